This design comes from an exercise in tuning for small area and a short achievable clock period on the open sky130 flow, not from production work. At most, simulation tests tie the RTL to the original design; equivalence was not proved. Runs are listed by start time; runs that overlapped did not see each other's results, and the first one shown may already differ from the original design. Some runs may be left out. An edit can pass the tests and still lose a function that they never use. The RTL of runs 3 to 7 was laid out without a check of its function.

<file path="design/flow/run.sh">
#!/bin/bash
# synth_recipe.tcl (not shown) runs the flow's synth.tcl, then flattens the netlist and writes it again
# the make line also repeats each setting of config.mk as NAME=value (left out here)
make -C /OpenROAD-flow-scripts/flow DESIGN_CONFIG=/design/flow/config.mk WORK_HOME=/design/flow/orfs CLKGATE_MAP_FILE= SYNTH_SCRIPT=/design/flow/synth_recipe.tcl finish
</file>
<file path="design/flow/config.mk">
export PLATFORM = sky130hd
export DESIGN_NAME = CentralProcessingUnit
export DESIGN_NICKNAME = CentralProcessingUnit
export VERILOG_FILES = /design/flow/design.v
export SDC_FILE = /design/flow/constraint.sdc
export NUM_CORES = 4
export LEC_CHECK = 0
export CAP_MARGIN = 20
export CORE_MARGIN = 2
export CORE_UTILIZATION = 40
export PLACE_DENSITY = 0.6
export SLEW_MARGIN = 20
</file>
<file path="design/flow/constraint.sdc">
create_clock -name core_clock -period 11.0 [get_ports {clock}]
set_input_delay 2.2000 -clock core_clock [delete_from_list [all_inputs] [get_ports {clock}]]
set_output_delay 2.2000 -clock core_clock [all_outputs]
set_load 0.01 [all_outputs]
</file>
<file path="design/flow/design.v">
parameter Z_2 = 2'bZZ;
parameter Z_4 = 4'bZZZZ;
parameter Z_8 = 8'bZZZZZZZZ;
parameter Z_16 = 16'bZZZZZZZZZZZZZZZZ;
parameter IDLE = 2'b00;
parameter WRITE_CONTROL = 2'b01;
parameter READ_CONTROL = 2'b10;
parameter REG_SP = 4'b1000;
parameter REG_EPC = 4'b1001;
parameter REG_ESP = 4'b1010;
parameter REG_IH = 4'b1011;
parameter REG_RA = 4'b1100;
parameter OP_ADDIU = 5'b01001;
parameter OP_ADDIU3 = 5'b01000;
parameter OP_B = 5'b00010;
parameter OP_BEQZ = 5'b00100;
parameter OP_BNEZ = 5'b00101;
parameter OP_LI = 5'b01101;
parameter OP_LW = 5'b10011;
parameter OP_SW = 5'b11011;
parameter OP_ADDSP3 = 5'b00000;
parameter OP_CMPI = 5'b01110;
parameter OP_LW_SP = 5'b10010;
parameter OP_SW_SP = 5'b11010;
parameter OP_INT = 5'b11111;
parameter OP_BTEQZ_PREFIX = 5'b01100;
parameter OP_BTEQZ_SUFFIX = 3'b000;
parameter OP_ADDSP_PREFIX = 5'b01100;
parameter OP_ADDSP_SUFFIX = 3'b011;
parameter OP_MTSP_PREFIX = 5'b01100;
parameter OP_MTSP_SUFFIX = 3'b100;
parameter OP_AND_PREFIX = 5'b11101;
parameter OP_AND_SUFFIX = 5'b01100;
parameter OP_CMP_PREFIX = 5'b11101;
parameter OP_CMP_SUFFIX = 5'b01010;
parameter OP_OR_PREFIX = 5'b11101;
parameter OP_OR_SUFFIX = 5'b01101;
parameter OP_NOT_PREFIX = 5'b11101;
parameter OP_NOT_SUFFIX = 5'b01111;
parameter OP_SLLV_PREFIX = 5'b11101;
parameter OP_SLLV_SUFFIX = 5'b00100;
parameter OP_SLTU_PREFIX = 5'b11101;
parameter OP_SLTU_SUFFIX = 5'b00011;
parameter OP_JR_PREFIX = 5'b11101;
parameter OP_JR_MIDFIX = 3'b000;
parameter OP_JR_SUFFIX = 5'b00000;
parameter OP_MFPC_PREFIX = 5'b11101;
parameter OP_MFPC_MIDFIX = 3'b010;
parameter OP_MFPC_SUFFIX = 5'b00000;
parameter OP_JALR_PREFIX = 5'b11101;
parameter OP_JALR_MIDFIX = 3'b110;
parameter OP_JALR_SUFFIX = 5'b00000;
parameter OP_JRRA_PREFIX = 5'b11101;
parameter OP_JRRA_MIDFIX = 3'b001;
parameter OP_JRRA_SUFFIX = 5'b00000;
parameter OP_MFIH_PREFIX = 5'b11110;
parameter OP_MFIH_SUFFIX = 8'b00000000;
parameter OP_MTIH_PREFIX = 5'b11110;
parameter OP_MTIH_SUFFIX = 8'b00000001;
parameter OP_SLL_PREFIX = 5'b00110;
parameter OP_SLL_SUFFIX = 2'b00;
parameter OP_SRA_PREFIX = 5'b00110;
parameter OP_SRA_SUFFIX = 2'b11;
parameter OP_SUBU_PREFIX = 5'b11100;
parameter OP_SUBU_SUFFIX = 2'b11;
parameter OP_ADDU_PREFIX = 5'b11100;
parameter OP_ADDU_SUFFIX = 2'b01;
parameter OP_NOP = 16'b0000100000000000;
module ByPass (
  input [3:0] sourceAddress,
  input [15:0] sourceValue,
  input [3:0] updatedAddress,
  input [15:0] updatedValue,
  output [15:0] selectedValue
);
assign selectedValue = updatedAddress == sourceAddress ? updatedValue : sourceValue;
endmodule
module Forwarder (
	input clk,
	input rst,
	input [15:0] in,
	output reg [15:0] out
);
reg [15:0] temp;
always @ (negedge clk or negedge rst) begin
	if (!rst) begin
		temp <= 0;
	end else begin
		temp <= in;
	end
end
always @ (posedge clk or negedge rst) begin
	if (!rst) begin
		out <= 0;
	end else begin
		out <= temp;
	end
end
endmodule
module Forwarder4Bit (
	input clk,
	input rst,
	input [3:0] in,
	output reg [3:0] out
);
reg [3:0] temp;
always @ (negedge clk or negedge rst) begin
	if (!rst) begin
		temp <= 0;
	end else begin
		temp <= in;
	end
end
always @ (posedge clk or negedge rst) begin
	if (!rst) begin
		out <= 0;
	end else begin
		out <= temp;
	end
end
endmodule
module InterruptSelector (
  input [15:0] normalInstruction,
  input [15:0] interruptInstruction,
  input interruptSignal,
  output [15:0] selectedInstruction
);
assign selectedInstruction = interruptSignal ? interruptInstruction : normalInstruction;
endmodule
module HardwareInterruptHandler (
  input clock, 
  input reset,
  input interruptSignal,
  input handInterruptSignalIn,
  output interruptSignalOut
);
reg [3:0] handSignalCache;
always @ (posedge clock or negedge reset) begin
  if (!reset) begin
    handSignalCache <= 4'b1111;
  end else begin
    handSignalCache[0] <= handSignalCache[1];
    handSignalCache[1] <= handSignalCache[2];
    handSignalCache[2] <= handSignalCache[3];
    handSignalCache[3] <= handInterruptSignalIn;
  end
end
assign interruptSignalOut = (handSignalCache[0] && handSignalCache[1] && !handSignalCache[2] && !handSignalCache[3]) ?  1'b1   :  interruptSignal;
endmodule
module InterruptHandler (
  input clock,
  input reset,
  input [3:0] interruptIndexIn,
  input interruptSignalIn,
  output reg interruptSignalOut,
  output reg [15:0] interruptInstructionOut
);
parameter OP_ADDIU = 5'b01001;
parameter OP_ADDIU3 = 5'b01000;
parameter OP_B = 5'b00010;
parameter OP_BEQZ = 5'b00100;
parameter OP_BNEZ = 5'b00101;
parameter OP_LI = 5'b01101;
parameter OP_LW = 5'b10011;
parameter OP_SW = 5'b11011;
parameter OP_ADDSP3 = 5'b00000;
parameter OP_CMPI = 5'b01110;
parameter OP_LW_SP = 5'b10010;
parameter OP_SW_SP = 5'b11010;
parameter OP_INT = 5'b11111;
parameter OP_BTEQZ_PREFIX = 5'b01100;
parameter OP_BTEQZ_SUFFIX = 3'b000;
parameter OP_ADDSP_PREFIX = 5'b01100;
parameter OP_ADDSP_SUFFIX = 3'b011;
parameter OP_MTSP_PREFIX = 5'b01100;
parameter OP_MTSP_SUFFIX = 3'b100;
parameter OP_AND_PREFIX = 5'b11101;
parameter OP_AND_SUFFIX = 5'b01100;
parameter OP_CMP_PREFIX = 5'b11101;
parameter OP_CMP_SUFFIX = 5'b01010;
parameter OP_OR_PREFIX = 5'b11101;
parameter OP_OR_SUFFIX = 5'b01101;
parameter OP_NOT_PREFIX = 5'b11101;
parameter OP_NOT_SUFFIX = 5'b01111;
parameter OP_SLLV_PREFIX = 5'b11101;
parameter OP_SLLV_SUFFIX = 5'b00100;
parameter OP_SLTU_PREFIX = 5'b11101;
parameter OP_SLTU_SUFFIX = 5'b00011;
parameter OP_JR_PREFIX = 5'b11101;
parameter OP_JR_MIDFIX = 3'b000;
parameter OP_JR_SUFFIX = 5'b00000;
parameter OP_MFPC_PREFIX = 5'b11101;
parameter OP_MFPC_MIDFIX = 3'b010;
parameter OP_MFPC_SUFFIX = 5'b00000;
parameter OP_JALR_PREFIX = 5'b11101;
parameter OP_JALR_MIDFIX = 3'b110;
parameter OP_JALR_SUFFIX = 5'b00000;
parameter OP_JRRA_PREFIX = 5'b11101;
parameter OP_JRRA_MIDFIX = 3'b001;
parameter OP_JRRA_SUFFIX = 5'b00000;
parameter OP_MFIH_PREFIX = 5'b11110;
parameter OP_MFIH_SUFFIX = 8'b00000000;
parameter OP_MTIH_PREFIX = 5'b11110;
parameter OP_MTIH_SUFFIX = 8'b00000001;
parameter OP_SLL_PREFIX = 5'b00110;
parameter OP_SLL_SUFFIX = 2'b00;
parameter OP_SRA_PREFIX = 5'b00110;
parameter OP_SRA_SUFFIX = 2'b11;
parameter OP_SUBU_PREFIX = 5'b11100;
parameter OP_SUBU_SUFFIX = 2'b11;
parameter OP_ADDU_PREFIX = 5'b11100;
parameter OP_ADDU_SUFFIX = 2'b01;
parameter OP_NOP = 16'b0000100000000000;
reg [3:0] interruptState;
reg [3:0] interruptIndex;
reg insideInterrupt;
localparam STATE_TOTAL = 10;
always @ (negedge clock or negedge reset) begin
  if (!reset) begin
    interruptState <= 1;
    interruptIndex <= 0;
    insideInterrupt <= 0;
  end else begin
    if (interruptSignalIn == 1 && insideInterrupt == 0 && interruptState == 1) begin
      interruptIndex <= interruptIndexIn;
      insideInterrupt <= 1;
    end else if (interruptState < STATE_TOTAL && insideInterrupt == 1) begin
      interruptState <= interruptState + 1;
    end else if (interruptState == STATE_TOTAL) begin
      interruptState <= 1;
      insideInterrupt <= 0;
      interruptIndex <= 0;
    end
  end
end
always @ (posedge clock or negedge reset) begin
  if (!reset) begin
    interruptInstructionOut <= OP_NOP;
    interruptSignalOut <= 0;
  end else begin
    if (insideInterrupt == 1) begin 
	    interruptInstructionOut <= {8'hF8, interruptState, interruptIndex};
		  interruptSignalOut <= 1;
	  end else begin
	    interruptInstructionOut <= OP_NOP;
		  interruptSignalOut <= 0;
	  end
  end
end
endmodule
module InstructionFetcher (
	input clk,
	input rst,
	input [15:0] current_PC,  
	input [15:0] mem_read,  
	output reg [15:0] current_IR_addr,
	output reg [15:0] current_IR
);
parameter OP_ADDIU = 5'b01001;
parameter OP_ADDIU3 = 5'b01000;
parameter OP_B = 5'b00010;
parameter OP_BEQZ = 5'b00100;
parameter OP_BNEZ = 5'b00101;
parameter OP_LI = 5'b01101;
parameter OP_LW = 5'b10011;
parameter OP_SW = 5'b11011;
parameter OP_ADDSP3 = 5'b00000;
parameter OP_CMPI = 5'b01110;
parameter OP_LW_SP = 5'b10010;
parameter OP_SW_SP = 5'b11010;
parameter OP_INT = 5'b11111;
parameter OP_BTEQZ_PREFIX = 5'b01100;
parameter OP_BTEQZ_SUFFIX = 3'b000;
parameter OP_ADDSP_PREFIX = 5'b01100;
parameter OP_ADDSP_SUFFIX = 3'b011;
parameter OP_MTSP_PREFIX = 5'b01100;
parameter OP_MTSP_SUFFIX = 3'b100;
parameter OP_AND_PREFIX = 5'b11101;
parameter OP_AND_SUFFIX = 5'b01100;
parameter OP_CMP_PREFIX = 5'b11101;
parameter OP_CMP_SUFFIX = 5'b01010;
parameter OP_OR_PREFIX = 5'b11101;
parameter OP_OR_SUFFIX = 5'b01101;
parameter OP_NOT_PREFIX = 5'b11101;
parameter OP_NOT_SUFFIX = 5'b01111;
parameter OP_SLLV_PREFIX = 5'b11101;
parameter OP_SLLV_SUFFIX = 5'b00100;
parameter OP_SLTU_PREFIX = 5'b11101;
parameter OP_SLTU_SUFFIX = 5'b00011;
parameter OP_JR_PREFIX = 5'b11101;
parameter OP_JR_MIDFIX = 3'b000;
parameter OP_JR_SUFFIX = 5'b00000;
parameter OP_MFPC_PREFIX = 5'b11101;
parameter OP_MFPC_MIDFIX = 3'b010;
parameter OP_MFPC_SUFFIX = 5'b00000;
parameter OP_JALR_PREFIX = 5'b11101;
parameter OP_JALR_MIDFIX = 3'b110;
parameter OP_JALR_SUFFIX = 5'b00000;
parameter OP_JRRA_PREFIX = 5'b11101;
parameter OP_JRRA_MIDFIX = 3'b001;
parameter OP_JRRA_SUFFIX = 5'b00000;
parameter OP_MFIH_PREFIX = 5'b11110;
parameter OP_MFIH_SUFFIX = 8'b00000000;
parameter OP_MTIH_PREFIX = 5'b11110;
parameter OP_MTIH_SUFFIX = 8'b00000001;
parameter OP_SLL_PREFIX = 5'b00110;
parameter OP_SLL_SUFFIX = 2'b00;
parameter OP_SRA_PREFIX = 5'b00110;
parameter OP_SRA_SUFFIX = 2'b11;
parameter OP_SUBU_PREFIX = 5'b11100;
parameter OP_SUBU_SUFFIX = 2'b11;
parameter OP_ADDU_PREFIX = 5'b11100;
parameter OP_ADDU_SUFFIX = 2'b01;
parameter OP_NOP = 16'b0000100000000000;
always @ (negedge clk) begin
	current_IR_addr <= current_PC;
end
always @ (negedge rst or posedge clk) begin
	if (!rst) begin
		current_IR <= OP_NOP;
	end else begin
		current_IR <= mem_read;
	end
end
endmodule
module InstructionDecoder (
  input clock,
  input reset,
  input [15:0] currentInstruction,
  output reg [3:0] firstRegisiterAddress,
  output reg [3:0] secondRegisiterAddress,   
  output reg [3:0] targetRegisiterAddress,
  output reg [2:0] jumpControl,
  output reg [3:0] interruptIndex,
  output reg interruptSignal,
  output reg interruptInstructionSignal
);
parameter OP_ADDIU = 5'b01001;
parameter OP_ADDIU3 = 5'b01000;
parameter OP_B = 5'b00010;
parameter OP_BEQZ = 5'b00100;
parameter OP_BNEZ = 5'b00101;
parameter OP_LI = 5'b01101;
parameter OP_LW = 5'b10011;
parameter OP_SW = 5'b11011;
parameter OP_ADDSP3 = 5'b00000;
parameter OP_CMPI = 5'b01110;
parameter OP_LW_SP = 5'b10010;
parameter OP_SW_SP = 5'b11010;
parameter OP_INT = 5'b11111;
parameter OP_BTEQZ_PREFIX = 5'b01100;
parameter OP_BTEQZ_SUFFIX = 3'b000;
parameter OP_ADDSP_PREFIX = 5'b01100;
parameter OP_ADDSP_SUFFIX = 3'b011;
parameter OP_MTSP_PREFIX = 5'b01100;
parameter OP_MTSP_SUFFIX = 3'b100;
parameter OP_AND_PREFIX = 5'b11101;
parameter OP_AND_SUFFIX = 5'b01100;
parameter OP_CMP_PREFIX = 5'b11101;
parameter OP_CMP_SUFFIX = 5'b01010;
parameter OP_OR_PREFIX = 5'b11101;
parameter OP_OR_SUFFIX = 5'b01101;
parameter OP_NOT_PREFIX = 5'b11101;
parameter OP_NOT_SUFFIX = 5'b01111;
parameter OP_SLLV_PREFIX = 5'b11101;
parameter OP_SLLV_SUFFIX = 5'b00100;
parameter OP_SLTU_PREFIX = 5'b11101;
parameter OP_SLTU_SUFFIX = 5'b00011;
parameter OP_JR_PREFIX = 5'b11101;
parameter OP_JR_MIDFIX = 3'b000;
parameter OP_JR_SUFFIX = 5'b00000;
parameter OP_MFPC_PREFIX = 5'b11101;
parameter OP_MFPC_MIDFIX = 3'b010;
parameter OP_MFPC_SUFFIX = 5'b00000;
parameter OP_JALR_PREFIX = 5'b11101;
parameter OP_JALR_MIDFIX = 3'b110;
parameter OP_JALR_SUFFIX = 5'b00000;
parameter OP_JRRA_PREFIX = 5'b11101;
parameter OP_JRRA_MIDFIX = 3'b001;
parameter OP_JRRA_SUFFIX = 5'b00000;
parameter OP_MFIH_PREFIX = 5'b11110;
parameter OP_MFIH_SUFFIX = 8'b00000000;
parameter OP_MTIH_PREFIX = 5'b11110;
parameter OP_MTIH_SUFFIX = 8'b00000001;
parameter OP_SLL_PREFIX = 5'b00110;
parameter OP_SLL_SUFFIX = 2'b00;
parameter OP_SRA_PREFIX = 5'b00110;
parameter OP_SRA_SUFFIX = 2'b11;
parameter OP_SUBU_PREFIX = 5'b11100;
parameter OP_SUBU_SUFFIX = 2'b11;
parameter OP_ADDU_PREFIX = 5'b11100;
parameter OP_ADDU_SUFFIX = 2'b01;
parameter OP_NOP = 16'b0000100000000000;
parameter Z_2 = 2'bZZ;
parameter Z_4 = 4'bZZZZ;
parameter Z_8 = 8'bZZZZZZZZ;
parameter Z_16 = 16'bZZZZZZZZZZZZZZZZ;
parameter IDLE = 2'b00;
parameter WRITE_CONTROL = 2'b01;
parameter READ_CONTROL = 2'b10;
parameter REG_SP = 4'b1000;
parameter REG_EPC = 4'b1001;
parameter REG_ESP = 4'b1010;
parameter REG_IH = 4'b1011;
parameter REG_RA = 4'b1100;
localparam NONE_CONTROL = 3'b000;
localparam B_CONTROL = 3'b001;
localparam BEQZ_CONTROL = 3'b010;
localparam BNEZ_CONTROL = 3'b011;
localparam BTEQZ_CONTROL = 3'b100;
localparam JR_CONTROL = 3'b101;
localparam JALR_CONTROL = 3'b110;
localparam JRRA_CONTROL = 3'b111;
reg [15:0] instruction;
wire [3:0] firstParameter = {1'b0, instruction[10:8]};
wire [3:0] secondParameter = {1'b0, instruction[7:5]};
wire [3:0] thirdParameter = {1'b0, instruction[4:2]};
always @ (negedge clock or negedge reset) begin
  if (!reset) begin
    instruction <= OP_NOP;
  end else begin
    instruction <= currentInstruction;
  end
end
always @ (posedge clock or negedge reset) begin
  firstRegisiterAddress <= 0;
  secondRegisiterAddress <= 0;
  targetRegisiterAddress <= 4'hf;
  interruptSignal <= 0;
  interruptIndex <= 0;
  interruptInstructionSignal <= 0;
  jumpControl <= NONE_CONTROL;
  if (!reset) begin
    firstRegisiterAddress <= 0;
    secondRegisiterAddress <= 0;
    interruptSignal <= 0;
    interruptIndex <= 0;
    interruptInstructionSignal <= 0;
    targetRegisiterAddress <= 4'hf;
    jumpControl <= NONE_CONTROL;
  end else begin
    case (instruction[15:11])
      OP_ADDIU: begin
        targetRegisiterAddress <= firstParameter;
        firstRegisiterAddress <= firstParameter;
      end
      OP_ADDIU3: begin
        targetRegisiterAddress <= secondParameter;
        firstRegisiterAddress <= firstParameter;
      end
      OP_B: begin
        jumpControl <= B_CONTROL;
      end
      OP_BEQZ: begin
        jumpControl <= BEQZ_CONTROL;
        firstRegisiterAddress <= firstParameter;
      end
      OP_BNEZ: begin
        jumpControl <= BNEZ_CONTROL;
        firstRegisiterAddress <= firstParameter;
      end
      OP_LI: begin
        targetRegisiterAddress <= firstParameter;
      end
      OP_LW: begin
        targetRegisiterAddress <= secondParameter;
        firstRegisiterAddress <= firstParameter;
      end
      OP_SW: begin
        firstRegisiterAddress <= firstParameter;
        secondRegisiterAddress <= secondParameter;
      end
      OP_ADDSP3: begin
        targetRegisiterAddress <= firstParameter;
        secondRegisiterAddress <= REG_SP;
      end
      OP_CMPI: begin
        firstRegisiterAddress <= firstParameter;
      end
      OP_LW_SP: begin
        targetRegisiterAddress <= firstParameter;
        secondRegisiterAddress <= REG_SP;
      end
      OP_SW_SP: begin
        firstRegisiterAddress <= firstParameter;
        secondRegisiterAddress <= REG_SP;
      end
      OP_INT: begin
        case (instruction[7:4])
          0: begin
            interruptSignal <= 1;
            interruptIndex <= instruction[3:0];
          end
          1: begin 
            targetRegisiterAddress <= REG_EPC;
          end
          2: begin
            targetRegisiterAddress <= REG_ESP;
            firstRegisiterAddress <= REG_SP;
          end
          3: begin
            targetRegisiterAddress <= REG_SP;
          end
          4: begin
            firstRegisiterAddress <= REG_EPC;
            secondRegisiterAddress <= REG_SP;
          end
          5: begin
            secondRegisiterAddress <= REG_SP;
          end
          6: begin
            firstRegisiterAddress <= REG_ESP;
            secondRegisiterAddress <= REG_SP;
          end
          7: begin
				interruptInstructionSignal <= 1;
            firstRegisiterAddress <= REG_IH;
          end
        endcase
      end
      5'b01100: begin
        case (instruction[10:8])
          OP_BTEQZ_SUFFIX: begin
            jumpControl <= BTEQZ_CONTROL;
          end
          OP_ADDSP_SUFFIX: begin
            targetRegisiterAddress <= REG_SP;
            secondRegisiterAddress <= REG_SP;
          end
          OP_MTSP_SUFFIX: begin
            targetRegisiterAddress <= REG_SP;
            secondRegisiterAddress <= secondParameter;
          end
        endcase
      end
      5'b11101: begin
        case (instruction[4:0])
          OP_AND_SUFFIX: begin
            targetRegisiterAddress <= firstParameter;
            firstRegisiterAddress  <= firstParameter;
            secondRegisiterAddress <= secondParameter;
          end
          OP_CMP_SUFFIX: begin
            firstRegisiterAddress <= firstParameter;
            secondRegisiterAddress <= secondParameter;
          end
          OP_OR_SUFFIX: begin
            targetRegisiterAddress <= firstParameter;
            firstRegisiterAddress <= firstParameter;
            secondRegisiterAddress <= secondParameter;
          end
          OP_NOT_SUFFIX: begin
            targetRegisiterAddress <= firstParameter;
            secondRegisiterAddress <= secondParameter;
          end
          OP_SLLV_SUFFIX: begin
            targetRegisiterAddress <= secondParameter;
            firstRegisiterAddress <= firstParameter;
            secondRegisiterAddress <= secondParameter;
          end
          OP_SLTU_SUFFIX: begin
            firstRegisiterAddress <= firstParameter;
            secondRegisiterAddress <= secondParameter;
          end
          5'b00000: begin
            case (instruction[7:5])
              OP_JR_MIDFIX: begin
				    jumpControl <= JR_CONTROL;
                firstRegisiterAddress <= firstParameter;
              end
              OP_MFPC_MIDFIX: begin
                targetRegisiterAddress <= firstParameter;
              end
              OP_JALR_MIDFIX: begin
				    jumpControl <= JALR_CONTROL;
                targetRegisiterAddress <= REG_RA;
                firstRegisiterAddress <= firstParameter;
              end
              OP_JRRA_MIDFIX: begin
				    jumpControl <= JRRA_CONTROL;
                firstRegisiterAddress <= REG_RA;
              end
            endcase
          end
        endcase
      end
      5'b11110: begin
        case (instruction[7:0])
          OP_MFIH_SUFFIX: begin
            targetRegisiterAddress <= firstParameter;
            firstRegisiterAddress <= REG_IH;
          end
          OP_MTIH_SUFFIX: begin
            targetRegisiterAddress <= REG_IH;
            firstRegisiterAddress <= firstParameter;
          end
        endcase
      end
      5'b00110: begin
        case (instruction[1:0])
          OP_SLL_SUFFIX: begin
            targetRegisiterAddress <= firstParameter;
            secondRegisiterAddress <= secondParameter;
          end
          OP_SRA_SUFFIX: begin
            targetRegisiterAddress <= firstParameter;
            secondRegisiterAddress <= secondParameter;
          end
        endcase
      end
      5'b11100: begin
        case (instruction[1:0])
          OP_SUBU_SUFFIX: begin
            targetRegisiterAddress <= thirdParameter;
            firstRegisiterAddress <= firstParameter;
            secondRegisiterAddress <= secondParameter;
          end
          OP_ADDU_SUFFIX: begin
            targetRegisiterAddress <= thirdParameter;
            firstRegisiterAddress <= firstParameter;
            secondRegisiterAddress <= secondParameter;
          end
        endcase
      end
      default: begin
      end
    endcase
  end
end
endmodule
module ProgramCounterAdder (
  input clock,
  input reset,
  input [15:0] currentPC,
  input [15:0] currentInstruction,
  input [15:0] finalRegisterValue,
  input t,
  input interruptSignal,
  input interruptInstructionSignal,
  input [2:0] jumpControl,
  output [15:0] nextPC
);
localparam NONE_CONTROL = 3'b000;
localparam B_CONTROL = 3'b001;
localparam BEQZ_CONTROL = 3'b010;
localparam BNEZ_CONTROL = 3'b011;
localparam BTEQZ_CONTROL = 3'b100;
localparam JR_CONTROL = 3'b101;
reg [15:0] instruction, jumpPC;
reg [15:0] programCounterRegister;
reg jump;
wire [15:0] immediateSignExtend_8bit = {instruction[7] ? 8'hff : 8'h00, instruction[7:0]};
wire [15:0] immediateSignExtend_11bit = {instruction[10] ?  5'b11111 : 5'b00000, instruction[10:0]};
always @ (negedge clock or negedge reset) begin
  if (!reset) begin
    instruction <= 16'h8000;  
    programCounterRegister <= 16'hffff;  
  end else begin
    instruction <= currentInstruction;
    programCounterRegister <= currentPC;
  end
end
always @ (*) begin
  jumpPC = 0;
  jump = 0;
  if (!reset) begin
    jumpPC = 0;
    jump = 0;
  end else begin
    case (jumpControl)
      NONE_CONTROL: begin
        jumpPC = 0;
        jump = 0;
      end
      B_CONTROL: begin
        jumpPC = programCounterRegister + immediateSignExtend_11bit;
        jump = 1;
      end
      BEQZ_CONTROL: begin
        if (finalRegisterValue == 0) begin
          jumpPC = programCounterRegister + immediateSignExtend_8bit;
          jump = 1;
        end
      end
      BNEZ_CONTROL: begin
        if (finalRegisterValue != 0) begin
          jumpPC = programCounterRegister + immediateSignExtend_8bit;
          jump = 1;
        end
      end
      BTEQZ_CONTROL: begin
        if (t == 0) begin
          jumpPC = programCounterRegister + immediateSignExtend_8bit;
          jump = 1;
        end
      end
      JR_CONTROL: begin
        jumpPC = finalRegisterValue;
        jump = 1;
      end
    endcase
  end
end
assign nextPC = interruptInstructionSignal ? finalRegisterValue : (interruptSignal ? programCounterRegister : (jump ? jumpPC : programCounterRegister + 1));
endmodule
module ArithmeticLogicalUnit (
  input clock,
  input reset,
  input [15:0] finalFirstRegisterValue,
  input [15:0] finalSecondRegisterValue,
  input [15:0] currentProgramCounter,
  input [15:0] currentInstruction,
  output reg [15:0] targetValue,
  output reg tRead
);
reg tWriteEnable;
reg tToWrite;
reg [15:0] programCounter;
reg [15:0] instruction;
reg [15:0] firstRegisterValue;
reg [15:0] secondRegisterValue;
wire [15:0] immediateSignExtend_8bit = {instruction[7] ? 8'hff : 8'h00, instruction[7:0]};
wire [15:0] immediateSignExtend_11bit = {instruction[10] ?  5'b11111 : 5'b00000, instruction[10:0]};
wire [15:0] immediateZeroExtend_8bit = {8'h00, instruction[7:0]};
wire [15:0] immediateSignExtend_4bit = {instruction[3] ? 12'hfff : 12'h000, instruction[3:0]};
wire [3:0] shiftImmediate = instruction[4:2] ? instruction[4:2] : 8;
parameter OP_ADDIU = 5'b01001;
parameter OP_ADDIU3 = 5'b01000;
parameter OP_B = 5'b00010;
parameter OP_BEQZ = 5'b00100;
parameter OP_BNEZ = 5'b00101;
parameter OP_LI = 5'b01101;
parameter OP_LW = 5'b10011;
parameter OP_SW = 5'b11011;
parameter OP_ADDSP3 = 5'b00000;
parameter OP_CMPI = 5'b01110;
parameter OP_LW_SP = 5'b10010;
parameter OP_SW_SP = 5'b11010;
parameter OP_INT = 5'b11111;
parameter OP_BTEQZ_PREFIX = 5'b01100;
parameter OP_BTEQZ_SUFFIX = 3'b000;
parameter OP_ADDSP_PREFIX = 5'b01100;
parameter OP_ADDSP_SUFFIX = 3'b011;
parameter OP_MTSP_PREFIX = 5'b01100;
parameter OP_MTSP_SUFFIX = 3'b100;
parameter OP_AND_PREFIX = 5'b11101;
parameter OP_AND_SUFFIX = 5'b01100;
parameter OP_CMP_PREFIX = 5'b11101;
parameter OP_CMP_SUFFIX = 5'b01010;
parameter OP_OR_PREFIX = 5'b11101;
parameter OP_OR_SUFFIX = 5'b01101;
parameter OP_NOT_PREFIX = 5'b11101;
parameter OP_NOT_SUFFIX = 5'b01111;
parameter OP_SLLV_PREFIX = 5'b11101;
parameter OP_SLLV_SUFFIX = 5'b00100;
parameter OP_SLTU_PREFIX = 5'b11101;
parameter OP_SLTU_SUFFIX = 5'b00011;
parameter OP_JR_PREFIX = 5'b11101;
parameter OP_JR_MIDFIX = 3'b000;
parameter OP_JR_SUFFIX = 5'b00000;
parameter OP_MFPC_PREFIX = 5'b11101;
parameter OP_MFPC_MIDFIX = 3'b010;
parameter OP_MFPC_SUFFIX = 5'b00000;
parameter OP_JALR_PREFIX = 5'b11101;
parameter OP_JALR_MIDFIX = 3'b110;
parameter OP_JALR_SUFFIX = 5'b00000;
parameter OP_JRRA_PREFIX = 5'b11101;
parameter OP_JRRA_MIDFIX = 3'b001;
parameter OP_JRRA_SUFFIX = 5'b00000;
parameter OP_MFIH_PREFIX = 5'b11110;
parameter OP_MFIH_SUFFIX = 8'b00000000;
parameter OP_MTIH_PREFIX = 5'b11110;
parameter OP_MTIH_SUFFIX = 8'b00000001;
parameter OP_SLL_PREFIX = 5'b00110;
parameter OP_SLL_SUFFIX = 2'b00;
parameter OP_SRA_PREFIX = 5'b00110;
parameter OP_SRA_SUFFIX = 2'b11;
parameter OP_SUBU_PREFIX = 5'b11100;
parameter OP_SUBU_SUFFIX = 2'b11;
parameter OP_ADDU_PREFIX = 5'b11100;
parameter OP_ADDU_SUFFIX = 2'b01;
parameter OP_NOP = 16'b0000100000000000;
parameter Z_2 = 2'bZZ;
parameter Z_4 = 4'bZZZZ;
parameter Z_8 = 8'bZZZZZZZZ;
parameter Z_16 = 16'bZZZZZZZZZZZZZZZZ;
parameter IDLE = 2'b00;
parameter WRITE_CONTROL = 2'b01;
parameter READ_CONTROL = 2'b10;
parameter REG_SP = 4'b1000;
parameter REG_EPC = 4'b1001;
parameter REG_ESP = 4'b1010;
parameter REG_IH = 4'b1011;
parameter REG_RA = 4'b1100;
always @ (negedge clock or negedge reset) begin
  if (!reset) begin
    programCounter <= 0;
    instruction <= OP_NOP;
    firstRegisterValue <= 0;
    secondRegisterValue <= 0;
  end else begin
    programCounter <= currentProgramCounter;
    instruction <= currentInstruction;
    firstRegisterValue <= finalFirstRegisterValue;
    secondRegisterValue <= finalSecondRegisterValue;
  end
end
always @(posedge clock or negedge reset) begin
  if (!reset) begin
    tWriteEnable <= 1;
    tToWrite <= 0;
    targetValue <= 0;
    tRead <= 0;
  end else begin
    case (instruction[15:11])
      OP_ADDIU: begin
        targetValue <= firstRegisterValue + immediateSignExtend_8bit;
      end
      OP_ADDIU3: begin
        targetValue <= firstRegisterValue + immediateSignExtend_4bit;
      end
      OP_LI: begin
        targetValue <= immediateZeroExtend_8bit;
      end
      OP_SW: begin
        targetValue <= secondRegisterValue;
      end		  
      OP_ADDSP3: begin
        targetValue <= secondRegisterValue + immediateSignExtend_8bit;
      end
      OP_CMPI: begin
        tToWrite <= firstRegisterValue != immediateSignExtend_8bit;
        if (tWriteEnable) tRead <= firstRegisterValue != immediateSignExtend_8bit;
        tWriteEnable <= 0;
      end
      OP_SW_SP: begin
		    targetValue <= firstRegisterValue;
		  end
      OP_INT: begin
        case (instruction[7:4])
          1: begin 
            targetValue <= programCounter;
          end
          2: begin
            targetValue <= firstRegisterValue;
          end
          3: begin
            targetValue <= 16'hBF20;
          end
          4: begin
            targetValue <= firstRegisterValue;
          end 
          5: begin
            targetValue <= instruction[3:0];
          end
          6: begin
            targetValue <= firstRegisterValue;
          end 
        endcase
      end
      5'b01100: begin
        case (instruction[10:8])
          OP_ADDSP_SUFFIX: begin
            targetValue <= secondRegisterValue + immediateSignExtend_8bit;
          end
          OP_MTSP_SUFFIX: begin
            targetValue <= secondRegisterValue;
          end
        endcase
      end
      5'b11101: begin
        case (instruction[4:0])
          OP_AND_SUFFIX: begin
            targetValue <= firstRegisterValue & secondRegisterValue;
          end
          OP_CMP_SUFFIX: begin
            tToWrite <= firstRegisterValue != secondRegisterValue;
            if (tWriteEnable) tRead <= firstRegisterValue != secondRegisterValue;
            tWriteEnable <= 0;
          end
          OP_OR_SUFFIX: begin
            targetValue <= firstRegisterValue | secondRegisterValue;
          end
          OP_NOT_SUFFIX: begin
            targetValue <= ~secondRegisterValue;
          end
          OP_SLLV_SUFFIX: begin
            targetValue <= secondRegisterValue << firstRegisterValue;
          end
          OP_SLTU_SUFFIX: begin
            tToWrite <= $unsigned(firstRegisterValue) < $unsigned(secondRegisterValue);
            if (tWriteEnable) tRead <= $unsigned(firstRegisterValue) < $unsigned(secondRegisterValue);
            tWriteEnable <= 0;
          end
          5'b00000: begin
            case (instruction[7:5])
              OP_MFPC_MIDFIX: begin
                targetValue <= programCounter;
              end
              OP_JALR_MIDFIX: begin
                targetValue <= programCounter;
              end
            endcase
          end
        endcase
      end
      5'b11110: begin
        case (instruction[7:0])
          OP_MFIH_SUFFIX: begin
            targetValue <= firstRegisterValue;
          end
          OP_MTIH_SUFFIX: begin
            targetValue <= firstRegisterValue;
          end
        endcase
      end
      5'b00110: begin
        case (instruction[1:0])
          OP_SLL_SUFFIX: begin
            targetValue <= secondRegisterValue << shiftImmediate;
          end
          OP_SRA_SUFFIX: begin
            targetValue <= secondRegisterValue >>> shiftImmediate;
          end
        endcase
      end
      5'b11100: begin
        case (instruction[1:0])
          OP_SUBU_SUFFIX: begin
            targetValue <= firstRegisterValue - secondRegisterValue;
          end
          OP_ADDU_SUFFIX: begin
            targetValue <= firstRegisterValue + secondRegisterValue;
          end
        endcase
      end
      default: begin
			tWriteEnable <= 1;
			targetValue <= 0;
      end
    endcase
  end
end
endmodule
module MemoryAddressCalculator (
	input clk,
	input rst,
	input [15:0] instruction_in,
	input [15:0] first_register_value,
	input [15:0] second_reigster_value,
	output reg [1:0] memory_control,
	output reg [15:0] memory_address
);
wire [15:0] immediate_from_5;
wire [15:0] immediate_from_8;
reg [15:0] instruction;
reg [15:0] rm_1, rm_2;
parameter OP_ADDIU = 5'b01001;
parameter OP_ADDIU3 = 5'b01000;
parameter OP_B = 5'b00010;
parameter OP_BEQZ = 5'b00100;
parameter OP_BNEZ = 5'b00101;
parameter OP_LI = 5'b01101;
parameter OP_LW = 5'b10011;
parameter OP_SW = 5'b11011;
parameter OP_ADDSP3 = 5'b00000;
parameter OP_CMPI = 5'b01110;
parameter OP_LW_SP = 5'b10010;
parameter OP_SW_SP = 5'b11010;
parameter OP_INT = 5'b11111;
parameter OP_BTEQZ_PREFIX = 5'b01100;
parameter OP_BTEQZ_SUFFIX = 3'b000;
parameter OP_ADDSP_PREFIX = 5'b01100;
parameter OP_ADDSP_SUFFIX = 3'b011;
parameter OP_MTSP_PREFIX = 5'b01100;
parameter OP_MTSP_SUFFIX = 3'b100;
parameter OP_AND_PREFIX = 5'b11101;
parameter OP_AND_SUFFIX = 5'b01100;
parameter OP_CMP_PREFIX = 5'b11101;
parameter OP_CMP_SUFFIX = 5'b01010;
parameter OP_OR_PREFIX = 5'b11101;
parameter OP_OR_SUFFIX = 5'b01101;
parameter OP_NOT_PREFIX = 5'b11101;
parameter OP_NOT_SUFFIX = 5'b01111;
parameter OP_SLLV_PREFIX = 5'b11101;
parameter OP_SLLV_SUFFIX = 5'b00100;
parameter OP_SLTU_PREFIX = 5'b11101;
parameter OP_SLTU_SUFFIX = 5'b00011;
parameter OP_JR_PREFIX = 5'b11101;
parameter OP_JR_MIDFIX = 3'b000;
parameter OP_JR_SUFFIX = 5'b00000;
parameter OP_MFPC_PREFIX = 5'b11101;
parameter OP_MFPC_MIDFIX = 3'b010;
parameter OP_MFPC_SUFFIX = 5'b00000;
parameter OP_JALR_PREFIX = 5'b11101;
parameter OP_JALR_MIDFIX = 3'b110;
parameter OP_JALR_SUFFIX = 5'b00000;
parameter OP_JRRA_PREFIX = 5'b11101;
parameter OP_JRRA_MIDFIX = 3'b001;
parameter OP_JRRA_SUFFIX = 5'b00000;
parameter OP_MFIH_PREFIX = 5'b11110;
parameter OP_MFIH_SUFFIX = 8'b00000000;
parameter OP_MTIH_PREFIX = 5'b11110;
parameter OP_MTIH_SUFFIX = 8'b00000001;
parameter OP_SLL_PREFIX = 5'b00110;
parameter OP_SLL_SUFFIX = 2'b00;
parameter OP_SRA_PREFIX = 5'b00110;
parameter OP_SRA_SUFFIX = 2'b11;
parameter OP_SUBU_PREFIX = 5'b11100;
parameter OP_SUBU_SUFFIX = 2'b11;
parameter OP_ADDU_PREFIX = 5'b11100;
parameter OP_ADDU_SUFFIX = 2'b01;
parameter OP_NOP = 16'b0000100000000000;
parameter Z_2 = 2'bZZ;
parameter Z_4 = 4'bZZZZ;
parameter Z_8 = 8'bZZZZZZZZ;
parameter Z_16 = 16'bZZZZZZZZZZZZZZZZ;
parameter IDLE = 2'b00;
parameter WRITE_CONTROL = 2'b01;
parameter READ_CONTROL = 2'b10;
parameter REG_SP = 4'b1000;
parameter REG_EPC = 4'b1001;
parameter REG_ESP = 4'b1010;
parameter REG_IH = 4'b1011;
parameter REG_RA = 4'b1100;
assign immediate_from_5 = {instruction[4]? 11'b11111111111: 11'b00000000000, instruction[4:0]};
assign immediate_from_8 = {instruction[7]? 8'hFF: 8'h00, instruction[7:0]};
always @ (negedge clk or negedge rst) begin
	if (!rst) begin
		instruction <= 16'b0000100000000000;
		rm_1 <= 0;
		rm_2 <= 0;
	end else begin
		instruction <= instruction_in;
		rm_1 <= first_register_value;
		rm_2 <= second_reigster_value;
	end
end
always @ (posedge clk or negedge rst) begin
	if (!rst) begin
		memory_address <= 16'hFFFF;
		memory_control <= IDLE;
	end else begin
		case (instruction[15:11])
			OP_LW_SP: begin
				memory_address <= rm_2 + immediate_from_8;
				memory_control <= READ_CONTROL;
			end
			OP_LW: begin
				memory_address <= rm_1 + immediate_from_5;
				memory_control <= READ_CONTROL;
			end
			OP_SW_SP: begin
				memory_address <= rm_2 + immediate_from_8;
				memory_control <= WRITE_CONTROL;
			end
			OP_SW: begin
				memory_address <= rm_1 + immediate_from_5;
				memory_control <= WRITE_CONTROL;
			end
      OP_INT: begin
        case (instruction[7:4])
          4: begin
            memory_address <= rm_2;
            memory_control <= WRITE_CONTROL;
          end
          5: begin
            memory_address <= rm_2 + 1;
            memory_control <= WRITE_CONTROL;
          end
          6: begin
            memory_address <= rm_2 + 2;
            memory_control <= WRITE_CONTROL;
          end 
        endcase
      end
			default begin
				memory_address <= 16'hFFFF;
				memory_control <= IDLE;
			end
		endcase
	end
end
endmodule
module MemoryInterface (
	input clk,
	input rst,
	input [15:0] memory_address_from_cpu,
	input [15:0] target_value_from_cpu,
	input [1:0] memory_control_signal_from_cpu,
	input [15:0] data_fetched_from_memory,
	output reg [15:0] memory_address_to_memory,
	output [15:0] data_fetched_to_cpu,
	output reg [1:0] memory_control_signal_to_memory,
	output reg [15:0] target_value_to_memory
);
reg [15:0] memory_address_temp;
reg [1:0] memory_control_signal_temp;
reg [15:0] target_value_temp;
assign data_fetched_to_cpu = data_fetched_from_memory;
always @ (negedge clk or negedge rst) begin
	if (!rst) begin
		memory_address_temp <= 0;
		memory_control_signal_temp <= 0;
		target_value_temp <= 0;
	end else begin
		memory_address_temp <= memory_address_from_cpu;
		memory_control_signal_temp <= memory_control_signal_from_cpu;
		target_value_temp <= target_value_from_cpu;
	end
end
always @ (posedge clk or negedge rst) begin
	if (!rst) begin
		memory_address_to_memory <= 0;
		memory_control_signal_to_memory <= 0;
		target_value_to_memory <= 0;
	end else begin
		memory_address_to_memory <= memory_address_temp;
		memory_control_signal_to_memory <= memory_control_signal_temp;
		target_value_to_memory <= target_value_temp;
	end
end
endmodule
module Selector (
  input clk, rst,
  input [1:0] memory_control,
  input [15:0] mem_data_read,
  input [15:0] alu_cal_result,
  output [15:0] select_cal_result
);
reg [15:0] temp_result;
reg [1:0] memory_control_temp;
always @ (negedge clk or negedge rst) begin
  if (!rst) begin
    temp_result <= 0;
    memory_control_temp <= 0;
  end
  else begin
    temp_result <= alu_cal_result;
	 memory_control_temp <= memory_control;
  end
end
assign select_cal_result = memory_control_temp[1]? mem_data_read : temp_result;
endmodule
module Register (
  input clock,
  input reset,
  input [3:0] firstRegisterAddress,
  input [3:0] secondRegisterAddress,
  input [3:0] targetRegisterAddress,
  input [15:0] targetValue,
  output [15:0] firstRegisterValueOrigin,
  output [15:0] secondRegisterValueOrigin,
  output [175:0] debug_registers
);
reg [207:0] registers;
assign debug_registers = {
    registers[0*16 +: 16],
    registers[1*16 +: 16],
    registers[2*16 +: 16],
    registers[3*16 +: 16],
    registers[4*16 +: 16],
    registers[5*16 +: 16],
    registers[6*16 +: 16],
    registers[7*16 +: 16],
    registers[8*16 +: 16],
    registers[9*16 +: 16],
    registers[10*16 +: 16]
};
assign firstRegisterValueOrigin = firstRegisterAddress <= 12 ? registers[firstRegisterAddress*16 +: 16] : 16'h0000;
assign secondRegisterValueOrigin = secondRegisterAddress <= 12 ? registers[secondRegisterAddress*16 +: 16] : 16'h0000;
always @ (negedge clock, negedge reset) begin
  if (!reset) begin
    registers <= 0;
  end else begin
    if (targetRegisterAddress <= 12) begin
      registers[targetRegisterAddress*16 +: 16] <= targetValue;
    end
  end
end
endmodule
module CentralProcessingUnit (
  input clock,
  input reset,
  input handInterruptSignalIn,
  input [15:0] IF_memory_read,
  output [15:0] IF_address,
  input [15:0] MEM_memory_read,
  output [1:0] MEM_memory_control,
  output [15:0] MEM_memory_address,
  output [15:0] MEM_target_value,
  output [175:0] register_value
);
wire [15:0] programCounter_0;   
wire [15:0] programCounter_1;   
wire [15:0] programCounter_2;   
wire [15:0] programCounter_3;   
wire [15:0] programCounter_4;   
wire [15:0] programCounter_5;   
wire [15:0] instruction_1_origin;
wire [15:0] instruction_1_selected;
wire [15:0] instruction_2;
wire [15:0] instruction_3;
wire [15:0] instruction_4;
wire [3:0] firstRegisterAddress;
wire [15:0] firstRegisterValueOrigin;
wire [15:0] firstRegisterValueMiddle;
wire [15:0] firstRegisterValueFinal;
wire [3:0] secondRegisterAddress;
wire [15:0] secondRegisterValueOrigin;
wire [15:0] secondRegisterValueMiddle;
wire [15:0] secondRegisterValueFinal;
wire [3:0] targetRegisterAddress_2;
wire [3:0] targetRegisterAddress_3;
wire [3:0] targetRegisterAddress_4;
wire [15:0] targetValue_3;
wire [15:0] targetValue_4;
wire t;
wire [2:0] jumpControl;
wire [1:0] memoryControl;
wire [15:0] dataMemoryAddress;
wire [15:0] dataFetched;
wire [3:0] interruptIndex;
wire interruptSignalDecoder;
wire interruptSignalHandler;
wire interruptSignalHardware;
wire interruptInstructionSignal;
wire [15:0] interruptInstruction;
ProgramCounterAdder pcAdder (
  clock,
  reset,
  programCounter_0,
  instruction_1_selected,
  firstRegisterValueFinal,
  t,
  interruptSignalHandler,
  interruptInstructionSignal,
  jumpControl,
  programCounter_0
);
InstructionFetcher fetcher (
  .clk(clock),
  .rst(reset),
  .current_PC(programCounter_0),
  .mem_read(IF_memory_read),
  .current_IR_addr(IF_address),
  .current_IR(instruction_1_origin)
);
InstructionDecoder decoder (
  clock,
  reset,
  instruction_1_selected,
  firstRegisterAddress,
  secondRegisterAddress,
  targetRegisterAddress_2,
  jumpControl,
  interruptIndex,
  interruptSignalDecoder,
  interruptInstructionSignal
);
InterruptHandler handler (
  clock,
  reset,
  interruptIndex,
  interruptSignalHardware,
  interruptSignalHandler,
  interruptInstruction
);
InterruptSelector interruptSelector (
  instruction_1_origin,
  interruptInstruction,
  interruptSignalHandler,
  instruction_1_selected
);
HardwareInterruptHandler hardwareHandler (
  clock, 
  reset,
  interruptSignalDecoder,
  handInterruptSignalIn,
  interruptSignalHardware
);
Forwarder programCounterForwarder_2 (
  clock,
  reset,
  programCounter_0,
  programCounter_2
);
Forwarder instructionForwarder_2 (
  clock,
  reset,
  instruction_1_selected,
  instruction_2
);
ByPass firstRegisiterByPass_II (
  firstRegisterAddress,
  firstRegisterValueOrigin,
  targetRegisterAddress_4,
  targetValue_4,
  firstRegisterValueMiddle
);
ByPass firstRegisiterByPass_I (
  firstRegisterAddress,
  firstRegisterValueMiddle,
  targetRegisterAddress_3,
  targetValue_3,
  firstRegisterValueFinal
);
ByPass secondRegisterByPass_II (
  secondRegisterAddress,
  secondRegisterValueOrigin,
  targetRegisterAddress_4,
  targetValue_4,
  secondRegisterValueMiddle
);
ByPass secondRegisterByPass_I (
  secondRegisterAddress,
  secondRegisterValueMiddle,
  targetRegisterAddress_3,
  targetValue_3,
  secondRegisterValueFinal
);
ArithmeticLogicalUnit alu (
  clock,
  reset,
  firstRegisterValueFinal,
  secondRegisterValueFinal,
  programCounter_2,
  instruction_2,
  targetValue_3,
  t
);
MemoryAddressCalculator addressCalculator (
  clock,
  reset,
  instruction_2,
  firstRegisterValueFinal,
  secondRegisterValueFinal,
  memoryControl,
  dataMemoryAddress
);
Forwarder4Bit targetRegisterAddressForwarder_3 (
  clock,
  reset,
  targetRegisterAddress_2,
  targetRegisterAddress_3
);
MemoryInterface memoryCommunicator (
  .clk(clock),
  .rst(reset),
  .memory_address_from_cpu(dataMemoryAddress),  
  .target_value_from_cpu(targetValue_3), 
  .memory_control_signal_from_cpu(memoryControl),  
  .data_fetched_from_memory(MEM_memory_read),
  .memory_address_to_memory(MEM_memory_address),
  .memory_control_signal_to_memory(MEM_memory_control),
  .target_value_to_memory(MEM_target_value),
  .data_fetched_to_cpu(dataFetched)     
);
Selector selector (
  .clk(clock),
  .rst(reset),
  .memory_control(memoryControl),
  .mem_data_read(dataFetched),
  .alu_cal_result(targetValue_3),
  .select_cal_result(targetValue_4)
);
Forwarder4Bit targetRegisterAddressForwarder_4 (
  clock,
  reset,
  targetRegisterAddress_3,
  targetRegisterAddress_4
);
Register register (
  clock,
  reset,
  firstRegisterAddress,
  secondRegisterAddress,
  targetRegisterAddress_4,
  targetValue_4,
  firstRegisterValueOrigin,
  secondRegisterValueOrigin,
  register_value
);
endmodule
</file>
==> run notes, run 1 <==
- The run finished with no timing, DRC or antenna violations.
- The final antenna-violating net count is 0.
- For this run, design rule violations remaining after detail routing come to 0.
- The count of buffers added on input and output ports is 260.
- The vias per cell is roughly 6.0.
- The initial core utilization is roughly two fifths.
- The longest clock path from root to sink contains 3 buffers.
- At the end of routability-driven placement, the weighted congestion stood at between 0.9 and 1.
- Of all cell types, the one taking the most synthesized area is sky130_fd_sc_hd__dfrtn_1.
- The final setup slack of the worst path is 584 ps.
- The proportion of register bits with asynchronous set or reset after synthesis is 97.1%.
- The synthesized netlist occupies a cell area of roughly 33000 sq um.
- The type of element launching the critical path is a primary input.
- For this run, the share of the core covered by cells in the final layout is a little under half.
- In the post-synthesis netlist, the biggest area contributors are sky130_fd_sc_hd__dfrtn_1 27%, sky130_fd_sc_hd__dfrtp_1 10%, sky130_fd_sc_hd__mux4_2 5.9%.
- Across the run, the number of max-cap violations was 0.
- The global-route wire length before repair is ~180 mm.
- The finished cells cover 38000 sq um.
- From synthesis to final layout, the design area changed by 14.6%.
- The synthesis warning total is 28.
- The maximum fanout count along the critical path is 8.
- The number of global-route vias before repair was 26.9k.
- Setup repair after global routing left no endpoint under its margin.
- Entering global routing, the biggest net connects 153 pins.
- The clock insertion delay at the later pin of the skew report is about 670 ps.
- The final clock skew is between 90 and 100 ps.
- The die width is approximately 290 microns.
- Ranked by instance count, the synthesized netlist is headed by 383 x sky130_fd_sc_hd__nand2_1, 353 x sky130_fd_sc_hd__dfrtn_1, 342 x sky130_fd_sc_hd__o21ai_0.
- Prior to clock tree synthesis, the placed netlist has a worst setup slack of -67.7 ps.
- For the worst setup path, the data required time is 5890 ps.
- Cells with a size suffix above 1 make up roughly an eighth of the layout.
- The net count of the finished layout is around 3.7k.
- At the pin with the least slew margin, the transition time is between 1000 and 1500 ps.
- The number of hold violations in the final report is 0.
- The wire length after detailed routing is 125 mm.
- The number of vias after detailed routing is ~28k.
- The count of buffers added by post-CTS timing repair for setup is 0.
- In this run, distinct cell masters in the synthesized netlist total just over 90.
- The detailed router finished its first iteration with between 3k and 4k violations.
- The top cell type by area accounts for a little over a quarter of the synthesized area.
- The die covers 85200 sq um.
- The overall overflow remaining after global route is 0.
- The number of enable-type register cells in the synthesized netlist is 0.
- By startpoint and endpoint, the worst setup path is classified as in2reg.
- TritonCTS built the clock tree.
- In this run the worst hold path is classified as reg2reg.
- In this run, synthesis produced a sequential element count of between 500 and 600.
- Row generation in the floorplan step produced ~110 rows.
- The pre-antenna-repair detailed-routing pass consisted of 8 iterations.
- The initial antenna violation count is 4.
- The count of pins on the block boundary is 261.
- Adding up every negative setup slack in the final design gives 0 ps.
- The share of the Yosys chip area taken by registers is just over 40%.
- The number of hold buffers added after CTS was 0.
- The max-slew violation total from the final report is 0.
- Measured against its own limit, the worst slew margin works out to 24.0%.
- From bottom edge to top edge, the die measures 292 microns.
- TritonCTS created 60 clock buffers.
- The most frequently used flop master after synthesis is sky130_fd_sc_hd__dfrtn_1.
- Detailed placement ended at an HPWL of between 90 and 100 mm.
- Clock-pin slew was measured on the worst setup and hold paths at 60 ps.
- The average wire per cell in the routed design is 26.7 microns.
- The deepest level of the CTS H-tree is 2.
- Summing all placed instances gives a cell area of roughly 36000 sq um.
- The number of nets in the synthesized netlist is between 3k and 4k.
- The average footprint of a synthesized cell is approximately 9.4 sq um.
- The type of destination of the critical path is a register.
- The number of fill cells in the layout is roughly 7.8k.
- Setup violations remaining at the end of the flow were counted as 0.
- The critical path data arrival time is 5300 ps.
- The total routing usage reported by global routing is 28.9%.
- The post-CTS resize count is 0.
- The cell sitting at the root of the clock tree is a sky130_fd_sc_hd__clkbuf_16.
- The most repeated cell in the gate-level netlist after synthesis is sky130_fd_sc_hd__nand2_1.
- In this run the standard cell core region covers 82100 sq um.
- Synthesis produced between 3k and 4k cells.
- The clock sink count is about 550.
[cells by family (layout without fill, tap and decap cells)]
family	after synthesis	count (layout)	synth area share [%]
other cells	0	1	0
xor+xnor	112	112	2.96
fa+ha+maj	133	133	5.12
compound gates	1003	1003	19.0
mux	206	206	9.58
simple gates	1019	1019	14.1
flops	548	548	41.3
buf+inv	509	606	7.96
[layer usage]
metal  part of all wire (%)  GRT usage (%)
met1                     42           41.0
met3                    9.9           6.50
met4                    4.1           10.8
met2                     44           43.1
met5                  0.020              0
[metrics by stage]
stage	instances	hold WS [ps]
final	4698	357
after global routing	4697	366
after CTS	4697	359
after floorplan	3530	354
after global placement	4549	355
after detailed placement	4550	357
[flip-flops by register name (all words and copies together), names as in the netlist, 9 cells and up]
signal and cells:
pcAdder.programCounterRegister 16, alu.programCounter 16, handler.interruptInstructionOut 9, fetcher.current_IR 16, fetcher.current_IR_addr 16, memoryCommunicator.memory_address_to_memory 16, programCounterForwarder_2.temp 16, programCounterForwarder_2.out 16
alu.secondRegisterValue 16, memoryCommunicator.target_value_temp 16, instructionForwarder_2.out 16, addressCalculator.instruction 16, instructionForwarder_2.temp 15, alu.targetValue 16, alu.firstRegisterValue 16, memoryCommunicator.memory_address_temp 16
memoryCommunicator.target_value_to_memory 16, addressCalculator.memory_address 16, register.registers 208
[placed cells by master, fill, tap and decap left out, drive strengths merged, types with 19 or more instances in the layout]
cell type / Yosys / layout
a211oi: 37 / 37
a21o: 29 / 29
a21oi: 246 / 246
a221oi: 29 / 29
a22oi: 38 / 38
a31oi: 26 / 26
and2: 22 / 22
buf: 223 / 110
clkbuf: 196 / 82
clkdlybuf4s50: 0 / 259
clkinv: 5 / 22
dfrtn: 353 / 353
dfrtp: 134 / 134
dfstp: 45 / 45
ha: 127 / 127
inv: 85 / 126
mux2: 21 / 21
mux2i: 98 / 98
mux4: 87 / 87
nand2: 383 / 383
nand2b: 31 / 31
nand3: 55 / 55
nand3b: 19 / 19
nor2: 275 / 275
nor2b: 40 / 40
nor3: 75 / 75
o21a: 24 / 24
o21ai: 345 / 345
o21bai: 23 / 23
o221ai: 23 / 23
o22ai: 30 / 30
or2: 19 / 19
xnor2: 78 / 78
xor2: 34 / 34
[layout make-up]
cell class | instances | area [sq um] | share of cell area [%]
Timing Repair Buffer | 369 | 3480 | 9.16
Tap cell | 1070 | 1340 | 3.52
Clock buffer | 82 | 1750 | 4.60
Sequential cell | 548 | 13700 | 36.0
Inverter | 89 | 334 | 0.879
Antenna cell | 1 | 2.50 | 0.00658
Multi-Input combinational cell | 2473 | 16900 | 44.5
Clock inverter | 66 | 477 | 1.25
[worst paths after layout]
path,start,end,slack [ps],cells after the start
max in group asynchronous,reset,register.registers[63],2560,3
worst max-delay path,MEM_memory_read[15],programCounterForwarder_2.temp[1],580,13
worst min-delay path,hardwareHandler.handSignalCache[1],hardwareHandler.handSignalCache[0],360,0
worst min register to register,hardwareHandler.handSignalCache[1],hardwareHandler.handSignalCache[0],360,0
min in group asynchronous,reset,decoder.secondRegisiterAddress[0],1450,1
worst max register to register,decoder.firstRegisiterAddress[0],programCounterForwarder_2.temp[1],790,12
[critical path, stage by stage]
cell and delay, ps:
sky130_fd_sc_hd__clkdlybuf4s50_1 410, sky130_fd_sc_hd__mux2i_2 300, sky130_fd_sc_hd__inv_1 110, sky130_fd_sc_hd__a21oi_1 150
sky130_fd_sc_hd__o31ai_1 100, sky130_fd_sc_hd__a22o_1 260, sky130_fd_sc_hd__or4b_1 570, sky130_fd_sc_hd__o22a_1 270
sky130_fd_sc_hd__a21boi_4 190, sky130_fd_sc_hd__buf_4 190, sky130_fd_sc_hd__nand2_1 110, sky130_fd_sc_hd__a221oi_1 220
sky130_fd_sc_hd__o21ai_0 220
Power of run 1 is not shown: the default activity estimate is doubtful for this run.
==> inputs of run 2 (changes only) <==
==> design/flow/design.v (replaced) <==
module CentralProcessingUnit (
  input clock,
  input reset,
  input handInterruptSignalIn,
  input [15:0] IF_memory_read,
  output [15:0] IF_address,
  input [15:0] MEM_memory_read,
  output reg [1:0] MEM_memory_control,
  output reg [15:0] MEM_memory_address,
  output reg [15:0] MEM_target_value,
  output [175:0] register_value
);
localparam [15:0] NOP = 16'h0800;
reg [15:0] fetched;         
reg [15:0] inst;            
reg [15:0] pc;              
reg        inInt;          
reg [3:0]  istate;
reg [3:0]  iindex;
reg [3:0]  handCache;
reg [15:0] aluResult;       
reg        tFlag;
reg        tWriteEnable;
reg [15:0] dataAddress;     
reg [1:0]  dataControl;
reg [3:0]  target3;         
reg [3:0]  target4;         
reg [207:0] regs;           
wire [15:0] selected = inInt ? {8'hF8, istate, iindex} : fetched;
reg [3:0] fa, sa, ta;
reg [2:0] jc;
reg [3:0] decIndex;
reg       decInt, decIntJump;
wire [3:0] p1 = {1'b0, inst[10:8]};
wire [3:0] p2 = {1'b0, inst[7:5]};
wire [3:0] p3 = {1'b0, inst[4:2]};
always @(*) begin
  fa = 0; sa = 0; ta = 4'hf; jc = 0; decIndex = 0; decInt = 0; decIntJump = 0;
  case (inst[15:11])
    5'b01001: begin ta = p1; fa = p1; end                  
    5'b01000: begin ta = p2; fa = p1; end                  
    5'b00010: jc = 3'd1;                                   
    5'b00100: begin jc = 3'd2; fa = p1; end                
    5'b00101: begin jc = 3'd3; fa = p1; end                
    5'b01101: ta = p1;                                     
    5'b10011: begin ta = p2; fa = p1; end                  
    5'b11011: begin fa = p1; sa = p2; end                  
    5'b00000: begin ta = p1; sa = 4'd8; end                
    5'b01110: fa = p1;                                     
    5'b10010: begin ta = p1; sa = 4'd8; end                
    5'b11010: begin fa = p1; sa = 4'd8; end                
    5'b11111: case (inst[7:4])                             
      4'd0: begin decInt = 1; decIndex = inst[3:0]; end
      4'd1: ta = 4'd9;
      4'd2: begin ta = 4'd10; fa = 4'd8; end
      4'd3: ta = 4'd8;
      4'd4: begin fa = 4'd9; sa = 4'd8; end
      4'd5: sa = 4'd8;
      4'd6: begin fa = 4'd10; sa = 4'd8; end
      4'd7: begin decIntJump = 1; fa = 4'd11; end
      default: ;
    endcase
    5'b01100: case (inst[10:8])
      3'b000: jc = 3'd4;                                   
      3'b011: begin ta = 4'd8; sa = 4'd8; end              
      3'b100: begin ta = 4'd8; sa = p2; end                
      default: ;
    endcase
    5'b11101: case (inst[4:0])
      5'b01100: begin ta = p1; fa = p1; sa = p2; end       
      5'b01010: begin fa = p1; sa = p2; end                
      5'b01101: begin ta = p1; fa = p1; sa = p2; end       
      5'b01111: begin ta = p1; sa = p2; end                
      5'b00100: begin ta = p2; fa = p1; sa = p2; end       
      5'b00011: begin fa = p1; sa = p2; end                
      5'b00000: case (inst[7:5])
        3'b000: begin jc = 3'd5; fa = p1; end              
        3'b010: ta = p1;                                   
        3'b110: begin jc = 3'd6; ta = 4'd12; fa = p1; end  
        3'b001: begin jc = 3'd7; fa = 4'd12; end           
        default: ;
      endcase
      default: ;
    endcase
    5'b11110: case (inst[7:0])
      8'h00: begin ta = p1; fa = 4'd11; end                
      8'h01: begin ta = 4'd11; fa = p1; end                
      default: ;
    endcase
    5'b00110: case (inst[1:0])
      2'b00, 2'b11: begin ta = p1; sa = p2; end            
      default: ;
    endcase
    5'b11100: case (inst[1:0])
      2'b11, 2'b01: begin ta = p3; fa = p1; sa = p2; end   
      default: ;
    endcase
    default: ;
  endcase
end
wire [15:0] wbValue = MEM_memory_control[1] ? MEM_memory_read : MEM_target_value;
function [15:0] readReg(input [3:0] a, input [207:0] r);
  readReg = (a <= 12) ? r[a*16 +: 16] : 16'h0000;
endfunction
wire [15:0] rf1 = readReg(fa, regs);
wire [15:0] rf2 = readReg(sa, regs);
wire [15:0] op1 = (fa == target3) ? aluResult : (fa == target4) ? wbValue : rf1;
wire [15:0] op2 = (sa == target3) ? aluResult : (sa == target4) ? wbValue : rf2;
wire [15:0] imm8s  = {{8{inst[7]}}, inst[7:0]};
wire [15:0] imm11s = {{5{inst[10]}}, inst[10:0]};
reg jump;
always @(*) begin
  case (jc)
    3'd1: jump = 1;
    3'd2: jump = (op1 == 0);
    3'd3: jump = (op1 != 0);
    3'd4: jump = (tFlag == 0);
    3'd5: jump = 1;
    default: jump = 0;
  endcase
end
wire [15:0] branchTarget = pc + (jc == 3'd1 ? imm11s : imm8s);
wire [15:0] jumpTarget = (jc == 3'd5) ? op1 : branchTarget;
wire [15:0] nextPC = decIntJump ? op1 : (inInt ? pc : (jump ? jumpTarget : pc + 16'd1));
assign IF_address = nextPC;
wire [15:0] imm4s = {{12{inst[3]}}, inst[3:0]};
wire [15:0] imm8z = {8'h00, inst[7:0]};
wire [15:0] imm5s = {{11{inst[4]}}, inst[4:0]};
wire [3:0] shiftImm = inst[4:2] ? {1'b0, inst[4:2]} : 4'd8;
reg [15:0] aluNext;
reg tNext, tweNext;
always @(*) begin
  aluNext = aluResult; tNext = tFlag; tweNext = tWriteEnable;
  case (inst[15:11])
    5'b01001: aluNext = op1 + imm8s;
    5'b01000: aluNext = op1 + imm4s;
    5'b01101: aluNext = imm8z;
    5'b11011: aluNext = op2;
    5'b00000: aluNext = op2 + imm8s;
    5'b01110: begin if (tWriteEnable) tNext = op1 != imm8s; tweNext = 0; end
    5'b11010: aluNext = op1;
    5'b11111: case (inst[7:4])
      4'd1: aluNext = pc;
      4'd2, 4'd4, 4'd6: aluNext = op1;
      4'd3: aluNext = 16'hBF20;
      4'd5: aluNext = {12'h000, inst[3:0]};
      default: ;
    endcase
    5'b01100: case (inst[10:8])
      3'b011: aluNext = op2 + imm8s;
      3'b100: aluNext = op2;
      default: ;
    endcase
    5'b11101: case (inst[4:0])
      5'b01100: aluNext = op1 & op2;
      5'b01010: begin if (tWriteEnable) tNext = op1 != op2; tweNext = 0; end
      5'b01101: aluNext = op1 | op2;
      5'b01111: aluNext = ~op2;
      5'b00100: aluNext = op2 << op1;
      5'b00011: begin if (tWriteEnable) tNext = op1 < op2; tweNext = 0; end
      5'b00000: case (inst[7:5])
        3'b010, 3'b110: aluNext = pc;
        default: ;
      endcase
      default: ;
    endcase
    5'b11110: case (inst[7:0])
      8'h00, 8'h01: aluNext = op1;
      default: ;
    endcase
    5'b00110: case (inst[1:0])
      2'b00: aluNext = op2 << shiftImm;
      2'b11: aluNext = op2 >> shiftImm;
      default: ;
    endcase
    5'b11100: case (inst[1:0])
      2'b11: aluNext = op1 - op2;
      2'b01: aluNext = op1 + op2;
      default: ;
    endcase
    default: begin tweNext = 1; aluNext = 0; end
  endcase
end
reg [15:0] addrNext;
reg [1:0] ctlNext;
always @(*) begin
  addrNext = dataAddress; ctlNext = dataControl;
  case (inst[15:11])
    5'b10010: begin addrNext = op2 + imm8s; ctlNext = 2'b10; end
    5'b10011: begin addrNext = op1 + imm5s; ctlNext = 2'b10; end
    5'b11010: begin addrNext = op2 + imm8s; ctlNext = 2'b01; end
    5'b11011: begin addrNext = op1 + imm5s; ctlNext = 2'b01; end
    5'b11111: case (inst[7:4])
      4'd4: begin addrNext = op2; ctlNext = 2'b01; end
      4'd5: begin addrNext = op2 + 16'd1; ctlNext = 2'b01; end
      4'd6: begin addrNext = op2 + 16'd2; ctlNext = 2'b01; end
      default: ;
    endcase
    default: begin addrNext = 16'hFFFF; ctlNext = 2'b00; end
  endcase
end
wire handEdge = handCache[0] & handCache[1] & ~handCache[2] & ~handCache[3];
wire intRequest = handEdge | decInt;
always @(posedge clock or negedge reset) begin
  if (!reset) begin
    fetched <= NOP;
    inst <= NOP;
    pc <= 16'hFFFF;
    inInt <= 0;
    istate <= 4'd1;
    iindex <= 0;
    handCache <= 4'b1111;
    aluResult <= 0;
    tFlag <= 0;
    tWriteEnable <= 1;
    dataAddress <= 16'hFFFF;
    dataControl <= 0;
    target3 <= 0;
    target4 <= 0;
    MEM_memory_address <= 0;
    MEM_memory_control <= 0;
    MEM_target_value <= 0;
  end else begin
    fetched <= IF_memory_read;
    inst <= selected;
    pc <= nextPC;
    if (intRequest && !inInt && istate == 4'd1) begin
      iindex <= decIndex;
      inInt <= 1;
    end else if (istate < 4'd10 && inInt) begin
      istate <= istate + 4'd1;
    end else if (istate == 4'd10) begin
      istate <= 4'd1;
      inInt <= 0;
      iindex <= 0;
    end
    handCache <= {handInterruptSignalIn, handCache[3:1]};
    aluResult <= aluNext;
    tFlag <= tNext;
    tWriteEnable <= tweNext;
    dataAddress <= addrNext;
    dataControl <= ctlNext;
    target3 <= ta;
    target4 <= target3;
    MEM_memory_address <= dataAddress;
    MEM_memory_control <= dataControl;
    MEM_target_value <= aluResult;
  end
end
reg [207:0] regsNext;
integer k;
always @(*) begin
  regsNext = regs;
  for (k = 0; k <= 12; k = k + 1)
    if (target4 == k) regsNext[k*16 +: 16] = wbValue;
end
always @(posedge clock or negedge reset) begin
  if (!reset) regs <= 0;
  else regs <= regsNext;
end
assign register_value = {
  regsNext[0*16 +: 16], regsNext[1*16 +: 16], regsNext[2*16 +: 16], regsNext[3*16 +: 16],
  regsNext[4*16 +: 16], regsNext[5*16 +: 16], regsNext[6*16 +: 16], regsNext[7*16 +: 16],
  regsNext[8*16 +: 16], regsNext[9*16 +: 16], regsNext[10*16 +: 16]
};
endmodule
==> run 2 against run 1 <==
Against the previous run:
- utilization increased by 1.8 points
- critical path type is now reg2out
- global-route usage increased by 9.4 points
- still clean on timing, DRC and antenna
- area after synthesis decreased by 18%
- worst hold slack improved by 7.5 ps
- largest cell class unchanged
==> run notes, run 2 <==
- The startpoint identified for the worst hold timing path is handCache[2].
- The proportion of register bits with asynchronous set or reset after synthesis is 100%.
- The relative area change from synthesis to final layout is 19.2%.
- The overall overflow remaining after global route is 0.
- The total routing usage reported by global routing is a little under two fifths.
- Ranked by instance count, the synthesized netlist is headed by 364 x sky130_fd_sc_hd__nor2_1, 357 x sky130_fd_sc_hd__a21oi_1, 307 x sky130_fd_sc_hd__dfrtp_1.
- The height of the die is ~260 microns.
- The total negative slack is 0 ps.
- The number of global-route vias before repair came to ~27k.
- The minimum period implied by the final worst setup slack is roughly 11000 ps.
- The type of the worst min-delay path is reg2reg.
- The synthesized design contains 0 enable-type register cells.
- The worst setup path startpoint is inst[1].
- In the final routed layout, each cell accounts on average for roughly 31 microns.
- After synthesis the cells add up to around 27000 sq um.
- The final clock skew is about 32 ps.
- The relative slew slack is 19.3%.
- The number of different library cells used by synthesis comes to about 100.
- The deepest level of the CTS H-tree is 2.
- Across all register-to-register paths, the minimum setup slack is 1670 ps.
- The max-slew violation total from the final report is 0.
- Clock latency on the worst-skew pair, taken at its later pin, is around 600 ps.
- The worst setup path is launched from a register.
- The initial utilization of the core area, before any placement, comes to around two fifths.
- The startpoint identified for the worst register-to-register timing path is inst[1].
- The final antenna-violating net count is 0.
- From left edge to right edge, the die measures ~260 microns.
- The number of placement rows is 95.
- The final critical path takes up between 90% and 100% of the cycle.
- The critical path goes through inv_1 -> ha_1 -> nor4b_4 -> nand4_1 -> nand2_1 -> buf_4 -> a221oi_1 -> a21oi_1 -> or4_1 -> nand2_1 -> nor4_1 -> o22a_1 -> inv_1 -> nand4_1 -> nor2_4 -> o211ai_4 -> a21oi_2 -> a222oi_1 -> clkdlybuf4s50_1.
- Buffers placed on the I/O ports in this run total 260.
- The count of buffers added by post-CTS timing repair for setup is 0.
- In the routed design, unresolved DRC markers number 0.
- On the worst path, the slowest cell contributes a delay of about 660 ps.
- The detailed router placed just under 30k vias in this run.
- The flip-flop count of the largest register after layout is roughly 210.
- After clock tree synthesis, the clock-pin slew on the worst setup and hold paths is about 60 ps.
- The core box area is about 67000 sq um.
- The first TritonRoute pass finished after 12 iterations.
- The wire length after detailed routing is about 140 mm.
- Of the cells placed in the final design, the portion with a size suffix greater than 1 is a little over a tenth.
- The proportion of synthesized chip area in sequential cells is 32.2%.
- The number of DRC violations after detailed-routing iteration 0 is 4341.
- The area share of the largest cell type after synthesis is between 20% and 30%.
- The most common cell after layout, fill and taps aside is sky130_fd_sc_hd__nor2_1.
- At the end of the flow, the number of nets in the layout was approximately 3.6k.
- Routability-driven placement finished with a final weighted congestion of 1.05.
- The global-route wire length before repair is a little under 200 mm.
- The synthesized net count is between 3k and 4k.
- The clock root buffer is sky130_fd_sc_hd__clkbuf_16.
- The worst endpoint required time is just under 9000 ps.
- The count of pins on the block boundary is roughly 260.
- For this design, the slowest cell found on the critical path is sky130_fd_sc_hd__o22a_1.
- The clock net in this run drives a total of around 350 sinks.
- Counting the buffers created by CTS gives 42.
- The tool flagged a number of max-cap violations equal to 0.
- The biggest area contributor in the post-synthesis netlist is sky130_fd_sc_hd__dfrtp_1.
- The run finished with no timing, DRC or antenna violations.
- The CTS tree is built.
- The average footprint of a synthesized cell is between 8 and 9 sq um.
- The HPWL after detailed placement is between 100 and 150 mm.
- In this run the worst path has a maximum fanout of 25.
- In the synthesized netlist, the number of instances is 3330.
- Sorting the synthesized cells by area gives the leading types as sky130_fd_sc_hd__dfrtp_1 28%, sky130_fd_sc_hd__a21oi_1 6.6%, sky130_fd_sc_hd__ha_1 5.3%.
- sky130_fd_sc_hd__nor2_1 is the most common cell in the netlist.
- The critical path data arrival time is between 8000 and 9000 ps.
- The total setup violations reported at the end of the flow is 0.
- The synthesized design contains 347 register bits.
- The synthesis warning total is 1.
- Setup repair after global routing left no endpoint under its margin.
- Among all flip-flop cells after synthesis, the most frequent one is sky130_fd_sc_hd__dfrtp_1.
- The top cell types in the final layout, fill and taps aside, are 359 x sky130_fd_sc_hd__nor2_1, 355 x sky130_fd_sc_hd__a21oi_1, 304 x sky130_fd_sc_hd__dfrtp_1.
- The clock passes through at most 3 buffers.
- The register ranked first by flip-flop count is regs.
- The type of destination of the critical path is an output pin.
- The maximum clock frequency is approximately 0.094 GHz.
- The maximum number of pins on one net before global-route repair is ~150.
- In the routed layout, each cell is associated on average with a via count of just under 7.
- At the pin with the least slew margin, the transition time is 1210 ps.
- The number of hold violations in the final report came to 0.
- The initial antenna violation count was 4.
- The setup path with the least slack is of type reg2out.
- The floorplan step defined a die boundary enclosing 69900 sq um.
run 2: cell count changes in the layout (fill, tap and decap cells not counted), moves of 44 or more:
cell	delta
sky130_fd_sc_hd__dfrtp_1	+175
sky130_fd_sc_hd__and3_1	+68
sky130_fd_sc_hd__mux4_2	-76
sky130_fd_sc_hd__nor2_1	+84
sky130_fd_sc_hd__a21oi_1	+109
sky130_fd_sc_hd__nand3_1	+55
sky130_fd_sc_hd__dfrtn_1	-353
sky130_fd_sc_hd__a211oi_1	+44
sky130_fd_sc_hd__nand2_1	-108
sky130_fd_sc_hd__o21ai_0	-137
run 2: cells by family (layout without fill, tap and decap cells):
kind of cell / Yosys count / count (layout) / synth area share [%]
AOI/OAI and AO/OA: 1163 / 1163 / 28.4
xor gates and xnor gates: 94 / 94 / 3.04
adders and majority gates: 119 / 119 / 5.63
buffers and inverters: 367 / 562 / 5.40
DFF: 347 / 347 / 32.2
muxes: 155 / 155 / 6.42
other: 0 / 1 / 0
and+or+nand+nor: 1085 / 1085 / 18.9
run 2: metrics by stage:
step                      setup WS [ps]  hold WS [ps]  std cells  instance area (sq um)  util (%)
after floorplan                    3580           354       3330                  27100         -
after global placement             1350           355       4323                  30900      46.0
after detailed placement           1090           358       4323                  30900      46.0
after CTS                           441           366       4398                  32300      48.1
after global routing               41.2           373       4398                  32300      48.1
final                               368           365       4399                  32300      48.1
run 2: final timing paths:
path / to / depth (start not counted)
setup / recovery: IF_address[2] / 19
hold / removal: handCache[1] / 0
setup reg to reg: aluResult[13] / 27
max in group asynchronous: inst[4] / 3
hold reg to reg: handCache[1] / 0
min in group asynchronous: regs[35] / 1
run 2: routing by layer:
| metal | up-vias | global-route usage, % | share of wire (%) |
|---|---|---|---|
| met2 | 2188 | 55.3 | 42 |
| met3 | 394 | 10.5 | 13 |
| met1 | 14463 | 54.0 | 41 |
| met4 | 6 | 15.1 | 4.6 |
| met5 | - | 0.416 | 0.050 |
| li1 | 12702 | - | - |
run 2: final cells by class:
| type | count | area, sq um |
|---|---|---|
| diodes | 1 | 2.50 |
| clock buffers | 54 | 1170 |
| clock inverters | 21 | 254 |
| fillers | 6510 | 34800 |
| inverters | 94 | 353 |
| multi-input cells | 2616 | 17100 |
| flip-flops and latches | 347 | 8740 |
| well taps | 873 | 1090 |
| repair buffers | 393 | 3620 |
run 2: worst max-delay path: cells and delay by family, from the launching register on:
| family | cells | cell delay, ps |
|---|---|---|
| AND/OR/NAND/NOR | 8 | 3210 |
| AO/OA/AOI/OAI | 6 | 2240 |
| buffers and inverters | 4 | 1460 |
| flip-flops | 1 | 500 |
| adder cells (fa/ha/maj) | 1 | 390 |
run 2: timing repair:
item,4_1_cts,5_1_grt
gates resized for setup,0,1
hold buffers,0,0
endpoints found under the setup margin,0,1
Power of run 2 is not shown: the default activity estimate is doubtful for this run.
==> inputs of run 3 (changes only) <==
--- a/design/flow/design.v
+++ b/design/flow/design.v
@@ -99,11 +99,15 @@
   endcase
 end
 wire [15:0] wbValue = MEM_memory_control[1] ? MEM_memory_read : MEM_target_value;
-function [15:0] readReg(input [3:0] a, input [207:0] r);
-  readReg = (a <= 12) ? r[a*16 +: 16] : 16'h0000;
-endfunction
-wire [15:0] rf1 = readReg(fa, regs);
-wire [15:0] rf2 = readReg(sa, regs);
+reg [15:0] rf1, rf2;
+integer j;
+always @(*) begin
+  rf1 = 0; rf2 = 0;
+  for (j = 0; j <= 12; j = j + 1) begin
+    if (fa == j) rf1 = rf1 | regs[j*16 +: 16];
+    if (sa == j) rf2 = rf2 | regs[j*16 +: 16];
+  end
+end
 wire [15:0] op1 = (fa == target3) ? aluResult : (fa == target4) ? wbValue : rf1;
 wire [15:0] op2 = (sa == target3) ? aluResult : (sa == target4) ? wbValue : rf2;
 wire [15:0] imm8s  = {{8{inst[7]}}, inst[7:0]};
@@ -123,82 +127,122 @@
 wire [15:0] jumpTarget = (jc == 3'd5) ? op1 : branchTarget;
 wire [15:0] nextPC = decIntJump ? op1 : (inInt ? pc : (jump ? jumpTarget : pc + 16'd1));
 assign IF_address = nextPC;
-wire [15:0] imm4s = {{12{inst[3]}}, inst[3:0]};
-wire [15:0] imm8z = {8'h00, inst[7:0]};
-wire [15:0] imm5s = {{11{inst[4]}}, inst[4:0]};
+localparam A_OP1 = 1'b0, A_OP2 = 1'b1;
+localparam T_HOLD = 3'd0, T_SUM = 3'd1, T_OP1 = 3'd2, T_OP2 = 3'd3, T_PC = 3'd4,
+           T_CONST = 3'd5, T_LOGIC = 3'd6, T_SHIFT = 3'd7;
+reg aSel;             
+reg bOp2;             
+reg inv;              
+reg [15:0] imm;
+reg [2:0] tSel;
+reg [15:0] constVal;
+reg [1:0] logicOp;    
+reg shRight, shVar;
+reg cmpNe, cmpLt;     
+reg tweSet;           
+reg memOp;            
+reg [1:0] memCtl;
+reg memHold;          
 wire [3:0] shiftImm = inst[4:2] ? {1'b0, inst[4:2]} : 4'd8;
-reg [15:0] aluNext;
-reg tNext, tweNext;
-always @(*) begin
-  aluNext = aluResult; tNext = tFlag; tweNext = tWriteEnable;
+always @(*) begin
+  aSel = A_OP1; bOp2 = 0; inv = 0; imm = 0; tSel = T_HOLD; constVal = 0;
+  logicOp = 0; shRight = 0; shVar = 0; cmpNe = 0; cmpLt = 0; tweSet = 0;
+  memOp = 0; memCtl = 2'b00; memHold = 0;
   case (inst[15:11])
-    5'b01001: aluNext = op1 + imm8s;
-    5'b01000: aluNext = op1 + imm4s;
-    5'b01101: aluNext = imm8z;
-    5'b11011: aluNext = op2;
-    5'b00000: aluNext = op2 + imm8s;
-    5'b01110: begin if (tWriteEnable) tNext = op1 != imm8s; tweNext = 0; end
-    5'b11010: aluNext = op1;
-    5'b11111: case (inst[7:4])
-      4'd1: aluNext = pc;
-      4'd2, 4'd4, 4'd6: aluNext = op1;
-      4'd3: aluNext = 16'hBF20;
-      4'd5: aluNext = {12'h000, inst[3:0]};
-      default: ;
-    endcase
-    5'b01100: case (inst[10:8])
-      3'b011: aluNext = op2 + imm8s;
-      3'b100: aluNext = op2;
-      default: ;
-    endcase
-    5'b11101: case (inst[4:0])
-      5'b01100: aluNext = op1 & op2;
-      5'b01010: begin if (tWriteEnable) tNext = op1 != op2; tweNext = 0; end
-      5'b01101: aluNext = op1 | op2;
-      5'b01111: aluNext = ~op2;
-      5'b00100: aluNext = op2 << op1;
-      5'b00011: begin if (tWriteEnable) tNext = op1 < op2; tweNext = 0; end
-      5'b00000: case (inst[7:5])
-        3'b010, 3'b110: aluNext = pc;
+    5'b01001: begin imm = {{8{inst[7]}}, inst[7:0]}; tSel = T_SUM; end             
+    5'b01000: begin imm = {{12{inst[3]}}, inst[3:0]}; tSel = T_SUM; end            
+    5'b01101: begin tSel = T_CONST; constVal = {8'h00, inst[7:0]}; end             
+    5'b11011: begin imm = {{11{inst[4]}}, inst[4:0]}; tSel = T_OP2;                
+                    memOp = 1; memCtl = 2'b01; end
+    5'b00000: begin aSel = A_OP2; imm = {{8{inst[7]}}, inst[7:0]}; tSel = T_SUM; end  
+    5'b01110: begin imm = {{8{inst[7]}}, inst[7:0]}; inv = 1; cmpNe = 1; end       
+    5'b11010: begin aSel = A_OP2; imm = {{8{inst[7]}}, inst[7:0]}; tSel = T_OP1;   
+                    memOp = 1; memCtl = 2'b01; end
+    5'b10011: begin imm = {{11{inst[4]}}, inst[4:0]}; tweSet = 1;                   
+                    memOp = 1; memCtl = 2'b10; end
+    5'b10010: begin aSel = A_OP2; imm = {{8{inst[7]}}, inst[7:0]}; tweSet = 1;     
+                    memOp = 1; memCtl = 2'b10; end
+    5'b11111: begin                                                                
+      aSel = A_OP2; memHold = 1;
+      case (inst[7:4])
+        4'd1: tSel = T_PC;
+        4'd2: tSel = T_OP1;
+        4'd3: begin tSel = T_CONST; constVal = 16'hBF20; end
+        4'd4: begin tSel = T_OP1; memOp = 1; memCtl = 2'b01; memHold = 0; end
+        4'd5: begin tSel = T_CONST; constVal = {12'h000, inst[3:0]}; imm = 16'd1;
+                    memOp = 1; memCtl = 2'b01; memHold = 0; end
+        4'd6: begin tSel = T_OP1; imm = 16'd2; memOp = 1; memCtl = 2'b01; memHold = 0; end
         default: ;
       endcase
+    end
+    5'b01100: case (inst[10:8])
+      3'b011: begin aSel = A_OP2; imm = {{8{inst[7]}}, inst[7:0]}; tSel = T_SUM; end  
+      3'b100: tSel = T_OP2;                                                        
+      default: ;
+    endcase
+    5'b11101: case (inst[4:0])
+      5'b01100: begin tSel = T_LOGIC; logicOp = 0; end                             
+      5'b01010: begin bOp2 = 1; inv = 1; cmpNe = 1; end                            
+      5'b01101: begin tSel = T_LOGIC; logicOp = 1; end                             
+      5'b01111: begin tSel = T_LOGIC; logicOp = 2; end                             
+      5'b00100: begin tSel = T_SHIFT; shVar = 1; end                               
+      5'b00011: begin bOp2 = 1; inv = 1; cmpLt = 1; end                            
+      5'b00000: case (inst[7:5])
+        3'b010, 3'b110: tSel = T_PC;                                               
+        default: ;
+      endcase
       default: ;
     endcase
     5'b11110: case (inst[7:0])
-      8'h00, 8'h01: aluNext = op1;
+      8'h00, 8'h01: tSel = T_OP1;                                                  
       default: ;
     endcase
     5'b00110: case (inst[1:0])
-      2'b00: aluNext = op2 << shiftImm;
-      2'b11: aluNext = op2 >> shiftImm;
+      2'b00: tSel = T_SHIFT;                                                       
+      2'b11: begin tSel = T_SHIFT; shRight = 1; end                                
       default: ;
     endcase
     5'b11100: case (inst[1:0])
-      2'b11: aluNext = op1 - op2;
-      2'b01: aluNext = op1 + op2;
-      default: ;
-    endcase
-    default: begin tweNext = 1; aluNext = 0; end
+      2'b11: begin bOp2 = 1; inv = 1; tSel = T_SUM; end                            
+      2'b01: begin bOp2 = 1; tSel = T_SUM; end                                     
+      default: ;
+    endcase
+    default: tweSet = 1;                                                           
   endcase
 end
-reg [15:0] addrNext;
-reg [1:0] ctlNext;
-always @(*) begin
-  addrNext = dataAddress; ctlNext = dataControl;
-  case (inst[15:11])
-    5'b10010: begin addrNext = op2 + imm8s; ctlNext = 2'b10; end
-    5'b10011: begin addrNext = op1 + imm5s; ctlNext = 2'b10; end
-    5'b11010: begin addrNext = op2 + imm8s; ctlNext = 2'b01; end
-    5'b11011: begin addrNext = op1 + imm5s; ctlNext = 2'b01; end
-    5'b11111: case (inst[7:4])
-      4'd4: begin addrNext = op2; ctlNext = 2'b01; end
-      4'd5: begin addrNext = op2 + 16'd1; ctlNext = 2'b01; end
-      4'd6: begin addrNext = op2 + 16'd2; ctlNext = 2'b01; end
-      default: ;
-    endcase
-    default: begin addrNext = 16'hFFFF; ctlNext = 2'b00; end
+wire [15:0] addA = (aSel == A_OP2) ? op2 : op1;
+wire [15:0] addB = (bOp2 ? op2 : imm) ^ {16{inv}};
+wire [16:0] sum = {1'b0, addA} + {1'b0, addB} + {16'h0000, inv};
+function [15:0] rev16(input [15:0] x);
+  integer b;
+  for (b = 0; b < 16; b = b + 1) rev16[b] = x[15 - b];
+endfunction
+wire [15:0] shIn = shRight ? rev16(op2) : op2;
+wire [3:0] shAmt = shVar ? op1[3:0] : shiftImm;
+wire shZero = shVar & (|op1[15:4]);
+wire [15:0] shl = shZero ? 16'h0000 : (shIn << shAmt);
+wire [15:0] shOut = shRight ? rev16(shl) : shl;
+wire [15:0] logicOut = (logicOp == 2'd0) ? (op1 & op2) : (logicOp == 2'd1) ? (op1 | op2) : ~op2;
+reg [15:0] aluNext;
+always @(*) begin
+  case (tSel)
+    T_SUM: aluNext = sum[15:0];
+    T_OP1: aluNext = op1;
+    T_OP2: aluNext = op2;
+    T_PC: aluNext = pc;
+    T_CONST: aluNext = constVal;
+    T_LOGIC: aluNext = logicOut;
+    T_SHIFT: aluNext = shOut;
+    default: aluNext = aluResult;
   endcase
-end
+  if (tweSet) aluNext = 0;
+end
+wire cmpResult = cmpLt ? ~sum[16] : (|sum[15:0]);
+wire cmp = cmpNe | cmpLt;
+wire tNext = (cmp & tWriteEnable) ? cmpResult : tFlag;
+wire tweNext = tweSet ? 1'b1 : (cmp ? 1'b0 : tWriteEnable);
+wire [15:0] addrNext = memOp ? sum[15:0] : dataAddress;
+wire [1:0] ctlNext = memHold ? dataControl : memCtl;
 wire handEdge = handCache[0] & handCache[1] & ~handCache[2] & ~handCache[3];
 wire intRequest = handEdge | decInt;
 always @(posedge clock or negedge reset) begin
@@ -213,11 +257,9 @@
     aluResult <= 0;
     tFlag <= 0;
     tWriteEnable <= 1;
-    dataAddress <= 16'hFFFF;
     dataControl <= 0;
     target3 <= 0;
     target4 <= 0;
-    MEM_memory_address <= 0;
     MEM_memory_control <= 0;
     MEM_target_value <= 0;
   end else begin
@@ -238,26 +280,26 @@
     aluResult <= aluNext;
     tFlag <= tNext;
     tWriteEnable <= tweNext;
-    dataAddress <= addrNext;
     dataControl <= ctlNext;
     target3 <= ta;
     target4 <= target3;
-    MEM_memory_address <= dataAddress;
     MEM_memory_control <= dataControl;
     MEM_target_value <= aluResult;
   end
 end
+always @(posedge clock) begin
+  dataAddress <= addrNext;
+  MEM_memory_address <= dataAddress;
+end
+wire [15:0] wbGated = reset ? wbValue : 16'h0000;
 reg [207:0] regsNext;
 integer k;
 always @(*) begin
   regsNext = regs;
   for (k = 0; k <= 12; k = k + 1)
-    if (target4 == k) regsNext[k*16 +: 16] = wbValue;
-end
-always @(posedge clock or negedge reset) begin
-  if (!reset) regs <= 0;
-  else regs <= regsNext;
-end
+    if (target4 == k || !reset) regsNext[k*16 +: 16] = wbGated;
+end
+always @(posedge clock) regs <= regsNext;
 assign register_value = {
   regsNext[0*16 +: 16], regsNext[1*16 +: 16], regsNext[2*16 +: 16], regsNext[3*16 +: 16],
   regsNext[4*16 +: 16], regsNext[5*16 +: 16], regsNext[6*16 +: 16], regsNext[7*16 +: 16],
--- a/design/flow/config.mk
+++ b/design/flow/config.mk
@@ -5,8 +5,10 @@
 export SDC_FILE = /design/flow/constraint.sdc
 export NUM_CORES = 4
 export LEC_CHECK = 0
+export ABC_CLOCK_PERIOD_IN_PS = 6000
 export CAP_MARGIN = 20
 export CORE_MARGIN = 2
 export CORE_UTILIZATION = 40
 export PLACE_DENSITY = 0.6
+export SETUP_SLACK_MARGIN = 4
 export SLEW_MARGIN = 20
==> run 3 against run 2 <==
Against the previous run:
- still clean
- sequential cell count is the same
- clock-buffer cell count is 4 higher
- worst setup slack improved by 2400 ps
- routed wire length decreased by 15%
- cell count is 17% lower
- global-route usage increased by 1.8 points
- via count decreased by 19%
- critical path type unchanged
- highest routed layer unchanged
==> run notes, run 3 <==
- The worst pin sits at a relative slew slack of between 20% and 30%.
- The xor and xnor area share after synthesis is ~2.3%.
- The wire length after detailed routing is 117 mm.
- The CTS tree is built.
- Counting every sink on the clock net gives between 300 and 400.
- Leaving out fill and tap cells, the most frequent cells in the layout are 350 x sky130_fd_sc_hd__nand2_1, 243 x sky130_fd_sc_hd__clkdlybuf4s50_1, 192 x sky130_fd_sc_hd__dfxtp_1.
- The worst-case clock buffer depth is 3.
- For the pin with the worst max-slew slack, the measured transition is between 1000 and 1500 ps.
- The average wire per cell in the routed design is approximately 32 microns.
- The most critical setup path has its startpoint at inst[0].
- The final core utilization is a little over half.
- For this run, asynchronously set or reset flops after synthesis account for 30.8%.
- From synthesis to final layout, the design area changed by 32.0%.
- The smallest hold slack is 342 ps.
- The simple logic cell fraction of the synthesized area is approximately 18%.
- After detailed routing, the number of remaining DRC violations is 0.
- For this run, the number of Yosys warnings is 1.
- The minimum period implied by the final worst setup slack is 8240 ps.
- Timing would allow up to roughly 0.12 GHz.
- Of the total synthesized cell area, the portion taken by full adders, half adders and majority gates is 2.33%.
- Entering global routing, the biggest net connects 149 pins.
- In this run the critical register-to-register path is launched from inst[14].
- The number of vias after detailed routing is around 24k.
- The global-route wire length before repair is 166 mm.
- The number of hold violations in the final report is 0.
- Buffers inserted to repair hold after CTS numbered 0.
- Summing the sequential cell areas from Yosys gives around 36% of the chip area.
- sky130_fd_sc_hd__dfxtp_1 takes more of the synthesized area than any other cell.
- The register with the most flip-flops in the layout has 208 of them.
- The most repeated cell in the gate-level netlist after synthesis is sky130_fd_sc_hd__nand2_1.
- The number of global-route vias before repair was about 23k.
- In this run the tool buffered the top-level ports with 260 buffer cells.
- The overall overflow remaining after global route is 0.
- The most frequently used flop master after synthesis is sky130_fd_sc_hd__dfxtp_1.
- For the worst setup path, the data arrival time is slightly above 6000 ps.
- The flow ran to the end and the layout has no timing, DRC or antenna violations.
- Once routing completed, OpenROAD measured the worst setup slack at about 2800 ps.
- The count of nets left with antenna violations once routing finished came out at 0.
- More flip-flops sit in one register than any other, and that register is regs.
- The number of enable-type register cells in the synthesized netlist is 48.
- The worst setup path is captured at an output pin.
- The total iterations of the first detailed-routing run is 9.
- The fraction of the cycle the final worst path needs is about three quarters.
- The count of pins on the block boundary is between 200 and 300.
- The area share of the largest cell type after synthesis is about 17%.
- The number of flip-flops and latches in the synthesized netlist is ~350.
- The vias per cell is 6.62.
- The final clock skew is ~34 ps.
- After the last flow step, the layout net total stands at around 3k.
- The core box area is 55000 sq um.
- The max-cap check violation count is 0.
- The average footprint of a synthesized cell is about 8.8 sq um.
- The maximum fanout count along the critical path is 6.
- In this run, the number of DRC markers left after iteration 0 of detailed routing was 3024.
- The initial core utilization is between 40% and 50%.
- In this run the clock root is driven by a sky130_fd_sc_hd__clkbuf_16.
- The startpoint of the lowest-slack hold path is dataAddress[10].
- The later pin in the worst-skew pair is clocked with a latency of about 600 ps.
- The fraction of the mapped netlist area in compound gates is 29.7%.
- The CTS clock-pin slew for the worst setup and hold paths is 60 ps.
- The type of element launching the critical path is a register.
- The die outline area is about 57000 sq um.
- By area, the combinational part of the netlist is dominated by compound AO/OA/AOI/OAI gates.
- The number of buffers added by the clock tree synthesis step is 40.
- In the final layout, the share of cells above drive strength 1 is between 20 and 25%.
- Setup repair after global routing could not meet its margin everywhere.
- Global routing used 40.1% of the available tracks.
- Counting distinct cell types in the post-synthesis netlist gives 114.
- The synthesized netlist occupies a cell area of ~22000 sq um.
- The height of the die is around 240 microns.
- The commonest cells after synthesis are 359 x sky130_fd_sc_hd__nand2_1, 192 x sky130_fd_sc_hd__dfxtp_1, 182 x sky130_fd_sc_hd__o211a_1.
- Yosys attributes the largest share of cell area to sky130_fd_sc_hd__dfxtp_1 17%, sky130_fd_sc_hd__dfrtp_1 9.4%, sky130_fd_sc_hd__o211a_1 8.2%.
- The cell count after synthesis is about 2.5k.
- The total negative slack is 0 ps.
- The worst endpoint required time is around 8800 ps.
- The total setup violations reported at the end of the flow is 0.
- The multiplexer fraction of the synthesized cell area is under 10%.
- The floorplan has 86 rows.
- The wire-length estimate of the detail-placed layout is roughly 86 mm.
- The initial antenna violation count was 7.
- The synthesized net count is about 2.6k.
- From left edge to right edge, the die measures 239 microns.
- The worst hold path belongs to the class reg2reg.
- The most common cell after layout, fill and taps aside is sky130_fd_sc_hd__nand2_1.
- The H-tree was split into 2 levels.
- Routability-driven placement finished with a final weighted congestion of about 1.0.
- The max-slew violation total from the final report is 0.
- The path type of the worst setup path is reg2out.
- Timing analysis after detailed placement gives a worst setup slack of roughly 1500 ps.
run 3: worst max-delay path, stage by stage, from the launching register on:
cell	delay (ps)
sky130_fd_sc_hd__dfrtp_2	450
sky130_fd_sc_hd__buf_6	140
sky130_fd_sc_hd__ha_4	170
sky130_fd_sc_hd__or2_4	270
sky130_fd_sc_hd__a211oi_4	280
sky130_fd_sc_hd__a311oi_4	130
sky130_fd_sc_hd__o31ai_4	260
sky130_fd_sc_hd__buf_12	180
sky130_fd_sc_hd__buf_12	120
sky130_fd_sc_hd__nand4_1	260
sky130_fd_sc_hd__o211ai_1	210
sky130_fd_sc_hd__o2111ai_1	150
sky130_fd_sc_hd__or4_4	550
sky130_fd_sc_hd__a22oi_2	150
sky130_fd_sc_hd__buf_6	150
sky130_fd_sc_hd__nand4b_1	170
sky130_fd_sc_hd__nor3_4	240
sky130_fd_sc_hd__nand4b_1	190
sky130_fd_sc_hd__mux2i_4	280
sky130_fd_sc_hd__buf_6	130
sky130_fd_sc_hd__buf_4	100
sky130_fd_sc_hd__nor2_4	50
sky130_fd_sc_hd__buf_6	150
sky130_fd_sc_hd__a32o_1	220
sky130_fd_sc_hd__a211o_1	300
sky130_fd_sc_hd__buf_2	150
run 3: worst paths after layout:
check / endpoint / slack, ps / cells past startpoint
setup / recovery: IF_address[9] / 2760 / 25
hold reg to reg: MEM_memory_address[10] / 340 / 0
max in group asynchronous: handCache[3] / 8050 / 3
hold / removal: MEM_memory_address[10] / 340 / 0
min in group asynchronous: aluResult[12] / 1540 / 1
setup reg to reg: tFlag / 3560 / 33
run 3: final cells by class:
class                           instances  area, sq um
Inverter                               35          134
Clock inverter                         16          269
Antenna cell                            2         5.00
Timing Repair Buffer                  483         4420
Clock buffer                           58         1190
Sequential cell                       347         8030
Fill cell                            5049        25700
Tap cell                              748          936
Multi-Input combinational cell       1953        14300
run 3: through the flow:
step                cell area (sq um)  cells
floorplan                       22300   2530
global placement                25700   3427
detailed placement              25700   3427
CTS                             28800   3615
global route                    29300   3641
finish                          29300   3642
run 3: cell families (layout without fill, tap and decap cells):
logic type / after synthesis / after routing
buffers and inverters: 238 / 592
adders and majority gates: 40 / 40
AOI/OAI and AO/OA: 860 / 860
and+or+nand+nor: 845 / 853
xor gates and xnor gates: 54 / 54
DFF: 347 / 347
other: 0 / 2
muxes: 146 / 146
run 3: timing repair:
| action | 4_1_cts | 5_1_grt |
|---|---|---|
| setup buffers | 106 | 25 |
| endpoints found under the setup margin | 45 | 19 |
| hold endpoints to repair | 0 | 0 |
| gates resized for setup | 239 | 53 |
| gates cloned | 8 | 0 |
| pin swaps | 57 | 36 |
run 3: routing by layer:
layer | track usage [%] | vias up | wire length [microns]
li1 | - | 10249 | -
met1 | 51.6 | 11920 | 46300
met2 | 63.8 | 1584 | 52900
met3 | 8.19 | 355 | 11200
met4 | 20.5 | 6 | 6980
met5 | 0 | - | 35
Power of run 3 is not shown: the default activity estimate is doubtful for this run.
==> inputs of run 4 (changes only) <==
--- a/design/flow/design.v
+++ b/design/flow/design.v
@@ -27,16 +27,17 @@
 reg [3:0]  target4;         
 reg [207:0] regs;           
 wire [15:0] selected = inInt ? {8'hF8, istate, iindex} : fetched;
-reg [3:0] fa, sa, ta;
-reg [2:0] jc;
-reg [3:0] decIndex;
-reg       decInt, decIntJump;
-wire [3:0] p1 = {1'b0, inst[10:8]};
-wire [3:0] p2 = {1'b0, inst[7:5]};
-wire [3:0] p3 = {1'b0, inst[4:2]};
-always @(*) begin
+function [20:0] decode(input [15:0] i);
+  reg [3:0] fa, sa, ta, p1, p2, p3;
+  reg [2:0] jc;
+  reg [3:0] decIndex;
+  reg decInt, decIntJump;
+  begin
+  p1 = {1'b0, i[10:8]};
+  p2 = {1'b0, i[7:5]};
+  p3 = {1'b0, i[4:2]};
   fa = 0; sa = 0; ta = 4'hf; jc = 0; decIndex = 0; decInt = 0; decIntJump = 0;
-  case (inst[15:11])
+  case (i[15:11])
     5'b01001: begin ta = p1; fa = p1; end                  
     5'b01000: begin ta = p2; fa = p1; end                  
     5'b00010: jc = 3'd1;                                   
@@ -49,8 +50,8 @@
     5'b01110: fa = p1;                                     
     5'b10010: begin ta = p1; sa = 4'd8; end                
     5'b11010: begin fa = p1; sa = 4'd8; end                
-    5'b11111: case (inst[7:4])                             
-      4'd0: begin decInt = 1; decIndex = inst[3:0]; end
+    5'b11111: case (i[7:4])                             
+      4'd0: begin decInt = 1; decIndex = i[3:0]; end
       4'd1: ta = 4'd9;
       4'd2: begin ta = 4'd10; fa = 4'd8; end
       4'd3: ta = 4'd8;
@@ -60,20 +61,20 @@
       4'd7: begin decIntJump = 1; fa = 4'd11; end
       default: ;
     endcase
-    5'b01100: case (inst[10:8])
+    5'b01100: case (i[10:8])
       3'b000: jc = 3'd4;                                   
       3'b011: begin ta = 4'd8; sa = 4'd8; end              
       3'b100: begin ta = 4'd8; sa = p2; end                
       default: ;
     endcase
-    5'b11101: case (inst[4:0])
+    5'b11101: case (i[4:0])
       5'b01100: begin ta = p1; fa = p1; sa = p2; end       
       5'b01010: begin fa = p1; sa = p2; end                
       5'b01101: begin ta = p1; fa = p1; sa = p2; end       
       5'b01111: begin ta = p1; sa = p2; end                
       5'b00100: begin ta = p2; fa = p1; sa = p2; end       
       5'b00011: begin fa = p1; sa = p2; end                
-      5'b00000: case (inst[7:5])
+      5'b00000: case (i[7:5])
         3'b000: begin jc = 3'd5; fa = p1; end              
         3'b010: ta = p1;                                   
         3'b110: begin jc = 3'd6; ta = 4'd12; fa = p1; end  
@@ -82,50 +83,57 @@
       endcase
       default: ;
     endcase
-    5'b11110: case (inst[7:0])
+    5'b11110: case (i[7:0])
       8'h00: begin ta = p1; fa = 4'd11; end                
       8'h01: begin ta = 4'd11; fa = p1; end                
       default: ;
     endcase
-    5'b00110: case (inst[1:0])
+    5'b00110: case (i[1:0])
       2'b00, 2'b11: begin ta = p1; sa = p2; end            
       default: ;
     endcase
-    5'b11100: case (inst[1:0])
+    5'b11100: case (i[1:0])
       2'b11, 2'b01: begin ta = p3; fa = p1; sa = p2; end   
       default: ;
     endcase
     default: ;
   endcase
-end
+  decode = {fa, sa, ta, jc, decIndex, decInt, decIntJump};
+  end
+endfunction
+wire [3:0] fa, sa, ta;
+wire [2:0] jc;
+wire [3:0] decIndex;
+wire decInt, decIntJump;
+assign {fa, sa, ta, jc, decIndex, decInt, decIntJump} = decode(inst);
+wire [20:0] decNext = decode(selected);
+wire [3:0] faNext = decNext[20:17];
 wire [15:0] wbValue = MEM_memory_control[1] ? MEM_memory_read : MEM_target_value;
-reg [15:0] rf1, rf2;
-integer j;
-always @(*) begin
-  rf1 = 0; rf2 = 0;
-  for (j = 0; j <= 12; j = j + 1) begin
-    if (fa == j) rf1 = rf1 | regs[j*16 +: 16];
-    if (sa == j) rf2 = rf2 | regs[j*16 +: 16];
+function [15:0] readReg(input [3:0] a, input [207:0] r);
+  integer j;
+  begin
+    readReg = 0;
+    for (j = 0; j <= 12; j = j + 1)
+      if (a == j) readReg = readReg | r[j*16 +: 16];
   end
-end
-wire [15:0] op1 = (fa == target3) ? aluResult : (fa == target4) ? wbValue : rf1;
+endfunction
+reg [15:0] read1;
+reg byAlu1, byWb1;
+wire [15:0] read1Next = (faNext == target4) ? wbValue : readReg(faNext, regs);
+wire [15:0] rf2 = readReg(sa, regs);
+wire [15:0] op1 = byAlu1 ? aluResult : byWb1 ? wbValue : read1;
 wire [15:0] op2 = (sa == target3) ? aluResult : (sa == target4) ? wbValue : rf2;
 wire [15:0] imm8s  = {{8{inst[7]}}, inst[7:0]};
 wire [15:0] imm11s = {{5{inst[10]}}, inst[10:0]};
-reg jump;
-always @(*) begin
-  case (jc)
-    3'd1: jump = 1;
-    3'd2: jump = (op1 == 0);
-    3'd3: jump = (op1 != 0);
-    3'd4: jump = (tFlag == 0);
-    3'd5: jump = 1;
-    default: jump = 0;
-  endcase
-end
+wire zeroWb = MEM_memory_control[1] ? (MEM_memory_read == 16'h0000) : (MEM_target_value == 16'h0000);
+wire zero1 = byAlu1 ? (aluResult == 16'h0000) : byWb1 ? zeroWb : (read1 == 16'h0000);
+wire condBranch = (jc == 3'd2) | (jc == 3'd3);
+wire takenEarly = (jc == 3'd1) | ((jc == 3'd4) & ~tFlag);
+wire taken = takenEarly | ((jc == 3'd2) & zero1) | ((jc == 3'd3) & ~zero1);
+wire useOp1 = decIntJump | (~inInt & (jc == 3'd5));
 wire [15:0] branchTarget = pc + (jc == 3'd1 ? imm11s : imm8s);
-wire [15:0] jumpTarget = (jc == 3'd5) ? op1 : branchTarget;
-wire [15:0] nextPC = decIntJump ? op1 : (inInt ? pc : (jump ? jumpTarget : pc + 16'd1));
+wire [15:0] seqPC = inInt ? pc : pc + 16'd1;
+wire [15:0] nextPC = useOp1 ? op1 : ((taken & ~inInt) ? branchTarget : seqPC);
 assign IF_address = nextPC;
 localparam A_OP1 = 1'b0, A_OP2 = 1'b1;
 localparam T_HOLD = 3'd0, T_SUM = 3'd1, T_OP1 = 3'd2, T_OP2 = 3'd3, T_PC = 3'd4,
@@ -260,6 +268,8 @@
     dataControl <= 0;
     target3 <= 0;
     target4 <= 0;
+    byAlu1 <= 1;
+    byWb1 <= 1;
     MEM_memory_control <= 0;
     MEM_target_value <= 0;
   end else begin
@@ -283,11 +293,14 @@
     dataControl <= ctlNext;
     target3 <= ta;
     target4 <= target3;
+    byAlu1 <= (faNext == ta);
+    byWb1 <= (faNext == target3);
     MEM_memory_control <= dataControl;
     MEM_target_value <= aluResult;
   end
 end
 always @(posedge clock) begin
+  read1 <= read1Next;
   dataAddress <= addrNext;
   MEM_memory_address <= dataAddress;
 end
==> run 4 against run 3 <==
Against the previous run:
- synthesized cell count increased by 2.5%
- register-to-register slack improved by 640 ps
- via count fell by 3.8%
- critical path depth is 10 lower
- non-clock buffer count decreased by 79
- sequential cell count is 18 higher
- die area up 1.2%
- clock skew about the same
- utilization down 2.3 points
- worst setup slack improved by 950 ps
- global-route usage down 5.7 points
- sequential share of layout area is 2.3 points higher
==> run notes, run 4 <==
- Clock tree synthesis inserted a total of between 40 and 50 buffers.
- The clock passes through at most 3 buffers.
- Along the worst path, the maximum fanout reaches 5.
- The post-placement worst setup slack is between 2000 and 3000 ps.
- The first TritonRoute pass finished after 13 iterations.
- The proportion of register bits with asynchronous set or reset after synthesis is between 20 and 30%.
- For this design the top-level I/O count stands at between 200 and 300.
- The worst endpoint required time is between 8000 and 9000 ps.
- The delay of the slowest cell on the worst path is ~470 ps.
- The clock sink count is approximately 370.
- For the pin with the worst max-slew slack, the measured transition is 1250 ps.
- Entering global routing, the biggest net connects between 90 and 100 pins.
- The final core utilization is between 50 and 60%.
- The HPWL after detailed placement is 74.1 mm.
- The CTS clock-pin slew for the worst setup and hold paths is 60 ps.
- The core region is between 50000 and 60000 sq um.
- The count of nets left with antenna violations once routing finished came out at 0.
- The tree is rooted in a sky130_fd_sc_hd__clkbuf_16.
- Summed over all layers, the global routing overflow is 0.
- The smallest clock period supported by the final layout is computed as 7290 ps.
- The number of DRC violations after detailed-routing iteration 0 is roughly 3.3k.
- The clock insertion delay at the later pin of the skew report is 610 ps.
- The number of vias after detailed routing is around 23k.
- The height of the die is approximately 240 microns.
- The summed instance area of the synthesized netlist is 22400 sq um.
- Grouping stages by cell kind, the critical path spends the most delay in buffers and inverters.
- The register with the most flip-flops in the layout has between 200 and 250 of them.
- The synthesized design contains about 370 register bits.
- Leaving out fill and tap cells, the most frequent cell in the layout is sky130_fd_sc_hd__nand2_1.
- The first global-routing pass estimated 147 mm of wire.
- After Yosys synthesis, and, or, nand and nor cells account for between 15 and 20% of the synthesized area.
- After layout, the worst setup slack is approximately 3700 ps.
- The final routed DRC violation total is 0.
- Setup violations remaining at the end of the flow were counted as 0.
- The critical path goes through clkdlybuf4s50_1 -> nor4_1 -> nand4b_1 -> a311o_1 -> o41ai_4 -> mux2i_2 -> nor2_2 -> nor2_2 -> buf_4 -> buf_6 -> buf_6 -> buf_6 -> a211oi_4 -> a21oi_2 -> buf_2.
- The floorplan step defined a die boundary enclosing 58000 sq um.
- The floorplan has 86 rows.
- The number of global-route vias before repair is around 21k.
- The initial antenna violation count is 1.
- Setup repair after global routing could not meet its margin everywhere.
- The final weighted congestion in routability-driven placement is ~0.99.
- Timing would allow up to 0.137 GHz.
- The number of hold violations in the final report is 0.
- The multiplexer fraction of the synthesized cell area is 6.78%.
- For this block, the routed nets add up to around 100 mm of wire.
- The relative slew slack is approximately 17%.
- By instance count, the cell type seen most on the critical path is sky130_fd_sc_hd__buf_6.
- After technology mapping, the gate count stands at roughly 2.6k.
- In the post-synthesis netlist, the biggest area contributors are sky130_fd_sc_hd__dfxtp_1 19%, sky130_fd_sc_hd__dfrtp_1 9.3%, sky130_fd_sc_hd__o211a_1 7.9%.
- Adding up every negative setup slack in the final design gives 0 ps.
- The run finished with no timing, DRC or antenna violations.
- Relative to the synthesized area, the layout overhead comes to 25.5%.
- The fraction of final layout cells with drive strength greater than 1 is between 10% and 20%.
- For this run, the post-layout net count is just under 3k.
- The worst setup path is captured at an output pin.
- Data arrives at the worst endpoint at 5090 ps.
- The proportion of synthesized chip area in sequential cells is a little under two fifths.
- The path type of the worst setup path is in2out.
- The type of the worst min-delay path is reg2reg.
- The average wire per cell in the routed design is approximately 29 microns.
- For the final database, setup skew stands at approximately 35 ps.
- The layout has between 5k and 6k filler cells.
- The count of buffer and inverter cells on the critical path is 6.
- The number of nets handed over by synthesis was about 2.7k.
- For this run, the total global-route usage over all layers was measured as between 30% and 40%.
- TritonCTS built the clock tree.
- The synthesis warning total is 1.
- On the critical path, the stage with the largest delay is an instance of sky130_fd_sc_hd__a311o_1.
- The top cell types in the final layout, fill and taps aside, are 371 x sky130_fd_sc_hd__nand2_1, 230 x sky130_fd_sc_hd__clkdlybuf4s50_1, 208 x sky130_fd_sc_hd__dfxtp_1.
- STA classifies the critical path startpoint as a primary input.
- The xor and xnor area share after synthesis is between 2 and 3%.
- The max-slew violation total from the final report came to 0.
- The number of distinct library cell variants in the gate-level netlist after synthesis is just over 90.
- A synthesized cell averages ~8.7 sq um.
- The area share of the largest cell type after synthesis is 18.6%.
- Summing the areas of all compound-gate instances in the mapped netlist gives 29.2% of the synthesized area.
- The most used flip-flop cell after synthesis is sky130_fd_sc_hd__dfxtp_1.
- In the routed layout, each cell is associated on average with a via count of 6.42.
- The initial core utilization is between 40% and 50%.
- The most repeated cell in the gate-level netlist after synthesis is sky130_fd_sc_hd__nand2_1.
- The adder-cell share of the synthesized area is 2.61%.
- During placement, the flow inserted port buffers numbering 260.
- Yosys mapped a number of flops with a built-in enable equal to 48.
- The die is 241 microns wide.
- The H-tree was split into 2 levels.
- By area, the combinational part of the netlist is dominated by compound AO/OA/AOI/OAI gates.
- After synthesis, the most frequently instantiated cells are 372 x sky130_fd_sc_hd__nand2_1, 208 x sky130_fd_sc_hd__dfxtp_1, 182 x sky130_fd_sc_hd__nor2_1.
- Across the run, the number of max-cap violations was 0.
- Counting flops per register, the top entry is regs.
- The largest area contributor in the synthesized netlist is sky130_fd_sc_hd__dfxtp_1.
- Across all hold checks on the routed design, the worst slack comes to about 340 ps.
- The fraction of the cycle the final worst path needs is 66.3%.
[run 4: changes by cell type after synthesis, sizes merged, moves of 19 or more]
| cell | change |
|---|---|
| a222oi | +20 |
| o21ai | +28 |
| clkbuf | +28 |
| a22o | +29 |
| xor2 | +19 |
| a21oi | -21 |
| a211oi | +24 |
| inv | +19 |
| nor3 | -24 |
| nand4 | -23 |
| nor2 | +49 |
[run 4: through the flow]
| step | cell area [sq um] | std cells |
|---|---|---|
| after detailed placement | 25900 | 3462 |
| after global placement | 25900 | 3462 |
| final | 28100 | 3611 |
| after CTS | 27700 | 3586 |
| after floorplan | 22400 | 2592 |
| after global routing | 28100 | 3609 |
[run 4: kinds of logic after synthesis]
kind of cell	Yosys count
AOI/OAI and AO/OA	866
DFF	365
xor gates and xnor gates	69
muxes	143
and+or+nand+nor	832
buffers and inverters	270
adders and majority gates	47
[run 4: layout make-up]
cell class                 count  area, sq um  area share (%)
multi-input combinational   1958        13500            47.8
timing repair buffer         404         3730            13.3
clock buffer                  57         1190            4.22
antenna                        2         5.00          0.0178
tap                          748          936            3.33
inverter                      55          206           0.733
sequential                   365         8380            29.8
clock inverter                22          244           0.867
[run 4: metal layers]
layer | track usage (%) | routed length [microns]
met4 | 11.8 | 3970
met5 | 0 | 0
met3 | 8.12 | 11400
met1 | 48.6 | 44000
met2 | 51.4 | 44000
[run 4: final timing paths]
check / startpoint / end / slack, ps / cells after the start
max reg2reg: inst[12] / tFlag / 4200 / 21
min reg2reg: dataAddress[1] / MEM_memory_address[1] / 340 / 0
max in group asynchronous: reset / inst[6] / 7960 / 2
min: dataAddress[1] / MEM_memory_address[1] / 340 / 0
min in group asynchronous: reset / MEM_target_value[0] / 1620 / 1
max: MEM_memory_read[9] / IF_address[8] / 3710 / 15
[run 4: timing repair]
| item | in CTS | in global routing |
|---|---|---|
| resized for setup | 136 | 45 |
| pin swaps | 18 | 19 |
| hold buffers | 0 | 0 |
| endpoints found under the setup margin | 23 | 21 |
| setup buffers | 44 | 21 |
| gates cloned | 1 | 2 |
[run 4: worst register-to-register path: stages, from the launching register on]
cell                       delay (ps)
sky130_fd_sc_hd__dfrtp_2          590
sky130_fd_sc_hd__or3b_4           490
sky130_fd_sc_hd__or3_1            560
sky130_fd_sc_hd__o2111a_2         280
sky130_fd_sc_hd__buf_4            180
sky130_fd_sc_hd__o21ai_1          170
sky130_fd_sc_hd__nand4_1          530
sky130_fd_sc_hd__a21oi_2          770
sky130_fd_sc_hd__o21ai_0          220
sky130_fd_sc_hd__xor2_1           200
sky130_fd_sc_hd__ha_1             440
sky130_fd_sc_hd__a21oi_1          100
sky130_fd_sc_hd__a21oi_1          270
sky130_fd_sc_hd__o41ai_4          160
sky130_fd_sc_hd__o211ai_1         300
sky130_fd_sc_hd__o21a_1           170
sky130_fd_sc_hd__o21ai_0          100
sky130_fd_sc_hd__a21oi_1          200
sky130_fd_sc_hd__a211o_1          170
sky130_fd_sc_hd__nand4b_1          90
sky130_fd_sc_hd__or4_1            400
sky130_fd_sc_hd__o41a_1           310
Power of run 4 is not shown: the default activity estimate is doubtful for this run.
==> inputs of run 5 (changes only) <==
--- a/design/flow/design.v
+++ b/design/flow/design.v
@@ -121,19 +121,26 @@
 reg byAlu1, byWb1;
 wire [15:0] read1Next = (faNext == target4) ? wbValue : readReg(faNext, regs);
 wire [15:0] rf2 = readReg(sa, regs);
-wire [15:0] op1 = byAlu1 ? aluResult : byWb1 ? wbValue : read1;
 wire [15:0] op2 = (sa == target3) ? aluResult : (sa == target4) ? wbValue : rf2;
 wire [15:0] imm8s  = {{8{inst[7]}}, inst[7:0]};
 wire [15:0] imm11s = {{5{inst[10]}}, inst[10:0]};
-wire zeroWb = MEM_memory_control[1] ? (MEM_memory_read == 16'h0000) : (MEM_target_value == 16'h0000);
-wire zero1 = byAlu1 ? (aluResult == 16'h0000) : byWb1 ? zeroWb : (read1 == 16'h0000);
-wire condBranch = (jc == 3'd2) | (jc == 3'd3);
+wire selM1 = ~byAlu1 & byWb1 & MEM_memory_control[1];        
+wire [15:0] op1Early = byAlu1 ? aluResult : byWb1 ? MEM_target_value : read1;
+wire [15:0] op1 = selM1 ? MEM_memory_read : op1Early;
+wire zeroEarly = (op1Early == 16'h0000);
+wire nonzeroM = |MEM_memory_read;
+wire isBeqz = (jc == 3'd2);
+wire isBnez = (jc == 3'd3);
 wire takenEarly = (jc == 3'd1) | ((jc == 3'd4) & ~tFlag);
-wire taken = takenEarly | ((jc == 3'd2) & zero1) | ((jc == 3'd3) & ~zero1);
+wire takenIfZero = takenEarly | isBeqz;
+wire takenIfNonzero = takenEarly | isBnez;
+wire takenE = zeroEarly ? takenIfZero : takenIfNonzero;
+wire taken = selM1 ? (nonzeroM ? takenIfNonzero : takenIfZero) : takenE;
 wire useOp1 = decIntJump | (~inInt & (jc == 3'd5));
 wire [15:0] branchTarget = pc + (jc == 3'd1 ? imm11s : imm8s);
 wire [15:0] seqPC = inInt ? pc : pc + 16'd1;
-wire [15:0] nextPC = useOp1 ? op1 : ((taken & ~inInt) ? branchTarget : seqPC);
+wire [15:0] pcEarly = useOp1 ? op1Early : ((taken & ~inInt) ? branchTarget : seqPC);
+wire [15:0] nextPC = (useOp1 & selM1) ? MEM_memory_read : pcEarly;
 assign IF_address = nextPC;
 localparam A_OP1 = 1'b0, A_OP2 = 1'b1;
 localparam T_HOLD = 3'd0, T_SUM = 3'd1, T_OP1 = 3'd2, T_OP2 = 3'd3, T_PC = 3'd4,
==> design/flow/flow/run.sh (new file) <==
#!/bin/bash
# Standard layout, run whole; its output goes to standard.log here.
set -e
bash standard.sh > standard.log 2>&1
==> design/flow/standard.sh (new file) <==
#!/bin/bash
# synth_recipe.tcl (not shown) runs the flow's synth.tcl, then flattens the netlist and writes it again
# the make line also repeats each setting of config.mk as NAME=value (left out here)
make -C /OpenROAD-flow-scripts/flow DESIGN_CONFIG=/design/flow/config.mk WORK_HOME=/design/flow/orfs CLKGATE_MAP_FILE= SYNTH_SCRIPT=/design/flow/synth_recipe.tcl "${@:-finish}"
removed: design/flow/run.sh
==> run 5 against run 4 <==
Against the previous run:
- first-iteration DRC count decreased by 14%
- highest routed layer is now met5
- final area is 0.42% lower
- sequential share of layout area increased by 0.11 points
- clock-buffer cell count is the same
- clock skew down 6.4 ps
- area after synthesis is 1.9% higher
- worst setup slack better by 430 ps
- utilization decreased by 1.2 points
- via count is 0.95% lower
- cell count fell by 1.0%
==> run notes, run 5 <==
- The flow ran to the end and the layout has no timing, DRC or antenna violations.
- The fraction of final layout cells with drive strength greater than 1 is 12.9%.
- Synthesis produced a netlist whose cell count is about 2.6k.
- Prior to clock tree synthesis, the placed netlist has a worst setup slack of slightly below 3000 ps.
- The clock root buffer is sky130_fd_sc_hd__clkbuf_16.
- The CTS clock-pin slew for the worst setup and hold paths is ~60 ps.
- A synthesized cell averages 8.85 sq um.
- The synthesized design contains ~370 register bits.
- In this run the critical register-to-register path is launched from inst[6].
- The max-cap check violation count is 0.
- The register ranked first by flip-flop count is regs.
- The total negative slack is 0 ps.
- The deepest level of the CTS H-tree is 2.
- The worst pin sits at a relative slew slack of a little over a fifth.
- The startpoint of the lowest-slack hold path is dataAddress[12].
- The clock drives about 370 sinks.
- For this run the aggregate overflow at the end of global routing stands at 0.
- For the final database, setup skew stands at approximately 28 ps.
- The number of buffer cells added on primary ports is between 200 and 300.
- The largest area contributor in the synthesized netlist is sky130_fd_sc_hd__dfxtp_1.
- The most repeated cell in the gate-level netlist after synthesis is sky130_fd_sc_hd__nand2_1.
- The clock passes through at most 3 buffers.
- The total routing usage reported by global routing is about 34%.
- The clock insertion delay at the later pin of the skew report is a little over 600 ps.
- By area the synthesized netlist is led by sky130_fd_sc_hd__dfxtp_1 18%, sky130_fd_sc_hd__dfrtp_1 9.1%, sky130_fd_sc_hd__o211a_1 7.8%.
- The height of the die is 243 microns.
- Buffers inserted during clock tree synthesis total 43.
- The wire length after detailed routing is 105 mm.
- The path class of the tightest hold or removal check is reg2reg.
- After detailed routing, the number of remaining DRC violations is 0.
- Setup repair after global routing could not meet its margin everywhere.
- Hold repair after CTS inserted 0 buffers.
- The worst-margin pin slew is approximately 1200 ps.
- In the layout the commonest cells are 349 x sky130_fd_sc_hd__nand2_1, 227 x sky130_fd_sc_hd__clkdlybuf4s50_1, 208 x sky130_fd_sc_hd__dfxtp_1.
- The final core utilization is between 40% and 50%.
- Registers take roughly 8400 sq um.
- The proportion of register bits with asynchronous set or reset after synthesis is between 20 and 30%.
- The average wire per cell in the routed design is roughly 29 microns.
- The final setup slack of the worst path is approximately 4100 ps.
- After layout, the worst path uses between 60% and 70% of the clock period.
- The most frequently used flop master after synthesis is sky130_fd_sc_hd__dfxtp_1.
- The smallest hold slack is about 340 ps.
- Entering global routing, the biggest net connects 91 pins.
- TritonCTS built the clock tree.
- The proportion of synthesized chip area in sequential cells is roughly 37%.
- Leaving out fill and tap cells, the most frequent cell in the layout is sky130_fd_sc_hd__nand2_1.
- The total number of nets in the final design is around 2.9k.
- Data arrives at the worst endpoint at 4660 ps.
- The relative area change from synthesis to final layout is 22.7%.
- The initialized floorplan defines just under 90 standard-cell rows.
- The number of hold violations in the final report is 0.
- The type of destination of the critical path is an output pin.
- The initial core utilization is between 40 and 50%.
- The worst setup path startpoint is MEM_memory_read[13].
- At the end of routability-driven placement, the weighted congestion stood at slightly below 1.
- In the final layout, the multi-input gates occupy ~14000 sq um.
- The core box area is roughly 56000 sq um.
- The maximum fanout count along the critical path is 5.
- The total setup violations reported at the end of the flow is 0.
- Synthesis produced a netlist with a net count of about 2.7k.
- STA classifies the critical path startpoint as a primary input.
- The minimum period implied by the final worst setup slack is approximately 7000 ps.
- The path type of the worst setup path is in2out.
- The top cell type by area accounts for 18.2% of the synthesized area.
- The vias per cell is around 6.4.
- The max-slew violation total from the final report came to 0.
- The number of global-route vias before repair came to around 22k.
- Ranked by instance count, the synthesized netlist is headed by 350 x sky130_fd_sc_hd__nand2_1, 208 x sky130_fd_sc_hd__dfxtp_1, 179 x sky130_fd_sc_hd__o211a_1.
- The number of distinct library cell variants in the gate-level netlist after synthesis is around 100.
- The register with the most flip-flops in the layout has between 200 and 250 of them.
- The synthesis warning total is 1.
- Detailed placement ended at an HPWL of a little under 80 mm.
- The first global-routing pass estimated between 150 and 200 mm of wire.
- The die covers between 50000 and 60000 sq um.
- The number of vias after detailed routing is 23.0k.
- The initial antenna violation count is 3.
- Based on the critical path, the design can be clocked at up to roughly 0.15 GHz.
- The summed instance area of the synthesized netlist is 22800 sq um.
- In this run the horizontal extent of the chip is 243 microns.
- The worst endpoint required time is roughly 8800 ps.
- The final antenna-violating net count is 0.
- In this run, the number of DRC markers left after iteration 0 of detailed routing was 2802.
- The total iterations of the first detailed-routing run is 6.
- The count of pins on the block boundary is between 200 and 300.
- The filler cells instantiated in the layout total approximately 5.4k.
- Counting flops with a built-in enable in the synthesized netlist gives 48.
## run 5: cell count changes after synthesis, sizes merged, moves of 12 or more
| cell | change |
|---|---|
| nand2 | -20 |
| nand3 | +18 |
| a22o | -17 |
| a31oi | +13 |
| a22oi | +61 |
| a211oi | -27 |
| clkbuf | -18 |
| a222oi | -37 |
| nand4 | +12 |
| o21ai | -35 |
| a21oi | +19 |
| and3 | +19 |
## run 5: stage by stage
| step | area (sq um) | cells |
|---|---|---|
| 5_1_grt | 28000 | 3574 |
| 3_5_place_dp | 26300 | 3477 |
| 6_report | 28000 | 3575 |
| 4_1_cts | 27900 | 3565 |
| 3_3_place_gp | 26300 | 3477 |
| 2_1_floorplan | 22800 | 2583 |
## run 5: logic make-up after synthesis
family          share of synthesized area (%)
fa+ha+maj                                2.26
mux                                      8.21
xor+xnor                                 2.68
compound gates                           28.8
flops                                    36.6
buf+inv                                  4.44
simple gates                             17.0
## run 5: final timing paths
| path | to | slack, ps | depth (start not counted) |
|---|---|---|---|
| max | IF_address[8] | 4140 | 12 |
| min | MEM_memory_address[12] | 340 | 0 |
| max reg2reg | tFlag | 4340 | 24 |
| min reg2reg | MEM_memory_address[12] | 340 | 0 |
| max in group asynchronous | inst[5] | 7360 | 3 |
| min in group asynchronous | tFlag | 1580 | 1 |
## run 5: final cells by class
class                   instances  share of cell area (%)
clock buffers                  57                    4.32
inverters                      43                   0.576
repair buffers                360                    11.9
flip-flops and latches        365                    29.9
clock inverters                23                   0.817
diodes                          1                 0.00893
well taps                     756                    3.37
multi-input cells            1970                    49.1
## run 5: routing by layer
layer / global-route usage [%] / part of all wire, %
met1: 46.8 / 43
met2: 53.4 / 44
met3: 7.15 / 8.9
met4: 12.5 / 3.9
met5: 0 / 0.021
## run 5: repair_timing
| item | 4_1_cts | 5_1_grt |
|---|---|---|
| resized for setup | 61 | 24 |
| pin swaps | 9 | 9 |
| hold endpoints to repair | 0 | 0 |
| setup buffers | 5 | 8 |
| cloned | 3 | 0 |
| endpoints found under the setup margin | 22 | 21 |
## run 5: critical path, stage by stage
cell                            delay [ps]
sky130_fd_sc_hd__dlygate4sd2_1         290
sky130_fd_sc_hd__nor4_2                290
sky130_fd_sc_hd__nand4_1               170
sky130_fd_sc_hd__mux2i_4               330
sky130_fd_sc_hd__and3_1                230
sky130_fd_sc_hd__nor3_2                 70
sky130_fd_sc_hd__nor2_4                180
sky130_fd_sc_hd__buf_2                 220
sky130_fd_sc_hd__nor2_1                 70
sky130_fd_sc_hd__a211oi_1              200
sky130_fd_sc_hd__a21oi_1                80
sky130_fd_sc_hd__dlygate4sd2_1         330
Power of run 5 is not shown: the default activity estimate is doubtful for this run.
==> inputs of run 6 (changes only) <==
==> design/flow/flow/run.sh (replaced) <==
#!/bin/bash
# The standard layout, with the port buffers made from the smallest buffer cell
# instead of ORFS's default pick (a delay cell). Every port still gets a buffer.
set -e
export BUFFER_PORTS_ARGS="-buffer_cell sky130_fd_sc_hd__buf_1"
bash standard.sh > standard.log 2>&1
--- a/design/flow/config.mk
+++ b/design/flow/config.mk
@@ -5,10 +5,11 @@
 export SDC_FILE = /design/flow/constraint.sdc
 export NUM_CORES = 4
 export LEC_CHECK = 0
-export ABC_CLOCK_PERIOD_IN_PS = 6000
+export ABC_AREA = 1
 export CAP_MARGIN = 20
 export CORE_MARGIN = 2
-export CORE_UTILIZATION = 40
+export CORE_UTILIZATION = 50
+export CTS_BUF_LIST = sky130_fd_sc_hd__clkbuf_8
 export PLACE_DENSITY = 0.6
 export SETUP_SLACK_MARGIN = 4
 export SLEW_MARGIN = 20
==> run 6 against run 5 <==
Against the previous run:
- worst setup slack worse by 180 ps
- via count increased by 6.8%
- highest routed layer unchanged
- synthesized cell count up 19%
- sequential share of layout area grew 4.2 points
- maximum frequency fell by 2.6%
==> run notes, run 6 <==
- The run finished with no timing, DRC or antenna violations.
- Synthesis instantiated 72 different standard cells from the library.
- The final antenna-violating net count is 0.
- 0 antenna diodes ended up in the layout.
- The fraction of the cycle the final worst path needs is 64.0%.
- The clock insertion delay at the later pin of the skew report is roughly 740 ps.
- The total iterations of the first detailed-routing run is 9.
- The die covers about 45000 sq um.
- Clock skew on the completed layout was measured at approximately 42 ps.
- Setup violations remaining at the end of the flow were counted as 0.
- The simple logic cell fraction of the synthesized area is 27.6%.
- The number of placement rows is 75.
- After synthesis, the largest family of logic cells by area is simple AND/OR/NAND/NOR gates.
- The root buffer cell chosen for the clock tree is sky130_fd_sc_hd__clkbuf_8.
- The fraction of the mapped netlist area in compound gates is between 10% and 20%.
- The overall overflow remaining after global route is 0.
- The number of fill cells in the layout is slightly above 4k.
- Measured along the y axis, the die boundary spans between 200 and 250 microns.
- The critical path data arrival time is a little under 5000 ps.
- The cell count after synthesis is between 3k and 4k.
- The flip-flop count of the largest register after layout is about 210.
- The post-detailed-placement cell area is around 23000 sq um.
- The multiplexer fraction of the synthesized cell area is less than 1%.
- The max-slew violation total from the final report is 0.
- The number of global-route vias before repair is 22.2k.
- The share of the Yosys chip area taken by registers is 39.0%.
- Counting instances in the post-synthesis netlist gives the leading cell types as 745 x sky130_fd_sc_hd__nand2_1, 394 x sky130_fd_sc_hd__o21ai_0, 373 x sky130_fd_sc_hd__inv_1.
- The tightest hold path in the finished design has a slack of between 300 and 400 ps.
- The register ranked first by flip-flop count is regs.
- The CTS clock-pin slew for the worst setup and hold paths is about 50 ps.
- Dividing the detail-routed via count by the number of cells gives approximately 6.3.
- After routing the design area is ~25000 sq um.
- The setup path with the least slack is of type in2out.
- Measured along the x axis, the die boundary spans approximately 210 microns.
- The number of hold violations in the final report came to 0.
- In the post-synthesis netlist, the biggest area contributors are sky130_fd_sc_hd__dfxtp_1 19%, sky130_fd_sc_hd__nand2_1 13%, sky130_fd_sc_hd__dfrtp_1 9.7%.
- The maximum fanout count along the critical path is 50.
- The area growth from synthesis to layout is 14.4%.
- In this run the biggest area consumer among cell types represents 19.4% of the synthesized area.
- In the post-synthesis netlist, the cell with the most instances is sky130_fd_sc_hd__nand2_1.
- The global-route wire length before repair is roughly 140 mm.
- Pin placement for this block handled between 200 and 300 I/O pins.
- The number of buffer cells added on primary ports is 260.
- The minimum period implied by the final worst setup slack is between 7000 and 8000 ps.
- Entering global routing, the biggest net connects 64 pins.
- In this run the cell area of the synthesized design comes to approximately 21000 sq um.
- After the last flow step, the layout net total stands at around 3.4k.
- Yosys mapped a number of flops with a built-in enable equal to 48.
- The clock sink count is 365.
- At the pin with the least slew margin, the transition time is 1190 ps.
- The fraction of final layout cells with drive strength greater than 1 is under 10%.
- The initial antenna violation count is 2.
- The H-tree generated during clock tree synthesis spans 2 levels.
- Based on the critical path, the design can be clocked at up to about 0.14 GHz.
- The worst pin sits at a relative slew slack of between 10% and 20%.
- The total negative slack is 0 ps.
- Detailed placement finished with a half-perimeter wire length of between 70 and 80 mm.
- The synthesis warning total is 1.
- The max-cap check violation count is 0.
- Leaving out fill and tap cells, the most frequent cells in the layout are 744 x sky130_fd_sc_hd__nand2_1, 390 x sky130_fd_sc_hd__o21ai_0, 385 x sky130_fd_sc_hd__inv_1.
- The synthesized net count is between 3k and 4k.
- The post-placement worst setup slack is ~3300 ps.
- The wire length after detailed routing is ~100 mm.
- STA classifies the critical path startpoint as a primary input.
- Setup repair after global routing could not meet its margin everywhere.
- After floorplanning, the core was sized to cover 42100 sq um.
- The total of hold buffers inserted after clock tree synthesis is 0.
- The final weighted congestion in routability-driven placement is around 1.1.
- The average instance in the mapped netlist occupies 6.98 sq um.
- In this run the deepest clock path goes through 3 buffers.
- The final setup slack of the worst path is a little under 4000 ps.
- The largest area contributor in the synthesized netlist is sky130_fd_sc_hd__dfxtp_1.
- The worst endpoint required time is around 9000 ps.
- The most frequently used flop master after synthesis is sky130_fd_sc_hd__dfxtp_1.
- The number of DRC violations after detailed-routing iteration 0 is just over 4k.
- The final routed DRC violation total is 0.
- The min-delay analysis places its worst path in the category reg2reg.
- The detailed router placed roughly 25k vias in this run.
- The total routing usage reported by global routing is roughly 44%.
- The initial core utilization is between 50% and 60%.
- Synthesis inferred between 300 and 400 register bits.
- The average wire per cell in the routed design is between 20 and 30 microns.
- Summing the areas of all xor and xnor instances in the mapped netlist gives about 2.1% of the synthesized area.
- After synthesis, the share of flip-flops with an asynchronous set or reset is 29.9%.
- Leaving out fill and tap cells, the most frequent cell in the layout is sky130_fd_sc_hd__nand2_1.
- The synthesized netlist devotes roughly 2.4% of its cell area to adder and majority cells.
- TritonCTS built the clock tree.
- The number of buffers added by the clock tree synthesis step is 61.
- The type of destination of the critical path is an output pin.
[run 6: per-layer routing]
layer	GRT usage [%]	up-vias	wire [microns]
met5	0	-	27
met4	14.9	4	3890
met3	16.4	282	15100
met2	59.8	1802	39700
met1	62.2	11638	41100
li1	-	10823	-
[run 6: worst max-delay path, cell delays in order]
cell                       delay, ps
sky130_fd_sc_hd__clkbuf_8        380
sky130_fd_sc_hd__clkinv_1        120
sky130_fd_sc_hd__buf_4           280
sky130_fd_sc_hd__nor2_1          560
sky130_fd_sc_hd__inv_1           500
sky130_fd_sc_hd__o21ai_0         470
sky130_fd_sc_hd__buf_1           220
[run 6: cell families (layout without fill, tap and decap cells)]
family,Yosys count,after routing
xor+xnor,50,50
buf+inv,518,824
mux,2,2
fa+ha+maj,40,40
simple gates,1366,1368
flops,365,365
compound gates,732,732
[run 6: worst paths after layout]
check	cells past startpoint	start	slack (ps)	endpoint
setup reg to reg	45	inst[0]	4340	tFlag
hold reg to reg	0	dataAddress[5]	340	MEM_memory_address[5]
hold / removal	0	dataAddress[5]	340	MEM_memory_address[5]
setup / recovery	7	reset	3960	register_value[68]
max in group asynchronous	2	reset	8310	inst[6]
min in group asynchronous	1	reset	1420	fetched[7]
[run 6: cell type report]
class / count / area, sq um / share of cell area, %
clock buffer: 74 / 1020 / 4.15
clock inverter: 42 / 320 / 1.31
inverter: 395 / 1500 / 6.10
multi-input combinational: 2192 / 11300 / 45.9
sequential: 365 / 8370 / 34.1
tap: 539 / 674 / 2.75
timing repair buffer: 313 / 1400 / 5.71
[run 6: through the flow]
step | std cells | util (%)
floorplan | 3073 | -
global placement | 3785 | 54.3
detailed placement | 3786 | 54.4
CTS | 3903 | 57.7
global route | 3920 | 58.2
finish | 3920 | 58.2
[run 6: repair_timing]
| item | 4_1_cts | 5_1_grt |
|---|---|---|
| buffers inserted | 0 | 16 |
| cloned | 1 | 1 |
| gates resized for setup | 6 | 21 |
| pin swaps | 1 | 6 |
| setup endpoints to repair | 25 | 20 |
Power of run 6 is not shown: the default activity estimate is doubtful for this run.
==> inputs of run 7 (changes only) <==
--- a/design/flow/design.v
+++ b/design/flow/design.v
@@ -117,15 +117,15 @@
       if (a == j) readReg = readReg | r[j*16 +: 16];
   end
 endfunction
-reg [15:0] read1;
+reg [3:0] faReg;
 reg byAlu1, byWb1;
-wire [15:0] read1Next = (faNext == target4) ? wbValue : readReg(faNext, regs);
+wire [15:0] rf1 = readReg(faReg, regs);
 wire [15:0] rf2 = readReg(sa, regs);
 wire [15:0] op2 = (sa == target3) ? aluResult : (sa == target4) ? wbValue : rf2;
 wire [15:0] imm8s  = {{8{inst[7]}}, inst[7:0]};
 wire [15:0] imm11s = {{5{inst[10]}}, inst[10:0]};
 wire selM1 = ~byAlu1 & byWb1 & MEM_memory_control[1];        
-wire [15:0] op1Early = byAlu1 ? aluResult : byWb1 ? MEM_target_value : read1;
+wire [15:0] op1Early = byAlu1 ? aluResult : byWb1 ? MEM_target_value : rf1;
 wire [15:0] op1 = selM1 ? MEM_memory_read : op1Early;
 wire zeroEarly = (op1Early == 16'h0000);
 wire nonzeroM = |MEM_memory_read;
@@ -228,15 +228,17 @@
 wire [15:0] addA = (aSel == A_OP2) ? op2 : op1;
 wire [15:0] addB = (bOp2 ? op2 : imm) ^ {16{inv}};
 wire [16:0] sum = {1'b0, addA} + {1'b0, addB} + {16'h0000, inv};
-function [15:0] rev16(input [15:0] x);
-  integer b;
-  for (b = 0; b < 16; b = b + 1) rev16[b] = x[15 - b];
-endfunction
-wire [15:0] shIn = shRight ? rev16(op2) : op2;
-wire [3:0] shAmt = shVar ? op1[3:0] : shiftImm;
+wire [3:0] shK = shVar ? op1[3:0] : shiftImm;
+wire [3:0] shRot = shRight ? (4'd0 - shK) : shK;
+wire [31:0] shDouble = {op2, op2} << shRot;
+wire [15:0] shRotated = shDouble[31:16];
 wire shZero = shVar & (|op1[15:4]);
-wire [15:0] shl = shZero ? 16'h0000 : (shIn << shAmt);
-wire [15:0] shOut = shRight ? rev16(shl) : shl;
+reg [15:0] shMask;
+integer m;
+always @(*)
+  for (m = 0; m < 16; m = m + 1)
+    shMask[m] = ~shZero & (shRight ? (m + shK < 16) : (m >= shK));
+wire [15:0] shOut = shRotated & shMask;
 wire [15:0] logicOut = (logicOp == 2'd0) ? (op1 & op2) : (logicOp == 2'd1) ? (op1 | op2) : ~op2;
 reg [15:0] aluNext;
 always @(*) begin
@@ -277,6 +279,7 @@
     target4 <= 0;
     byAlu1 <= 1;
     byWb1 <= 1;
+    faReg <= 0;
     MEM_memory_control <= 0;
     MEM_target_value <= 0;
   end else begin
@@ -301,13 +304,13 @@
     target3 <= ta;
     target4 <= target3;
     byAlu1 <= (faNext == ta);
+    faReg <= faNext;
     byWb1 <= (faNext == target3);
     MEM_memory_control <= dataControl;
     MEM_target_value <= aluResult;
   end
 end
 always @(posedge clock) begin
-  read1 <= read1Next;
   dataAddress <= addrNext;
   MEM_memory_address <= dataAddress;
 end
--- a/design/flow/config.mk
+++ b/design/flow/config.mk
@@ -11,5 +11,5 @@
 export CORE_UTILIZATION = 50
 export CTS_BUF_LIST = sky130_fd_sc_hd__clkbuf_8
 export PLACE_DENSITY = 0.6
-export SETUP_SLACK_MARGIN = 4
+export SETUP_SLACK_MARGIN = 5
 export SLEW_MARGIN = 20
==> run 7 against run 6 <==
Against the previous run:
- non-clock buffer count rose by 84
- still clean
- clock-buffer cell count fell by 9
- register-to-register slack improved by 630 ps
- die area fell by 1.7%
- clock skew rose by 9.4 ps
- worst hold slack got worse by 0.84 ps
- largest cell class unchanged
- critical path type is now reg2out
- first-iteration DRC count fell by 17%
==> run notes, run 7 <==
- The deepest level of the CTS H-tree is 2.
- The worst flop-to-flop path endpoint is tFlag.
- The delay of the slowest cell on the worst path is 460 ps.
- The number of enable-type register cells in the synthesized netlist is between 40 and 50.
- The detailed router finished its first iteration with around 3.4k violations.
- The die outline area is ~44000 sq um.
- The layout has ~3.9k filler cells.
- The synthesized net count is approximately 3.1k.
- The commonest cells after synthesis are 779 x sky130_fd_sc_hd__nand2_1, 351 x sky130_fd_sc_hd__o21ai_0, 339 x sky130_fd_sc_hd__inv_1.
- Summing the areas of all and, or, nand and nor instances in the mapped netlist gives about 29% of the synthesized area.
- The die is about 210 microns wide.
- The clock root buffer is sky130_fd_sc_hd__clkbuf_8.
- The worst path meets setup with approximately 4300 ps of slack.
- The relative area change from synthesis to final layout is 22.4%.
- The final routed DRC violation total is 0.
- The first global-routing pass estimated approximately 140 mm of wire.
- The repair_antennas step left the layout with diodes totalling 0.
- The final antenna-violating net count is 0.
- In this run the count of I/O pins placed on the die edge is 261.
- The type of destination of the critical path is an output pin.
- Using the TritonRoute via totals, the vias-per-cell ratio works out to slightly above 6.
- The share of the Yosys chip area taken by registers is roughly two fifths.
- Traced cell by cell, the critical path runs through inv_1 -> nor2_2 -> nand2_2 -> o22ai_1 -> a211oi_2 -> nand4_1 -> o21ai_1 -> nand2_1 -> nor3_4 -> nand3_4 -> a21oi_4 -> o21ai_4 -> nand2_4 -> clkinvlp_4 -> nand2_1 -> nand3_1 -> o21ai_1 -> nand2_1 -> buf_2.
- In this run the cell area measured after placement is between 20000 and 25000 sq um.
- The final instance area is ~26000 sq um.
- By area the synthesized netlist is led by sky130_fd_sc_hd__dfxtp_1 18%, sky130_fd_sc_hd__nand2_1 14%, sky130_fd_sc_hd__dfrtp_1 10%.
- The amount of wire on met3 after detailed routing is between 9 and 10 mm.
- Of the cells placed in the final design, the portion with a size suffix greater than 1 is around 16%.
- The worst setup path startpoint is faReg[2].
- For the pin with the worst max-slew slack, the measured transition is ~1100 ps.
- Input and output buffers added on the ports amount to 260.
- The final weighted congestion in routability-driven placement is 1.08.
- The clock sink count is about 350.
- The worst-case clock buffer depth is 3.
- The capture endpoint of the worst hold path is MEM_memory_address[9].
- The path class of the tightest hold or removal check is reg2reg.
- TritonCTS built the clock tree.
- For this run, the number of Yosys warnings is 1.
- The critical path data arrival time is ~4500 ps.
- The total negative slack is 0 ps.
- The max-slew violation total from the final report is 0.
- The top cell type by area accounts for 18.2% of the synthesized area.
- The max-cap check violation count is 0.
- The most common cell after layout, fill and taps aside is sky130_fd_sc_hd__nand2_1.
- The routed metal-1 wirelength is between 30 and 40 mm.
- After clock tree synthesis, the clock-pin slew on the worst setup and hold paths is ~60 ps.
- The relative slew slack is 27.9%.
- For this run, the leading register cell type out of synthesis is sky130_fd_sc_hd__dfxtp_1.
- The cell depth of the worst hold path is 0.
- The number of placement rows is 75.
- The startpoint identified for the worst hold timing path is dataAddress[9].
- The clock insertion delay at the later pin of the skew report is between 700 and 800 ps.
- The core box area is 41800 sq um.
- After layout, the worst path uses 60.6% of the clock period.
- The type of element launching the critical path is a register.
- The initial antenna violation count is 1.
- The register with the most flip-flops in the layout has approximately 210 of them.
- The total of hold buffers inserted after clock tree synthesis is 0.
- The minimum period implied by the final worst setup slack is 6670 ps.
- STA puts the critical path data required time at 8800 ps.
- The height of the die is 209 microns.
- Wires add up to roughly 95 mm.
- The worst flop-to-flop path startpoint is inst[15].
- In the layout the commonest cells are 748 x sky130_fd_sc_hd__nand2_1, 326 x sky130_fd_sc_hd__inv_1, 254 x sky130_fd_sc_hd__o21ai_0.
- The path type of the worst setup path is reg2out.
- Summing all multi-input logic gate instances after layout gives 11900 sq um.
- The largest area contributor in the synthesized netlist is sky130_fd_sc_hd__dfxtp_1.
- The summed instance area of the synthesized netlist is roughly 21000 sq um.
- Derived from the worst setup path, the maximum achievable clock frequency is roughly 0.15 GHz.
- The cell repeated most along the worst path is sky130_fd_sc_hd__nand2_1.
- After synthesis, the mean cell area works out to slightly below 7 sq um.
- The most repeated cell in the gate-level netlist after synthesis is sky130_fd_sc_hd__nand2_1.
- The total routing usage reported by global routing is a little over two fifths.
- Counting flops and latches in the post-synthesis netlist gives ~350.
- The first TritonRoute pass finished after 7 iterations.
- The initial core utilization is 50.5%.
- The final core utilization is 61.8%.
- The routed layout has approximately 24k vias.
- The number of global-route vias before repair is 22.7k.
- Setup repair after global routing could not meet its margin everywhere.
- The cell count after synthesis came out at between 3k and 4k.
- The adder-cell share of the synthesized area is 2.62%.
- The netlist uses 70 different library cells.
- Summing the areas of all xor and xnor instances in the mapped netlist gives under 10% of the synthesized area.
- The combinational family with the most area after synthesis is simple AND/OR/NAND/NOR gates.
- The register-to-register path setup slack is ~5000 ps.
- After detailed routing, the average wire length per cell comes to around 24 microns.
- The fraction of the mapped netlist area in compound gates is 18.5%.
- The run finished with no timing, DRC or antenna violations.
- Setup violations remaining at the end of the flow were counted as 0.
- The total number of nets in the final design is between 3k and 4k.
- The maximum fanout count along the critical path is 6.
- Detailed placement finished with a half-perimeter wire length of between 70 and 80 mm.
- Before CTS, the worst setup slack after placement is around 3300 ps.
- The slowest stage of the critical path belongs to the cell sky130_fd_sc_hd__dfrtp_2.
- The register ranked first by flip-flop count is regs.
- The maximum number of pins on one net before global-route repair is 65.
- Signal routing reaches up to met4.
- In the synthesized netlist the async set-or-reset flop fraction comes to around 32%.
- Measured in cells, the most critical reg-to-reg path has a length of 35.
- The number of hold violations in the final report is 0.
- Detailed routing placed a total of ~42 mm of wire on met2.
- Clock skew on the completed layout was measured at between 50 and 60 ps.
- The sequential cell area is approximately 8000 sq um.
- The overall overflow remaining after global route is 0.
- The multiplexer fraction of the synthesized cell area is less than 1%.
- The number of buffers added by the clock tree synthesis step is 60.
==> run 7: changes by cell type after synthesis, sizes merged, moves of 8 or more <==
cell and delta:
nand2 +35, nand4 -8, o21ai -45, nor3 +12, or2 -8, a221oi -14, inv -33, o22ai +19
a21oi -11, dfxtp -16, nor2 +40
==> run 7: repair_timing <==
item                       in CTS  in global routing
setup endpoints to repair     197                187
hold endpoints to repair        0                  0
gates cloned                    6                  1
pin swaps                      64                 68
gates resized for setup       246                149
buffers inserted               71                 34
==> run 7: cell type report <==
class                      count  area share (%)
timing repair buffer         397            8.86
clock buffer                  65            3.47
inverter                     363            5.72
tap                          539            2.61
clock inverter                46            1.35
timing repair inverter         1          0.0291
multi-input combinational   2220            46.3
sequential                   353            31.6
==> run 7: how the worst max path moves through the flow <==
stage                               to  cells after the start
finish                  IF_address[13]                     19
global route            IF_address[13]                     22
CTS                     IF_address[13]                     24
detailed placement  register_value[15]                      5
global placement    register_value[15]                      5
floorplan                IF_address[4]                     12
==> run 7: kinds of logic after synthesis <==
logic type | Yosys count
DFF | 353
adders and majority gates | 43
and+or+nand+nor | 1443
muxes | 1
buffers and inverters | 484
AOI/OAI and AO/OA | 677
xor gates and xnor gates | 52
==> run 7: through the flow <==
step / cells / hold slack, ps
detailed placement: 3761 / 329
CTS: 3949 / 342
global route: 3984 / 345
floorplan: 3053 / 323
finish: 3984 / 340
global placement: 3761 / 326
==> run 7: layer usage <==
metal	vias to the layer above	track usage, %
met5	-	0
met3	416	8.05
met4	0	29.9
li1	10891	-
met1	11194	52.3
met2	1684	67.1
==> run 7: critical path, delay by kind of cell (launching register included) <==
kind | cells | cell delay (ps)
AOI/OAI and AO/OA | 6 | 1290
buffers and inverters | 3 | 410
DFF | 1 | 460
and+or+nand+nor | 10 | 1610
Power of run 7 is not shown: the default activity estimate is doubtful for this run.
==> inputs of run 8 (changes only) <==
--- a/design/flow/design.v
+++ b/design/flow/design.v
@@ -117,30 +117,44 @@
       if (a == j) readReg = readReg | r[j*16 +: 16];
   end
 endfunction
-reg [3:0] faReg;
 reg byAlu1, byWb1;
-wire [15:0] rf1 = readReg(faReg, regs);
+reg [12:0] rsel1;
+reg [15:0] rf1;
+reg zeroRf1;                  
+integer q;
+always @(*) begin
+  rf1 = 0; zeroRf1 = 0;
+  for (q = 0; q <= 12; q = q + 1) begin
+    rf1 = rf1 | (regs[q*16 +: 16] & {16{rsel1[q]}});
+    zeroRf1 = zeroRf1 | (rsel1[q] & ~|regs[q*16 +: 16]);
+  end
+end
 wire [15:0] rf2 = readReg(sa, regs);
 wire [15:0] op2 = (sa == target3) ? aluResult : (sa == target4) ? wbValue : rf2;
 wire [15:0] imm8s  = {{8{inst[7]}}, inst[7:0]};
 wire [15:0] imm11s = {{5{inst[10]}}, inst[10:0]};
-wire selM1 = ~byAlu1 & byWb1 & MEM_memory_control[1];        
-wire [15:0] op1Early = byAlu1 ? aluResult : byWb1 ? MEM_target_value : rf1;
+wire selM1 = byWb1 & MEM_memory_control[1];        
+wire selV1 = byWb1 & ~MEM_memory_control[1];
+wire [15:0] op1Early = ({16{byAlu1}} & aluResult) | ({16{selV1}} & MEM_target_value) | rf1;
 wire [15:0] op1 = selM1 ? MEM_memory_read : op1Early;
-wire zeroEarly = (op1Early == 16'h0000);
+wire zeroEarly = (byAlu1 & ~|aluResult) | (selV1 & ~|MEM_target_value) | zeroRf1;
 wire nonzeroM = |MEM_memory_read;
 wire isBeqz = (jc == 3'd2);
 wire isBnez = (jc == 3'd3);
 wire takenEarly = (jc == 3'd1) | ((jc == 3'd4) & ~tFlag);
 wire takenIfZero = takenEarly | isBeqz;
 wire takenIfNonzero = takenEarly | isBnez;
-wire takenE = zeroEarly ? takenIfZero : takenIfNonzero;
-wire taken = selM1 ? (nonzeroM ? takenIfNonzero : takenIfZero) : takenE;
 wire useOp1 = decIntJump | (~inInt & (jc == 3'd5));
 wire [15:0] branchTarget = pc + (jc == 3'd1 ? imm11s : imm8s);
 wire [15:0] seqPC = inInt ? pc : pc + 16'd1;
-wire [15:0] pcEarly = useOp1 ? op1Early : ((taken & ~inInt) ? branchTarget : seqPC);
-wire [15:0] nextPC = (useOp1 & selM1) ? MEM_memory_read : pcEarly;
+wire [15:0] pcTaken = useOp1 ? op1Early : (inInt ? seqPC : branchTarget);
+wire [15:0] pcNotTaken = useOp1 ? op1Early : seqPC;
+wire takenE = zeroEarly ? takenIfZero : takenIfNonzero;
+wire takenWhenNonzero = selM1 ? takenIfNonzero : takenE;
+wire takenWhenZero = selM1 ? takenIfZero : takenE;
+wire [15:0] pcWhenNonzero = takenWhenNonzero ? pcTaken : pcNotTaken;
+wire [15:0] pcWhenZero = takenWhenZero ? pcTaken : pcNotTaken;
+wire [15:0] nextPC = (useOp1 & selM1) ? MEM_memory_read : (nonzeroM ? pcWhenNonzero : pcWhenZero);
 assign IF_address = nextPC;
 localparam A_OP1 = 1'b0, A_OP2 = 1'b1;
 localparam T_HOLD = 3'd0, T_SUM = 3'd1, T_OP1 = 3'd2, T_OP2 = 3'd3, T_PC = 3'd4,
@@ -271,17 +285,15 @@
     istate <= 4'd1;
     iindex <= 0;
     handCache <= 4'b1111;
-    aluResult <= 0;
     tFlag <= 0;
     tWriteEnable <= 1;
     dataControl <= 0;
-    target3 <= 0;
-    target4 <= 0;
-    byAlu1 <= 1;
-    byWb1 <= 1;
-    faReg <= 0;
+    target3 <= 4'hf;    
+    target4 <= 4'hf;
+    byAlu1 <= 0;
+    byWb1 <= 0;
+    rsel1 <= 0;
     MEM_memory_control <= 0;
-    MEM_target_value <= 0;
   end else begin
     fetched <= IF_memory_read;
     inst <= selected;
@@ -297,20 +309,21 @@
       iindex <= 0;
     end
     handCache <= {handInterruptSignalIn, handCache[3:1]};
-    aluResult <= aluNext;
     tFlag <= tNext;
     tWriteEnable <= tweNext;
     dataControl <= ctlNext;
     target3 <= ta;
     target4 <= target3;
     byAlu1 <= (faNext == ta);
-    faReg <= faNext;
-    byWb1 <= (faNext == target3);
+    byWb1 <= (faNext != ta) & (faNext == target3);
+    for (q = 0; q <= 12; q = q + 1)
+      rsel1[q] <= (faNext != ta) & (faNext != target3) & (faNext == q);
     MEM_memory_control <= dataControl;
-    MEM_target_value <= aluResult;
   end
 end
 always @(posedge clock) begin
+  aluResult <= aluNext;
+  MEM_target_value <= aluResult;
   dataAddress <= addrNext;
   MEM_memory_address <= dataAddress;
 end
==> design/flow/flow/run.sh (replaced) <==
#!/bin/bash
# Standard layout with two changes:
#  - synthesis maps the logic with a stronger ABC area script (flow/abc_area.script);
#    everything else in synthesis, registers included, is the standard one;
#  - the port buffers use the smallest buffer cell. Every port still gets a buffer.
# Each step's full output goes to a log file of its own in this folder.
set -e
HERE=$(pwd)
rm -rf "$HERE/scripts"
cp -r "$FLOW_HOME/scripts" "$HERE/scripts"
cp "$HERE/flow/abc_area.script" "$HERE/scripts/abc_area.script"
export BUFFER_PORTS_ARGS="-buffer_cell sky130_fd_sc_hd__buf_1"
bash standard.sh SCRIPTS_DIR="$HERE/scripts" synth > synth.log 2>&1
bash standard.sh finish > standard.log 2>&1
==> design/flow/flow/abc_area.script (new file) <==
strash
ifraig
dc2
dch -f
map -a -B 0.9
topo
strash
dc2
dch -f
map -a -B 0.9
topo
strash
dch -f
map -a -B 0.9
topo
stime -c
buffer -c
upsize -c
dnsize -c
--- a/design/flow/config.mk
+++ b/design/flow/config.mk
@@ -13,3 +13,4 @@
 export PLACE_DENSITY = 0.6
 export SETUP_SLACK_MARGIN = 5
 export SLEW_MARGIN = 20
+export TNS_END_PERCENT = 0
==> run 8 against run 7 <==
Against the previous run:
- still clean
- cell count fell by 12%
- synthesized cell count fell by 15%
- die area fell by 4.9%
- critical path depth fell by 10
- worst hold slack got worse by 8.4 ps
- worst setup slack got worse by 490 ps
- sequential share of layout area rose by 3.0 points
==> run notes, run 8 <==
- Measured on the finished design, the core utilization comes to 59.9%.
- Setup repair after global routing could not meet its margin everywhere.
- The average footprint of a synthesized cell is 7.69 sq um.
- Summing the areas of all compound-gate instances in the mapped netlist gives a little over a quarter of the synthesized area.
- The worst endpoint required time is about 9000 ps.
- After synthesis, the largest family of logic cells by area is compound AO/OA/AOI/OAI gates.
- In the finished design, the share of the clock period the worst path needs comes to 65.1%.
- By area the synthesized netlist is led by sky130_fd_sc_hd__dfxtp_1 22%, sky130_fd_sc_hd__inv_1 7.7%, sky130_fd_sc_hd__o22ai_1 7.3%.
- The number of different library cells used by synthesis comes to 65.
- The total number of cells along the worst setup path is 9.
- For this run, the top clock speed supported by timing is roughly 0.14 GHz.
- The most frequently used flop master after synthesis is sky130_fd_sc_hd__dfxtp_1.
- The end point of the critical path is IF_address[12].
- The type of destination of the critical path is an output pin.
- The cell family contributing the most delay on the critical path is compound AO/OA/AOI/OAI gates.
- The depth of the worst register-to-register path is between 40 and 50.
- After detailed routing, the total wire length is 111 mm.
- After detailed routing, the number of vias per cell comes to between 6 and 7.
- The cell count after synthesis is between 2k and 3k.
- Yosys instantiated no cell more often than sky130_fd_sc_hd__inv_1.
- STA classifies the critical path startpoint as a register.
- For the final database, setup skew stands at between 60 and 70 ps.
- In the layout the commonest cells are 413 x sky130_fd_sc_hd__inv_1, 288 x sky130_fd_sc_hd__nand2_1, 258 x sky130_fd_sc_hd__buf_1.
- The first TritonRoute pass finished after 8 iterations.
- The critical-path cell with the highest stage delay is sky130_fd_sc_hd__a2111oi_1.
- In this run the core area contains 73 standard-cell rows.
- The average wire per cell in the routed design is between 30 and 40 microns.
- The number of vias after detailed routing is 24.1k.
- Setup violations remaining at the end of the flow were counted as 0.
- At the end of routability-driven placement, the weighted congestion stood at about 1.1.
- The type of the worst min-delay path is reg2reg.
- The max-cap check violation count is 0.
- For this run, the number of Yosys warnings is 1.
- The adder-cell share of the synthesized area is 2.76%.
- The initial antenna violation count is 4.
- The HPWL after detailed placement is around 84 mm.
- The endpoint identified for the worst register-to-register timing path is aluResult[15].
- The register ranked first by flip-flop count is regs.
- The total number of nets in the final design is approximately 3.0k.
- The initial core utilization is between 50 and 60%.
- At the pin with the least slew margin, the transition time is 1360 ps.
- The deepest level of the CTS H-tree is 2.
- The final routed DRC violation total is 0.
- The worst-case clock buffer depth is 3.
- Once detail routing completed, the nets flagged for antenna violations numbered 0.
- The count of pins on the block boundary is ~260.
- For this run the aggregate overflow at the end of global routing stands at 0.
- The worst flop-to-flop path startpoint is inst[14].
- The clock insertion delay at the later pin of the skew report is 750 ps.
- Hold timing on the final database bottoms out at a slack of around 330 ps.
- In the synthesized netlist the async set-or-reset flop fraction comes to 24.9%.
- The proportion of synthesized chip area in sequential cells is roughly two fifths.
- The largest single stage delay on the critical path is a little over 1000 ps.
- The clock root buffer is sky130_fd_sc_hd__clkbuf_8.
- The worst register-to-register path has a setup slack of 4160 ps.
- Measured against its own limit, the worst slew margin works out to 8.75%.
- The clock sink count is about 360.
- The synthesized design contains 48 enable-type register cells.
- The fraction of final layout cells with drive strength greater than 1 is 11.4%.
- The register with the most flip-flops in the layout has ~210 of them.
- The xor and xnor area share after synthesis is approximately 2.2%.
- The count of buffer and inverter cells on the critical path is 2.
- The number of DRC violations after detailed-routing iteration 0 is approximately 3.6k.
- The simple logic cell fraction of the synthesized area is 16.7%.
- TritonCTS built the clock tree.
- The most critical setup path has its startpoint at rsel1[9].
- The area growth from synthesis to layout is 18.6%.
- The total negative slack is 0 ps.
- Traced cell by cell, the critical path runs through clkinv_1 -> o22ai_1 -> a2111oi_0 -> o2111ai_1 -> a2111oi_1 -> nor2_1 -> a221oi_1 -> a21oi_1 -> buf_1.
- The critical path is of the reg2out type.
- In this run the worst path has a maximum fanout of 9.
- The area share of the largest cell type after synthesis is between 20 and 25%.
- The run finished with no timing, DRC or antenna violations.
- Entering global routing, the biggest net connects 70 pins.
- The summed instance area of the synthesized netlist is around 20000 sq um.
- The height of the die is between 200 and 250 microns.
- The die outline area is ~42000 sq um.
- In this run, synthesis produced a sequential element count of between 300 and 400.
- The critical path data arrival time is 4960 ps.
- Counting every net in the synthesized netlist gives about 2.7k.
- After clock tree synthesis, the clock-pin slew on the worst setup and hold paths is approximately 70 ps.
- The number of buffer cells added on primary ports is 260.
- The biggest area contributor in the post-synthesis netlist is sky130_fd_sc_hd__dfxtp_1.
- The max-slew violation total from the final report was 0.
- Ranked by instance count, the synthesized netlist is headed by 409 x sky130_fd_sc_hd__inv_1, 294 x sky130_fd_sc_hd__nand2_1, 234 x sky130_fd_sc_hd__o22ai_1.
- After filler insertion, the fill cell instance count of the layout stands at between 3k and 4k.
- Counting I/O delays and the setup requirement, the final critical path takes approximately 7200 ps.
- The number of global-route vias before repair is roughly 22k.
- The die width is 204 microns.
- In the global route stage, overall resource usage came out at between 50% and 60%.
- The total of hold buffers inserted after clock tree synthesis is 0.
- The portion of synthesized area spent on multiplexers is less than 1%.
- The number of buffers added by the clock tree synthesis step is 60.
- The first global-routing pass estimated 155 mm of wire.
- The core region is between 30000 and 40000 sq um.
- The number of hold violations in the final report came to 0.
- The most common cell after layout, fill and taps aside is sky130_fd_sc_hd__inv_1.
run 8: changes by cell type in the layout (fill, tap and decap cells not counted), sizes merged, moves of 35 or more:
cell | before | now
nand3 | 241 | 74
buf | 390 | 355
a221oi | 15 | 59
o21ai | 367 | 221
o22ai | 51 | 234
nor2 | 278 | 231
inv | 370 | 435
nand2 | 810 | 296
run 8: how the worst min path moves through the flow:
stage | end | start | cells after the start
after floorplan | MEM_memory_address[0] | dataAddress[0] | 0
after global placement | MEM_memory_address[0] | dataAddress[0] | 0
after detailed placement | MEM_memory_address[15] | dataAddress[15] | 0
after CTS | MEM_memory_address[15] | dataAddress[15] | 0
after global routing | MEM_memory_address[13] | dataAddress[13] | 0
final | MEM_memory_address[15] | dataAddress[15] | 0
run 8: repair_timing:
action | in CTS | in global routing
endpoints found under the setup margin | 222 | 216
buffers inserted | 33 | 25
pin swaps | 17 | 33
resized for setup | 58 | 22
run 8: final cells by class:
class | instances | area [sq um] | share of cell area [%]
antenna | 5 | 12.5 | 0.0527
clock buffer | 71 | 977 | 4.12
clock inverter | 40 | 357 | 1.50
inverter | 429 | 1630 | 6.88
multi-input combinational | 1706 | 10100 | 42.7
sequential | 362 | 8220 | 34.7
tap | 525 | 657 | 2.77
timing repair buffer | 357 | 1730 | 7.27
run 8: logic make-up (layout without fill, tap and decap cells):
logic type,count (synthesis),count (layout)
AOI/OAI and AO/OA,846,846
xor gates and xnor gates,49,49
adders and majority gates,43,43
buffers and inverters,534,897
DFF,362,362
muxes,10,10
other,0,5
and+or+nand+nor,758,758
run 8: through the flow:
step	setup slack (ps)	instance area (sq um)	instances
2_1_floorplan	4930	20100	2602
3_3_place_gp	3010	21600	3319
3_5_place_dp	2990	21600	3319
6_report	3840	23700	3495
5_1_grt	3760	23700	3490
4_1_cts	4190	23400	3463
run 8: routing by layer:
metal	GRT usage (%)	vias to the layer above	routed length (microns)
met5	0	-	14
met2	77.3	2346	46700
met4	42.7	2	11500
li1	-	9869	-
met3	18.2	640	14900
met1	60.2	11196	38100
Power of run 8 is not shown: the default activity estimate is doubtful for this run.
==> inputs of run 9 (changes only) <==
==> design/flow/flow/run.sh (replaced) <==
#!/bin/bash
# The standard layout, with the port buffers made from the smallest buffer cell
# instead of ORFS's default pick (a delay cell). Every port still gets a buffer.
set -e
export BUFFER_PORTS_ARGS="-buffer_cell sky130_fd_sc_hd__buf_1"
bash standard.sh > standard.log 2>&1
removed: design/flow/flow/abc_area.script
==> run 9 against run 8 <==
Against the previous run:
- still clean on timing, DRC and antenna
- final area is 6.9% higher
- worst hold slack improved by 6.9 ps
- via count rose by 7.4%
- first-iteration DRC count increased by 18%
- worst setup slack improved by 700 ps
- utilization down 0.85 points
- global-route usage decreased by 6.4 points
- die area increased by 8.2%
- area after synthesis up 8.3%
- routed wire length fell by 4.8%
- clock-buffer cell count rose by 1
- cell count up 15%
- critical endpoint is now IF_address[8]
- highest routed layer unchanged
==> run notes, run 9 <==
- The total of hold buffers inserted after clock tree synthesis is 0.
- After filler insertion, the fill cell instance count of the layout stands at around 4.2k.
- The total negative slack is 0 ps.
- The type of destination of the critical path is an output pin.
- For the final database, setup skew stands at between 30 and 40 ps.
- The initial antenna violation count is 2.
- The initial utilization of the core area, before any placement, comes to between 50% and 60%.
- Leaving out fill and tap cells, the most frequent cell in the layout is sky130_fd_sc_hd__nand2_1.
- The number of DRC violations after detailed-routing iteration 0 is 4301.
- Measured on the finished design, the core utilization comes to approximately three fifths.
- After clock tree synthesis, the clock-pin slew on the worst setup and hold paths is roughly 70 ps.
- The tool flagged a number of max-cap violations equal to 0.
- The register with the most flip-flops in the layout has 208 of them.
- By area, the combinational part of the netlist is dominated by simple AND/OR/NAND/NOR gates.
- The routed layout has approximately 26k vias.
- For the worst setup path, the data required time is 8800 ps.
- In this run the clock root is driven by a sky130_fd_sc_hd__clkbuf_8.
- Compared with the post-synthesis result, the final layout area differs by 17.0%.
- The total area inside the core boundary comes to around 43000 sq um.
- The total routing usage reported by global routing is a little under half.
- The met1 global-route usage is a little under two thirds.
- The finished cells cover between 20000 and 30000 sq um.
- By count the netlist is led by 815 x sky130_fd_sc_hd__nand2_1, 363 x sky130_fd_sc_hd__o21ai_0, 314 x sky130_fd_sc_hd__inv_1.
- The largest area contributor in the synthesized netlist is sky130_fd_sc_hd__dfxtp_1.
- In this run the core area contains 76 standard-cell rows.
- The average footprint of a synthesized cell is 6.95 sq um.
- The area share of the largest cell type after synthesis is 20.7%.
- Ranked by flip-flop count, first place goes to regs.
- The critical-path cell with the highest stage delay is sky130_fd_sc_hd__or4_1.
- Global routing used about a fifth of the available met3 tracks.
- The floorplan step defined a die boundary enclosing between 40000 and 50000 sq um.
- In the synthesized netlist the async set-or-reset flop fraction comes to between 20% and 30%.
- The total number of nets in the final design is about 3.5k.
- In this run the most used layer during global routing was met1.
- After legalization and detailed placement, the total HPWL measured slightly above 80 mm.
- The height of the die is approximately 210 microns.
- The clock insertion delay at the later pin of the skew report is a little over 700 ps.
- The most used flip-flop cell after synthesis is sky130_fd_sc_hd__dfxtp_1.
- The number of buffer cells added on primary ports is 260.
- The die width is ~210 microns.
- For this run, the top clock speed supported by timing is approximately 0.15 GHz.
- Dividing the final minimum period by the clock period gives 58.7%.
- The total iterations of the first detailed-routing run is 8.
- The sequential cells in the finished layout cover a total of 8230 sq um.
- Setup violations remaining at the end of the flow were counted as 0.
- The worst-case clock buffer depth is 3.
- In the final layout, the share of cells above drive strength 1 is between 10% and 20%.
- The number of nets handed over by synthesis was approximately 3.2k.
- The worst setup path is launched from a register.
- Setup repair after global routing could not meet its margin everywhere.
- The synthesized design contains 362 register bits.
- The summed instance area of the synthesized netlist is approximately 22000 sq um.
- Dividing the detail-routed wire length by the instance count gives between 20 and 30 microns.
- The final weighted congestion in routability-driven placement is between 1 and 1.5.
- After detailed routing, the number of vias per cell comes to ~6.4.
- At the pin with the least slew margin, the transition time is roughly 1200 ps.
- The final routed DRC violation total is 0.
- The type of the worst min-delay path is reg2reg.
- The multiplexer fraction of the synthesized cell area is 0.185%.
- TritonCTS created 60 clock buffers.
- The smallest clock period supported by the final layout is computed as between 6000 and 7000 ps.
- The flow ran to the end and the layout has no timing, DRC or antenna violations.
- The critical path data arrival time is 4260 ps.
- The post-detailed-placement cell area is 23100 sq um.
- After Yosys synthesis, full adders, half adders and majority gates account for 2.55% of the synthesized area.
- Headroom to the max-slew limit came out at 19.8%.
- Synthesis produced ~3.1k cells.
- The maximum number of pins on one net before global-route repair is slightly above 50.
- For this run, the number of Yosys warnings is 1.
- The simple logic cell fraction of the synthesized area is between 30% and 40%.
- The most repeated cell in the gate-level netlist after synthesis is sky130_fd_sc_hd__nand2_1.
- The H-tree was split into 2 levels.
- After synthesis, the cell types taking the most area are sky130_fd_sc_hd__dfxtp_1 21%, sky130_fd_sc_hd__nand2_1 14%, sky130_fd_sc_hd__o21ai_0 8.4%.
- The global-route wire length before repair is 150 mm.
- Summing all multi-input logic gate instances after layout gives ~12000 sq um.
- After detailed routing, the total wire length is about 110 mm.
- The number of different library cells used by synthesis comes to 74.
- The max-slew violation total from the final report came to 0.
- The global routing met2 resource utilization is between 60% and 70%.
- The path type of the worst setup path is reg2out.
- Of the total synthesized cell area, the portion taken by XOR and XNOR cells is 2.18%.
- Of all nets on the critical path, the largest fanout is 8.
- In the layout the commonest cells are 800 x sky130_fd_sc_hd__nand2_1, 332 x sky130_fd_sc_hd__o21ai_0, 310 x sky130_fd_sc_hd__inv_1.
- Sequential cells were found to cover 37.9% of the synthesized design area.
- In this run the count of I/O pins placed on the die edge is about 260.
- The number of hold violations in the final report is 0.
- The synthesized design contains 48 enable-type register cells.
- The final antenna-violating net count is 0.
- The number of global-route vias before repair is between 20k and 25k.
- The overall overflow remaining after global route is 0.
- Summing the areas of all compound-gate instances in the mapped netlist gives a little under a fifth of the synthesized area.
- The clock sink count is between 300 and 400.
- TritonCTS built the clock tree.
- The delay of the slowest cell on the worst path is between 500 and 600 ps.
- Traced cell by cell, the critical path runs through or4_1 -> nor4_1 -> nand4_1 -> nand3_1 -> nor3_4 -> a21oi_1 -> o21ai_0 -> nand2_4 -> clkinvlp_4 -> o211ai_1 -> o21ai_1 -> a21oi_2 -> buf_2.
-- run 9: critical path, delay by kind of cell, from the launching register on --
| family | cells | cell delay, ps |
|---|---|---|
| compound gates | 5 | 780 |
| buf+inv | 2 | 420 |
| flops | 1 | 370 |
| simple gates | 6 | 1970 |
-- run 9: timing repair --
action	CTS	global route
pin swaps	9	20
resized for setup	130	92
cloned	2	1
buffers inserted	30	17
endpoints found under the setup margin	210	213
-- run 9: logic make-up after synthesis --
family | after synthesis
multiplexers | 4
buffers and inverters | 458
flip-flops | 362
XOR/XNOR | 53
AND/OR/NAND/NOR | 1514
AO/OA/AOI/OAI | 687
adder cells (fa/ha/maj) | 43
-- run 9: stage by stage --
step / hold slack [ps] / instances / worst slack, ps
global route: 346 / 4027 / 4550
CTS: 340 / 4009 / 4680
detailed placement: 328 / 3865 / 3720
global placement: 324 / 3865 / 3630
floorplan: 323 / 3121 / 5120
finish: 338 / 4028 / 4540
-- run 9: path summary, 6_finish.rpt --
| kind | slack (ps) | cells past startpoint | endpoint | start |
|---|---|---|---|---|
| setup reg to reg | 4850 | 33 | tFlag | inst[11] |
| hold / removal | 340 | 0 | MEM_memory_address[1] | dataAddress[1] |
| hold reg to reg | 340 | 0 | MEM_memory_address[1] | dataAddress[1] |
| setup / recovery | 4540 | 13 | IF_address[8] | regs[102] |
| min in group asynchronous | 1380 | 1 | iindex[0] | reset |
| max in group asynchronous | 8670 | 2 | rsel1[3] | reset |
-- run 9: layout make-up --
class / instances / share of cell area, %
well taps: 585 / 2.89
inverters: 340 / 5.25
flip-flops and latches: 362 / 32.4
repair inverters: 1 / 0.0296
repair buffers: 324 / 6.32
diodes: 1 / 0.00987
clock inverters: 40 / 0.942
clock buffers: 72 / 3.91
multi-input cells: 2303 / 48.2
-- run 9: per-layer routing --
layer	wire, microns	share of wire, %
met5	113	0.11
met4	4870	4.6
met3	17700	17
met2	41400	39
met1	41800	39
Power of run 9 is not shown: the default activity estimate is doubtful for this run.
==> inputs of run 10 (changes only) <==
--- a/design/flow/config.mk
+++ b/design/flow/config.mk
@@ -10,6 +10,8 @@
 export CORE_MARGIN = 2
 export CORE_UTILIZATION = 50
 export CTS_BUF_LIST = sky130_fd_sc_hd__clkbuf_8
+export CTS_CLUSTER_DIAMETER = 50
+export CTS_CLUSTER_SIZE = 16
 export PLACE_DENSITY = 0.6
 export SETUP_SLACK_MARGIN = 5
 export SLEW_MARGIN = 20
==> run 10 against run 9 <==
Against the previous run:
- still clean on timing, DRC and antenna
- synthesized cell count stayed put
- non-clock buffer count grew 3
- critical path depth is 4 lower
- routed wire length fell by 0.31%
- worst setup slack improved by 46 ps
- register-to-register slack worse by 70 ps
- sequential share of layout area is 0.44 points higher
- maximum frequency increased by 0.72%
- clock skew rose by 28 ps
- via count is 0.46% lower
- die area unchanged
- global-route usage decreased by 0.27 points
- largest cell class unchanged
==> run notes, run 10 <==
- The number of flip-flops and latches in the synthesized netlist is around 360.
- The initial antenna violation count is 2.
- The largest area contributor in the synthesized netlist is sky130_fd_sc_hd__dfxtp_1.
- Broken down by cell family, the worst path's largest delay share belongs to compound AO/OA/AOI/OAI gates.
- The commonest cells after synthesis are 815 x sky130_fd_sc_hd__nand2_1, 363 x sky130_fd_sc_hd__o21ai_0, 314 x sky130_fd_sc_hd__inv_1.
- Among all cell types in the netlist, the one instantiated most often is sky130_fd_sc_hd__nand2_1.
- For this run, the total global-route usage over all layers was measured as 45.3%.
- The delay of the slowest cell on the worst path is between 600 and 700 ps.
- Hold timing on the final database bottoms out at a slack of 328 ps.
- Setup violations remaining at the end of the flow were counted as 0.
- The final antenna-violating net count is 0.
- Of the cells placed in the final design, the portion with a size suffix greater than 1 is a little under an eighth.
- Ranked by flip-flop count, first place goes to regs.
- The count of buffer and inverter cells on the critical path is 2.
- The maximum number of pins on one net before global-route repair is between 50 and 60.
- The number of buffer cells added on primary ports is 260.
- The clock root buffer is sky130_fd_sc_hd__clkbuf_8.
- Detailed placement finished with a half-perimeter wire length of roughly 82 mm.
- TritonCTS built the clock tree.
- Wires add up to about 110 mm.
- The max-slew violation total from the final report was 0.
- The die outline area is approximately 45000 sq um.
- Sequential elements use a little under two fifths of the synthesized area.
- From bottom edge to top edge, the die measures between 200 and 250 microns.
- The worst-margin pin slew is 1140 ps.
- At the end of routability-driven placement, the weighted congestion stood at approximately 1.1.
- The most frequently used flop master after synthesis is sky130_fd_sc_hd__dfxtp_1.
- Of all nets on the critical path, the largest fanout is 12.
- The signal on the critical path passes through inv_1 -> o21ai_0 -> a221oi_1 -> nand4_1 -> nor4_1 -> nor2_1 -> a21oi_1 -> a31oi_4 -> buf_2.
- The initialized floorplan defines 76 standard-cell rows.
- The flow ran to the end and the layout has no timing, DRC or antenna violations.
- The tightest min-delay check is of the reg2reg type.
- Dividing the detail-routed wire length by the instance count gives roughly 26 microns.
- Data on the critical path is required at its endpoint by about 8800 ps.
- Setup total negative slack on the finished layout was measured at 0 ps.
- The CTS clock-pin slew for the worst setup and hold paths is roughly 90 ps.
- The floorplan step defined a core boundary enclosing 43000 sq um.
- The die width is 212 microns.
- The proportion of register bits with asynchronous set or reset after synthesis is between 20% and 30%.
- Each instance of the synthesized netlist takes up on average approximately 6.9 sq um.
- Counting every sink on the clock net gives 362.
- The global-route wire length before repair is approximately 150 mm.
- The most common cell after layout, fill and taps aside is sky130_fd_sc_hd__nand2_1.
- In the finished design, the share of the clock period the worst path needs comes to 58.3%.
- Measured against its own limit, the worst slew margin works out to between 20% and 30%.
- Using the TritonRoute via totals, the vias-per-cell ratio works out to 6.45.
- STA puts the critical path data arrival time at between 4000 and 5000 ps.
- The area share of the largest cell type after synthesis is between 20% and 30%.
- Setup repair after global routing could not meet its margin everywhere.
- In the final design database the tool counted about 3.5k nets.
- The critical-path cell with the highest stage delay is sky130_fd_sc_hd__dfrtp_1.
- The number of nets handed over by synthesis was approximately 3.2k.
- The number of buffers added by the clock tree synthesis step is 40.
- The type of element launching the critical path is a register.
- The H-tree was split into 2 levels.
- After the first detailed-routing iteration, the DRC count stood at between 4k and 5k.
- Across the run, the number of max-cap violations was 0.
- The initial core utilization is between 50% and 60%.
- The critical path is of the reg2out type.
- The mapped netlist covers roughly 22000 sq um.
- The number of enable-type register cells in the synthesized netlist is 48.
- Global routing finished with a remaining overflow of 0.
- The synthesis warning total is 1.
- The number of global-route vias before repair is 22.8k.
- The maximum clock frequency is 0.156 GHz.
- The longest clock path from root to sink contains 3 buffers.
- The final routed DRC violation total is 0.
- The number of hold violations in the final report came to 0.
- The final clock skew is slightly below 70 ps.
- Synthesis produced a netlist whose cell count is about 3.1k.
- Counting the fill cells in the layout gives roughly 4.2k.
- The later pin in the worst-skew pair is clocked with a latency of about 670 ps.
- In the layout the commonest cells are 801 x sky130_fd_sc_hd__nand2_1, 329 x sky130_fd_sc_hd__o21ai_0, 290 x sky130_fd_sc_hd__inv_1.
- The number of distinct library cell variants in the gate-level netlist after synthesis is 74.
- The flip-flop count of the largest register after layout is 208.
- For this block, the via count after detailed routing is between 20k and 30k.
- STA classifies the critical path endpoint as an output pin.
- The relative area change from synthesis to final layout is 15.4%.
- Yosys attributes the largest share of cell area to sky130_fd_sc_hd__dfxtp_1 21%, sky130_fd_sc_hd__nand2_1 14%, sky130_fd_sc_hd__o21ai_0 8.4%.
- For this design the top-level I/O count stands at about 260.
- For this run, the detailed router's first-pass iteration total came to 11.
- For the finished layout, the period the worst path requires is 6410 ps.
==> run 10: metal layers <==
layer | routed length [microns] | vias up | GRT usage, % | share of wire (%)
met3 | 17700 | 368 | 18.7 | 17
met4 | 4760 | 8 | 16.7 | 4.5
met1 | 41600 | 12083 | 63.4 | 39
met2 | 41300 | 2178 | 61.5 | 39
li1 | - | 11086 | - | -
met5 | 250 | - | 1.89 | 0.24
==> run 10: what timing repair did <==
item,CTS,global route
buffers inserted,29,21
resized for setup,119,107
hold endpoints to repair,0,0
pin swaps,10,19
hold buffers,0,0
cloned,2,1
endpoints found under the setup margin,210,214
==> run 10: logic make-up (layout without fill, tap and decap cells) <==
kind of cell,Yosys count,count (layout),synth area share (%)
AO/OA/AOI/OAI,687,687,18.4
XOR/XNOR,53,53,2.18
adder cells (fa/ha/maj),43,43,2.55
buffers and inverters,458,738,8.19
flip-flops,362,362,37.9
multiplexers,4,4,0.185
other,0,2,0
AND/OR/NAND/NOR,1514,1516,30.6
==> run 10: per-stage QoR <==
step	setup slack (ps)	util [%]	area, sq um	cells
6_report	4590	58.2	25000	3990
5_1_grt	4500	58.2	25000	3988
4_1_cts	4650	57.0	24500	3966
3_5_place_dp	3720	53.7	23100	3865
3_3_place_gp	3630	53.7	23100	3865
2_1_floorplan	5120	-	21700	3121
==> run 10: path summary, 6_finish.rpt <==
kind	from	to	slack [ps]	depth (start not counted)
worst max-delay path	rsel1[7]	IF_address[12]	4590	9
worst min-delay path	dataAddress[1]	MEM_memory_address[1]	330	0
worst max register to register	MEM_memory_control[1]	aluResult[5]	4780	20
worst min register to register	dataAddress[1]	MEM_memory_address[1]	330	0
max in group asynchronous	reset	rsel1[3]	8630	2
min in group asynchronous	reset	inst[14]	1400	1
==> run 10: final cells by class <==
class                      instances  area [sq um]  area share [%]
antenna                            2          5.00          0.0200
timing repair buffer             327          1630            6.50
clock inverter                    27           245           0.980
clock buffer                      43           592            2.37
inverter                         340          1330            5.33
timing repair inverter             1          7.51          0.0300
multi-input combinational       2303         12300            49.0
tap                              585           732            2.93
sequential                       362          8230            32.9
==> run 10: worst reg2reg max path: stages, from the launching register on <==
cell and delay (ps):
sky130_fd_sc_hd__dfrtp_1 350, sky130_fd_sc_hd__buf_4 320, sky130_fd_sc_hd__inv_1 230, sky130_fd_sc_hd__nand2_4 200, sky130_fd_sc_hd__clkinv_4 160, sky130_fd_sc_hd__a211oi_1 620
sky130_fd_sc_hd__nand4_1 420, sky130_fd_sc_hd__o21ai_1 690, sky130_fd_sc_hd__a21oi_4 380, sky130_fd_sc_hd__clkinvlp_4 450, sky130_fd_sc_hd__ha_1 280, sky130_fd_sc_hd__nor2_1 90
sky130_fd_sc_hd__nand2_1 90, sky130_fd_sc_hd__nand2_1 370, sky130_fd_sc_hd__inv_1 570, sky130_fd_sc_hd__nand2_1 150, sky130_fd_sc_hd__nand3_1 110, sky130_fd_sc_hd__nand3_1 200
sky130_fd_sc_hd__nand4_1 150, sky130_fd_sc_hd__nand2_1 120, sky130_fd_sc_hd__o21ai_1 170
Power of run 10 is not shown: the default activity estimate is doubtful for this run.
==> inputs of run 11 (changes only) <==
--- a/design/flow/design.v
+++ b/design/flow/design.v
@@ -118,7 +118,12 @@
   end
 endfunction
 reg byAlu1, byWb1;
-reg [12:0] rsel1;
+reg [3:0] fa1;                
+wire [12:0] rsel1;
+genvar g1;
+generate for (g1 = 0; g1 <= 12; g1 = g1 + 1) begin : rsel1Decode
+  assign rsel1[g1] = ~byAlu1 & ~byWb1 & (fa1 == g1);
+end endgenerate
 reg [15:0] rf1;
 reg zeroRf1;                  
 integer q;
@@ -292,7 +297,7 @@
     target4 <= 4'hf;
     byAlu1 <= 0;
     byWb1 <= 0;
-    rsel1 <= 0;
+    fa1 <= 4'hf;
     MEM_memory_control <= 0;
   end else begin
     fetched <= IF_memory_read;
@@ -316,8 +321,7 @@
     target4 <= target3;
     byAlu1 <= (faNext == ta);
     byWb1 <= (faNext != ta) & (faNext == target3);
-    for (q = 0; q <= 12; q = q + 1)
-      rsel1[q] <= (faNext != ta) & (faNext != target3) & (faNext == q);
+    fa1 <= faNext;
     MEM_memory_control <= dataControl;
   end
 end
@@ -327,13 +331,15 @@
   dataAddress <= addrNext;
   MEM_memory_address <= dataAddress;
 end
-wire [15:0] wbGated = reset ? wbValue : 16'h0000;
+reg resetSeen;
+always @(posedge clock) resetSeen <= ~reset;
+wire [15:0] wbGated = resetSeen ? 16'h0000 : wbValue;
 reg [207:0] regsNext;
 integer k;
 always @(*) begin
   regsNext = regs;
   for (k = 0; k <= 12; k = k + 1)
-    if (target4 == k || !reset) regsNext[k*16 +: 16] = wbGated;
+    if (target4 == k || resetSeen) regsNext[k*16 +: 16] = wbGated;
 end
 always @(posedge clock) regs <= regsNext;
 assign register_value = {
==> design/flow/flow/run.sh (replaced) <==
#!/bin/bash
set -e
export BUFFER_PORTS_ARGS="-buffer_cell sky130_fd_sc_hd__buf_1"
export CTS_ARGS="-sink_clustering_enable -repair_clock_nets -sink_clustering_size 16 -sink_clustering_max_diameter 50 -buf_list sky130_fd_sc_hd__clkbuf_8 -dont_use_dummy_load"
bash standard.sh > standard.log 2>&1
==> design/flow/config.mk (replaced) <==
export PLATFORM = sky130hd
export DESIGN_NAME = CentralProcessingUnit
export DESIGN_NICKNAME = CentralProcessingUnit
export VERILOG_FILES = /design/flow/design.v
export SDC_FILE = /design/flow/constraint.sdc
export NUM_CORES = 4
export LEC_CHECK = 0
export ABC_AREA = 1
export CAP_MARGIN = 20
export CORE_MARGIN = 2
export CORE_UTILIZATION = 60
export PLACE_DENSITY = 0.65
export SETUP_SLACK_MARGIN = 5
export SLEW_MARGIN = 20
export TNS_END_PERCENT = 0
==> run 11 against run 10 <==
Against the previous run:
- still clean on timing, DRC and antenna
- worst setup slack got worse by 110 ps
- maximum frequency decreased by 1.7%
- clock-buffer cell count decreased by 6
- non-clock buffer count increased by 53
- routed wire length decreased by 6.2%
- clock skew increased by 18 ps
- sequential cell count decreased by 8
- critical path depth increased by 2
- critical path type unchanged
- highest routed layer unchanged
==> run notes, run 11 <==
- After synthesis, the share of flip-flops with an asynchronous set or reset is between 20% and 30%.
- Of the synthesized area, sequential elements account for a little under two fifths.
- The worst-case clock buffer depth is 3.
- The die outline area is roughly 37000 sq um.
- The critical path data arrival time is ~4300 ps.
- The slowest stage of the critical path belongs to the cell sky130_fd_sc_hd__nand4_1.
- The final routed DRC violation total is 0.
- The type of the worst min-delay path is reg2reg.
- Traced cell by cell, the critical path runs through inv_1 -> nand3_1 -> nor2_1 -> buf_4 -> nand2_1 -> o2111ai_1 -> nor3_1 -> nand4_1 -> a221oi_1 -> a21oi_1 -> buf_2.
- In the synthesized netlist, the cells that appear most often are 764 x sky130_fd_sc_hd__nand2_1, 347 x sky130_fd_sc_hd__inv_1, 347 x sky130_fd_sc_hd__o21ai_0.
- TritonCTS created 37 clock buffers.
- The most frequently used flop master after synthesis is sky130_fd_sc_hd__dfxtp_1.
- Global routing used about half of the available tracks across all layers.
- The first global-routing pass estimated 140 mm of wire.
- The cell count after synthesis is between 3k and 4k.
- The relative slew slack is between 10% and 20%.
- Of the available clock period, the critical path in the final layout requires roughly 60%.
- After clock tree synthesis, the flow added hold-fix buffers numbering 0.
- The number of hold violations in the final report was 0.
- The initial antenna violation count is 6.
- In this run the remaining antenna-violating nets after routing total 0.
- The net count of the finished layout is approximately 3.5k.
- In this run the core area contains just under 70 standard-cell rows.
- The summed instance area of the synthesized netlist is 21400 sq um.
- In this run, distinct cell masters in the synthesized netlist total 72.
- The die is between 150 and 200 microns tall.
- CTS placed an instance of sky130_fd_sc_hd__clkbuf_8 at the clock tree root.
- At the worst endpoint, the required time is ~9000 ps.
- Setup total negative slack on the finished layout was measured at 0 ps.
- TritonCTS built the clock tree.
- The type of destination of the critical path is an output pin.
- The overall overflow remaining after global route is 0.
- The register-to-register path setup slack is between 4000 and 5000 ps.
- The final weighted congestion in routability-driven placement is roughly 1.2.
- The total iterations of the first detailed-routing run is 11.
- Averaged over all synthesized cells, the footprint is just under 7 sq um.
- The clock insertion delay at the later pin of the skew report is approximately 680 ps.
- Setup repair after global routing could not meet its margin everywhere.
- The die width is between 150 and 200 microns.
- The worst-margin pin slew is between 1000 and 1500 ps.
- The count of buffer and inverter cells on the critical path is 3.
- The synthesis warning total is 1.
- The HPWL after detailed placement is 74.4 mm.
- Ranked by flip-flop count, first place goes to regs.
- The share of synthesized area in the top cell type comes to a little over a fifth.
- Of all nets on the critical path, the largest fanout is 12.
- The deepest level of the CTS H-tree is 2.
- The minimum period implied by the final worst setup slack is around 6500 ps.
- The average wire per cell in the routed design is around 26 microns.
- In the post-synthesis netlist, the biggest area contributors are sky130_fd_sc_hd__dfxtp_1 21%, sky130_fd_sc_hd__nand2_1 13%, sky130_fd_sc_hd__o21ai_0 8.1%.
- Synthesis produced a netlist with a net count of approximately 3.2k.
- For this run, the slowest stage of the critical path takes ~720 ps.
- The max-slew violation total from the final report is 0.
- After clock tree synthesis, the clock-pin slew on the worst setup and hold paths is roughly 70 ps.
- For the final database, setup skew stands at 86.4 ps.
- The register with the most flip-flops in the layout has ~210 of them.
- The relative area change from synthesis to final layout is 14.9%.
- The vias per cell is 6.75.
- The run finished with no timing, DRC or antenna violations.
- ~260 I/O pins were placed.
- The clock sink count is ~350.
- The most common cell after layout, fill and taps aside is sky130_fd_sc_hd__nand2_1.
- The number of vias after detailed routing is 26.0k.
- The most repeated cell in the gate-level netlist after synthesis is sky130_fd_sc_hd__nand2_1.
- The total setup violations reported at the end of the flow is 0.
- The number of global-route vias before repair was 23.0k.
- The top cell types in the final layout, fill and taps aside, are 752 x sky130_fd_sc_hd__nand2_1, 338 x sky130_fd_sc_hd__inv_1, 330 x sky130_fd_sc_hd__o21ai_0.
- After detailed routing, the total wire length is 99.0 mm.
- The number of buffer cells added on primary ports is 260.
- The synthesized design contains between 40 and 50 enable-type register cells.
- The path type of the worst setup path is reg2out.
- The first routing iteration left 4536 violations.
- The type of element launching the critical path is a register.
- Entering global routing, the biggest net connects ~70 pins.
- Once the floorplan was initialized, standard cells occupied 60.6% of the core.
- The critical path's top delay family is simple AND/OR/NAND/NOR gates.
- The largest area contributor in the synthesized netlist is sky130_fd_sc_hd__dfxtp_1.
- The core box area is roughly 35000 sq um.
- The fraction of final layout cells with drive strength greater than 1 is between 10 and 15%.
- After synthesis the netlist holds a flip-flop and latch count of 354.
- Max-cap violations in this run came to 0.
- The maximum clock frequency is around 0.15 GHz.
==> run 11: changes by cell type after synthesis, sizes merged, moves of 9 or more <==
cell and delta:
a21oi -29, clkbuf -10, o21ai -21, nor4 +16, inv +34, nor2 +9
buf +9, xor2 +16, dfrtp -13, a31oi -9, nand2 -53, o22ai +15
a22oi +27
==> run 11: logic make-up (layout without fill, tap and decap cells) <==
kind of cell,count (synthesis),after routing,synth area share (%)
and+or+nand+nor,1473,1475,30.3
AOI/OAI and AO/OA,663,663,18.2
buffers and inverters,487,788,8.73
DFF,354,354,37.4
xor gates and xnor gates,62,62,2.60
adders and majority gates,43,43,2.58
muxes,3,3,0.140
other,0,4,0
==> run 11: repair_timing <==
| item | in CTS | in global routing |
|---|---|---|
| pin swaps | 12 | 39 |
| setup endpoints to repair | 83 | 170 |
| resized for setup | 59 | 119 |
| gates cloned | 3 | 0 |
| setup buffers | 53 | 34 |
==> run 11: final timing paths <==
check	end	cells past startpoint	startpoint
min	MEM_memory_address[11]	0	dataAddress[11]
min in group asynchronous	pc[8]	1	reset
max	IF_address[7]	11	fa1[1]
min reg2reg	MEM_memory_address[11]	0	dataAddress[11]
max reg2reg	pc[10]	45	byAlu1
max in group asynchronous	byAlu1	2	reset
==> run 11: layer usage <==
metal  GRT usage, %  wire, microns
met1           65.2          34600
met2           72.4          39500
met3           20.5          17300
met4           26.5           7480
met5           1.19            117
==> run 11: area by class of cell <==
type,count,area (sq um)
multi-input combinational,2246,12000
clock buffer,37,509
timing repair inverter,1,5.00
fill,3042,10800
timing repair buffer,380,2020
sequential,354,8030
tap,461,577
antenna,4,10.0
inverter,370,1450
==> run 11: per-stage QoR <==
stage	worst slack (ps)	area, sq um	utilization, %	std cells	hold slack (ps)
global placement	3940	22800	64.3	3722	325
detailed placement	3810	22800	64.3	3722	327
floorplan	5130	21400	-	3085	323
finish	4470	24600	69.6	3853	297
global route	4300	24600	69.5	3850	300
CTS	4820	23900	67.6	3815	296
Power of run 11 is not shown: the default activity estimate is doubtful for this run.
==> inputs of run 12 (changes only) <==
--- a/design/flow/config.mk
+++ b/design/flow/config.mk
@@ -8,8 +8,8 @@
 export ABC_AREA = 1
 export CAP_MARGIN = 20
 export CORE_MARGIN = 2
-export CORE_UTILIZATION = 60
-export PLACE_DENSITY = 0.65
+export CORE_UTILIZATION = 55
+export PLACE_DENSITY = 0.6
 export SETUP_SLACK_MARGIN = 5
 export SLEW_MARGIN = 20
 export TNS_END_PERCENT = 0
==> run 12 against run 11 <==
Against the previous run:
- sequential share of layout area down 0.31 points
- worst hold slack better by 39 ps
- critical path depth down 2
- largest cell class unchanged
==> run notes, run 12 <==
- The flow ran to the end and the layout has no timing, DRC or antenna violations.
- The total routing usage reported by global routing is a little under half.
- The total of hold buffers inserted after clock tree synthesis is 0.
- The register with the most flip-flops in the layout has between 200 and 250 of them.
- The initial antenna violation count came to 6.
- The summed instance area of the synthesized netlist is 21400 sq um.
- sky130_fd_sc_hd__dfxtp_1 takes more of the synthesized area than any other cell.
- The clock root buffer is sky130_fd_sc_hd__clkbuf_8.
- For hold timing, the worst endpoint is MEM_memory_address[0].
- The average wire per cell in the routed design is roughly 26 microns.
- The type of destination of the critical path is an output pin.
- TritonCTS built the clock tree.
- The minimum period implied by the final worst setup slack is approximately 6400 ps.
- Yosys mapped the design onto 72 distinct sky130hd cell types.
- The first global-routing pass estimated 145 mm of wire.
- The number of nets in the synthesized netlist is between 3k and 4k.
- Of the post-synthesis cell area, the dominant cell type holds 21.0%.
- Setup repair after global routing could not meet its margin everywhere.
- From left edge to right edge, the die measures ~200 microns.
- Detailed routing inserted a total of 25.5k vias.
- In this design, the stage delay of the slowest critical-path cell is roughly 290 ps.
- The HPWL after detailed placement is 78.5 mm.
- The total area inside the core boundary comes to 38600 sq um.
- The type of the worst min-delay path is reg2reg.
- The total setup violations reported at the end of the flow is 0.
- The worst register-to-register path ends at tFlag.
- The register ranked first by flip-flop count is regs.
- The deepest level of the CTS H-tree is 2.
- The library cell used most frequently in the layout, excluding fill and tap cells, is sky130_fd_sc_hd__nand2_1.
- The vias per cell is around 6.5.
- The overall overflow remaining after global route is 0.
- The count of buffer and inverter cells on the critical path is 6.
- The critical-path cell with the highest stage delay is sky130_fd_sc_hd__buf_1.
- The number of DRC violations after detailed-routing iteration 0 is 4638.
- On the critical path the largest part of the delay comes from buffers and inverters.
- The combinational family with the most area after synthesis is simple AND/OR/NAND/NOR gates.
- Of all nets on the critical path, the largest fanout is 11.
- The average footprint of a synthesized cell is between 6 and 7 sq um.
- In this run, synthesis produced a sequential element count of 354.
- The number of placement rows is a little over 70.
- The number of global-route vias before repair is 23.0k.
- Entering global routing, the biggest net connects 74 pins.
- The relative area change from synthesis to final layout is 16.0%.
- The height of the die is 201 microns.
- After Yosys synthesis, full adders, half adders and majority gates account for about 2.6% of the synthesized area.
- In the post-synthesis netlist, the cell with the most instances is sky130_fd_sc_hd__nand2_1.
- The xor and xnor area share after synthesis is 2.60%.
- The maximum clock frequency is ~0.16 GHz.
- Walking the worst path, the cells encountered are buf_1 -> inv_1 -> o21ai_0 -> inv_1 -> nor2_2 -> clkinvlp_4 -> buf_12 -> o21ai_0 -> buf_1.
- Summing the areas of all compound-gate instances in the mapped netlist gives between 10% and 20% of the synthesized area.
- In this run the remaining antenna-violating nets after routing total 0.
- The worst setup path is launched from a primary input.
- TritonCTS created 38 clock buffers.
- The max-cap check violation count is 0.
- The later pin in the worst-skew pair is clocked with a latency of between 600 and 700 ps.
- In the layout the commonest cells are 749 x sky130_fd_sc_hd__nand2_1, 333 x sky130_fd_sc_hd__inv_1, 324 x sky130_fd_sc_hd__o21ai_0.
- The initial utilization of the core area, before any placement, comes to 55.6%.
- At the end of routability-driven placement, the weighted congestion stood at approximately 1.1.
- The worst flop-to-flop path startpoint is fa1[1].
- The path type of the worst setup path is in2out.
- Counting instances, the worst hold path has a depth of 0.
- The startpoint of the lowest-slack hold path is dataAddress[0].
- The worst-case clock buffer depth is 3.
- In the post-synthesis netlist, the biggest area contributors are sky130_fd_sc_hd__dfxtp_1 21%, sky130_fd_sc_hd__nand2_1 13%, sky130_fd_sc_hd__o21ai_0 8.1%.
- In the final layout, the share of cells above drive strength 1 is between 10% and 20%.
- The layout has 3466 filler cells.
- The worst-margin pin slew is between 1000 and 1500 ps.
- The total negative slack is 0 ps.
- The register-to-register path setup slack is 4980 ps.
- The share of the Yosys chip area taken by registers is between 30% and 40%.
- Dividing the final minimum period by the clock period gives a little under 60%.
- At the end of the flow, the number of nets in the layout was approximately 3.5k.
- The count of buffers added on input and output ports is 260.
- The count of pins on the block boundary is between 200 and 300.
- Between clock sinks in the finished design, the worst skew comes to around 81 ps.
- The relative slew slack is between 20% and 30%.
- The number of hold violations in the final report was 0.
- For this run, the leading register cell type out of synthesis is sky130_fd_sc_hd__dfxtp_1.
- The synthesis warning total is 1.
- The synthesized netlist devotes a little under a third of its cell area to simple gates.
- The final layout contains routed wiring with a total length of around 100 mm.
- Of all flip-flops after synthesis, the portion carrying an async set or reset was around 23%.
- Ranked by instance count, the synthesized netlist is headed by 764 x sky130_fd_sc_hd__nand2_1, 347 x sky130_fd_sc_hd__inv_1, 347 x sky130_fd_sc_hd__o21ai_0.
- After clock tree synthesis, the clock-pin slew on the worst setup and hold paths is 40 ps.
- The die covers approximately 41000 sq um.
- Measured in cells, the most critical reg-to-reg path has a length of 35.
- The critical path data arrival time is 4160 ps.
- In the routed design, unresolved DRC markers number 0.
- Yosys mapped a number of flops with a built-in enable equal to 48.
- The cell count after synthesis is slightly above 3k.
- The max-slew violation total from the final report was 0.
- At the worst endpoint, the required time is 8800 ps.
- For this design, the sink count on the clock tree is 354.
- The first detailed-routing pass ran for 7 iterations.
- The multiplexer fraction of the synthesized cell area is less than 1%.
[run 12: cell counts after synthesis]
Identical to the previous run, type by type.
[run 12: repair_timing]
action                                  4_1_cts  5_1_grt
gates cloned                                  2        2
buffers inserted                             21       53
endpoints found under the setup margin       85      160
pin swaps                                    12       46
gates resized for setup                      65      174
[run 12: worst register-to-register path, delay by kind of cell (launching register included)]
family	cells	cell delay, ps
buffers and inverters	6	960
DFF	1	580
and+or+nand+nor	17	1870
AOI/OAI and AO/OA	11	2060
adders and majority gates	1	430
[run 12: worst max path at each step]
stage	startpoint	end	cells past startpoint
floorplan	MEM_memory_read[15]	IF_address[12]	5
global placement	MEM_memory_read[12]	IF_address[15]	11
detailed placement	MEM_memory_read[12]	IF_address[14]	11
CTS	MEM_memory_read[0]	IF_address[15]	12
global route	inst[14]	tFlag	43
finish	MEM_memory_read[7]	register_value[39]	9
[run 12: cell families after synthesis]
family | count (synthesis)
muxes | 3
DFF | 354
and+or+nand+nor | 1473
buffers and inverters | 487
adders and majority gates | 43
AOI/OAI and AO/OA | 663
xor gates and xnor gates | 62
[run 12: layout make-up]
class	count	area, sq um	area share [%]
antenna	4	10.0	0.0402
clock buffer	38	523	2.10
inverter	370	1460	5.89
multi-input combinational	2247	12300	49.3
sequential	354	8040	32.3
tap	518	648	2.61
timing repair buffer	367	1910	7.70
timing repair inverter	1	6.26	0.0252
[run 12: metal layers]
metal	part of all wire, %	up-vias	track usage, %	wire, microns
li1	-	10996	-	-
met1	37	11737	62.9	37400
met2	41	2285	69.3	42000
met3	16	451	17.0	16200
met4	6.2	4	24.1	6350
met5	0.025	-	0	26
[run 12: per-stage QoR]
step	cell area [sq um]	hold WS (ps)	instances	worst slack (ps)	utilization (%)
global placement	22900	324	3778	3890	59.3
floorplan	21400	323	3085	5130	-
finish	24900	336	3899	4640	64.5
detailed placement	22900	327	3778	3880	59.3
CTS	23700	339	3839	4800	61.6
global route	24900	350	3895	4710	64.5
Power of run 12 is not shown: the default activity estimate is doubtful for this run.
==> inputs of run 13 (changes only) <==
--- a/design/flow/config.mk
+++ b/design/flow/config.mk
@@ -12,4 +12,4 @@
 export PLACE_DENSITY = 0.6
 export SETUP_SLACK_MARGIN = 5
 export SLEW_MARGIN = 20
-export TNS_END_PERCENT = 0
+export TNS_END_PERCENT = 10
==> run 13 against run 12 <==
Against the previous run:
- maximum frequency increased by 0.13%
- non-clock buffer count increased by 3
- routed wire length up 0.86%
- global-route usage up 0.066 points
- still clean
- utilization grew 0.37 points
- sequential cell count unchanged
- sequential share of layout area fell by 0.18 points
- clock skew up 4.3 ps
- via count is 0.78% higher
==> run notes, run 13 <==
- The flow ran to the end and the layout has no timing, DRC or antenna violations.
- Subtracting the final worst setup slack from the clock period gives between 6000 and 7000 ps.
- The multi-input logic area is 12400 sq um.
- For this design, the CTS-stage hold fixing added 0 buffers.
- The clock net in this run drives a total of around 350 sinks.
- For this design the top-level I/O count stands at around 260.
- The maximum clock frequency is 0.158 GHz.
- For this run, the number of Yosys warnings is 1.
- From synthesis to final layout, the design area changed by 16.7%.
- The number of flip-flops and latches in the synthesized netlist is between 300 and 400.
- The die covers 40600 sq um.
- In this run the worst setup path begins at MEM_memory_read[2].
- The multiplexer fraction of the synthesized cell area is less than 1%.
- Setup slack on the worst reg-to-reg path comes out at 4980 ps.
- Entering global routing, the biggest net connects between 70 and 80 pins.
- The worst-case clock buffer depth is 3.
- The area share of the largest cell type after synthesis is about a fifth.
- The largest total area in the synthesized netlist belongs to sky130_fd_sc_hd__dfxtp_1.
- The wire length after detailed routing is slightly above 100 mm.
- When the netlist entered floorplanning its net count stood at 3163.
- The worst endpoint required time is 8800 ps.
- The worst flop-to-flop path startpoint is fa1[1].
- After layout, the worst path uses roughly 58% of the clock period.
- The initial antenna violation count came to 5.
- The simple logic cell fraction of the synthesized area is between 30% and 40%.
- For this run, design rule violations remaining after detail routing come to 0.
- The critical path is of the in2out type.
- The proportion of synthesized chip area in sequential cells is 37.4%.
- Clock-pin slew was measured on the worst setup and hold paths at ~50 ps.
- Counting every instance in the synthesized netlist gives 3085.
- Between clock sinks in the finished design, the worst skew comes to between 80 and 90 ps.
- In this run, the number of DRC markers left after iteration 0 of detailed routing was 4570.
- The overall overflow remaining after global route is 0.
- Measured in cells, the most critical reg-to-reg path has a length of 35.
- Yosys attributes the largest share of cell area to sky130_fd_sc_hd__dfxtp_1 21%, sky130_fd_sc_hd__nand2_1 13%, sky130_fd_sc_hd__o21ai_0 8.1%.
- The register with the most flip-flops in the layout has 208 of them.
- For the pin with the worst max-slew slack, the measured transition is about 1200 ps.
- The deepest level of the CTS H-tree is 2.
- The max-slew violation total from the final report was 0.
- Walking the worst path, the cells encountered are buf_8 -> nor4_4 -> nand4_1 -> buf_6 -> nor2_4 -> a21oi_4 -> buf_12 -> nand2_8 -> buf_6 -> o22ai_2 -> a31oi_1 -> buf_2.
- At the later pin of the worst-skew pair, clock insertion delay measures roughly 640 ps.
- The fraction of the mapped netlist area in compound gates is about 18%.
- The maximum fanout count along the critical path is 6.
- The total number of nets in the final design is 3460.
- The register ranked first by flip-flop count is regs.
- After synthesis, the netlist uses 72 different library cells.
- The critical-path cell with the highest stage delay is sky130_fd_sc_hd__nor4_4.
- The initialized floorplan defines between 70 and 80 standard-cell rows.
- The number of hold violations in the final report is 0.
- The number of global-route vias before repair is about 23k.
- Together, buffers and inverters on the worst path number 5.
- The average footprint of a synthesized cell is approximately 7 sq um.
- The delay of the slowest cell on the worst path is roughly 400 ps.
- The number of buffers added by the clock tree synthesis step is 38.
- The number of vias after detailed routing is between 20k and 30k.
- Across the run, the number of max-cap violations was 0.
- Setup repair after global routing could not meet its margin everywhere.
- CTS placed an instance of sky130_fd_sc_hd__clkbuf_8 at the clock tree root.
- The library cells used most frequently in the layout, excluding fill and tap cells, are 746 x sky130_fd_sc_hd__nand2_1, 332 x sky130_fd_sc_hd__inv_1, 324 x sky130_fd_sc_hd__o21ai_0.
- Counting flops with an async set or reset pin after synthesis yields a share of 22.9%.
- TritonCTS built the clock tree.
- The sequential cell area is between 8000 and 9000 sq um.
- The number of buffer cells added on primary ports is between 200 and 300.
- The global-route wire length before repair is between 100 and 150 mm.
- The worst setup path is launched from a primary input.
- The die width is 201 microns.
- The number of fill cells in the layout is between 3k and 4k.
- The library cell used most frequently in the layout, excluding fill and tap cells, is sky130_fd_sc_hd__nand2_1.
- For the worst setup path, the data arrival time is roughly 4200 ps.
- The summed instance area of the synthesized netlist is 21400 sq um.
- The worst flop-to-flop path endpoint is tFlag.
- In this run the remaining antenna-violating nets after routing total 0.
- The most frequently used flop master after synthesis is sky130_fd_sc_hd__dfxtp_1.
- The height of the die is slightly above 200 microns.
- The cell repeated most along the worst path is sky130_fd_sc_hd__buf_6.
- The adder-cell share of the synthesized area is about 2.6%.
- The congestion estimate from routability-driven global placement came to roughly 1.1.
- The xor and xnor area share after synthesis is 2.60%.
- Ranked by instance count, the synthesized netlist is headed by 764 x sky130_fd_sc_hd__nand2_1, 347 x sky130_fd_sc_hd__inv_1, 347 x sky130_fd_sc_hd__o21ai_0.
- Counting buffers and inverters, the worst setup path is 12 cells deep.
- In this run the tightest slew margin relative to its limit is around 22%.
- The initial utilization of the core area, before any placement, comes to around 56%.
- Setup violations remaining at the end of the flow were counted as 0.
- The total negative slack is 0 ps.
- The critical path's top delay family is buffers and inverters.
- The total iterations of the first detailed-routing run is 10.
- Dividing the detail-routed via count by the number of cells gives ~6.6.
- The type of the worst min-delay path is reg2reg.
- Across every metal layer, demand over resource in global routing totals 47.9%.
- The fraction of final layout cells with drive strength greater than 1 is 12.8%.
- The combinational family with the most area after synthesis is simple AND/OR/NAND/NOR gates.
- The core region is 38600 sq um.
- The end point of the critical path is IF_address[5].
- The most repeated cell in the gate-level netlist after synthesis is sky130_fd_sc_hd__nand2_1.
- Dividing the detail-routed wire length by the instance count gives ~26 microns.
- STA classifies the critical path endpoint as an output pin.
- The HPWL after detailed placement is 78.5 mm.
- The number of enable-type register cells in the synthesized netlist is 48.
-- run 13: worst min-delay path by stage --
stage / slack [ps] / cells past startpoint / from / endpoint
floorplan: 320 / 0 / dataAddress[0] / MEM_memory_address[0]
global placement: 320 / 0 / dataAddress[15] / MEM_memory_address[15]
detailed placement: 330 / 0 / dataAddress[1] / MEM_memory_address[1]
CTS: 340 / 0 / dataAddress[0] / MEM_memory_address[0]
global route: 350 / 0 / dataAddress[1] / MEM_memory_address[1]
finish: 340 / 0 / dataAddress[0] / MEM_memory_address[0]
-- run 13: repair_timing --
| item | in CTS | in global routing |
|---|---|---|
| gates cloned | 2 | 2 |
| setup endpoints to repair | 85 | 161 |
| setup buffers | 23 | 55 |
| gates resized for setup | 78 | 186 |
| pin swaps | 13 | 48 |
-- run 13: cell type report --
| class | instances | area share, % |
|---|---|---|
| flip-flops and latches | 354 | 32.1 |
| multi-input cells | 2247 | 49.5 |
| inverters | 370 | 5.85 |
| repair buffers | 370 | 7.80 |
| well taps | 518 | 2.59 |
| clock buffers | 38 | 2.09 |
| repair inverters | 1 | 0.0250 |
| diodes | 4 | 0.0400 |
-- run 13: cell families after synthesis --
logic type	after synthesis
compound gates	663
xor+xnor	62
fa+ha+maj	43
buf+inv	487
flops	354
mux	3
simple gates	1473
-- run 13: per-stage QoR --
stage	instances	utilization, %	hold WS (ps)	area [sq um]	setup slack, ps
after floorplan	3085	-	323	21400	5130
after global placement	3778	59.3	324	22900	3890
after detailed placement	3778	59.3	327	22900	3880
after CTS	3841	61.7	339	23800	4820
after global routing	3898	64.8	350	25000	4660
final	3902	64.9	338	25000	4650
-- run 13: metal layers --
metal / share of wire, % / GRT usage, % / wire [microns] / vias up
met5: 0.025 / 0 / 26 / -
met4: 6.7 / 23.8 / 6850 / 4
met3: 16 / 17.1 / 16200 / 489
met2: 41 / 69.6 / 42100 / 2271
met1: 37 / 63.0 / 37700 / 11889
li1: - / - / - / 11019
-- run 13: worst register-to-register path: cells and delay by family, from the launching register on --
family / cells / cell delay (ps)
compound gates: 11 / 2070
fa+ha+maj: 1 / 410
buf+inv: 6 / 970
flops: 1 / 590
simple gates: 17 / 1870
Power of run 13 is not shown: the default activity estimate is doubtful for this run.
==> inputs of run 14 (changes only) <==
--- a/design/flow/config.mk
+++ b/design/flow/config.mk
@@ -8,8 +8,8 @@
 export ABC_AREA = 1
 export CAP_MARGIN = 20
 export CORE_MARGIN = 2
-export CORE_UTILIZATION = 55
+export CORE_UTILIZATION = 50
 export PLACE_DENSITY = 0.6
 export SETUP_SLACK_MARGIN = 5
 export SLEW_MARGIN = 20
-export TNS_END_PERCENT = 10
+export TNS_END_PERCENT = 0
==> run 14 against run 13 <==
Against the previous run:
- routed wire length shrank 0.35%
- highest routed layer unchanged
- sequential cell count unchanged
- critical path depth is 2 higher
- critical path type is now reg2out
- sequential share of layout area increased by 0.32 points
- global-route usage shrank 3.6 points
- non-clock buffer count is 8 lower
- synthesized cell count unchanged
- maximum frequency grew 0.55%
- cell count increased by 0.18%
- clock skew fell by 9.2 ps
==> run notes, run 14 <==
- Summing every instance area after synthesis gives between 20000 and 25000 sq um.
- At the pin with the least slew margin, the transition time is 1160 ps.
- Counting every net in the synthesized netlist gives around 3.2k.
- The CTS tree is built.
- The total of hold buffers inserted after clock tree synthesis is 0.
- Synthesis handed over a netlist of 3085 instances.
- The worst register-to-register path ends at tFlag.
- The worst flop-to-flop path startpoint is fa1[1].
- The flip-flop count of the largest register after layout is 208.
- The final weighted congestion in routability-driven placement is about 1.1.
- The number of enable-type register cells in the synthesized netlist is 48.
- The floorplan has 75 rows.
- The register ranked first by flip-flop count is regs.
- CTS built an H-tree with a depth of 2.
- The cell depth of the worst hold path is 0.
- The total setup violations reported at the end of the flow is 0.
- The final setup slack of the worst path is ~4700 ps.
- The largest total area in the synthesized netlist belongs to sky130_fd_sc_hd__dfxtp_1.
- The share of the Yosys chip area taken by registers is 37.4%.
- Among all flip-flop cells after synthesis, the most frequent one is sky130_fd_sc_hd__dfxtp_1.
- In this run, the number of DRC markers left after iteration 0 of detailed routing was slightly above 4k.
- The number of flip-flops and latches in the synthesized netlist is around 350.
- In this run the most critical hold path is launched from dataAddress[6].
- Timing would allow up to 0.158 GHz.
- The total number of nets in the final design is ~3.4k.
- The number of instances in the placed design is around 3.8k.
- Setup repair after global routing could not meet its margin everywhere.
- The max-slew violation total from the final report is 0.
- The die width is 211 microns.
- The height of the die is around 210 microns.
- Hold is met by about 350 ps.
- Of all flip-flops after synthesis, the portion carrying an async set or reset was a little under a quarter.
- The path type of the worst setup path is reg2out.
- The max-cap check violation count is 0.
- Once detailed placement completed, the half-perimeter wirelength came to 80.0 mm.
- The library cell used most frequently in the layout, excluding fill and tap cells, is sky130_fd_sc_hd__nand2_1.
- The average wire per cell in the routed design is ~26 microns.
- The flow ran to the end and the layout has no timing, DRC or antenna violations.
- The maximum number of pins on one net before global-route repair is just under 70.
- For this configuration, the core starts out at a cell density of roughly 50%.
- Yosys instantiated no cell more often than sky130_fd_sc_hd__nand2_1.
- Once detail routing completed, the nets flagged for antenna violations numbered 0.
- The number of distinct library cell variants in the gate-level netlist after synthesis is 72.
- Clock tree synthesis selected as its root buffer the cell sky130_fd_sc_hd__clkbuf_8.
- The die outline area is 44500 sq um.
- Dividing the synthesized area by the synthesized cell count gives 6.95 sq um.
- From synthesis to final layout, the design area changed by 15.5%.
- The capture endpoint of the worst hold path is MEM_memory_address[6].
- Data on the critical path arrives at its endpoint at 4110 ps.
- The first global-routing pass estimated 145 mm of wire.
- The initial antenna violation count is 5.
- Leaving out filler cells and counting taps, the final layout contains about 3.9k.
- The area share of the largest cell type after synthesis is between 20% and 30%.
- The routed layout has between 20k and 30k vias.
- By count the netlist is led by 764 x sky130_fd_sc_hd__nand2_1, 347 x sky130_fd_sc_hd__inv_1, 347 x sky130_fd_sc_hd__o21ai_0.
- Adding up every negative setup slack in the final design gives 0 ps.
- For this run, design rule violations remaining after detail routing come to 0.
- The fraction of the cycle the final worst path needs is 57.4%.
- For the worst setup path, the data required time is just under 9000 ps.
- The number of buffers added by the clock tree synthesis step is 36.
- The wire length after detailed routing is 102 mm.
- The setup check on the worst reg-to-reg path leaves a slack of between 4000 and 5000 ps.
- The type of destination of the critical path is an output pin.
- Headroom to the max-slew limit came out at roughly 23%.
- The core box area is ~42000 sq um.
- The count of pins on the block boundary is about 260.
- STA classifies the critical path startpoint as a register.
- In the routed layout, each cell is associated on average with a via count of between 6 and 7.
- The library cells used most frequently in the layout, excluding fill and tap cells, are 748 x sky130_fd_sc_hd__nand2_1, 333 x sky130_fd_sc_hd__inv_1, 324 x sky130_fd_sc_hd__o21ai_0.
- The number of hold violations in the final report came to 0.
- The CTS clock-pin slew for the worst setup and hold paths is 90 ps.
- The tightest min-delay check is of the reg2reg type.
- Summed over all layers, the global routing overflow is 0.
- The clock reaches the later pin of the worst-skew pair after about 650 ps.
- The fraction of final layout cells with drive strength greater than 1 is around 12%.
- The maximum fanout count along the critical path is 12.
- Across every metal layer, demand over resource in global routing totals approximately 44%.
- In the post-synthesis netlist, the biggest area contributors are sky130_fd_sc_hd__dfxtp_1 21%, sky130_fd_sc_hd__nand2_1 13%, sky130_fd_sc_hd__o21ai_0 8.1%.
- Port buffering added 260 buffers.
- The worst-case clock buffer depth is 3.
- The number of global-route vias before repair is ~23k.
- The synthesis warning total is 1.
- The depth of the worst register-to-register path is 35.
- Counting every sink on the clock net gives around 350.
- Prior to clock tree synthesis, the placed netlist has a worst setup slack of between 3000 and 4000 ps.
- The minimum period implied by the final worst setup slack is around 6300 ps.
- The first detailed-routing pass ran for 8 iterations.
- The final clock skew is about 76 ps.
-- run 14: cell types whose count changed in the layout (fill, tap and decap cells not counted), sizes merged --
cell,delta
nor2,-1
diode,-1
nand3,-1
buf,-12
clkinvlp,-1
clkbuf,+2
-- run 14: final cells by class --
class / count / area (sq um)
Fill cell: 3957 / 17400
Multi-Input combinational cell: 2245 / 12200
Sequential cell: 354 / 8030
Timing Repair Buffer: 362 / 1920
Inverter: 370 / 1470
Tap cell: 539 / 674
Clock buffer: 36 / 495
Antenna cell: 3 / 7.51
-- run 14: cells by family (layout without fill, tap and decap cells) --
| logic type | after synthesis | count (layout) | synth area share [%] |
|---|---|---|---|
| flops | 354 | 354 | 37.4 |
| compound gates | 663 | 663 | 18.2 |
| other cells | 0 | 3 | 0 |
| xor+xnor | 62 | 62 | 2.60 |
| fa+ha+maj | 43 | 43 | 2.58 |
| simple gates | 1473 | 1474 | 30.3 |
| mux | 3 | 3 | 0.140 |
| buf+inv | 487 | 768 | 8.73 |
-- run 14: timing repair --
item                                   CTS  global route
gates cloned                             0             1
setup buffers                           24            47
endpoints found under the hold margin    0             0
pin swaps                               15            45
setup endpoints to repair               97           168
resized for setup                       73           155
-- run 14: per-layer routing --
metal / part of all wire [%] / track usage (%) / up-vias
met4: 6.1 / 22.1 / 10
met5: 0.060 / 0 / -
met1: 39 / 61.7 / 11778
met2: 40 / 62.4 / 2058
met3: 15 / 12.8 / 420
li1: - / - / 10973
-- run 14: worst max path at each step --
stage	startpoint	endpoint	depth (start not counted)
2_1_floorplan	MEM_memory_read[15]	IF_address[12]	5
3_3_place_gp	MEM_memory_read[15]	IF_address[15]	11
3_5_place_dp	MEM_memory_read[15]	IF_address[15]	11
4_1_cts	inst[1]	tFlag	43
5_1_grt	inst[11]	tFlag	44
6_report	fa1[1]	IF_address[2]	14
-- run 14: stage by stage --
step           util (%)  instance area (sq um)
2_1_floorplan         -                  21400
3_3_place_gp       54.3                  22900
3_5_place_dp       54.3                  22900
4_1_cts            56.5                  23800
5_1_grt            58.7                  24800
6_report           58.8                  24800
-- run 14: worst max-delay path: stages (launching register included) --
cell                       delay (ps)
sky130_fd_sc_hd__dfstp_2          590
sky130_fd_sc_hd__inv_1            100
sky130_fd_sc_hd__nand3_1          160
sky130_fd_sc_hd__nor2_1            60
sky130_fd_sc_hd__buf_4            190
sky130_fd_sc_hd__inv_1            250
sky130_fd_sc_hd__o22ai_1          150
sky130_fd_sc_hd__a221oi_1         770
sky130_fd_sc_hd__nand4_1          350
sky130_fd_sc_hd__nand2_1          130
sky130_fd_sc_hd__o21ai_0          120
sky130_fd_sc_hd__buf_4            210
sky130_fd_sc_hd__nand2_1          120
sky130_fd_sc_hd__o221ai_2         110
sky130_fd_sc_hd__buf_2            160
Power of run 14 is not shown: the default activity estimate is doubtful for this run.
==> inputs of run 15 (changes only) <==
--- a/design/flow/config.mk
+++ b/design/flow/config.mk
@@ -8,8 +8,8 @@
 export ABC_AREA = 1
 export CAP_MARGIN = 20
 export CORE_MARGIN = 2
-export CORE_UTILIZATION = 50
-export PLACE_DENSITY = 0.6
+export CORE_UTILIZATION = 45
+export PLACE_DENSITY = 0.55
 export SETUP_SLACK_MARGIN = 5
 export SLEW_MARGIN = 20
 export TNS_END_PERCENT = 0
==> run 15 against run 14 <==
Against the previous run:
- still clean
- clock skew rose by 30 ps
- first-iteration DRC count decreased by 17%
- routed wire length grew 4.3%
- non-clock buffer count is 14 lower
- global-route usage down 2.9 points
- worst setup slack improved by 6.8 ps
- die area grew 11%
- sequential share of layout area up 0.11 points
- final area down 0.36%
- critical endpoint is now IF_address[14]
==> run notes, run 15 <==
- The clock insertion delay at the later pin of the skew report is 680 ps.
- The flip-flop count of the largest register after layout is between 200 and 250.
- The critical-path cell with the highest stage delay is sky130_fd_sc_hd__nor4_4.
- The height of the die is approximately 220 microns.
- Pin placement for this block handled about 260 I/O pins.
- The fraction of the mapped netlist area in compound gates is 18.2%.
- Using the TritonRoute via totals, the vias-per-cell ratio works out to 6.22.
- The deepest level of the CTS H-tree is 2.
- The critical path data arrival time is 4110 ps.
- In the layout the commonest cells are 750 x sky130_fd_sc_hd__nand2_1, 335 x sky130_fd_sc_hd__inv_1, 324 x sky130_fd_sc_hd__o21ai_0.
- The minimum period implied by the final worst setup slack is between 6000 and 7000 ps.
- The xor and xnor area share after synthesis is ~2.6%.
- After synthesis, the largest family of logic cells by area is simple AND/OR/NAND/NOR gates.
- The synthesized net count is about 3.2k.
- The number of buffer cells added on primary ports is 260.
- The most repeated cell in the gate-level netlist after synthesis is sky130_fd_sc_hd__nand2_1.
- For this run, the number of Yosys warnings is 1.
- In the final routed layout, each cell accounts on average for 27.0 microns.
- Once the floorplan was initialized, standard cells occupied between 40% and 50% of the core.
- The die width is around 220 microns.
- The most frequently used flop master after synthesis is sky130_fd_sc_hd__dfxtp_1.
- The initial antenna violation count was 4.
- The maximum fanout count along the critical path is 4.
- Counting every sink on the clock net gives 354.
- The number of distinct library cell variants in the gate-level netlist after synthesis is slightly above 70.
- Between clock sinks in the finished design, the worst skew comes to 106 ps.
- The number of hold violations in the final report was 0.
- The number of placement rows is slightly below 80.
- In the post-synthesis netlist, the biggest area contributors are sky130_fd_sc_hd__dfxtp_1 21%, sky130_fd_sc_hd__nand2_1 13%, sky130_fd_sc_hd__o21ai_0 8.1%.
- The number of buffers added by the clock tree synthesis step is 38.
- The worst hold path belongs to the class reg2reg.
- The summed instance area of the synthesized netlist is roughly 21000 sq um.
- The maximum number of pins on one net before global-route repair is 64.
- The maximum clock frequency is 0.159 GHz.
- By count the netlist is led by 764 x sky130_fd_sc_hd__nand2_1, 347 x sky130_fd_sc_hd__inv_1, 347 x sky130_fd_sc_hd__o21ai_0.
- STA classifies the critical path endpoint as an output pin.
- The CTS tree is built.
- The count of buffer and inverter cells on the critical path is 5.
- The library cell used most frequently in the layout, excluding fill and tap cells, is sky130_fd_sc_hd__nand2_1.
- Summed over all layers, the global routing overflow is 0.
- The worst endpoint required time is around 9000 ps.
- After Yosys synthesis, and, or, nand and nor cells account for 30.3% of the synthesized area.
- The number of flip-flops and latches in the synthesized netlist is approximately 350.
- In this run the remaining antenna-violating nets after routing total 0.
- regs holds more flip-flops than any other register.
- The tool flagged a number of max-cap violations equal to 0.
- The run finished with no timing, DRC or antenna violations.
- The total setup violations reported at the end of the flow is 0.
- In the final layout, the share of cells above drive strength 1 is 11.1%.
- Summed over all failing endpoints, the final setup total negative slack is 0 ps.
- The multiplexer fraction of the synthesized cell area is less than 1%.
- Traced cell by cell, the critical path runs through clkbuf_4 -> nor4_4 -> nand4_1 -> nor2_2 -> a21oi_4 -> buf_12 -> buf_6 -> nor2_1 -> o21ai_1 -> nand3_1 -> o21ai_0 -> inv_1 -> buf_2.
- The final layout contains routed wiring with a total length of around 110 mm.
- After floorplanning, the core was sized to cover roughly 47000 sq um.
- The total routing usage reported by global routing is roughly 41%.
- The average footprint of a synthesized cell is a little under 7 sq um.
- Including well taps, the total number of placed cells is around 3.9k.
- The global-route wire length before repair is 152 mm.
- The number of DRC violations after detailed-routing iteration 0 is approximately 3.4k.
- Headroom to the max-slew limit came out at between 20% and 30%.
- At the pin with the least slew margin, the transition time is 1110 ps.
- The critical path's top delay family is simple AND/OR/NAND/NOR gates.
- The final routed DRC violation total is 0.
- The type of element launching the critical path is a primary input.
- The HPWL after detailed placement is 83.9 mm.
- The critical path is of the in2out type.
- The largest single stage delay on the critical path is roughly 400 ps.
- The relative area change from synthesis to final layout is 15.1%.
- The non-filler instance count after layout is 3966.
- Setup repair after global routing could not meet its margin everywhere.
- For this run, the detailed router's first-pass iteration total came to 8.
- The die outline area is between 40000 and 50000 sq um.
- The congestion estimate from routability-driven global placement came to around 1.1.
- The synthesized design contains 48 enable-type register cells.
- The proportion of synthesized chip area in sequential cells is between 30% and 40%.
- Summed over its instances, the top area cell type makes up a little over a fifth of the synthesized netlist area.
- Dividing the final minimum period by the clock period gives 57.3%.
- The total of hold buffers inserted after clock tree synthesis is 0.
- The number of global-route vias before repair was between 20k and 25k.
- The tree is rooted in a sky130_fd_sc_hd__clkbuf_8.
- Summing over every cut layer, the via total after detailed routing is around 25k.
- The adder-cell share of the synthesized area is 2.58%.
- The worst-case clock buffer depth is 3.
- The largest area contributor in the synthesized netlist is sky130_fd_sc_hd__dfxtp_1.
- Clock-pin slew was measured on the worst setup and hold paths at around 80 ps.
- The cell count after synthesis is about 3k.
- The max-slew violation total from the final report was 0.
- The total number of nets in the final design is about 3.4k.
- For this run, asynchronously set or reset flops after synthesis account for 22.9%.
run 15: cell families (layout without fill, tap and decap cells):
logic type / after synthesis / after routing
multiplexers: 3 / 3
adder cells (fa/ha/maj): 43 / 43
flip-flops: 354 / 354
AO/OA/AOI/OAI: 663 / 663
other: 0 / 3
XOR/XNOR: 62 / 62
buffers and inverters: 487 / 756
AND/OR/NAND/NOR: 1473 / 1475
run 15: path summary, 6_finish.rpt:
check	start	end	slack, ps	cells after the start
min in group asynchronous	reset	fetched[4]	1420	1
worst max register to register	fa1[0]	tFlag	4890	31
worst min register to register	dataAddress[6]	MEM_memory_address[6]	340	0
max in group asynchronous	reset	byAlu1	8370	2
worst max-delay path	MEM_memory_read[14]	IF_address[14]	4690	13
worst min-delay path	dataAddress[6]	MEM_memory_address[6]	340	0
run 15: per-stage QoR:
stage | instance area [sq um] | utilization, % | setup slack (ps) | hold WS, ps
after floorplan | 21400 | - | 5130 | 323
after global placement | 22900 | 49.1 | 3770 | 324
after detailed placement | 23000 | 49.1 | 3740 | 327
after CTS | 23900 | 51.1 | 4770 | 332
after global routing | 24700 | 52.8 | 4610 | 337
final | 24700 | 52.8 | 4690 | 335
run 15: layer usage:
metal  part of all wire, %  track usage, %  vias to the layer above
li1                      -               -                    10972
met1                    41            58.2                    11773
met2                    42            60.8                     1646
met3                    12            10.6                      286
met4                   4.7            16.2                        4
met5                 0.021               0                        -
run 15: worst register-to-register path, delay by kind of cell (launching register included):
family	cells	cell delay (ps)
DFF	1	590
buffers and inverters	5	810
adders and majority gates	1	450
and+or+nand+nor	16	2410
AOI/OAI and AO/OA	9	1720
run 15: layout make-up:
| cell class | instances | area (sq um) |
|---|---|---|
| inverter | 370 | 1460 |
| tap | 607 | 759 |
| fill | 4690 | 22100 |
| timing repair buffer | 348 | 1730 |
| clock buffer | 38 | 523 |
| antenna | 3 | 7.51 |
| multi-input combinational | 2246 | 12200 |
| sequential | 354 | 8030 |
run 15: repair_timing:
action,CTS,global route
gates resized for setup,68,120
gates cloned,2,0
pin swaps,18,48
buffers inserted,21,38
setup endpoints to repair,127,178
Power of run 15 is not shown: the default activity estimate is doubtful for this run.
==> inputs of run 16 (changes only) <==
--- a/design/flow/config.mk
+++ b/design/flow/config.mk
@@ -8,8 +8,8 @@
 export ABC_AREA = 1
 export CAP_MARGIN = 20
 export CORE_MARGIN = 2
-export CORE_UTILIZATION = 45
-export PLACE_DENSITY = 0.55
+export CORE_UTILIZATION = 50
+export PLACE_DENSITY = 0.68
 export SETUP_SLACK_MARGIN = 5
 export SLEW_MARGIN = 20
 export TNS_END_PERCENT = 0
==> run 16 against run 15 <==
Against the previous run:
- clock skew is 15 ps lower
- critical endpoint is now register_value[50]
- global-route usage is 4.4 points higher
- synthesized cell count stayed put
- first-iteration DRC count is 29% higher
- highest routed layer unchanged
- routed wire length is 1.8% lower
- non-clock buffer count is 11 lower
- cell count is 1.9% lower
- final area is 2.1% lower
- area after synthesis stayed put
- register-to-register slack worse by 60 ps
- worst hold slack worse by 10 ps
==> run notes, run 16 <==
- The flow ran to the end and the layout has no timing, DRC or antenna violations.
- The max-cap check violation count is 0.
- Ranked by total cell area, the synthesized netlist is headed by sky130_fd_sc_hd__dfxtp_1 21%, sky130_fd_sc_hd__nand2_1 13%, sky130_fd_sc_hd__o21ai_0 8.1%.
- At the end of the flow the core is filled with cells to between 50% and 60%.
- The largest area contributor in the synthesized netlist is sky130_fd_sc_hd__dfxtp_1.
- The number of global-route vias before repair is between 20k and 25k.
- The floorplan has 75 rows.
- The library cell used most frequently in the layout, excluding fill and tap cells, is sky130_fd_sc_hd__nand2_1.
- The core box area is 42100 sq um.
- Synthesis produced a netlist whose cell count is a little over 3k.
- The number of hold violations in the final report is 0.
- The top cell type by area accounts for 21.0% of the synthesized area.
- The most frequently used flop master after synthesis is sky130_fd_sc_hd__dfxtp_1.
- The post-route netlist has around a tenth of its cells at a drive strength greater than 1.
- The max-slew violation total from the final report is 0.
- For this run, the top clock speed supported by timing is 0.155 GHz.
- Counting along the longest clock path gives a buffer depth of 3.
- Clock latency on the worst-skew pair, taken at its later pin, is between 600 and 700 ps.
- The die is about 210 microns wide.
- Data arrives at the worst endpoint at 4240 ps.
- The sequential cells in the finished layout cover a total of 8030 sq um.
- The count of pins on the block boundary is ~260.
- Headroom to the max-slew limit came out at a little over a fifth.
- For the worst setup path, the data required time is 8800 ps.
- The worst setup path is launched from a primary input.
- The register with the most flip-flops in the layout has approximately 210 of them.
- The initial core utilization is about 50%.
- STA classifies the critical path endpoint as an output pin.
- The total routing usage reported by global routing is a little under half.
- The routed layout has between 20k and 30k vias.
- The worst setup path is of the in2out kind.
- The type of the worst min-delay path is reg2reg.
- The HPWL after detailed placement is 82.3 mm.
- The average footprint of a synthesized cell is approximately 6.9 sq um.
- The minimum period implied by the final worst setup slack is 6440 ps.
- After synthesis, the share of flip-flops with an asynchronous set or reset is ~23%.
- The synthesized net count is roughly 3.2k.
- After the last flow step, the layout net total stands at around 3.4k.
- The number of distinct library cell variants in the gate-level netlist after synthesis is between 70 and 80.
- In the layout the commonest cells are 756 x sky130_fd_sc_hd__nand2_1, 335 x sky130_fd_sc_hd__inv_1, 334 x sky130_fd_sc_hd__o21ai_0.
- For this run, the number of Yosys warnings is 1.
- The worst-margin pin slew is approximately 1200 ps.
- Entering global routing, the biggest net connects between 40 and 50 pins.
- The pre-antenna-repair detailed-routing pass consisted of 7 iterations.
- The deepest level of the CTS H-tree is 2.
- TritonCTS created 37 clock buffers.
- The number of buffer cells added on primary ports is 260.
- The area growth from synthesis to layout is 12.7%.
- Setup violations remaining at the end of the flow were counted as 0.
- The clock arrives with roughly 91 ps of skew.
- The maximum fanout count along the critical path is 11.
- The number of DRC violations after detailed-routing iteration 0 is roughly 4.4k.
- The commonest cells after synthesis are 764 x sky130_fd_sc_hd__nand2_1, 347 x sky130_fd_sc_hd__inv_1, 347 x sky130_fd_sc_hd__o21ai_0.
- Yosys mapped a number of flops with a built-in enable equal to 48.
- The total of hold buffers inserted after clock tree synthesis is 0.
- The first global-routing pass estimated ~150 mm of wire.
- The fraction of the cycle the final worst path needs is about three fifths.
- The clock root buffer is sky130_fd_sc_hd__clkbuf_8.
- Counting the fill cells in the layout gives between 4k and 5k.
- After global routing the overflow that remains totals 0.
- Summing every instance area after synthesis gives between 20000 and 25000 sq um.
- In the final timing run, aggregate negative setup slack is 0 ps.
- The die outline area is between 40000 and 50000 sq um.
- Summing the sequential cell areas from Yosys gives a little under two fifths of the chip area.
- The initial antenna violation count was 5.
- Ranked by flip-flop count, first place goes to regs.
- The most repeated cell in the gate-level netlist after synthesis is sky130_fd_sc_hd__nand2_1.
- Clock-pin slew was measured on the worst setup and hold paths at around 100 ps.
- Setup repair after global routing could not meet its margin everywhere.
- The count of nets left with antenna violations once routing finished came out at 0.
- The height of the die is about 210 microns.
- The vias per cell is 6.46.
- The clock sink count is 354.
- For this run, design rule violations remaining after detail routing come to 0.
- The CTS tree is built.
- After detailed routing, the average wire length per cell comes to ~27 microns.
- The congestion estimate from routability-driven global placement came to 1.14.
- The number of flip-flops and latches in the synthesized netlist is ~350.
- For this block, the routed nets add up to ~110 mm of wire.
- The multi-input logic area is roughly 12000 sq um.
[run 16: cell types whose count changed in the layout (fill, tap and decap cells not counted), moves of 4 or more]
cell	delta
sky130_fd_sc_hd__o21ai_1	-8
sky130_fd_sc_hd__ha_4	-4
sky130_fd_sc_hd__nor2_4	-8
sky130_fd_sc_hd__nor2_1	+9
sky130_fd_sc_hd__nand2_8	-5
sky130_fd_sc_hd__o21ai_0	+10
sky130_fd_sc_hd__buf_4	-6
sky130_fd_sc_hd__nand2_1	+6
[run 16: metrics by stage]
stage	cells	worst slack [ps]	cell area [sq um]	hold WS, ps
3_5_place_dp	3804	4090	22900	327
6_report	3889	4560	24200	325
3_3_place_gp	3804	4160	22900	324
4_1_cts	3867	4750	23800	322
5_1_grt	3883	4560	24100	325
2_1_floorplan	3085	5130	21400	323
[run 16: cells by family (layout without fill, tap and decap cells)]
family | count (synthesis) | after routing | share of synthesized area, %
AOI/OAI and AO/OA | 663 | 663 | 18.2
xor gates and xnor gates | 62 | 62 | 2.60
adders and majority gates | 43 | 43 | 2.58
buffers and inverters | 487 | 744 | 8.73
DFF | 354 | 354 | 37.4
muxes | 3 | 3 | 0.140
other | 0 | 6 | 0
and+or+nand+nor | 1473 | 1475 | 30.3
[run 16: layer usage]
layer / vias up / track usage (%) / wire, microns
met3: 336 / 14.9 / 15500
met1: 11810 / 64.5 / 41800
met4: 4 / 19.4 / 4970
met2: 2037 / 64.2 / 42800
li1: 10942 / - / -
met5: - / 0 / 27
[run 16: path summary, 6_finish.rpt]
kind,startpoint,end,slack [ps],depth (start not counted)
max,MEM_memory_read[2],register_value[50],4560,9
min,dataAddress[12],MEM_memory_address[12],330,0
max reg2reg,byAlu1,tFlag,4830,35
min reg2reg,dataAddress[12],MEM_memory_address[12],330,0
max in group asynchronous,reset,target4[1],8410,2
min in group asynchronous,reset,fetched[5],1590,1
[run 16: final cells by class]
type | count | area share (%)
timing repair buffer | 337 | 6.68
antenna | 6 | 0.0621
inverter | 370 | 5.99
clock buffer | 37 | 2.11
tap | 539 | 2.79
sequential | 354 | 33.2
multi-input combinational | 2246 | 49.1
[run 16: critical path, cell delays in order]
cell                         delay (ps)
sky130_fd_sc_hd__buf_1              300
sky130_fd_sc_hd__nand2_1            160
sky130_fd_sc_hd__o21ai_0            100
sky130_fd_sc_hd__inv_1               90
sky130_fd_sc_hd__nor2_1             460
sky130_fd_sc_hd__clkinvlp_4         170
sky130_fd_sc_hd__buf_4              240
sky130_fd_sc_hd__o21ai_0            300
sky130_fd_sc_hd__buf_1              200
[run 16: timing repair]
item	4_1_cts	5_1_grt
endpoints found under the setup margin	176	201
cloned	1	1
pin swaps	14	20
resized for setup	59	69
setup buffers	25	15
Power of run 16 is not shown: the default activity estimate is doubtful for this run.
==> inputs of run 17 (changes only) <==
--- a/design/flow/config.mk
+++ b/design/flow/config.mk
@@ -8,8 +8,8 @@
 export ABC_AREA = 1
 export CAP_MARGIN = 20
 export CORE_MARGIN = 2
-export CORE_UTILIZATION = 50
-export PLACE_DENSITY = 0.68
+export CORE_UTILIZATION = 40
+export PLACE_DENSITY = 0.5
 export SETUP_SLACK_MARGIN = 5
 export SLEW_MARGIN = 20
 export TNS_END_PERCENT = 0
==> run 17 against run 16 <==
Against the previous run:
- maximum frequency is 1.5% higher
- first-iteration DRC count shrank 24%
- critical path depth unchanged
- area after synthesis did not move
- cell count rose by 3.9%
- non-clock buffer count increased by 3
- die area up 25%
==> run notes, run 17 <==
- The flow ran to the end and the layout has no timing, DRC or antenna violations.
- The overall overflow remaining after global route is 0.
- Setup repair after global routing could not meet its margin everywhere.
- The floorplan has 84 rows.
- The number of hold violations in the final report is 0.
- The HPWL after detailed placement is between 80 and 90 mm.
- The register with the most flip-flops in the layout has roughly 210 of them.
- The number of buffers added by the clock tree synthesis step is 39.
- The busiest metal layer after global routing is met1.
- After clock tree synthesis, the clock-pin slew on the worst setup and hold paths is ~50 ps.
- The total number of nets in the final design is 3429.
- The final weighted congestion in routability-driven placement is ~1.1.
- The final instance area is around 25000 sq um.
- The vias per cell is about 6.
- The critical-path cell with the highest stage delay is sky130_fd_sc_hd__buf_1.
- The final antenna-violating net count is 0.
- The worst-case clock buffer depth is 3.
- The global-route wire length before repair is about 160 mm.
- Headroom to the max-slew limit came out at roughly 18%.
- The cell area that synthesis handed to floorplanning was 21400 sq um.
- Global routing consumed, over all layers together, roughly 38% of the routing resources.
- Leaving out fill and tap cells, the most frequent cell in the layout is sky130_fd_sc_hd__nand2_1.
- The post-placement worst setup slack is about 3700 ps.
- The type of destination of the critical path is an output pin.
- The post-detailed-placement cell area is between 20000 and 25000 sq um.
- At the pin with the least slew margin, the transition time is approximately 1200 ps.
- The type of the worst min-delay path is reg2reg.
- STA puts the critical path data arrival time at a little over 4000 ps.
- By area the synthesized netlist is led by sky130_fd_sc_hd__dfxtp_1 21%, sky130_fd_sc_hd__nand2_1 13%, sky130_fd_sc_hd__o21ai_0 8.1%.
- Summed over all failing endpoints, the final setup total negative slack is 0 ps.
- The maximum fanout count along the critical path is 11.
- The worst setup path is launched from a primary input.
- The initial core utilization is about two fifths.
- Setup violations remaining at the end of the flow were counted as 0.
- The final core utilization is between 40% and 50%.
- The clock period could shrink to ~6300 ps.
- The core box area is 52800 sq um.
- The fraction of the cycle the final worst path needs is 57.7%.
- The average wire per cell in the routed design is around 27 microns.
- The synthesis warning total is 1.
- In this run the number of H-tree levels came out at 2.
- The cell count after synthesis came out at roughly 3.1k.
- The most repeated cell in the gate-level netlist after synthesis is sky130_fd_sc_hd__nand2_1.
- Global routing used under 10% of the available met3 tracks.
- The clock drives about 350 sinks.
- The wire length after detailed routing is ~110 mm.
- Sequential cells were found to cover 37.4% of the synthesized design area.
- The number of global-route vias before repair is 22.4k.
- The initial antenna violation count is 1.
- The count of pins on the block boundary is roughly 260.
- The clock insertion delay at the later pin of the skew report is 660 ps.
- The number of enable-type register cells in the synthesized netlist is 48.
- The maximum clock frequency is 0.158 GHz.
- The number of distinct library cell variants in the gate-level netlist after synthesis is a little over 70.
- The critical path is of the in2out type.
- The tool flagged a number of max-cap violations equal to 0.
- The number of fill cells in the layout is between 5k and 6k.
- After synthesis, the most frequently instantiated cells are 764 x sky130_fd_sc_hd__nand2_1, 347 x sky130_fd_sc_hd__inv_1, 347 x sky130_fd_sc_hd__o21ai_0.
- In this run the horizontal extent of the chip is between 200 and 250 microns.
- In the global route stage, met2 resource usage came out at 54.8%.
- Synthesis produced a netlist with a net count of between 3k and 4k.
- The largest area contributor in the synthesized netlist is sky130_fd_sc_hd__dfxtp_1.
- In the routed design, unresolved DRC markers number 0.
- The count of buffers added on input and output ports is between 200 and 300.
- The number of DRC violations after detailed-routing iteration 0 is 3349.
- The maximum number of pins on one net before global-route repair is 54.
- The CTS tree is built.
- In the layout the commonest cells are 755 x sky130_fd_sc_hd__nand2_1, 332 x sky130_fd_sc_hd__inv_1, 325 x sky130_fd_sc_hd__o21ai_0.
- The register ranked first by flip-flop count is regs.
- The final clock skew is a little over 80 ps.
- Counting flops with an async set or reset pin after synthesis yields a share of 22.9%.
- The detailed router placed about 25k vias in this run.
- The cell depth of the worst hold path is 0.
- The depth of the worst register-to-register path is 42.
- The height of the die is ~240 microns.
- Traced cell by cell, the critical path runs through buf_1 -> nand2_1 -> nand2_1 -> inv_1 -> nor2_1 -> clkinvlp_4 -> buf_12 -> o21ai_0 -> buf_1.
- The worst endpoint required time is around 8800 ps.
- The die outline area is between 50000 and 60000 sq um.
- Compared with the post-synthesis result, the final layout area differs by 14.6%.
- The number of flip-flops and latches in the synthesized netlist is ~350.
- The post-route netlist has around a tenth of its cells at a drive strength greater than 1.
- The delay of the slowest cell on the worst path is 350 ps.
- The max-slew violation total from the final report is 0.
- The area share of the largest cell type after synthesis is 21.0%.
- The clock root buffer is sky130_fd_sc_hd__clkbuf_8.
- The first detailed-routing pass ran for 6 iterations.
- After synthesis, the mean cell area works out to 6.95 sq um.
- Setup slack on the critical path of the routed design comes to around 4700 ps.
- Global routing used 55.6% of the available met1 tracks.
- The most frequently used flop master after synthesis is sky130_fd_sc_hd__dfxtp_1.
[run 17: cell counts after synthesis]
Identical to the previous run, type by type.
[run 17: logic make-up (layout without fill, tap and decap cells)]
kind of cell             after synthesis  after routing  synth area share [%]
AO/OA/AOI/OAI                        663            663                  18.2
flip-flops                           354            354                  37.4
AND/OR/NAND/NOR                     1473           1475                  30.3
other                                  0              2                     0
XOR/XNOR                              62             62                  2.60
buffers and inverters                487            749                  8.73
multiplexers                           3              3                 0.140
adder cells (fa/ha/maj)               43             43                  2.58
[run 17: cell type report]
type | count | area [sq um] | area share (%)
clock buffer | 39 | 537 | 2.18
timing repair buffer | 340 | 1680 | 6.84
antenna | 2 | 5.00 | 0.0204
inverter | 370 | 1460 | 5.93
multi-input combinational | 2246 | 12000 | 48.8
sequential | 354 | 8030 | 32.7
tap | 688 | 861 | 3.50
[run 17: path summary, 6_finish.rpt]
path,slack (ps),start,to
max in group asynchronous,8360,reset,inst[15]
min in group asynchronous,1590,reset,tFlag
worst min-delay path,340,dataAddress[15],MEM_memory_address[15]
worst min register to register,340,dataAddress[15],MEM_memory_address[15]
worst max register to register,4850,inst[0],tFlag
worst max-delay path,4650,MEM_memory_read[8],register_value[168]
[run 17: per-layer routing]
layer,vias up,part of all wire [%]
met1,11883,43
li1,10946,-
met4,2,3.6
met5,-,0.011
met2,1527,42
met3,213,11
[run 17: repair_timing]
item	in CTS	in global routing
setup endpoints to repair	151	195
hold buffers	0	0
pin swaps	14	28
gates cloned	2	0
gates resized for setup	87	64
buffers inserted	25	24
[run 17: critical path: cells and delay by family]
| family | cells | cell delay (ps) |
|---|---|---|
| AND/OR/NAND/NOR | 3 | 660 |
| AO/OA/AOI/OAI | 1 | 280 |
| buffers and inverters | 5 | 990 |
[run 17: per-stage QoR]
step / hold WS [ps] / instances
floorplan: 323 / 3085
global placement: 324 / 3947
detailed placement: 328 / 3947
CTS: 347 / 4013
global route: 353 / 4037
finish: 343 / 4039
Power of run 17 is not shown: the default activity estimate is doubtful for this run.
==> inputs of run 18 (changes only) <==
--- a/design/flow/config.mk
+++ b/design/flow/config.mk
@@ -8,8 +8,8 @@
 export ABC_AREA = 1
 export CAP_MARGIN = 20
 export CORE_MARGIN = 2
-export CORE_UTILIZATION = 40
-export PLACE_DENSITY = 0.5
+export CORE_UTILIZATION = 45
+export PLACE_DENSITY = 0.65
 export SETUP_SLACK_MARGIN = 5
 export SLEW_MARGIN = 20
 export TNS_END_PERCENT = 0
==> run 18 against run 17 <==
Against the previous run:
- clock skew is 32 ps higher
- maximum frequency down 1.4%
- cell count down 1.0%
- critical path depth fell by 1
- sequential share of layout area shrank 0.22 points
- first-iteration DRC count is 13% higher
- synthesized cell count unchanged
- worst hold slack got worse by 9.8 ps
- sequential cell count unchanged
- critical path type unchanged
- largest cell class unchanged
- highest routed layer unchanged
==> run notes, run 18 <==
- The run finished with no timing, DRC or antenna violations.
- By area the synthesized netlist is led by sky130_fd_sc_hd__dfxtp_1 21%, sky130_fd_sc_hd__nand2_1 13%, sky130_fd_sc_hd__o21ai_0 8.1%.
- The clock sink count is between 300 and 400.
- The maximum number of pins on one net before global-route repair is 44.
- In the synthesized netlist the dominant register cell turns out to be sky130_fd_sc_hd__dfxtp_1.
- Setup repair after global routing could not meet its margin everywhere.
- At the placement stage, the worst setup path has a slack of between 3000 and 4000 ps.
- In the synthesized netlist, the number of instances is between 3k and 4k.
- The relative slew slack is 20.4%.
- Fill cells in the final layout number around 4.7k.
- Global routing finished with a remaining overflow of 0.
- The worst setup path is captured at an output pin.
- Setup violations remaining at the end of the flow were counted as 0.
- The depth of the worst register-to-register path is between 40 and 50.
- From bottom edge to top edge, the die measures roughly 220 microns.
- The largest area contributor in the synthesized netlist is sky130_fd_sc_hd__dfxtp_1.
- The routed layout has between 20k and 30k vias.
- The final setup slack of the worst path is between 4000 and 5000 ps.
- The final weighted congestion in routability-driven placement is ~1.1.
- The proportion of synthesized chip area in sequential cells is a little under two fifths.
- In this run, post-CTS hold repair placed 0 buffers.
- The worst flop-to-flop path startpoint is byAlu1.
- After synthesis, the share of flip-flops with an asynchronous set or reset is between 20% and 30%.
- In this run, the number of DRC markers left after iteration 0 of detailed routing was 3793.
- The initial utilization of the core area, before any placement, comes to a little under half.
- Yosys mapped the design onto 72 distinct sky130hd cell types.
- The number of flip-flops and latches in the synthesized netlist is about 350.
- Dividing the detail-routed wire length by the instance count gives 26.7 microns.
- Of all nets on the critical path, the largest fanout is 11.
- The number of enable-type register cells in the synthesized netlist is 48.
- The maximum clock frequency is roughly 0.16 GHz.
- Among all cell types in the netlist, the one instantiated most often is sky130_fd_sc_hd__nand2_1.
- Data on the critical path is required at its endpoint by between 8000 and 9000 ps.
- The tree is rooted in a sky130_fd_sc_hd__clkbuf_8.
- The type of the worst min-delay path is reg2reg.
- The max-slew violation total from the final report is 0.
- The type of element launching the critical path is a primary input.
- The smallest clock period supported by the final layout is computed as approximately 6400 ps.
- The area share of the largest cell type after synthesis is about a fifth.
- The sequential cell area is around 8000 sq um.
- The endpoint identified for the worst register-to-register timing path is pc[10].
- The startpoint of the lowest-slack hold path is target3[2].
- The clock insertion delay at the later pin of the skew report is around 670 ps.
- The initial antenna violation count is 8.
- The final clock skew is between 100 and 150 ps.
- The count of pins on the block boundary is between 200 and 300.
- Compared with the post-synthesis result, the final layout area differs by 15.4%.
- The total iterations of the first detailed-routing run is 6.
- For the final routed database, the setup TNS stands at 0 ps.
- The library cells used most frequently in the layout, excluding fill and tap cells, are 759 x sky130_fd_sc_hd__nand2_1, 336 x sky130_fd_sc_hd__inv_1, 334 x sky130_fd_sc_hd__o21ai_0.
- The most common cell after layout, fill and taps aside is sky130_fd_sc_hd__nand2_1.
- The die width is roughly 220 microns.
- The worst hold path was traced through 0 stages.
- The final antenna-violating net count is 0.
- The net count of the finished layout is roughly 3.5k.
- After detailed routing, the number of vias per cell comes to 6.26.
- Detailed placement ended at an HPWL of approximately 84 mm.
- For this block, the routed nets add up to 107 mm of wire.
- The synthesized net count is 3163.
- In the synthesized netlist, the cells that appear most often are 764 x sky130_fd_sc_hd__nand2_1, 347 x sky130_fd_sc_hd__inv_1, 347 x sky130_fd_sc_hd__o21ai_0.
- The register with the most flip-flops in the final layout is regs.
- For hold timing, the worst endpoint is target4[2].
- CTS built an H-tree with a depth of 2.
- The CTS tree is built.
- The global-route wire length before repair is approximately 150 mm.
- The number of placement rows is 79.
- The number of buffer cells added on primary ports is 260.
- The number of global-route vias before repair came to 23.0k.
- The synthesis warning total is 1.
- The final routed DRC violation total is 0.
- The die covers between 40000 and 50000 sq um.
- The critical path data arrival time is between 4000 and 5000 ps.
- The fraction of the cycle the final worst path needs is between 50% and 60%.
- The worst-margin pin slew is roughly 1200 ps.
- The fraction of final layout cells with drive strength greater than 1 is between 10% and 20%.
- The summed instance area of the synthesized netlist is around 21000 sq um.
- The number of buffers added by the clock tree synthesis step is 39.
- Across the run, the number of max-cap violations was 0.
- The CTS clock-pin slew for the worst setup and hold paths is around 70 ps.
- The core box area is roughly 47000 sq um.
- The multi-input logic area is around 12000 sq um.
- The register with the most flip-flops in the layout has roughly 210 of them.
- The number of hold violations in the final report is 0.
- A synthesized cell averages 6.95 sq um.
- The worst-case clock buffer depth is 3.
- The total routing usage reported by global routing is between 40% and 50%.
- In this run the register-to-register setup slack is between 4000 and 5000 ps.
- The critical path is of the in2out type.
run 18: routing by layer:
metal | vias up | part of all wire, % | global-route usage, % | wire length, microns
met2 | 1824 | 40 | 59.1 | 43100
met4 | 4 | 4.7 | 17.2 | 5000
met5 | - | 0.022 | 0 | 23
met3 | 297 | 13 | 12.2 | 14400
met1 | 11886 | 41 | 59.1 | 44300
li1 | 11011 | - | - | -
run 18: cell type report:
class,count,share of cell area (%)
multi-input combinational,2246,48.4
sequential,354,32.5
timing repair buffer,381,8.10
inverter,370,5.81
tap,607,3.07
clock buffer,39,2.17
antenna,1,0.0101
run 18: cell families after synthesis:
family / share of synthesized area [%]
AO/OA/AOI/OAI: 18.2
XOR/XNOR: 2.60
adder cells (fa/ha/maj): 2.58
buffers and inverters: 8.73
flip-flops: 37.4
multiplexers: 0.140
AND/OR/NAND/NOR: 30.3
run 18: stage by stage:
stage	instances	util (%)	hold WS [ps]	instance area, sq um
after floorplan	3085	-	323	21400
after global placement	3872	49.2	325	23000
after detailed placement	3872	49.2	327	23000
after CTS	3961	51.7	333	24200
after global routing	3997	52.9	335	24700
final	3998	52.9	333	24700
run 18: worst max-delay path by stage:
stage | from | endpoint | slack (ps)
finish | MEM_memory_read[10] | register_value[26] | 4560
global route | MEM_memory_read[5] | pc[10] | 4560
CTS | MEM_memory_read[4] | IF_address[10] | 4740
detailed placement | MEM_memory_read[3] | IF_address[13] | 3680
global placement | MEM_memory_read[3] | IF_address[15] | 3730
floorplan | MEM_memory_read[15] | IF_address[12] | 5130
run 18: worst max-delay path, stage by stage:
cell,delay [ps]
sky130_fd_sc_hd__buf_1,320
sky130_fd_sc_hd__nand2_1,230
sky130_fd_sc_hd__o21ai_0,120
sky130_fd_sc_hd__inv_1,80
sky130_fd_sc_hd__nor2_1,270
sky130_fd_sc_hd__inv_1,370
sky130_fd_sc_hd__o21ai_0,440
sky130_fd_sc_hd__buf_1,190
run 18: repair_timing:
item | in CTS | in global routing
resized for setup | 78 | 74
gates cloned | 2 | 0
setup buffers | 48 | 36
pin swaps | 20 | 19
endpoints found under the setup margin | 153 | 187
Power of run 18 is not shown: the default activity estimate is doubtful for this run.

-- what the ideal ports hide --
The flow's constraints put no driver on any port. The routed layouts listed below were extracted and timed again, unchanged, in two steps. Step 1, drivers: a clkbuf_16 drives clock and a buf_2 each remaining input, both assumed. Step 2 times the ports against the registers' clock, not the clock port: input delays grow and output delays shrink by t, the midpoint of the rising clock arrivals with the driver on. a / b / c = no drivers / after step 1 / after step 2; a / b = the first two.
run	t (ns)	setup WS [ns]	worst setup path after step 2	latest minus earliest clock arrival (ns)
run 2	0.649	0.368 / 0.298 / 0.948	register to output	0.033 / 0.033
run 3	0.649	2.758 / 2.696 / 2.790	input to output	0.036 / 0.035
run 4	0.651	3.707 / 3.676 / 3.122	input to register	0.034 / 0.035
run 5	0.655	4.138 / 4.097 / 3.863	input to register	0.029 / 0.029
run 6	0.781	3.955 / 3.923 / 3.923	input to output	0.042 / 0.042
run 7	0.762	4.330 / 4.277 / 4.489	input to register	0.059 / 0.060
run 8	0.776	3.841 / 3.781 / 3.870	input to output	0.072 / 0.071
run 9	0.742	4.542 / 4.487 / 4.338	input to register	0.039 / 0.040
run 10	0.695	4.588 / 4.532 / 4.383	input to register	0.069 / 0.069
run 11	0.686	4.475 / 4.421 / 3.901	input to register	0.086 / 0.087
run 12	0.665	4.643 / 4.609 / 4.487	input to register	0.096 / 0.097
run 13	0.658	4.651 / 4.603 / 4.444	input to register	0.098 / 0.098
run 14	0.666	4.686 / 4.631 / 4.500	input to register	0.078 / 0.078
run 15	0.688	4.693 / 4.650 / 4.491	input to register	0.106 / 0.106
run 16	0.673	4.561 / 4.520 / 4.520	input to output	0.091 / 0.091
run 17	0.680	4.655 / 4.624 / 4.409	input to register	0.084 / 0.085
run 18	0.672	4.564 / 4.448 / 3.921	input to register	0.115 / 0.116
After both steps setup and hold are still met in every run listed. The setup slack of run 18, which loses most, moves by -0.116 ns with the drivers and by -0.643 ns with both steps.
